What follows belongs to an exercise in optimizing a design on an open flow for small area and a short achievable clock period; a production flow would make more cautious choices.
At most, simulation tests tie the RTL to the original design; equivalence was not proved.
Order is by start time. A run may have started before the one above it ended, and the first run may already hold edits.
Not every run is shown, and edits may drop behaviour that the tests do not exercise.
For runs 2 to 6, 8 to 10, 14, 20, 21, 31 and 32, only the layout was checked, not whether the RTL still works.
Power figures rest on the tool's default switching activity, not on a simulated workload.

===== design/flow/config.mk =====
export PLATFORM = sky130hd
export DESIGN_NAME = lowp2
export DESIGN_NICKNAME = lowp2
export VERILOG_FILES = /design/flow/design.v
export SDC_FILE = /design/flow/constraint.sdc
export NUM_CORES = 4
export LEC_CHECK = 0
export CAP_MARGIN = 20
export CORE_MARGIN = 2
export CORE_UTILIZATION = 40
export SLEW_MARGIN = 20

===== design/flow/constraint.sdc =====
create_clock -name core_clock -period 18.0 [get_ports {clock_in}]
set_input_delay 3.6000 -clock core_clock [delete_from_list [all_inputs] [get_ports {clock_in}]]
set_output_delay 3.6000 -clock core_clock [all_outputs]
set_load 0.01 [all_outputs]

===== design/flow/design.v =====
module lowp2(signal_in,
             signal_out,
             time_constant,
             clock_in,
             reset,
             enable);
input                 enable;
input  signed [27:0]  signal_in;
output signed [27:0]  signal_out;
input  signed [4:0]   time_constant;
input                 clock_in;
input                 reset;
localparam N = 256;
reg  [28*N-1:0] sr;         
reg  [7:0]      cnt;        
reg             full;       
reg  [35:0]     sum;        
wire [27:0] oldest = sr[28*N-1 -: 28];
wire [35:0] drop   = full ? {{8{oldest[27]}}, oldest} : 36'd0;
wire [35:0] base   = sum - drop;
always @(posedge clock_in) begin
    sr <= {sr[28*N-29:0], signal_in};
end
always @(posedge clock_in) begin
    if (reset) begin
        cnt  <= 8'd0;
        full <= 1'b0;
        sum  <= 36'd0;
    end else begin
        cnt  <= cnt + 8'd1;
        if (cnt == 8'd255) full <= 1'b1;
        sum  <= base + {{8{signal_in[27]}}, signal_in};
    end
end
assign signal_out = sum[35:8];
endmodule

===== design/flow/run.sh =====
#!/bin/bash
# synth_recipe.tcl (not shown) runs the flow's synth.tcl, then flattens the netlist and writes it again
# the make line also repeats each setting of config.mk as NAME=value (left out here)
make -C /OpenROAD-flow-scripts/flow DESIGN_CONFIG=/design/flow/config.mk WORK_HOME=/design/flow/orfs CLKGATE_MAP_FILE= SYNTH_SCRIPT=/design/flow/synth_recipe.tcl finish

==> results of run 1 <==
## layer usage
layer  vias to the layer above  share of wire [%]  GRT usage [%]
met4                         0                4.0           4.39
met5                         -                  0              0
met3                       526                5.1           2.45
met2                       870                 41           12.7
li1                      25527                  -              -
met1                     23696                 50           12.4
## placed cells by master (no fill, tap or decap), drive strengths merged, types with 12 or more instances in the layout
cell / synthesis / layout
nor2b: 12 / 12
xnor2: 13 / 13
nor3: 12 / 12
o21ai: 27 / 27
xor2: 14 / 14
inv: 140 / 162
nand2: 32 / 32
nor2: 62 / 62
clkinvlp: 0 / 22
fa: 35 / 35
dfxtp: 7213 / 7213
clkbuf: 18 / 915
clkinv: 0 / 144
ha: 38 / 38
and2: 28 / 28
clkdlybuf4s50: 0 / 56
a21oi: 39 / 39
nand3: 15 / 15
bufinv: 0 / 57
## how the worst max path moves through the flow
stage                              from                  to  cells past startpoint
after CTS                 signal_in[15]  sum[27]$_SDFF_PP0_                     12
after detailed placement  signal_in[15]  sum[31]$_SDFF_PP0_                     12
final                      signal_in[3]  sum[30]$_SDFF_PP0_                     12
after global placement     signal_in[1]  sum[30]$_SDFF_PP0_                     12
after global routing      signal_in[15]  sum[27]$_SDFF_PP0_                     12
after floorplan           signal_in[14]  sum[27]$_SDFF_PP0_                     12
## worst reg2reg max path: stages (launching register included)
cell	delay, ns
dfxtp_1	0.30
buf_4	0.22
and2_1	0.22
fa_1	0.49
inv_1	0.07
fa_1	0.48
a211oi_1	0.29
o211ai_1	0.24
a41oi_2	0.36
a21oi_2	0.18
a31oi_1	0.40
o21ai_1	0.13
mux2_2	0.28
## cell usage after synthesis, types with 3 or more instances
| library cell | number | area (µm²) |
|---|---|---|
| dfxtp_1 | 7213 | 144000 |
| inv_1 | 140 | 526 |
| nor2_1 | 61 | 229 |
| ha_1 | 38 | 475 |
| a21oi_1 | 36 | 180 |
| fa_1 | 35 | 701 |
| nand2_1 | 31 | 116 |
| and2_1 | 28 | 175 |
| buf_4 | 28 | 210 |
| o21ai_0 | 22 | 110 |
| clkbuf_1 | 18 | 67.6 |
| nand3_1 | 15 | 75.1 |
| xor2_1 | 14 | 123 |
| xnor2_1 | 13 | 114 |
| nor2b_1 | 12 | 75.1 |
| nor3_1 | 12 | 60.1 |
| a21o_1 | 11 | 82.6 |
| nand4_1 | 11 | 68.8 |
| o211ai_1 | 11 | 82.6 |
| a31oi_1 | 6 | 37.5 |
| and3_1 | 6 | 37.5 |
| nand2b_1 | 5 | 31.3 |
| a211oi_1 | 4 | 30.0 |
| o21ai_1 | 4 | 20.0 |
| a21oi_2 | 3 | 26.3 |
| a41oi_1 | 3 | 26.3 |
| mux2_1 | 3 | 33.8 |
| mux2_2 | 3 | 33.8 |
| o21a_1 | 3 | 22.5 |
| or3_1 | 3 | 18.8 |
## power by group through the flow
| stage | clock [mW] | sequential, mW | combinational (mW) |
|---|---|---|---|
| global route | 14.8 | 16.2 | 0.873 |
| finish | 13.7 | 16.2 | 0.790 |
| CTS | 14.1 | 16.2 | 0.809 |
| detailed placement | 0 | 16.6 | 0.803 |
| floorplan | 0 | 16.6 | 0.544 |
| global placement | 0 | 16.6 | 0.803 |
## kinds of logic (layout without fill, tap and decap cells)
family | Yosys count | count (layout) | share of synthesized area (%)
AO/OA/AOI/OAI | 121 | 121 | 0.528
XOR/XNOR | 27 | 27 | 0.159
adder cells (fa/ha/maj) | 73 | 73 | 0.792
buffers and inverters | 192 | 1360 | 0.568
flip-flops | 7213 | 7213 | 97.3
multiplexers | 6 | 6 | 0.0455
other | 0 | 4 | 0
AND/OR/NAND/NOR | 193 | 193 | 0.644
## state kept, by name, indices dropped and copies added, names as in the netlist
signal	cells
cnt	8
full	1
sr	7168
sum	36
## metrics by stage
stage	power, mW	setup WS (ns)
2_1_floorplan	17.1	11.70
5_1_grt	31.9	11.35
4_1_cts	31.2	11.50
3_3_place_gp	17.4	10.40
3_5_place_dp	17.4	10.40
6_report	30.7	11.37
## layout make-up
cell class	count	area [µm²]
clock buffers	915	18300
diodes	4	10.0
inverters	140	526
well taps	4950	6190
repair buffers	60	588
fillers	30218	192000
clock inverters	245	3770
flip-flops and latches	7213	144000
multi-input cells	420	3220
==> results.sh, run 1 <==
export IMPL_outcome="no timing/DRC/antenna violations"
export IMPL_worst_path_buf_inv=3
export IMPL_ys_seq_area_share_pct=97.3
export IMPL_final_cells=13947
export IMPL_drt_iter0_markers=1918
export IMPL_dp_cells=12783
export IMPL_syn_mean_instance_area_um2=19.0
export IMPL_crit_arrival_ns=7.50
export IMPL_final_hold_viol_count=0
export IMPL_antenna_left=0
export IMPL_cts_buffers_inserted=640
export IMPL_antenna_found_initial=13
export IMPL_reg2reg_to="sum[30]$_SDFF_PP0_"
export IMPL_dr_pass1_iters=5
export IMPL_fin_setup_tns_ns=0
export IMPL_leakage_nw=71.5
export IMPL_cp_max_fo=5
export IMPL_p_clk_share_pct=44.6
export IMPL_synth_ff_type="dfxtp_1"
export IMPL_seq_power_share_pct=52.8
export IMPL_postLayoutCoreUtil_pct=48.0
export IMPL_required_ns=18.87
export IMPL_crit_path_end_kind="flop"
export IMPL_gp_congestion=0.759
export IMPL_die_x_um=613
export IMPL_syn_area_mm2=0.148
export IMPL_hold_path_class="flop to flop"
export IMPL_io_buffers=57
export IMPL_worst_hold_path_num_cells=0
export IMPL_finalCritPeriodShare_pct=36.8
export IMPL_clk_latency_ns=1.02
export IMPL_drcViolationCount=0
export IMPL_cts_root_buf="clkbuf_16"
export IMPL_r2r_slack_ns=14.23
export IMPL_placed_cell_area_mm2=0.155
export IMPL_drive_above_1_share_pct=11.4
export IMPL_fin_area_mm2=0.177
export IMPL_areaGrowthSynthToFinish_pct=19.2
export IMPL_hp_start="sr[1928]$_DFF_P_"
export IMPL_vias=50619
export IMPL_synthDistinctLibCells=59
export IMPL_grt_max_degree=59
export IMPL_yosys_warnings=1
export IMPL_worstSetupPathType="primary input to flop"
export IMPL_report_final_slew_viol_count=0
export IMPL_worstHoldEndpoint="sr[1956]$_DFF_P_"
export IMPL_finalSetupViolations=0
export IMPL_p_int_mw=24.5
export IMPL_pin_count=64
export IMPL_syn_inst=7825
export IMPL_critical_path_top_delay_family="compound AO/OA/AOI/OAI gates"
export IMPL_clock_tree_buffer_depth=4
export IMPL_p_comb_share_pct=2.6
export IMPL_grt_pass1_wl_mm=275
export IMPL_cp_slowest_cell="clkdlybuf4s50_1"
export IMPL_syn_num_nets=7934
export IMPL_cp_cell_sequence="clkdlybuf4s50_1, inv_1, fa_1, inv_1, ha_1, o211ai_1, o211ai_1, a41oi_2, a21oi_2, a31oi_1, o21ai_1, mux2_2"
export IMPL_fin_crit_ns=6.63
export IMPL_powerDensity_mw_per_mm2=173
export IMPL_tightest_slew_ns=0.752
export IMPL_cts_tree="done"
export IMPL_rsz0062_at_grt="no"
export IMPL_wire_per_inst_um=11.9
export IMPL_postCtsSetupRepairBufs=0
export IMPL_wirelength_mm=166
export IMPL_start_util_pct=40.2
export IMPL_dieArea_mm2=0.376
export IMPL_slew_headroom_pct=49.8
export IMPL_clock_fmax_mhz=151
export IMPL_via_per_inst=3.63
export IMPL_slowest_delay_ns=0.80
export IMPL_ir_drop_v=0.000131
export IMPL_fin_hold_ws_ns=0.263
export IMPL_core_area_mm2=0.369
export IMPL_cts_hold_buf=0
export IMPL_die_y_um=613
export IMPL_r2r_start="full$_SDFFE_PP0N_"
export IMPL_track_usage_pct=8.87
export IMPL_cts_sinks=7213
export IMPL_synth_edf_count=0
export IMPL_grt_pass1_vias=53089
export IMPL_clk_pin_slew_worst_paths_ns=0.06
export IMPL_startpoint_type="primary input"
export IMPL_clock_skew_ns=0.0628
export IMPL_final_nets=8584
export IMPL_cap_viol_max_count=0
export IMPL_h_tree_depth=6
export IMPL_worstRegToRegCells=12
export IMPL_ys_ff_latch=7213
export IMPL_power_switching_mw=6.25
export IMPL_post_dp_hpwl_mm=81.8
export IMPL_num_rows=223
export IMPL_grt_ovfl_total=0
export IMPL_cts_repair_resized=0
export IMPL_async_flop_share_pct=0
export IMPL_p_sw_share_pct=20.4
==> run 2: changes to the inputs <==
==> design/flow/design.v (replaced) <==
module lowp2(signal_in,
             signal_out,
             time_constant,
             clock_in,
             reset,
             enable);
input                 enable;
input  signed [27:0]  signal_in;
output signed [27:0]  signal_out;
input  signed [4:0]   time_constant;
input                 clock_in;
input                 reset;
localparam N = 256;
localparam W = 36;
reg  [28*(N-1)-1:0] sr;     
reg  [27:0]     last;       
reg  [7:0]      cnt;        
reg             full;       
reg  [W-1:0]    sum;        
wire            full_next = ~reset & (full | (cnt == 8'd255));
wire [W-1:0] base = sum - {{(W-28){last[27]}}, last};
wire [W-1:0] a = {{(W-28){signal_in[27]}}, signal_in};
wire [W-1:0] p0 = a ^ base;
wire [W-1:0] g0 = a & base;
wire [W-1:0] gl [0:6];
wire [W-1:0] pl [0:6];
assign gl[0] = g0;
assign pl[0] = p0;
genvar l, i;
generate
    for (l = 0; l < 6; l = l + 1) begin : lev
        for (i = 0; i < W; i = i + 1) begin : bt
            if (i >= (1 << l)) begin : mix
                assign gl[l+1][i] = gl[l][i] | (pl[l][i] & gl[l][i - (1 << l)]);
                assign pl[l+1][i] = pl[l][i] & pl[l][i - (1 << l)];
            end else begin : pass
                assign gl[l+1][i] = gl[l][i];
                assign pl[l+1][i] = pl[l][i];
            end
        end
    end
endgenerate
wire [W-1:0] nsum = p0 ^ {gl[6][W-2:0], 1'b0};
always @(posedge clock_in) begin
    sr   <= {sr[28*(N-2)-1:0], signal_in};
    last <= full_next ? sr[28*(N-1)-1 -: 28] : 28'd0;
end
always @(posedge clock_in) begin
    if (reset) begin
        cnt  <= 8'd0;
        full <= 1'b0;
        sum  <= {W{1'b0}};
    end else begin
        cnt  <= cnt + 8'd1;
        full <= full_next;
        sum  <= nsum;
    end
end
assign signal_out = sum[W-1:8];
endmodule
==> run 2 against run 1 <==
  * Total power rose by 2.9%
  * Via count is 1.1% higher
  * Die area grew 0.24%
  * Register-to-register slack worse by 1.8 ns
  * Final area is 0.35% higher
  * Synthesized cell count is 0.45% higher
  * Synthesized area is 0.25% higher
  * Worst setup slack improved by 0.18 ns
  * Critical path type unchanged
  * Largest cell class unchanged
  * Highest routed layer unchanged
==> results.sh, run 2 <==
export IMPL_pin_count=64
export IMPL_synthDistinctLibCells=64
export IMPL_p_comb_share_pct=4.9
export IMPL_cts_sinks=7213
export IMPL_power_switching_mw=6.66
export IMPL_postCtsSetupRepairBufs=0
export IMPL_placed_cell_area_mm2=0.155
export IMPL_crit_arrival_ns=7.38
export IMPL_regMostFlops="sr"
export IMPL_fin_area_mm2=0.178
export IMPL_mostFrequentLayoutCells="dfxtp_1, clkbuf_16, clkbuf_1"
export IMPL_synth_most_common_cell="dfxtp_1"
export IMPL_cts_repair_resized=0
export IMPL_yosys_warnings=1
export IMPL_async_flop_share_pct=0
export IMPL_slew_headroom_pct=55.6
export IMPL_grt_ovfl_total=0
export IMPL_mostFrequentLayoutCell="dfxtp_1"
export IMPL_fin_setup_tns_ns=0
export IMPL_cap_viol_max_count=0
export IMPL_dp_slack_ns=10.36
export IMPL_io_buffers=57
export IMPL_final_hold_viol_count=0
export IMPL_powerDensity_mw_per_mm2=178
export IMPL_grt_pass1_wl_mm=279
export IMPL_synth_top_area_share_pct=97.0
export IMPL_p_clk_share_pct=43.7
export IMPL_die_y_um=614
export IMPL_cts_hold_buf=0
export IMPL_multi_input_area_mm2=0.00399
export IMPL_synth_area_leaders="dfxtp_1, ha_1, a21oi_1"
export IMPL_reg_top3="sr: 7140 flops, sum: 36 flops, last: 28 flops"
export IMPL_drcViolationCount=0
export IMPL_syn_inst=7860
export IMPL_startpoint_type="primary input"
export IMPL_fin_crit_ns=6.45
export IMPL_clk_latency_ns=1.01
export IMPL_syn_num_nets=7970
export IMPL_core_area_mm2=0.370
export IMPL_clock_fmax_mhz=155
export IMPL_syn_mean_instance_area_um2=18.9
export IMPL_track_usage_pct=8.96
export IMPL_drive_above_1_share_pct=11.5
export IMPL_die_x_um=614
export IMPL_cts_tree="done"
export IMPL_h_tree_depth=6
export IMPL_cts_buffers_inserted=639
export IMPL_clock_skew_ns=0.0430
export IMPL_dieArea_mm2=0.377
export IMPL_hold_path_class="flop to flop"
export IMPL_wirelength_mm=167
export IMPL_synth_top_cells_by_count="dfxtp_1, ha_1, nor2_1"
export IMPL_via_per_inst=3.66
export IMPL_ir_drop_v=0.000107
export IMPL_largest_register_ffs=7140
export IMPL_regArea_mm2=0.144
export IMPL_rsz0062_at_grt="no"
export IMPL_areaGrowthSynthToFinish_pct=19.3
export IMPL_cp_max_fo=5
export IMPL_start_util_pct=40.3
export IMPL_grt_pass1_vias=53939
export IMPL_grt_max_degree=46
export IMPL_yosysTopAreaCell="dfxtp_1"
export IMPL_clock_tree_buffer_depth=4
export IMPL_seq_power_share_pct=51.4
export IMPL_syn_area_mm2=0.149
export IMPL_crit_path_end_kind="flop"
export IMPL_ys_seq_area_share_pct=97.0
export IMPL_worstSetupPathType="primary input to flop"
export IMPL_synth_edf_count=0
export IMPL_vias=51194
export IMPL_cts_root_buf="clkbuf_16"
export IMPL_required_ns=18.93
export IMPL_post_dp_hpwl_mm=83.2
export IMPL_finalSetupViolations=0
export IMPL_synth_ff_type="dfxtp_1"
export IMPL_p_int_mw=24.9
export IMPL_antenna_found_initial=9
export IMPL_worst_slack_ns=11.55
export IMPL_leakage_nw=71.6
export IMPL_drt_iter0_markers=1964
export IMPL_antenna_left=0
export IMPL_p_sw_share_pct=21.1
export IMPL_report_final_slew_viol_count=0
export IMPL_gp_congestion=0.760
export IMPL_wire_per_inst_um=11.9
export IMPL_num_rows=223
export IMPL_clk_pin_slew_worst_paths_ns=0.06
export IMPL_outcome="no timing/DRC/antenna violations"
export IMPL_postLayoutCoreUtil_pct=48.0
export IMPL_dr_pass1_iters=7
export IMPL_ys_ff_latch=7213
export IMPL_final_nets=8630
export IMPL_nFillCells=30284
export IMPL_tightest_slew_ns=0.661
export IMPL_finalCritPeriodShare_pct=35.8
==> run 2: cell type report <==
type | count | area share (%)
clock buffer | 930 | 10.4
timing repair buffer | 61 | 0.335
multi-input combinational | 558 | 2.25
antenna | 3 | 0.00423
inverter | 47 | 0.0993
clock inverter | 230 | 2.09
tap | 4950 | 3.49
sequential | 7213 | 81.3
==> run 2: logic make-up after synthesis <==
group | share of synthesized area, %
AND/OR/NAND/NOR | 0.682
flip-flops | 97.0
multiplexers | 0.00757
AO/OA/AOI/OAI | 0.996
buffers and inverters | 0.295
adder cells (fa/ha/maj) | 0.632
XOR/XNOR | 0.362
==> run 2: critical path, cell delays in order <==
cell	delay (ns)
clkdlybuf4s50_1	0.65
ha_1	0.47
o21ai_0	0.18
nor2_1	0.10
a41oi_1	0.48
o221ai_1	0.18
buf_4	0.19
a41oi_1	0.54
o2111ai_1	0.25
a21oi_1	0.21
xnor3_1	0.41
nor2_1	0.08
==> run 2: path summary, 6_finish.rpt <==
path | startpoint | to | slack (ns) | depth (start not counted)
min reg2reg | sr[3385]$_DFF_P_ | sr[3413]$_DFF_P_ | 0.29 | 0
max | signal_in[2] | sum[35]$_SDFF_PP0_ | 11.55 | 12
min | sr[3385]$_DFF_P_ | sr[3413]$_DFF_P_ | 0.29 | 0
max reg2reg | sum[0]$_SDFF_PP0_ | sum[34]$_SDFF_PP0_ | 12.44 | 23
==> run 2: routing by layer <==
metal	wire [µm]	track usage, %	vias up
li1	-	-	25935
met1	84600	12.4	23980
met2	68600	13.0	829
met3	8350	2.49	450
met4	5600	4.02	0
met5	0	0	-
==> run 2: per-stage QoR <==
stage                     power [mW]  hold WS [ns]  instances
after global placement          18.2         0.310      12829
after global routing            32.9         0.282      13990
after CTS                       32.1         0.278      13989
after floorplan                 17.7         0.310       7860
final                           31.6         0.286      13992
after detailed placement        18.2         0.312      12829
==> run 2: power by group through the flow <==
stage,Sequential (mW),Clock [mW],Combinational (mW)
CTS,16.2,14.2,1.59
floorplan,16.6,0,1.10
detailed placement,16.6,0,1.58
global route,16.2,14.9,1.74
global placement,16.6,0,1.61
finish,16.2,13.8,1.56
==> run 3: changes to the inputs <==
==> design/flow/flow/run.sh (new file) <==
#!/bin/bash
# The standard layout (standard.sh), with changes to how it is made:
#  - ports are buffered with buf_4 instead of the delay buffer buffer_ports picks by default;
#  - CTS inserts no dummy loads and clusters more sinks per leaf buffer;
#  - timing repair aims for a setup margin, so that it sizes the few paths through the
#    adder and the ports for speed (the SDC and its clock period are the standard flow's, unchanged).
set -euo pipefail
CTS="-sink_clustering_enable -repair_clock_nets -dont_use_dummy_load"
CTS="$CTS"
bash standard.sh \
  "BUFFER_PORTS_ARGS=-buffer_cell sky130_fd_sc_hd__buf_4" \
  "CTS_ARGS=$CTS" \
  "SETUP_SLACK_MARGIN=0" \
  finish > standard_make.log 2>&1
==> design/flow/standard.sh (new file) <==
#!/bin/bash
# synth_recipe.tcl (not shown) runs the flow's synth.tcl, then flattens the netlist and writes it again
# the make line also repeats each setting of config.mk as NAME=value (left out here)
make -C /OpenROAD-flow-scripts/flow DESIGN_CONFIG=/design/flow/config.mk WORK_HOME=/design/flow/orfs CLKGATE_MAP_FILE= SYNTH_SCRIPT=/design/flow/synth_recipe.tcl "${@:-finish}"
--- a/design/flow/config.mk
+++ b/design/flow/config.mk
@@ -7,5 +7,6 @@
 export LEC_CHECK = 0
 export CAP_MARGIN = 20
 export CORE_MARGIN = 2
-export CORE_UTILIZATION = 40
+export CORE_UTILIZATION = 70
+export PLACE_DENSITY = 0.78
 export SLEW_MARGIN = 20
removed: design/flow/run.sh
==> run 3 against run 2 <==
  * Global-route usage grew 16 points
  * Total power decreased by 7.9%
  * Core utilization rose by 31 points
  * Synthesized area is the same
  * Maximum frequency grew 8.9%
  * Register-to-register slack got worse by 0.04 ns
  * Via count is 3.0% higher
  * Count of clock-buffer cells in the layout is 325 lower
  * Hold slack worse by 0.018 ns
  * Wire length rose by 54%
==> results.sh, run 3 <==
export IMPL_outcome="no timing/DRC/antenna violations"
export IMPL_clk_latency_ns=0.95
export IMPL_synth_top_cells_by_count="dfxtp_1, ha_1, nor2_1"
export IMPL_slew_headroom_pct=58.3
export IMPL_dieArea_mm2=0.216
export IMPL_drcViolationCount=0
export IMPL_tightest_slew_ns=0.625
export IMPL_io_buffers=57
export IMPL_core_area_mm2=0.212
export IMPL_synth_xor_xnor_area_share_pct=0.362
export IMPL_cts_repair_resized=0
export IMPL_fin_crit_ns=5.92
export IMPL_ir_drop_v=0.000174
export IMPL_synth_edf_count=0
export IMPL_cts_tree="done"
export IMPL_cap_viol_max_count=0
export IMPL_h_tree_depth=6
export IMPL_clock_skew_ns=0.0893
export IMPL_syn_area_mm2=0.149
export IMPL_synth_top_family_by_area="compound AO/OA/AOI/OAI gates"
export IMPL_final_nets=8594
export IMPL_gp_congestion=0.798
export IMPL_cts_buffers_inserted=605
export IMPL_final_hold_viol_count=0
export IMPL_yosys_warnings=1
export IMPL_cp_max_fo=5
export IMPL_start_util_pct=70.3
export IMPL_synthSimpleGateAreaFrac_pct=0.682
export IMPL_die_x_um=465
export IMPL_drt_iter0_markers=2880
export IMPL_cts_hold_buf=0
export IMPL_p_sw_share_pct=22.0
export IMPL_hold_path_class="flop to flop"
export IMPL_synthMuxAreaShare_pct=0.00757
export IMPL_vias=52749
export IMPL_synthDistinctLibCells=64
export IMPL_fin_hold_ws_ns=0.268
export IMPL_grt_max_degree=46
export IMPL_regMostFlops="sr"
export IMPL_ys_ff_latch=7213
export IMPL_synth_top_area_share_pct=97.0
export IMPL_dr_pass1_iters=5
export IMPL_yosysTopAreaCell="dfxtp_1"
export IMPL_clock_tree_buffer_depth=4
export IMPL_post_dp_hpwl_mm=94.4
export IMPL_synth_area_leaders="dfxtp_1, ha_1, a21oi_1"
export IMPL_leakage_nw=68.2
export IMPL_rsz0062_at_grt="no"
export IMPL_mostFrequentLayoutCell="dfxtp_1"
export IMPL_syn_inst=7860
export IMPL_fin_setup_tns_ns=0
export IMPL_num_rows=169
export IMPL_largest_register_ffs=7140
export IMPL_required_ns=18.88
export IMPL_cts_root_buf="clkbuf_16"
export IMPL_finalSetupViolations=0
export IMPL_drive_above_1_share_pct=8.06
export IMPL_nFillCells=9520
export IMPL_synthAdderAreaFrac_pct=0.632
export IMPL_antenna_found_initial=17
export IMPL_pin_count=64
export IMPL_synth_compound_area_share_pct=0.996
export IMPL_worst_hold_path_num_cells=0
export IMPL_dp_cells=10698
export IMPL_finalCritPeriodShare_pct=32.9
export IMPL_syn_num_nets=7970
export IMPL_via_per_inst=4.67
export IMPL_die_y_um=465
export IMPL_p_clk_share_pct=38.9
export IMPL_synth_ff_type="dfxtp_1"
export IMPL_crit_arrival_ns=6.80
export IMPL_track_usage_pct=24.5
export IMPL_grt_ovfl_total=0
export IMPL_worstRegToRegCells=22
export IMPL_cts_sinks=7213
export IMPL_crit_path_end_kind="flop"
export IMPL_wire_per_inst_um=22.8
export IMPL_startpoint_type="primary input"
export IMPL_async_flop_share_pct=0
export IMPL_report_final_slew_viol_count=0
export IMPL_areaGrowthSynthToFinish_pct=12.7
export IMPL_mostFrequentLayoutCells="dfxtp_1, clkbuf_16, ha_1"
export IMPL_postCtsSetupRepairBufs=0
export IMPL_worstSetupPathType="primary input to flop"
export IMPL_seq_power_share_pct=55.9
export IMPL_antenna_left=0
export IMPL_clock_fmax_mhz=169
export IMPL_grt_pass1_wl_mm=395
export IMPL_syn_mean_instance_area_um2=18.9
export IMPL_p_int_mw=22.7
export IMPL_ys_seq_area_share_pct=97.0
export IMPL_grt_pass1_vias=62428
export IMPL_power_switching_mw=6.39
export IMPL_synth_most_common_cell="dfxtp_1"
export IMPL_wirelength_mm=258
export IMPL_clk_pin_slew_worst_paths_ns=0.06
export IMPL_p_comb_share_pct=5.2
export IMPL_reg_top3="sr: 7140 flops, sum: 36 flops, last: 28 flops"
export IMPL_final_cells=11305
export IMPL_powerDensity_mw_per_mm2=174
run 3: cell counts after synthesis:
Identical to the previous run, type by type.
run 3: worst paths after layout:
kind,start,endpoint,slack (ns)
max,signal_in[2],sum[35]$_SDFF_PP0_,12.08
min,sr[6707]$_DFF_P_,sr[6735]$_DFF_P_,0.27
max reg2reg,last[0]$_SDFF_PN0_,sum[35]$_SDFF_PP0_,12.40
min reg2reg,sr[6707]$_DFF_P_,sr[6735]$_DFF_P_,0.27
run 3: per-layer routing:
layer | track usage, % | wire length, µm | up-vias
met5 | 0 | 0 | -
met4 | 8.98 | 8740 | 0
met3 | 4.11 | 7210 | 477
met2 | 45.7 | 142000 | 951
met1 | 28.2 | 99800 | 25973
li1 | - | - | 25348
run 3: layout make-up:
type / count / area (µm²) / share of cell area (%)
Inverter: 47 / 176 / 0.105
Antenna cell: 2 / 5.00 / 0.00298
Multi-Input combinational cell: 558 / 3990 / 2.38
Sequential cell: 7213 / 144000 / 86.1
Clock buffer: 605 / 15100 / 9.03
Timing Repair Buffer: 59 / 443 / 0.264
Tap cell: 2821 / 3530 / 2.10
run 3: per-stage QoR:
step                      utilization (%)  setup WS [ns]  instance area [µm²]  total power [mW]
after floorplan                         -          11.94               149000              17.7
after global placement               72.1          11.11               153000              18.1
after detailed placement             72.1          11.15               153000              18.1
after CTS                            79.2          12.13               168000              29.3
after global routing                 79.2          12.03               168000              30.0
final                                79.2          12.08               168000              29.1
run 3: kinds of logic (layout without fill, tap and decap cells):
kind of cell,Yosys count,count (layout)
simple gates,204,204
other cells,0,2
fa+ha+maj,74,74
xor+xnor,60,60
compound gates,219,219
flops,7213,7213
buf+inv,89,711
mux,1,1
run 3: critical path, stage by stage:
cell and delay, ns:
buf_4 0.16, ha_1 0.40, o21ai_0 0.22, nor2_1 0.12, a41oi_1 0.44, o221ai_1 0.32, a41oi_1 0.60, o2111ai_1 0.26
a21oi_1 0.19, xnor3_1 0.40, nor2_1 0.08
run 3: power groups by stage:
| stage | clock network, mW | logic [mW] | registers [mW] |
|---|---|---|---|
| 5_1_grt | 12.1 | 1.68 | 16.3 |
| 6_report | 11.3 | 1.52 | 16.3 |
| 3_5_place_dp | 0 | 1.48 | 16.6 |
| 4_1_cts | 11.6 | 1.51 | 16.3 |
| 3_3_place_gp | 0 | 1.50 | 16.6 |
| 2_1_floorplan | 0 | 1.10 | 16.6 |
==> run 4: changes to the inputs <==
==> design/flow/design.v (replaced) <==
module lowp2(signal_in,
             signal_out,
             time_constant,
             clock_in,
             reset,
             enable);
input                 enable;
input  signed [27:0]  signal_in;
output signed [27:0]  signal_out;
input  signed [4:0]   time_constant;
input                 clock_in;
input                 reset;
localparam N = 256;
localparam W = 36;
reg  [28*(N-1)-1:0] sr;     
reg  [27:0]     last;       
reg  [7:0]      cnt;        
reg             full;       
reg  [W-1:0]    sum;        
wire            full_next = ~reset & (full | (cnt == 8'd255));
wire [W-1:0] base = sum - {{(W-28){last[27]}}, last};
wire [W-1:0] nsum;
lowp2_add #(.W(W)) add (.a({{(W-28){signal_in[27]}}, signal_in}), .b(base), .y(nsum));
always @(posedge clock_in) begin
    sr   <= {sr[28*(N-2)-1:0], signal_in};
    last <= full_next ? sr[28*(N-1)-1 -: 28] : 28'd0;
end
always @(posedge clock_in) begin
    if (reset) begin
        cnt  <= 8'd0;
        full <= 1'b0;
        sum  <= {W{1'b0}};
    end else begin
        cnt  <= cnt + 8'd1;
        full <= full_next;
        sum  <= nsum;
    end
end
assign signal_out = sum[W-1:8];
endmodule
module lowp2_add #(parameter W = 36) (a, b, y);
input  [W-1:0] a;
input  [W-1:0] b;
output [W-1:0] y;
localparam L = $clog2(W);
wire [W-1:0] gl [0:L];
wire [W-1:0] pl [0:L];
assign gl[0] = a & b;
assign pl[0] = a ^ b;
genvar l, i;
generate
    for (l = 0; l < L; l = l + 1) begin : lev
        for (i = 0; i < W; i = i + 1) begin : bt
            if (i >= (1 << l)) begin : mix
                assign gl[l+1][i] = gl[l][i] | (pl[l][i] & gl[l][i - (1 << l)]);
                assign pl[l+1][i] = pl[l][i] & pl[l][i - (1 << l)];
            end else begin : pass
                assign gl[l+1][i] = gl[l][i];
                assign pl[l+1][i] = pl[l][i];
            end
        end
    end
endgenerate
assign y = pl[0] ^ {gl[L][W-2:0], 1'b0};
endmodule
--- a/design/flow/flow/run.sh
+++ b/design/flow/flow/run.sh
@@ -6,9 +6,9 @@
 #    adder and the ports for speed (the SDC and its clock period are the standard flow's, unchanged).
 set -euo pipefail
 CTS="-sink_clustering_enable -repair_clock_nets -dont_use_dummy_load"
-CTS="$CTS"
+CTS="$CTS -sink_clustering_size 20 -sink_clustering_max_diameter 60"
 bash standard.sh \
   "BUFFER_PORTS_ARGS=-buffer_cell sky130_fd_sc_hd__buf_4" \
   "CTS_ARGS=$CTS" \
-  "SETUP_SLACK_MARGIN=0" \
+  "SETUP_SLACK_MARGIN=13.8" \
   finish > standard_make.log 2>&1
--- a/design/flow/config.mk
+++ b/design/flow/config.mk
@@ -10,3 +10,5 @@
 export CORE_UTILIZATION = 70
 export PLACE_DENSITY = 0.78
 export SLEW_MARGIN = 20
+export SYNTH_HIERARCHICAL = 1
+export SYNTH_MINIMUM_KEEP_SIZE = 0
==> run 4 against run 3 <==
  * The run now fails in 4_1_cts
  * Synthesized cell count increased by 1.1%
  * Synthesized area rose by 0.34%
==> results.sh, run 4 <==
export IMPL_synthAdderAreaFrac_pct=0.622
export IMPL_synth_top_family_by_area="compound AO/OA/AOI/OAI gates"
export IMPL_syn_inst=7950
export IMPL_synthSimpleGateAreaFrac_pct=0.903
export IMPL_cts_buffers_inserted=416
export IMPL_yosys_warnings=8
export IMPL_synth_top_cells_by_count="dfxtp_1, a21oi_1, ha_1"
export IMPL_ys_ff_latch=7213
export IMPL_synth_xor_xnor_area_share_pct=0.422
export IMPL_synthMuxAreaShare_pct=0
export IMPL_synthDistinctLibCells=70
export IMPL_postCtsSetupRepairBufs=40
export IMPL_outcome="aborted with a tool error"
export IMPL_syn_num_nets=8059
export IMPL_start_util_pct=70.4
export IMPL_synth_ff_type="dfxtp_1"
export IMPL_cts_repair_resized=206
export IMPL_error="[ERROR DPL-0033] detailed placement checks failed during check placement."
export IMPL_clock_tree_buffer_depth=4
export IMPL_pin_count=64
export IMPL_cts_root_buf="clkbuf_16"
export IMPL_gp_congestion=0.745
export IMPL_async_flop_share_pct=0
export IMPL_die_x_um=466
export IMPL_synth_area_leaders="dfxtp_1, ha_1, xnor2_1"
export IMPL_synth_top_area_share_pct=96.7
export IMPL_post_dp_hpwl_mm=114
export IMPL_lastStage="4_1_cts"
export IMPL_synth_compound_area_share_pct=0.985
export IMPL_syn_area_mm2=0.149
export IMPL_cts_hold_buf=0
export IMPL_die_y_um=466
export IMPL_h_tree_depth=5
export IMPL_yosysTopAreaCell="dfxtp_1"
export IMPL_synth_edf_count=0
export IMPL_ys_seq_area_share_pct=96.7
export IMPL_cts_sinks=7213
export IMPL_io_buffers=57
export IMPL_syn_mean_instance_area_um2=18.8
export IMPL_num_rows=169
export IMPL_synth_most_common_cell="dfxtp_1"
==> run 4: changes by cell type after synthesis, moves of 6 or more <==
cell,change
nor2_1,-22
nand4_1,+13
xnor2_1,+11
a21oi_1,+11
nand2_1,+29
o21a_1,-7
nor2b_1,+26
a31oi_1,+6
clkbuf_1,+12
a211oi_1,-8
o21ai_1,+7
a21o_1,-10
==> run 4: worst min-delay path by stage <==
stage / from / to / slack, ns / cells after the start
after detailed placement: sr[1202]$_DFF_P_ / sr[1230]$_DFF_P_ / 0.31 / 0
after global placement: sr[1952]$_DFF_P_ / sr[1980]$_DFF_P_ / 0.31 / 0
after floorplan: sr[972]$_DFF_P_ / sr[1000]$_DFF_P_ / 0.31 / 0
==> run 4: logic make-up after synthesis <==
kind of cell | Yosys count
AOI/OAI and AO/OA | 223
buffers and inverters | 115
adders and majority gates | 73
DFF | 7213
and+or+nand+nor | 254
xor gates and xnor gates | 72
==> run 4: through the flow <==
stage | power (mW) | area (µm²) | worst slack [ns] | hold slack (ns) | std cells
detailed placement | 18.6 | 153000 | 11.81 | 0.312 | 10766
global placement | 18.6 | 153000 | 11.84 | 0.310 | 10766
floorplan | 18.0 | 150000 | 12.63 | 0.310 | 7950
==> run 4: power by group through the flow <==
stage	sequential, mW	clock [mW]	combinational [mW]
floorplan	16.6	0	1.43
global placement	16.6	0	2.05
detailed placement	16.6	0	2.00
==> run 5: changes to the inputs <==
--- a/design/flow/config.mk
+++ b/design/flow/config.mk
@@ -7,8 +7,8 @@
 export LEC_CHECK = 0
 export CAP_MARGIN = 20
 export CORE_MARGIN = 2
-export CORE_UTILIZATION = 70
-export PLACE_DENSITY = 0.78
+export CORE_UTILIZATION = 62
+export PLACE_DENSITY = 0.72
 export SLEW_MARGIN = 20
 export SYNTH_HIERARCHICAL = 1
 export SYNTH_MINIMUM_KEEP_SIZE = 0
==> run 5 against run 4 <==
  * The run now finishes clean
  * Synthesized area unchanged
  * Synthesized cell count unchanged
==> results.sh, run 5 <==
export IMPL_outcome="no timing/DRC/antenna violations"
export IMPL_fin_crit_ns=5.03
export IMPL_cts_sinks=7213
export IMPL_cp_slowest_cell="dfxtp_4"
export IMPL_grt_pass1_wl_mm=291
export IMPL_post_dp_hpwl_mm=87.6
export IMPL_p_sw_share_pct=22.1
export IMPL_syn_inst=7950
export IMPL_cap_viol_max_count=0
export IMPL_cp_max_fo=2
export IMPL_powerDensity_mw_per_mm2=167
export IMPL_cts_tree="done"
export IMPL_cts_buffers_inserted=421
export IMPL_synth_top_area_share_pct=96.7
export IMPL_clk_pin_slew_worst_paths_ns=0.08
export IMPL_tightest_slew_ns=0.683
export IMPL_mostFrequentLayoutCell="dfxtp_1"
export IMPL_gp_congestion=0.748
export IMPL_reg_top3="sr: 7140 flops, sum: 36 flops, last: 28 flops"
export IMPL_multi_input_area_mm2=0.00533
export IMPL_wire_per_inst_um=15.6
export IMPL_finalSetupViolations=0
export IMPL_antenna_found_initial=7
export IMPL_nFillCells=14696
export IMPL_slowest_delay_ns=0.40
export IMPL_rsz0062_at_grt="yes"
export IMPL_power_switching_mw=6.10
export IMPL_drcViolationCount=0
export IMPL_async_flop_share_pct=0
export IMPL_cts_root_buf="clkbuf_16"
export IMPL_final_nets=8525
export IMPL_core_area_mm2=0.240
export IMPL_start_util_pct=62.2
export IMPL_synth_most_common_cell="dfxtp_1"
export IMPL_dieArea_mm2=0.245
export IMPL_mostFrequentLayoutCells="dfxtp_1, clkbuf_16, a21oi_1"
export IMPL_grt_max_degree=46
export IMPL_slew_headroom_pct=53.9
export IMPL_required_ns=14.40
export IMPL_regArea_mm2=0.144
export IMPL_syn_area_mm2=0.149
export IMPL_clock_fmax_mhz=199
export IMPL_largest_register_ffs=7140
export IMPL_fin_setup_tns_ns=0
export IMPL_cp_cell_sequence="buf_6"
export IMPL_crit_path_end_kind="primary output"
export IMPL_p_clk_share_pct=31.5
export IMPL_io_buffers=57
export IMPL_vias=49957
export IMPL_hold_path_class="flop to flop"
export IMPL_h_tree_depth=5
export IMPL_wirelength_mm=182
export IMPL_postLayoutCoreUtil_pct=69.0
export IMPL_antenna_left=0
export IMPL_clk_latency_ns=0.95
export IMPL_final_hold_viol_count=0
export IMPL_cts_hold_buf=0
export IMPL_startpoint_type="flop"
export IMPL_p_comb_share_pct=9.7
export IMPL_leakage_nw=66.5
export IMPL_ir_drop_v=0.000111
export IMPL_syn_num_nets=8059
export IMPL_p_int_mw=21.5
export IMPL_r2r_slack_ns=13.23
export IMPL_report_final_slew_viol_count=0
export IMPL_areaGrowthSynthToFinish_pct=10.9
export IMPL_track_usage_pct=15.0
export IMPL_synth_edf_count=0
export IMPL_drt_iter0_markers=2183
export IMPL_syn_mean_instance_area_um2=18.8
export IMPL_critical_path_top_delay_family="flip-flops"
export IMPL_finalCritPeriodShare_pct=28.0
export IMPL_ys_seq_area_share_pct=96.7
export IMPL_drive_above_1_share_pct=8.26
export IMPL_num_rows=180
export IMPL_die_y_um=495
export IMPL_yosys_warnings=8
export IMPL_die_x_um=495
export IMPL_power_total_mw=27.6
export IMPL_seq_power_share_pct=58.8
export IMPL_ys_ff_latch=7213
export IMPL_final_cells=11605
export IMPL_dp_cells=11129
export IMPL_grt_ovfl_total=0
export IMPL_clock_skew_ns=0.129
export IMPL_pin_count=64
export IMPL_crit_arrival_ns=1.43
export IMPL_synth_ff_type="dfxtp_1"
export IMPL_via_per_inst=4.30
export IMPL_synth_top_cells_by_count="dfxtp_1, a21oi_1, ha_1"
export IMPL_clock_tree_buffer_depth=4
export IMPL_dr_pass1_iters=4
export IMPL_yosysTopAreaCell="dfxtp_1"
export IMPL_grt_pass1_vias=53197
export IMPL_regMostFlops="sr"
export IMPL_synth_area_leaders="dfxtp_1, ha_1, xnor2_1"
export IMPL_worstSetupPathType="flop to primary output"
export IMPL_synthDistinctLibCells=70
export IMPL_worst_path_buf_inv=1
[run 5: path summary, 6_finish.rpt]
| path | endpoint | from | cells after the start |
|---|---|---|---|
| worst max register to register | sum[35]$_SDFF_PP0_ | last[0]$_SDFF_PN0_ | 18 |
| worst max-delay path | signal_out[20] | sum[28]$_SDFF_PP0_ | 1 |
| worst min register to register | sr[7083]$_DFF_P_ | sr[7055]$_DFF_P_ | 0 |
| worst min-delay path | sr[7083]$_DFF_P_ | sr[7055]$_DFF_P_ | 0 |
[run 5: final cells by class]
class	count	area share [%]
clock buffer	421	6.36
tap	3185	2.41
antenna	6	0.00907
multi-input combinational	622	3.22
sequential	7213	87.2
timing repair buffer	106	0.650
inverter	52	0.118
[run 5: repair_timing]
item,CTS,global route
hold endpoints to repair,0,0
resized for setup,201,34
pin swaps,38,29
setup endpoints to repair,76,58
buffers inserted,36,13
[run 5: metrics by stage]
step,setup WS (ns),instance area [µm²],hold WS (ns)
floorplan,12.63,150000,0.310
finish,12.97,166000,0.226
global placement,11.84,154000,0.310
global route,12.87,166000,0.223
detailed placement,11.86,154000,0.312
CTS,12.85,165000,0.225
[run 5: per-layer routing]
layer,vias up,GRT usage [%],part of all wire [%]
li1,25294,-,-
met1,23662,21.5,49
met2,599,23.1,44
met3,402,2.63,3.1
met4,0,5.59,3.4
met5,-,0,0
[run 5: kinds of logic after synthesis]
kind of cell    after synthesis  synth area share [%]
flops                      7213                  96.7
simple gates                254                 0.903
compound gates              223                 0.985
buf+inv                     115                 0.374
fa+ha+maj                    73                 0.622
xor+xnor                     72                 0.422
[run 5: power groups by stage]
stage,sequential (mW),clock [mW],combinational [mW]
floorplan,16.6,0,1.43
global placement,16.6,0,2.07
CTS,16.2,8.95,2.54
finish,16.2,8.69,2.67
detailed placement,16.6,0,2.04
global route,16.3,9.48,2.90
==> run 6: changes to the inputs <==
--- a/design/flow/design.v
+++ b/design/flow/design.v
@@ -16,9 +16,10 @@
 reg  [27:0]     last;       
 reg  [7:0]      cnt;        
 reg             full;       
-reg  [W-1:0]    sum;        
+reg  [W-1:0]    sumn;       
+reg  [27:0]     outq;       
 wire            full_next = ~reset & (full | (cnt == 8'd255));
-wire [W-1:0] base = sum - {{(W-28){last[27]}}, last};
+wire [W-1:0] base = ~sumn - {{(W-28){last[27]}}, last};
 wire [W-1:0] nsum;
 lowp2_add #(.W(W)) add (.a({{(W-28){signal_in[27]}}, signal_in}), .b(base), .y(nsum));
 always @(posedge clock_in) begin
@@ -29,14 +30,16 @@
     if (reset) begin
         cnt  <= 8'd0;
         full <= 1'b0;
-        sum  <= {W{1'b0}};
+        sumn <= {W{1'b1}};
+        outq <= 28'd0;
     end else begin
         cnt  <= cnt + 8'd1;
         full <= full_next;
-        sum  <= nsum;
+        sumn <= ~nsum;
+        outq <= nsum[W-1:8];
     end
 end
-assign signal_out = sum[W-1:8];
+assign signal_out = outq;
 endmodule
 module lowp2_add #(parameter W = 36) (a, b, y);
 input  [W-1:0] a;
--- a/design/flow/flow/run.sh
+++ b/design/flow/flow/run.sh
@@ -6,7 +6,7 @@
 #    adder and the ports for speed (the SDC and its clock period are the standard flow's, unchanged).
 set -euo pipefail
 CTS="-sink_clustering_enable -repair_clock_nets -dont_use_dummy_load"
-CTS="$CTS -sink_clustering_size 20 -sink_clustering_max_diameter 60"
+CTS="$CTS -sink_clustering_size 28 -sink_clustering_max_diameter 50"
 bash standard.sh \
   "BUFFER_PORTS_ARGS=-buffer_cell sky130_fd_sc_hd__buf_4" \
   "CTS_ARGS=$CTS" \
==> run 6 against run 5 <==
  * Largest power group unchanged
  * Global-route usage rose by 1.3 points
  * First-iteration DRC count rose by 2.9%
  * Non-clock buffer count rose by 3
  * Sequential cell count rose by 28
  * Synthesized area rose by 0.43%
  * Critical path depth rose by 13
==> results.sh, run 6 <==
export IMPL_start_util_pct=62.4
export IMPL_mostFrequentLayoutCells="dfxtp_1, clkbuf_16, inv_1"
export IMPL_slowest_delay_ns=0.35
export IMPL_cts_root_buf="clkbuf_16"
export IMPL_grt_pass1_vias=55361
export IMPL_synthDistinctLibCells=65
export IMPL_post_dp_hpwl_mm=87.8
export IMPL_dieArea_mm2=0.246
export IMPL_gp_congestion=0.748
export IMPL_die_y_um=496
export IMPL_h_tree_depth=5
export IMPL_worst_path_buf_inv=4
export IMPL_cp_max_fo=3
export IMPL_track_usage_pct=16.3
export IMPL_critical_path_top_delay_family="compound AO/OA/AOI/OAI gates"
export IMPL_mostFrequentLayoutCell="dfxtp_1"
export IMPL_fin_crit_ns=5.06
export IMPL_clk_pin_slew_worst_paths_ns=0.10
export IMPL_slew_headroom_pct=37.1
export IMPL_syn_area_mm2=0.150
export IMPL_cp_slowest_cell="fa_2"
export IMPL_yosysTopAreaCell="dfxtp_1"
export IMPL_syn_inst=8034
export IMPL_async_flop_share_pct=0
export IMPL_syn_mean_instance_area_um2=18.7
export IMPL_required_ns=18.77
export IMPL_final_nets=8625
export IMPL_cts_sinks=7241
export IMPL_wirelength_mm=196
export IMPL_multi_input_area_mm2=0.00569
export IMPL_wire_per_inst_um=16.7
export IMPL_drive_above_1_share_pct=8.35
export IMPL_clock_fmax_mhz=197
export IMPL_fin_setup_tns_ns=0
export IMPL_yosys_warnings=8
export IMPL_crit_arrival_ns=5.83
export IMPL_synth_most_common_cell="dfxtp_1"
export IMPL_dp_cells=11243
export IMPL_clock_tree_buffer_depth=4
export IMPL_synth_area_leaders="dfxtp_1, ha_1, a21oi_1"
export IMPL_antenna_found_initial=3
export IMPL_dr_pass1_iters=5
export IMPL_nFillCells=14085
export IMPL_ys_seq_area_share_pct=96.7
export IMPL_finalCritPeriodShare_pct=28.1
export IMPL_drcViolationCount=0
export IMPL_crit_path_end_kind="flop"
export IMPL_cap_viol_max_count=0
export IMPL_leakage_nw=67.1
export IMPL_cts_tree="done"
export IMPL_report_final_slew_viol_count=0
export IMPL_final_cells=11700
export IMPL_die_x_um=496
export IMPL_ys_ff_latch=7241
export IMPL_io_buffers=57
export IMPL_reg_top3="sr: 7140 flops, sumn: 36 flops"
export IMPL_hold_path_class="flop to flop"
export IMPL_largest_register_ffs=7140
export IMPL_antenna_left=0
export IMPL_ir_drop_v=0.000122
export IMPL_final_hold_viol_count=0
export IMPL_rsz0062_at_grt="yes"
export IMPL_finalSetupViolations=0
export IMPL_synth_top_area_share_pct=96.7
export IMPL_cts_buffers_inserted=405
export IMPL_drt_iter0_markers=2247
export IMPL_areaGrowthSynthToFinish_pct=10.9
export IMPL_synth_ff_type="dfxtp_1"
export IMPL_grt_ovfl_total=0
export IMPL_num_rows=180
export IMPL_cp_cell_sequence="buf_12, ha_4, inv_2, fa_2, nand2b_4, a21oi_4, o21ai_4, a31oi_4, buf_12, a31oi_4, o21ai_2, xor2_1, nor2b_4, inv_2"
export IMPL_clk_latency_ns=0.96
export IMPL_outcome="no timing/DRC/antenna violations"
export IMPL_core_area_mm2=0.241
export IMPL_vias=50590
export IMPL_tightest_slew_ns=0.943
export IMPL_startpoint_type="primary input"
export IMPL_clock_skew_ns=0.106
export IMPL_fin_area_mm2=0.166
export IMPL_pin_count=64
export IMPL_worstSetupPathType="primary input to flop"
export IMPL_placed_cell_area_mm2=0.155
export IMPL_grt_max_degree=46
export IMPL_syn_num_nets=8143
export IMPL_regMostFlops="sr"
export IMPL_synth_edf_count=0
export IMPL_via_per_inst=4.32
export IMPL_regArea_mm2=0.145
export IMPL_grt_pass1_wl_mm=316
export IMPL_synth_top_cells_by_count="dfxtp_1, inv_1, a21oi_1"
export IMPL_powerDensity_mw_per_mm2=168
==> run 6: worst reg2reg max path, delay by kind of cell (launching register included) <==
kind	cells	cell delay (ns)
simple gates	3	0.66
buf+inv	3	0.27
flops	1	0.32
xor+xnor	2	0.38
compound gates	10	2.10
fa+ha+maj	3	0.88
==> run 6: kinds of logic after synthesis <==
kind of cell | synth area share (%)
flops | 96.7
xor+xnor | 0.409
fa+ha+maj | 0.619
buf+inv | 0.381
mux | 0.0133
compound gates | 0.977
simple gates | 0.950
==> run 6: per-stage QoR <==
step                utilization (%)  power, mW  hold slack [ns]  worst slack (ns)
CTS                            68.9       28.0            0.252             12.88
floorplan                         -       18.1            0.310             12.54
global route                   69.2       29.0            0.244             12.89
global placement               64.3       19.0            0.310             11.60
finish                         69.2       27.9            0.249             12.94
detailed placement             64.3       18.9            0.312             11.59
==> run 6: what timing repair did <==
action | CTS | global route
resized for setup | 228 | 65
hold endpoints to repair | 0 | 0
hold buffers | 0 | 0
pin swaps | 56 | 41
endpoints found under the setup margin | 86 | 88
setup buffers | 27 | 24
==> run 6: final timing paths <==
path | from | end | slack (ns) | cells past startpoint
max | signal_in[0] | sumn[32]$_SDFF_PP1_ | 12.94 | 14
min | sr[6116]$_DFF_P_ | sr[6144]$_DFF_P_ | 0.25 | 0
max reg2reg | sumn[0]$_SDFF_PP1_ | sumn[35]$_SDFF_PP1_ | 13.25 | 21
min reg2reg | sr[6116]$_DFF_P_ | sr[6144]$_DFF_P_ | 0.25 | 0
==> run 6: report_power, final <==
group | internal (mW) | leakage [nW] | switching, mW | total, mW
Sequential | 16.3 | 58.9 | 0.0891 | 16.4
Combinational | 1.35 | 3.24 | 1.62 | 2.98
Clock | 3.99 | 4.99 | 4.61 | 8.60
Total | 21.6 | 67.1 | 6.32 | 27.9
==> run 6: area by class of cell <==
cell class / count / share of cell area, %
timing repair buffer: 109 / 0.652
clock buffer: 405 / 6.09
tap: 3185 / 2.40
sequential: 7241 / 87.2
multi-input combinational: 644 / 3.42
inverter: 115 / 0.259
antenna: 1 / 0.00150
==> run 6: metal layers <==
layer,global-route usage [%],wire length [µm],vias up
met5,0,0,-
met4,4.60,4600,0
met3,2.67,5220,366
met2,26.3,92000,513
met1,23.1,93900,24161
li1,-,-,25550
==> run 7: changes to the inputs <==
--- a/design/flow/design.v
+++ b/design/flow/design.v
@@ -16,10 +16,9 @@
 reg  [27:0]     last;       
 reg  [7:0]      cnt;        
 reg             full;       
-reg  [W-1:0]    sumn;       
-reg  [27:0]     outq;       
+reg  [W-1:0]    sum;        
 wire            full_next = ~reset & (full | (cnt == 8'd255));
-wire [W-1:0] base = ~sumn - {{(W-28){last[27]}}, last};
+wire [W-1:0] base = sum - {{(W-28){last[27]}}, last};
 wire [W-1:0] nsum;
 lowp2_add #(.W(W)) add (.a({{(W-28){signal_in[27]}}, signal_in}), .b(base), .y(nsum));
 always @(posedge clock_in) begin
@@ -30,22 +29,20 @@
     if (reset) begin
         cnt  <= 8'd0;
         full <= 1'b0;
-        sumn <= {W{1'b1}};
-        outq <= 28'd0;
+        sum  <= {W{1'b0}};
     end else begin
         cnt  <= cnt + 8'd1;
         full <= full_next;
-        sumn <= ~nsum;
-        outq <= nsum[W-1:8];
+        sum  <= nsum;
     end
 end
-assign signal_out = outq;
+assign signal_out = sum[W-1:8];
 endmodule
 module lowp2_add #(parameter W = 36) (a, b, y);
 input  [W-1:0] a;
 input  [W-1:0] b;
 output [W-1:0] y;
-localparam L = $clog2(W);
+localparam L = 6;                   
 wire [W-1:0] gl [0:L];
 wire [W-1:0] pl [0:L];
 assign gl[0] = a & b;
--- a/design/flow/flow/run.sh
+++ b/design/flow/flow/run.sh
@@ -6,7 +6,7 @@
 #    adder and the ports for speed (the SDC and its clock period are the standard flow's, unchanged).
 set -euo pipefail
 CTS="-sink_clustering_enable -repair_clock_nets -dont_use_dummy_load"
-CTS="$CTS -sink_clustering_size 28 -sink_clustering_max_diameter 50"
+CTS="$CTS -sink_clustering_size 20 -sink_clustering_max_diameter 60"
 bash standard.sh \
   "BUFFER_PORTS_ARGS=-buffer_cell sky130_fd_sc_hd__buf_4" \
   "CTS_ARGS=$CTS" \
==> run 7 against run 6 <==
  * Clock skew grew 0.022 ns
  * Clock power grew 1%
  * Sequential share of layout area grew 0.059 points
  * Maximum frequency grew 0.60%
  * Sequential cell count shrank 28
  * Largest power group unchanged
  * Worst setup slack gained 0.030 ns
  * Sequential power is essentially flat
==> results.sh, run 7 <==
export IMPL_regMostFlops="sr"
export IMPL_syn_inst=7950
export IMPL_vias=49957
export IMPL_wirelength_mm=182
export IMPL_via_per_inst=4.30
export IMPL_required_ns=14.40
export IMPL_synthDistinctLibCells=70
export IMPL_cts_tree="done"
export IMPL_grt_pass1_vias=53197
export IMPL_mostFrequentLayoutCells="dfxtp_1, clkbuf_16, a21oi_1"
export IMPL_fin_hold_ws_ns=0.226
export IMPL_worstSetupPathType="flop to primary output"
export IMPL_synth_area_leaders="dfxtp_1, ha_1, xnor2_1"
export IMPL_powerDensity_mw_per_mm2=167
export IMPL_dr_pass1_iters=4
export IMPL_ir_drop_v=0.000111
export IMPL_cp_max_fo=2
export IMPL_synth_top_area_share_pct=96.7
export IMPL_syn_mean_instance_area_um2=18.8
export IMPL_start_util_pct=62.2
export IMPL_tightest_slew_ns=0.683
export IMPL_drcViolationCount=0
export IMPL_worst_slack_ns=12.97
export IMPL_ys_seq_area_share_pct=96.7
export IMPL_syn_num_nets=8059
export IMPL_worst_path_buf_inv=1
export IMPL_finalSetupViolations=0
export IMPL_gp_congestion=0.748
export IMPL_crit_path_end_kind="primary output"
export IMPL_num_rows=180
export IMPL_synth_edf_count=0
export IMPL_fin_setup_tns_ns=0
export IMPL_grt_max_degree=46
export IMPL_cts_root_buf="clkbuf_16"
export IMPL_outcome="no timing/DRC/antenna violations"
export IMPL_clk_pin_slew_worst_paths_ns=0.08
export IMPL_track_usage_pct=15.0
export IMPL_finalCritPeriodShare_pct=28.0
export IMPL_mostFrequentLayoutCell="dfxtp_1"
export IMPL_antenna_left=0
export IMPL_cts_sinks=7213
export IMPL_largest_register_ffs=7140
export IMPL_slowest_delay_ns=0.40
export IMPL_rsz0062_at_grt="yes"
export IMPL_antenna_found_initial=7
export IMPL_clock_tree_buffer_depth=4
export IMPL_clock_fmax_mhz=199
export IMPL_grt_ovfl_total=0
export IMPL_syn_area_mm2=0.149
export IMPL_cp_cell_sequence="buf_6"
export IMPL_reg_top3="sr: 7140 flops, sum: 36 flops, last: 28 flops"
export IMPL_yosysTopAreaCell="dfxtp_1"
export IMPL_core_area_mm2=0.240
export IMPL_final_nets=8525
export IMPL_die_y_um=495
export IMPL_areaGrowthSynthToFinish_pct=10.9
export IMPL_drive_above_1_share_pct=8.26
export IMPL_pin_count=64
export IMPL_report_final_slew_viol_count=0
export IMPL_synth_top_cells_by_count="dfxtp_1, a21oi_1, ha_1"
export IMPL_synth_most_common_cell="dfxtp_1"
export IMPL_ys_ff_latch=7213
export IMPL_synth_ff_type="dfxtp_1"
export IMPL_wire_per_inst_um=15.6
export IMPL_startpoint_type="flop"
export IMPL_drt_iter0_markers=2183
export IMPL_clock_skew_ns=0.129
export IMPL_die_x_um=495
export IMPL_post_dp_hpwl_mm=87.6
export IMPL_clk_latency_ns=0.95
export IMPL_io_buffers=57
export IMPL_cap_viol_max_count=0
export IMPL_power_total_mw=27.6
export IMPL_yosys_warnings=8
export IMPL_cp_slowest_cell="dfxtp_4"
export IMPL_leakage_nw=66.5
export IMPL_slew_headroom_pct=53.9
export IMPL_critical_path_top_delay_family="flip-flops"
export IMPL_async_flop_share_pct=0
export IMPL_cts_buffers_inserted=421
export IMPL_final_hold_viol_count=0
export IMPL_crit_arrival_ns=1.43
export IMPL_fin_crit_ns=5.03
export IMPL_hold_path_class="flop to flop"
export IMPL_dp_slack_ns=11.86
export IMPL_h_tree_depth=5
export IMPL_nFillCells=14696
export IMPL_dieArea_mm2=0.245
export IMPL_grt_pass1_wl_mm=291
==> run 7: cell types whose count changed after synthesis, moves of 4 or more <==
cell	previous run	this run
inv_1	115	52
xor2_1	35	27
buf_4	1	30
xnor2_1	35	45
a21oi_1	90	78
dfxtp_1	7241	7213
nand2b_1	18	7
nor2b_1	35	40
nor2_1	51	46
o21ai_1	5	9
==> run 7: per-stage QoR <==
| stage | cell area, µm² | cells | util (%) |
|---|---|---|---|
| 2_1_floorplan | 150000 | 7950 | - |
| 6_report | 166000 | 11605 | 69.0 |
| 5_1_grt | 166000 | 11600 | 69.0 |
| 3_3_place_gp | 154000 | 11129 | 64.0 |
| 4_1_cts | 165000 | 11586 | 68.9 |
| 3_5_place_dp | 154000 | 11129 | 64.0 |
==> run 7: kinds of logic (layout without fill, tap and decap cells) <==
| logic type | count (synthesis) | in the layout | share of synthesized area (%) |
|---|---|---|---|
| simple gates | 254 | 254 | 0.903 |
| flops | 7213 | 7213 | 96.7 |
| buf+inv | 115 | 579 | 0.374 |
| compound gates | 223 | 223 | 0.985 |
| xor+xnor | 72 | 72 | 0.422 |
| fa+ha+maj | 73 | 73 | 0.622 |
| other cells | 0 | 6 | 0 |
==> run 7: per-layer routing <==
layer / track usage (%) / routed length [µm]
met1: 21.5 / 89000
met2: 23.1 / 80700
met3: 2.63 / 5570
met4: 5.59 / 6150
met5: 0 / 0
==> run 7: cell type report <==
class                           instances  area (µm²)  area share [%]
Inverter                               52         195           0.118
Tap cell                             3185        3990            2.41
Multi-Input combinational cell        622        5330            3.22
Antenna cell                            6        15.0         0.00907
Timing Repair Buffer                  106        1080           0.650
Sequential cell                      7213      144000            87.2
Clock buffer                          421       10500            6.36
==> run 7: worst paths after layout <==
check	startpoint	to	slack, ns	depth (start not counted)
worst max-delay path	sum[28]$_SDFF_PP0_	signal_out[20]	12.97	1
worst min-delay path	sr[7055]$_DFF_P_	sr[7083]$_DFF_P_	0.23	0
worst max register to register	last[0]$_SDFF_PN0_	sum[35]$_SDFF_PP0_	13.23	18
worst min register to register	sr[7055]$_DFF_P_	sr[7083]$_DFF_P_	0.23	0
==> run 7: timing repair <==
item,CTS,global route
pin swaps,38,29
gates resized for setup,201,34
buffers inserted,36,13
hold buffers,0,0
setup endpoints to repair,76,58
==> run 7: power by group <==
group          switching [mW]  internal (mW)
Sequential             0.0813           16.2
Clock                    4.56           4.14
Combinational            1.46           1.21
Total                    6.10           21.5
==> run 8: changes to the inputs <==
--- a/design/flow/design.v
+++ b/design/flow/design.v
@@ -16,9 +16,10 @@
 reg  [27:0]     last;       
 reg  [7:0]      cnt;        
 reg             full;       
-reg  [W-1:0]    sum;        
+reg  [W-1:0]    sumn;       
+reg  [27:0]     outq;       
 wire            full_next = ~reset & (full | (cnt == 8'd255));
-wire [W-1:0] base = sum - {{(W-28){last[27]}}, last};
+wire [W-1:0] base = ~sumn - {{(W-28){last[27]}}, last};
 wire [W-1:0] nsum;
 lowp2_add #(.W(W)) add (.a({{(W-28){signal_in[27]}}, signal_in}), .b(base), .y(nsum));
 always @(posedge clock_in) begin
@@ -29,14 +30,16 @@
     if (reset) begin
         cnt  <= 8'd0;
         full <= 1'b0;
-        sum  <= {W{1'b0}};
+        sumn <= {W{1'b1}};
+        outq <= 28'd0;
     end else begin
         cnt  <= cnt + 8'd1;
         full <= full_next;
-        sum  <= nsum;
+        sumn <= ~nsum;
+        outq <= nsum[W-1:8];
     end
 end
-assign signal_out = sum[W-1:8];
+assign signal_out = outq;
 endmodule
 module lowp2_add #(parameter W = 36) (a, b, y);
 input  [W-1:0] a;
--- a/design/flow/flow/run.sh
+++ b/design/flow/flow/run.sh
@@ -6,7 +6,7 @@
 #    adder and the ports for speed (the SDC and its clock period are the standard flow's, unchanged).
 set -euo pipefail
 CTS="-sink_clustering_enable -repair_clock_nets -dont_use_dummy_load"
-CTS="$CTS -sink_clustering_size 20 -sink_clustering_max_diameter 60"
+CTS="$CTS -sink_clustering_size 20 -sink_clustering_max_diameter 60 -sink_clustering_buffer sky130_fd_sc_hd__clkbuf_8"
 bash standard.sh \
   "BUFFER_PORTS_ARGS=-buffer_cell sky130_fd_sc_hd__buf_4" \
   "CTS_ARGS=$CTS" \
==> run 8 against run 7 <==
  * Sequential power hardly changed
  * Synthesized area is 0.43% higher
  * Total power is 5.9% lower
  * Core utilization fell by 1.4 points
  * Die area is 0.43% higher
  * Critical path depth is 14 higher
  * Wire length fell by 7.4%
  * Critical endpoint is now sumn[32]$_SDFF_PP1_
  * Maximum frequency down 1.9%
  * Synthesized cell count up 1.1%
  * Count of clock-buffer cells in the layout increased by 1
  * Clock skew shrank 0.017 ns
  * Final area is 1.8% lower
==> results.sh, run 8 <==
export IMPL_fin_setup_tns_ns=0
export IMPL_p_int_mw=20.0
export IMPL_dr_pass1_iters=5
export IMPL_largest_register_ffs=7140
export IMPL_tightest_slew_ns=0.959
export IMPL_powerDensity_mw_per_mm2=160
export IMPL_grt_pass1_vias=51590
export IMPL_vias=49683
export IMPL_met1_usage_pct=21.3
export IMPL_rsz0062_at_grt="yes"
export IMPL_regArea_mm2=0.145
export IMPL_startpoint="signal_in[0]"
export IMPL_gp_congestion=0.748
export IMPL_mostFrequentLayoutCells="dfxtp_1, clkbuf_8, inv_1"
export IMPL_worstHoldEndpoint="sr[1621]$_DFF_P_"
export IMPL_worst_hold_path_num_cells=0
export IMPL_drive_above_1_share_pct=8.50
export IMPL_start_util_pct=62.4
export IMPL_clk_latency_ns=0.91
export IMPL_finalSetupViolations=0
export IMPL_outcome="no timing/DRC/antenna violations"
export IMPL_cts_sinks=7241
export IMPL_groute_layer_met2_usage_pct=19.8
export IMPL_cts_root_buf="clkbuf_16"
export IMPL_async_flop_share_pct=0
export IMPL_clk_pin_slew_worst_paths_ns=0.11
export IMPL_grt_max_degree=46
export IMPL_ys_seq_area_share_pct=96.7
export IMPL_placed_cell_area_mm2=0.155
export IMPL_num_rows=180
export IMPL_power_switching_mw=5.96
export IMPL_final_hold_viol_count=0
export IMPL_yosysTopAreaCell="dfxtp_1"
export IMPL_fin_hold_ws_ns=0.279
export IMPL_multi_input_area_mm2=0.00575
export IMPL_reg2reg_to="sumn[28]$_SDFF_PP1_"
export IMPL_worstRegToRegCells=20
export IMPL_final_nets=8638
export IMPL_core_area_mm2=0.241
export IMPL_synth_area_leaders="dfxtp_1, ha_1, a21oi_1"
export IMPL_grt_pass1_wl_mm=274
export IMPL_via_per_inst=4.24
export IMPL_seq_power_share_pct=62.9
export IMPL_antenna_found_initial=6
export IMPL_wire_per_inst_um=14.3
export IMPL_startpoint_type="primary input"
export IMPL_r2r_slack_ns=13.26
export IMPL_reg_top3="sr: 7140 flops, sumn: 36 flops"
export IMPL_crit_arrival_ns=5.88
export IMPL_slew_headroom_pct=36.1
export IMPL_synth_ff_type="dfxtp_1"
export IMPL_antenna_left=0
export IMPL_syn_num_nets=8143
export IMPL_hp_start="sr[1593]$_DFF_P_"
export IMPL_top_usage_layer="met1"
export IMPL_drt_iter0_markers=1866
export IMPL_leakage_nw=65.4
export IMPL_finalCritPeriodShare_pct=28.5
export IMPL_report_final_slew_viol_count=0
export IMPL_clock_skew_ns=0.112
export IMPL_use_met3_pct=2.62
export IMPL_syn_area_mm2=0.150
export IMPL_fin_crit_ns=5.13
export IMPL_cp_max_fo=3
export IMPL_wirelength_mm=168
export IMPL_die_x_um=496
export IMPL_pin_count=64
export IMPL_dp_cells=11243
export IMPL_nFillCells=15061
export IMPL_p_clk_share_pct=25.4
export IMPL_clock_tree_buffer_depth=4
export IMPL_synth_top_area_share_pct=96.7
export IMPL_required_ns=18.75
export IMPL_fin_area_mm2=0.163
export IMPL_dieArea_mm2=0.246
export IMPL_synthDistinctLibCells=65
export IMPL_syn_inst=8034
export IMPL_areaGrowthSynthToFinish_pct=8.42
export IMPL_syn_mean_instance_area_um2=18.7
export IMPL_p_comb_share_pct=11.6
export IMPL_mostFrequentLayoutCell="dfxtp_1"
export IMPL_p_sw_share_pct=22.9
export IMPL_cts_tree="done"
export IMPL_grt_ovfl_total=0
export IMPL_synth_most_common_cell="dfxtp_1"
export IMPL_track_usage_pct=13.9
export IMPL_clock_fmax_mhz=195
export IMPL_regMostFlops="sr"
export IMPL_die_y_um=496
export IMPL_ir_drop_v=0.000112
export IMPL_worstSetupPathType="primary input to flop"
export IMPL_ys_ff_latch=7241
export IMPL_final_cells=11713
export IMPL_crit_path_end_kind="flop"
export IMPL_synth_top_cells_by_count="dfxtp_1, inv_1, a21oi_1"
export IMPL_post_dp_hpwl_mm=87.8
export IMPL_cap_viol_max_count=0
export IMPL_synth_edf_count=0
export IMPL_io_buffers=57
export IMPL_h_tree_depth=5
export IMPL_drcViolationCount=0
export IMPL_yosys_warnings=8
export IMPL_cts_buffers_inserted=422
export IMPL_hold_path_class="flop to flop"
export IMPL_r2r_start="last[1]$_SDFF_PN0_"
[run 8: cell count changes after synthesis, sizes merged, moves of 5 or more]
cell / delta
nor2b: -5
dfxtp: +28
buf: -28
xnor2: -10
nor2: +5
inv: +63
nand2b: +11
a21oi: +9
xor2: +8
[run 8: how the worst max path moves through the flow]
stage	to	cells past startpoint
5_1_grt	sumn[32]$_SDFF_PP1_	15
6_report	sumn[32]$_SDFF_PP1_	15
2_1_floorplan	sumn[32]$_SDFF_PP1_	12
4_1_cts	signal_out[1]	1
3_3_place_gp	sumn[26]$_SDFF_PP1_	13
3_5_place_dp	sumn[26]$_SDFF_PP1_	13
[run 8: critical path, cell delays in order]
cell,delay (ns)
buf_12,0.10
ha_4,0.14
inv_2,0.04
fa_2,0.35
nand2b_4,0.16
a21oi_4,0.19
o21ai_4,0.11
a31oi_4,0.21
buf_12,0.14
buf_6,0.09
a31oi_4,0.10
o21ai_2,0.20
xor2_1,0.21
nor2b_4,0.19
inv_2,0.04
[run 8: layout make-up]
type | count | share of cell area (%)
sequential | 7241 | 89.2
clock buffer | 422 | 3.91
multi-input combinational | 644 | 3.53
tap | 3185 | 2.45
timing repair buffer | 105 | 0.646
inverter | 115 | 0.265
antenna | 1 | 0.00154
[run 8: power by group through the flow]
stage / clock network [mW] / logic, mW / registers, mW
2_1_floorplan: 0 / 1.45 / 16.7
3_3_place_gp: 0 / 2.24 / 16.7
3_5_place_dp: 0 / 2.20 / 16.7
4_1_cts: 6.87 / 2.81 / 16.4
5_1_grt: 7.40 / 3.32 / 16.4
6_report: 6.61 / 3.02 / 16.3
[run 8: kinds of logic (layout without fill, tap and decap cells)]
| logic type | Yosys count | count (layout) | share of synthesized area (%) |
|---|---|---|---|
| flip-flops | 7241 | 7241 | 96.7 |
| buffers and inverters | 149 | 642 | 0.381 |
| AND/OR/NAND/NOR | 268 | 268 | 0.950 |
| XOR/XNOR | 70 | 70 | 0.409 |
| other | 0 | 1 | 0 |
| adder cells (fa/ha/maj) | 73 | 73 | 0.619 |
| AO/OA/AOI/OAI | 231 | 231 | 0.977 |
| multiplexers | 2 | 2 | 0.0133 |
[run 8: timing repair]
action                                  CTS  global route
gates resized for setup                 242            62
hold endpoints to repair                  0             0
pin swaps                                51            36
setup buffers                            25            22
hold buffers                              0             0
cloned                                    0             0
endpoints found under the setup margin   86            88
[run 8: metrics by stage]
step | util [%] | total power [mW] | setup WS [ns]
4_1_cts | 67.4 | 26.0 | 12.90
5_1_grt | 67.6 | 27.1 | 12.83
6_report | 67.6 | 26.0 | 12.87
2_1_floorplan | - | 18.1 | 12.54
3_3_place_gp | 64.3 | 19.0 | 11.60
3_5_place_dp | 64.3 | 18.9 | 11.59
[run 8: routing by layer]
| metal | part of all wire, % | vias up |
|---|---|---|
| li1 | - | 25501 |
| met1 | 53 | 23249 |
| met2 | 41 | 544 |
| met3 | 3.2 | 389 |
| met4 | 2.8 | 0 |
| met5 | 0 | - |
==> run 9: changes to the inputs <==
--- a/design/flow/design.v
+++ b/design/flow/design.v
@@ -20,8 +20,9 @@
 reg  [27:0]     outq;       
 wire            full_next = ~reset & (full | (cnt == 8'd255));
 wire [W-1:0] base = ~sumn - {{(W-28){last[27]}}, last};
-wire [W-1:0] nsum;
-lowp2_add #(.W(W)) add (.a({{(W-28){signal_in[27]}}, signal_in}), .b(base), .y(nsum));
+wire [W-1:0] nsum, nsumn;
+lowp2_add #(.W(W)) add (.a({{(W-28){signal_in[27]}}, signal_in}), .b(base), .clr(reset),
+                        .y(nsum), .yn(nsumn));
 always @(posedge clock_in) begin
     sr   <= {sr[28*(N-2)-1:0], signal_in};
     last <= full_next ? sr[28*(N-1)-1 -: 28] : 28'd0;
@@ -30,26 +31,28 @@
     if (reset) begin
         cnt  <= 8'd0;
         full <= 1'b0;
-        sumn <= {W{1'b1}};
-        outq <= 28'd0;
     end else begin
         cnt  <= cnt + 8'd1;
         full <= full_next;
-        sumn <= ~nsum;
-        outq <= nsum[W-1:8];
     end
+end
+always @(posedge clock_in) begin
+    sumn <= nsumn;
+    outq <= nsum[W-1:8];
 end
 assign signal_out = outq;
 endmodule
-module lowp2_add #(parameter W = 36) (a, b, y);
+module lowp2_add #(parameter W = 36) (a, b, clr, y, yn);
 input  [W-1:0] a;
 input  [W-1:0] b;
+input          clr;
 output [W-1:0] y;
+output [W-1:0] yn;
 localparam L = 6;                   
 wire [W-1:0] gl [0:L];
 wire [W-1:0] pl [0:L];
-assign gl[0] = a & b;
-assign pl[0] = a ^ b;
+assign gl[0] = a & b & {W{~clr}};
+assign pl[0] = (a ^ b) & {W{~clr}};
 genvar l, i;
 generate
     for (l = 0; l < L; l = l + 1) begin : lev
@@ -64,5 +67,6 @@
         end
     end
 endgenerate
-assign y = pl[0] ^ {gl[L][W-2:0], 1'b0};
+assign y  = pl[0] ^ {gl[L][W-2:0], 1'b0};
+assign yn = ~y;
 endmodule
--- a/design/flow/flow/run.sh
+++ b/design/flow/flow/run.sh
@@ -6,7 +6,7 @@
 #    adder and the ports for speed (the SDC and its clock period are the standard flow's, unchanged).
 set -euo pipefail
 CTS="-sink_clustering_enable -repair_clock_nets -dont_use_dummy_load"
-CTS="$CTS -sink_clustering_size 20 -sink_clustering_max_diameter 60 -sink_clustering_buffer sky130_fd_sc_hd__clkbuf_8"
+CTS="$CTS -sink_clustering_size 28 -sink_clustering_max_diameter 50"
 bash standard.sh \
   "BUFFER_PORTS_ARGS=-buffer_cell sky130_fd_sc_hd__buf_4" \
   "CTS_ARGS=$CTS" \
==> run 9 against run 8 <==
  * Highest routed layer unchanged
  * Synthesized area increased by 0.18%
  * Register-to-register slack got worse by 0.11 ns
  * Critical path type unchanged
  * Count of clock-buffer cells in the layout decreased by 16
  * Sequential cell count unchanged
  * Critical path depth unchanged
==> results.sh, run 9 <==
export IMPL_worstRegToRegCells=19
export IMPL_yosys_warnings=8
export IMPL_cts_sinks=7241
export IMPL_reg_top3="sr: 7140 flops, sumn: 36 flops"
export IMPL_p_comb_share_pct=8.5
export IMPL_cp_max_fo=3
export IMPL_dr_pass1_iters=4
export IMPL_drive_above_1_share_pct=7.85
export IMPL_required_ns=18.73
export IMPL_core_area_mm2=0.241
export IMPL_grt_pass1_wl_mm=308
export IMPL_fin_area_mm2=0.166
export IMPL_clk_latency_ns=0.95
export IMPL_rsz0062_at_grt="yes"
export IMPL_vias=50988
export IMPL_grt_pass1_vias=55064
export IMPL_largest_register_ffs=7140
export IMPL_worstSetupPathType="primary input to flop"
export IMPL_hold_path_class="flop to flop"
export IMPL_final_hold_viol_count=0
export IMPL_powerDensity_mw_per_mm2=164
export IMPL_drt_iter0_markers=2341
export IMPL_fin_crit_ns=5.37
export IMPL_report_final_slew_viol_count=0
export IMPL_grt_max_degree=34
export IMPL_clock_fmax_mhz=186
export IMPL_reg2reg_to="outq[26]$_DFF_P_"
export IMPL_track_usage_pct=15.9
export IMPL_cap_viol_max_count=0
export IMPL_areaGrowthSynthToFinish_pct=10.7
export IMPL_startpoint_type="primary input"
export IMPL_cts_root_buf="clkbuf_16"
export IMPL_post_dp_hpwl_mm=88.9
export IMPL_via_per_inst=4.34
export IMPL_seq_power_share_pct=60.0
export IMPL_crit_arrival_ns=6.10
export IMPL_regMostFlops="sr"
export IMPL_clock_skew_ns=0.118
export IMPL_final_nets=8659
export IMPL_finalCritPeriodShare_pct=29.8
export IMPL_critical_path_top_delay_family="compound AO/OA/AOI/OAI gates"
export IMPL_finalSetupViolations=0
export IMPL_worstHoldEndpoint="sr[4018]$_DFF_P_"
export IMPL_ir_drop_v=0.000114
export IMPL_worst_hold_path_num_cells=0
export IMPL_io_buffers=57
export IMPL_wirelength_mm=194
export IMPL_antenna_found_initial=8
export IMPL_wire_per_inst_um=16.5
export IMPL_outcome="no timing/DRC/antenna violations"
export IMPL_die_x_um=496
export IMPL_power_switching_mw=6.08
export IMPL_nFillCells=14372
export IMPL_r2r_start="last[0]$_SDFF_PN0_"
export IMPL_p_sw_share_pct=22.3
export IMPL_cts_buffers_inserted=406
export IMPL_clock_tree_buffer_depth=4
export IMPL_crit_path_end_kind="flop"
export IMPL_tightest_slew_ns=0.857
export IMPL_grt_ovfl_total=0
export IMPL_p_clk_share_pct=31.5
export IMPL_gp_congestion=0.745
export IMPL_syn_mean_instance_area_um2=18.6
export IMPL_pin_count=64
export IMPL_mostFrequentLayoutCells="dfxtp_1, clkbuf_16, inv_1"
export IMPL_h_tree_depth=5
export IMPL_dieArea_mm2=0.246
export IMPL_drcViolationCount=0
export IMPL_die_y_um=496
export IMPL_slew_headroom_pct=42.2
export IMPL_worst_path_buf_inv=4
export IMPL_syn_num_nets=8176
export IMPL_cts_tree="done"
export IMPL_leakage_nw=67.1
export IMPL_cts_hold_buf=0
export IMPL_fin_setup_tns_ns=0
export IMPL_multi_input_area_mm2=0.00572
export IMPL_regArea_mm2=0.145
export IMPL_cp_cell_sequence="buf_8, ha_4, nor2b_4, ha_4, or2_4, a32o_2, buf_4, buf_6, a32oi_4, a21oi_4, o21ai_4, o21ai_2, xor2_1, buf_4, and2_4"
export IMPL_syn_inst=8067
export IMPL_mostFrequentLayoutCell="dfxtp_1"
export IMPL_antenna_left=0
export IMPL_placed_cell_area_mm2=0.155
export IMPL_slowest_delay_ns=0.26
export IMPL_r2r_slack_ns=13.15
export IMPL_num_rows=180
export IMPL_cp_slowest_cell="a32o_2"
export IMPL_clk_pin_slew_worst_paths_ns=0.10
export IMPL_start_util_pct=62.4
export IMPL_p_int_mw=21.2
export IMPL_hp_start="sr[3990]$_DFF_P_"
export IMPL_syn_area_mm2=0.150
-- run 9: timing repair --
action,4_1_cts,5_1_grt
gates resized for setup,158,84
pin swaps,47,45
setup endpoints to repair,87,87
buffers inserted,25,17
gates cloned,0,1
-- run 9: per-layer routing --
metal | vias to the layer above | track usage (%) | part of all wire, %
met5 | - | 0 | 0
met4 | 0 | 4.71 | 2.5
met3 | 375 | 2.62 | 2.9
met2 | 575 | 25.1 | 45
met1 | 24255 | 22.9 | 50
li1 | 25783 | - | -
-- run 9: through the flow --
| stage | hold slack [ns] | cells | util, % | setup slack [ns] | power (mW) |
|---|---|---|---|---|---|
| finish | 0.239 | 11740 | 69.1 | 12.63 | 27.3 |
| global route | 0.239 | 11734 | 69.1 | 12.63 | 28.3 |
| CTS | 0.234 | 11715 | 68.8 | 12.53 | 27.3 |
| detailed placement | 0.312 | 11284 | 64.3 | 11.39 | 18.6 |
| global placement | 0.310 | 11284 | 64.3 | 11.47 | 18.6 |
| floorplan | 0.310 | 8067 | - | 11.86 | 17.9 |
-- run 9: power groups by stage --
stage / combinational, mW / sequential [mW] / clock, mW
2_1_floorplan: 1.23 / 16.7 / 0
3_3_place_gp: 1.89 / 16.7 / 0
3_5_place_dp: 1.85 / 16.7 / 0
4_1_cts: 2.11 / 16.4 / 8.84
5_1_grt: 2.54 / 16.4 / 9.37
6_report: 2.31 / 16.4 / 8.61
-- run 9: cell type report --
class	instances	share of cell area, %
Sequential cell	7241	87.2
Clock buffer	406	6.11
Multi-Input combinational cell	691	3.44
Tap cell	3185	2.40
Timing Repair Buffer	103	0.611
Inverter	107	0.244
Antenna cell	7	0.0105
-- run 9: worst max-delay path by stage --
stage / start / end / slack, ns / depth (start not counted)
final: signal_in[1] / outq[24]$_DFF_P_ / 12.63 / 15
after global routing: signal_in[1] / sumn[34]$_DFF_P_ / 12.63 / 13
after CTS: signal_in[1] / sumn[34]$_DFF_P_ / 12.53 / 12
after detailed placement: signal_in[1] / sumn[26]$_DFF_P_ / 11.39 / 12
after global placement: reset / sumn[26]$_DFF_P_ / 11.47 / 10
after floorplan: reset / sumn[34]$_DFF_P_ / 11.86 / 15
==> run 10: changes to the inputs <==
==> design/flow/flow/run.sh (replaced) <==
#!/bin/bash
# The standard layout (standard.sh), with changes to how it is made:
#  - ports are buffered with buf_4 instead of the delay buffer buffer_ports picks by default;
#  - CTS inserts no dummy loads, and drives up to 20 flip-flops from each clkbuf_8 leaf;
#  - timing repair aims for a setup margin, so that it sizes the few paths through the
#    adder and the ports for speed (the SDC and its clock period are the standard flow's, unchanged);
#  - synthesis leaves full/half adders to ABC instead of mapping them to fa/ha cells
#    (registers are untouched: same names, same cells).
set -euo pipefail
CTS="-sink_clustering_enable -repair_clock_nets -dont_use_dummy_load"
CTS="$CTS -sink_clustering_size 20 -sink_clustering_max_diameter 60"
CTS="$CTS -sink_clustering_buffer sky130_fd_sc_hd__clkbuf_8"
bash standard.sh \
  "ADDER_MAP_FILE=" \
  "BUFFER_PORTS_ARGS=-buffer_cell sky130_fd_sc_hd__buf_4" \
  "CTS_ARGS=$CTS" \
  "SETUP_SLACK_MARGIN=13.8" \
  finish > standard_make.log 2>&1
==> run 10 against run 9 <==
  * Critical endpoint is now sumn[25]$_DFF_P_
  * Critical path type unchanged
  * Final cell count hardly changed
  * Sequential cell count stayed put
  * Still clean on timing, DRC and antenna
  * Largest power group unchanged
  * Core utilization fell by 1.7 points
  * Highest routed layer unchanged
==> results.sh, run 10 <==
export IMPL_largest_register_ffs=7140
export IMPL_worstSetupPathType="primary input to flop"
export IMPL_die_x_um=496
export IMPL_cts_root_buf="clkbuf_16"
export IMPL_mostFrequentLayoutCells="dfxtp_1, clkbuf_8, nor2_1"
export IMPL_worst_path_buf_inv=4
export IMPL_fin_setup_tns_ns=0
export IMPL_drcViolationCount=0
export IMPL_crit_path_end_kind="flop"
export IMPL_syn_mean_instance_area_um2=18.6
export IMPL_crit_arrival_ns=5.90
export IMPL_ir_drop_v=0.000101
export IMPL_tightest_slew_ns=0.943
export IMPL_cp_slowest_cell="or4_4"
export IMPL_syn_inst=8082
export IMPL_yosys_warnings=8
export IMPL_clock_skew_ns=0.108
export IMPL_power_total_mw=24.5
export IMPL_finalCritPeriodShare_pct=28.7
export IMPL_grt_ovfl_total=0
export IMPL_outcome="no timing/DRC/antenna violations"
export IMPL_nFillCells=15107
export IMPL_mostFrequentLayoutCell="dfxtp_1"
export IMPL_report_final_slew_viol_count=0
export IMPL_cap_viol_max_count=0
export IMPL_drt_iter0_markers=2067
export IMPL_wire_per_inst_um=13.9
export IMPL_wirelength_mm=163
export IMPL_post_dp_hpwl_mm=86.7
export IMPL_gp_congestion=0.748
export IMPL_clk_pin_slew_worst_paths_ns=0.11
export IMPL_finalSetupViolations=0
export IMPL_core_area_mm2=0.241
export IMPL_num_rows=180
export IMPL_via_per_inst=4.27
export IMPL_io_buffers=57
export IMPL_final_hold_viol_count=0
export IMPL_cts_sinks=7241
export IMPL_worst_hold_path_num_cells=0
export IMPL_vias=50167
export IMPL_cts_tree="done"
export IMPL_die_y_um=496
export IMPL_critical_path_top_delay_family="simple AND/OR/NAND/NOR gates"
export IMPL_syn_num_nets=8118
export IMPL_cp_cell_sequence="buf_12, xnor2_4, or4_4, a211o_4, buf_6, nand2_4, a21oi_4, o311a_4, nor2_4, buf_12, xor2_4, inv_1"
export IMPL_slew_headroom_pct=36.7
export IMPL_cp_depth=12
export IMPL_regMostFlops="sr"
export IMPL_cp_max_fo=4
export IMPL_antenna_found_initial=6
export IMPL_required_ns=18.73
export IMPL_start_util_pct=62.4
export IMPL_hold_path_class="flop to flop"
export IMPL_cpMostUsedCell="buf_12"
export IMPL_leakage_nw=64.7
export IMPL_grt_max_degree=81
export IMPL_cts_buffers_inserted=419
export IMPL_track_usage_pct=13.4
export IMPL_pin_count=64
export IMPL_clock_fmax_mhz=193
export IMPL_dr_pass1_iters=5
export IMPL_startpoint_type="primary input"
export IMPL_slowest_delay_ns=0.61
export IMPL_final_nets=8588
export IMPL_fin_crit_ns=5.17
export IMPL_worstRegToRegCells=19
export IMPL_areaGrowthSynthToFinish_pct=7.96
export IMPL_drive_above_1_share_pct=7.92
export IMPL_grt_pass1_wl_mm=267
export IMPL_clk_latency_ns=0.94
export IMPL_dieArea_mm2=0.246
export IMPL_clock_tree_buffer_depth=4
export IMPL_powerDensity_mw_per_mm2=151
export IMPL_antenna_left=0
export IMPL_rsz0062_at_grt="yes"
export IMPL_syn_area_mm2=0.150
export IMPL_h_tree_depth=5
export IMPL_grt_pass1_vias=51411
export IMPL_reg_top3="sr: 7140 flops, sumn: 36 flops"
==> run 10: stage by stage <==
stage / utilization [%] / area [µm²] / std cells / hold slack (ns) / setup WS (ns)
floorplan: - / 151000 / 8082 / 0.310 / 12.36
detailed placement: 64.2 / 155000 / 11285 / 0.312 / 11.50
CTS: 67.2 / 162000 / 11724 / 0.267 / 12.82
global route: 67.3 / 162000 / 11738 / 0.260 / 12.85
global placement: 64.2 / 155000 / 11285 / 0.309 / 11.44
finish: 67.4 / 162000 / 11743 / 0.263 / 12.83
==> run 10: what timing repair did <==
| action | 4_1_cts | 5_1_grt |
|---|---|---|
| buffers inserted | 20 | 11 |
| pin swaps | 31 | 26 |
| endpoints found under the setup margin | 89 | 87 |
| hold endpoints to repair | 0 | 0 |
| hold buffers | 0 | 0 |
| resized for setup | 164 | 46 |
==> run 10: worst paths after layout <==
path | from | to | slack, ns
min reg2reg | sr[4591]$_DFF_P_ | sr[4619]$_DFF_P_ | 0.26
min | sr[4591]$_DFF_P_ | sr[4619]$_DFF_P_ | 0.26
max reg2reg | sumn[2]$_DFF_P_ | sumn[33]$_DFF_P_ | 13.21
max | signal_in[6] | sumn[25]$_DFF_P_ | 12.83
==> run 10: power breakdown <==
group,leakage [nW],switching (mW),internal [mW]
Combinational,2.55,0.875,0.622
Clock,3.26,4.20,2.36
Sequential,58.9,0.148,16.3
==> run 10: layout make-up <==
| type | instances | area [µm²] | area share (%) |
|---|---|---|---|
| Sequential cell | 7241 | 145000 | 89.5 |
| Multi-Input combinational cell | 766 | 5740 | 3.54 |
| Antenna cell | 8 | 20.0 | 0.0123 |
| Tap cell | 3185 | 3990 | 2.46 |
| Timing Repair Buffer | 88 | 892 | 0.550 |
| Clock buffer | 419 | 6320 | 3.90 |
| Inverter | 36 | 143 | 0.0880 |
==> run 10: metal layers <==
layer | vias up | global-route usage, % | wire length, µm
li1 | 25756 | - | -
met1 | 23453 | 20.4 | 87000
met2 | 618 | 19.0 | 65600
met3 | 340 | 3.05 | 6580
met4 | 0 | 4.54 | 3840
met5 | - | 0 | 0
==> run 11: changes to the inputs <==
--- a/design/flow/design.v
+++ b/design/flow/design.v
@@ -16,13 +16,11 @@
 reg  [27:0]     last;       
 reg  [7:0]      cnt;        
 reg             full;       
-reg  [W-1:0]    sumn;       
-reg  [27:0]     outq;       
+reg  [W-1:0]    sum;        
 wire            full_next = ~reset & (full | (cnt == 8'd255));
-wire [W-1:0] base = ~sumn - {{(W-28){last[27]}}, last};
-wire [W-1:0] nsum, nsumn;
-lowp2_add #(.W(W)) add (.a({{(W-28){signal_in[27]}}, signal_in}), .b(base), .clr(reset),
-                        .y(nsum), .yn(nsumn));
+wire [W-1:0] base = sum - {{(W-28){last[27]}}, last};
+wire [W-1:0] nsum;
+lowp2_add #(.W(W)) add (.a({{(W-28){signal_in[27]}}, signal_in}), .b(base), .y(nsum));
 always @(posedge clock_in) begin
     sr   <= {sr[28*(N-2)-1:0], signal_in};
     last <= full_next ? sr[28*(N-1)-1 -: 28] : 28'd0;
@@ -31,28 +29,24 @@
     if (reset) begin
         cnt  <= 8'd0;
         full <= 1'b0;
+        sum  <= {W{1'b0}};
     end else begin
         cnt  <= cnt + 8'd1;
         full <= full_next;
+        sum  <= nsum;
     end
 end
-always @(posedge clock_in) begin
-    sumn <= nsumn;
-    outq <= nsum[W-1:8];
-end
-assign signal_out = outq;
+assign signal_out = sum[W-1:8];
 endmodule
-module lowp2_add #(parameter W = 36) (a, b, clr, y, yn);
+module lowp2_add #(parameter W = 36) (a, b, y);
 input  [W-1:0] a;
 input  [W-1:0] b;
-input          clr;
 output [W-1:0] y;
-output [W-1:0] yn;
 localparam L = 6;                   
 wire [W-1:0] gl [0:L];
 wire [W-1:0] pl [0:L];
-assign gl[0] = a & b & {W{~clr}};
-assign pl[0] = (a ^ b) & {W{~clr}};
+assign gl[0] = a & b;
+assign pl[0] = a ^ b;
 genvar l, i;
 generate
     for (l = 0; l < L; l = l + 1) begin : lev
@@ -67,6 +61,5 @@
         end
     end
 endgenerate
-assign y  = pl[0] ^ {gl[L][W-2:0], 1'b0};
-assign yn = ~y;
+assign y = pl[0] ^ {gl[L][W-2:0], 1'b0};
 endmodule
==> run 11 against run 10 <==
  * Still clean on timing, DRC and antenna
  * Global-route usage fell by 0.19 points
  * Register-to-register slack got worse by 0.35 ns
  * Worst setup slack gained 0.021 ns
  * Largest cell class unchanged
==> results.sh, run 11 <==
export IMPL_syn_inst=7984
export IMPL_areaGrowthSynthToFinish_pct=8.31
export IMPL_synth_edf_count=0
export IMPL_die_y_um=495
export IMPL_clock_fmax_mhz=194
export IMPL_dieArea_mm2=0.245
export IMPL_synthDistinctLibCells=78
export IMPL_wirelength_mm=160
export IMPL_async_flop_share_pct=0
export IMPL_crit_path_end_kind="primary output"
export IMPL_fin_crit_ns=5.15
export IMPL_cts_hold_buf=0
export IMPL_met1_usage_pct=19.5
export IMPL_regMostFlops="sr"
export IMPL_dr_pass1_iters=5
export IMPL_cts_buffers_inserted=419
export IMPL_synth_top_cells_by_count="dfxtp_1, xnor2_1, nor2_1"
export IMPL_hold_path_class="flop to flop"
export IMPL_synth_ff_type="dfxtp_1"
export IMPL_slowest_delay_ns=0.47
export IMPL_vias=49518
export IMPL_cts_sinks=7213
export IMPL_report_final_slew_viol_count=0
export IMPL_fin_setup_tns_ns=0
export IMPL_powerDensity_mw_per_mm2=151
export IMPL_drive_above_1_share_pct=9.08
export IMPL_outcome="no timing/DRC/antenna violations"
export IMPL_drcViolationCount=0
export IMPL_h_tree_depth=5
export IMPL_gp_congestion=0.786
export IMPL_final_nets=8531
export IMPL_ir_drop_v=0.000107
export IMPL_leakage_nw=64.8
export IMPL_track_usage_pct=13.2
export IMPL_cap_viol_max_count=0
export IMPL_start_util_pct=62.3
export IMPL_reg_top3="sr: 7140 flops, sum: 36 flops, last: 28 flops"
export IMPL_antenna_found_initial=11
export IMPL_cts_tree="done"
export IMPL_clk_latency_ns=0.92
export IMPL_cts_root_buf="clkbuf_16"
export IMPL_r2r_start="sum[5]$_SDFF_PP0_"
export IMPL_fin_hold_ws_ns=0.242
export IMPL_groute_layer_met2_usage_pct=19.0
export IMPL_core_area_mm2=0.240
export IMPL_crit_arrival_ns=1.55
export IMPL_cp_slowest_cell="dfxtp_2"
export IMPL_clk_pin_slew_worst_paths_ns=0.10
export IMPL_yosys_warnings=8
export IMPL_grt_max_degree=54
export IMPL_post_dp_hpwl_mm=82.6
export IMPL_required_ns=14.40
export IMPL_grt_pass1_vias=50928
export IMPL_postLayoutCoreUtil_pct=67.5
export IMPL_die_x_um=495
export IMPL_worstSetupPathType="flop to primary output"
export IMPL_top_usage_layer="met1"
export IMPL_yosysTopAreaCell="dfxtp_1"
export IMPL_syn_area_mm2=0.150
export IMPL_startpoint_type="flop"
export IMPL_startpoint="sum[30]$_SDFF_PP0_"
export IMPL_cp_max_fo=12
export IMPL_wire_per_inst_um=13.7
export IMPL_tightest_slew_ns=1.05
export IMPL_synth_area_leaders="dfxtp_1, xnor2_1, xor2_1"
export IMPL_mostFrequentLayoutCells="dfxtp_1, clkbuf_8, buf_4"
export IMPL_mostFrequentLayoutCell="dfxtp_1"
export IMPL_syn_mean_instance_area_um2=18.7
export IMPL_cp_cell_sequence="buf_4"
export IMPL_antenna_left=0
export IMPL_finalSetupViolations=0
export IMPL_drt_iter0_markers=1825
export IMPL_via_per_inst=4.24
export IMPL_final_hold_viol_count=0
export IMPL_nFillCells=15329
export IMPL_grt_ovfl_total=0
export IMPL_grt_pass1_wl_mm=264
export IMPL_hp_start="sr[3014]$_DFF_P_"
export IMPL_worst_path_buf_inv=1
export IMPL_critical_path_top_delay_family="flip-flops"
export IMPL_use_met3_pct=2.96
export IMPL_rsz0062_at_grt="yes"
export IMPL_finalCritPeriodShare_pct=28.6
export IMPL_pin_count=64
export IMPL_syn_num_nets=8020
export IMPL_clock_tree_buffer_depth=4
export IMPL_num_rows=180
export IMPL_slew_headroom_pct=29.8
export IMPL_synth_top_area_share_pct=96.6
export IMPL_clock_skew_ns=0.0891
export IMPL_ys_ff_latch=7213
export IMPL_io_buffers=57
export IMPL_synth_most_common_cell="dfxtp_1"
export IMPL_largest_register_ffs=7140
export IMPL_ys_seq_area_share_pct=96.6
==> run 11: changes by cell type in the layout (fill, tap and decap cells not counted), sizes merged, moves of 15 or more <==
cell,delta
o31ai,-16
dfxtp,-28
buf,+73
a21oi,-24
nand2,-38
maj3,+15
nor2,-47
nor2b,+51
==> run 11: logic make-up after synthesis <==
kind of cell    Yosys count  share of synthesized area (%)
fa+ha+maj                46                          0.314
xor+xnor                139                          0.814
compound gates          186                          0.862
buf+inv                 101                          0.336
mux                       1                        0.00670
flops                  7213                           96.6
simple gates            298                           1.09
==> run 11: final timing paths <==
path | slack, ns | end | cells after the start
worst max register to register | 12.86 | sum[29]$_SDFF_PP0_ | 21
worst min-delay path | 0.24 | sr[3042]$_DFF_P_ | 0
worst min register to register | 0.24 | sr[3042]$_DFF_P_ | 0
worst max-delay path | 12.85 | signal_out[22] | 1
==> run 11: metal layers <==
layer	wire length, µm	vias up	part of all wire (%)
li1	-	25427	-
met1	83100	23123	52
met2	65400	608	41
met3	5950	360	3.7
met4	5530	0	3.5
met5	0	-	0
==> run 11: where the power goes <==
part / internal, mW / switching [mW] / total [mW]
Sequential: 16.2 / 0.0774 / 16.2
Combinational: 0.783 / 0.836 / 1.62
Clock: 2.36 / 4.17 / 6.53
==> run 11: cell type report <==
class / instances / area, µm² / share of cell area (%)
clock buffers: 419 / 6320 / 3.90
inverters: 30 / 113 / 0.0695
multi-input cells: 670 / 5550 / 3.43
flip-flops and latches: 7213 / 144000 / 89.2
diodes: 8 / 20.0 / 0.0124
repair buffers: 161 / 1470 / 0.907
well taps: 3185 / 3990 / 2.46
==> run 11: metrics by stage <==
| step | worst slack [ns] | std cells | power (mW) | cell area, µm² |
|---|---|---|---|---|
| after global routing | 12.63 | 11684 | 25.4 | 162000 |
| after CTS | 12.71 | 11648 | 24.5 | 161000 |
| final | 12.85 | 11686 | 24.4 | 162000 |
| after global placement | 11.75 | 11155 | 17.8 | 154000 |
| after detailed placement | 11.76 | 11155 | 17.8 | 154000 |
| after floorplan | 12.35 | 7984 | 17.5 | 150000 |
==> run 11: timing repair <==
| item | in CTS | in global routing |
|---|---|---|
| resized for setup | 194 | 70 |
| setup endpoints to repair | 75 | 59 |
| pin swaps | 56 | 55 |
| setup buffers | 74 | 30 |
==> run 12: changes to the inputs <==
--- a/design/flow/flow/run.sh
+++ b/design/flow/flow/run.sh
@@ -11,7 +11,6 @@
 CTS="$CTS -sink_clustering_size 20 -sink_clustering_max_diameter 60"
 CTS="$CTS -sink_clustering_buffer sky130_fd_sc_hd__clkbuf_8"
 bash standard.sh \
-  "ADDER_MAP_FILE=" \
   "BUFFER_PORTS_ARGS=-buffer_cell sky130_fd_sc_hd__buf_4" \
   "CTS_ARGS=$CTS" \
   "SETUP_SLACK_MARGIN=13.8" \
==> run 12 against run 11 <==
  * Still clean
  * Sequential share of layout area grew 0.34 points
  * Maximum frequency grew 2.5%
  * Worst setup slack gained 0.13 ns
  * Synthesized area shrank 0.12%
  * Clock power is essentially flat
  * Non-clock buffer count shrank 59
  * Final area shrank 0.39%
  * Critical endpoint is now signal_out[20]
  * Largest power group unchanged
==> results.sh, run 12 <==
export IMPL_syn_inst=7950
export IMPL_synthMuxAreaShare_pct=0
export IMPL_clock_fmax_mhz=199
export IMPL_die_x_um=495
export IMPL_syn_area_mm2=0.149
export IMPL_track_usage_pct=13.4
export IMPL_finalSetupViolations=0
export IMPL_clk_latency_ns=0.91
export IMPL_slew_headroom_pct=50.7
export IMPL_wirelength_mm=163
export IMPL_ys_ff_latch=7213
export IMPL_drcViolationCount=0
export IMPL_areaGrowthSynthToFinish_pct=8.02
export IMPL_crit_path_end_kind="primary output"
export IMPL_cts_tree="done"
export IMPL_cap_viol_max_count=0
export IMPL_syn_mean_instance_area_um2=18.8
export IMPL_critical_path_top_delay_family="flip-flops"
export IMPL_largest_register_ffs=7140
export IMPL_reg_top3="sr: 7140 flops, sum: 36 flops, last: 28 flops"
export IMPL_fin_area_mm2=0.161
export IMPL_synth_edf_count=0
export IMPL_worst_slack_ns=12.98
export IMPL_rsz0062_at_grt="yes"
export IMPL_antenna_found_initial=11
export IMPL_mostFrequentLayoutCell="dfxtp_1"
export IMPL_syn_num_nets=8059
export IMPL_hold_path_class="flop to flop"
export IMPL_synth_top_cells_by_count="dfxtp_1, a21oi_1, ha_1"
export IMPL_via_per_inst=4.23
export IMPL_async_flop_share_pct=0
export IMPL_worst_path_buf_inv=1
export IMPL_io_buffers=57
export IMPL_gp_congestion=0.748
export IMPL_finalCritPeriodShare_pct=27.9
export IMPL_ys_seq_area_share_pct=96.7
export IMPL_dr_wl_met3_mm=5.43
export IMPL_drt_iter0_markers=2011
export IMPL_yosys_warnings=8
export IMPL_cts_sinks=7213
export IMPL_vias=49073
export IMPL_slowest_delay_ns=0.41
export IMPL_synth_area_leaders="dfxtp_1, ha_1, xnor2_1"
export IMPL_cts_hold_buf=0
export IMPL_power_total_mw=25.4
export IMPL_regMostFlops="sr"
export IMPL_synth_most_common_cell="dfxtp_1"
export IMPL_leakage_nw=64.6
export IMPL_required_ns=14.40
export IMPL_synth_compound_area_share_pct=0.985
export IMPL_synthDistinctLibCells=70
export IMPL_core_area_mm2=0.240
export IMPL_synthSimpleGateAreaFrac_pct=0.903
export IMPL_grt_max_degree=46
export IMPL_final_hold_viol_count=0
export IMPL_dr_pass1_iters=4
export IMPL_cp_cell_sequence="buf_6"
export IMPL_fin_setup_tns_ns=0
export IMPL_report_final_slew_viol_count=0
export IMPL_antenna_left=0
export IMPL_startpoint_type="flop"
export IMPL_drt_met1_wl_mm=85.8
export IMPL_dp_slack_ns=11.86
export IMPL_powerDensity_mw_per_mm2=157
export IMPL_start_util_pct=62.2
export IMPL_cts_root_buf="clkbuf_16"
export IMPL_synth_ff_type="dfxtp_1"
export IMPL_dieArea_mm2=0.245
export IMPL_ir_drop_v=0.000139
export IMPL_cp_slowest_cell="dfxtp_4"
export IMPL_cts_buffers_inserted=421
export IMPL_num_rows=180
export IMPL_h_tree_depth=5
export IMPL_post_dp_hpwl_mm=87.6
export IMPL_clock_tree_buffer_depth=4
export IMPL_grt_ovfl_total=0
export IMPL_synthAdderAreaFrac_pct=0.622
export IMPL_route_met2_wl_mm=65.9
export IMPL_pin_count=64
export IMPL_fin_crit_ns=5.02
export IMPL_grt_pass1_vias=50479
export IMPL_yosysTopAreaCell="dfxtp_1"
export IMPL_outcome="no timing/DRC/antenna violations"
export IMPL_routed_top_layer="met4"
export IMPL_drive_above_1_share_pct=8.20
export IMPL_die_y_um=495
export IMPL_regArea_mm2=0.144
export IMPL_wire_per_inst_um=14.0
export IMPL_nFillCells=15482
export IMPL_crit_arrival_ns=1.42
export IMPL_mostFrequentLayoutCells="dfxtp_1, clkbuf_8, a21oi_1"
export IMPL_clk_pin_slew_worst_paths_ns=0.11
export IMPL_clock_skew_ns=0.121
export IMPL_cp_max_fo=2
export IMPL_synth_top_area_share_pct=96.7
export IMPL_synth_xor_xnor_area_share_pct=0.422
export IMPL_grt_pass1_wl_mm=263
export IMPL_tightest_slew_ns=0.730
export IMPL_worstSetupPathType="flop to primary output"
export IMPL_multi_input_area_mm2=0.00527
export IMPL_synth_top_family_by_area="compound AO/OA/AOI/OAI gates"
export IMPL_placed_cell_area_mm2=0.154
export IMPL_final_nets=8521
run 12: cell count changes in the layout (fill, tap and decap cells not counted), sizes merged, moves of 18 or more:
cell	delta
a21oi	+39
buf	-59
ha	+71
inv	+22
maj3	-46
nand4	+18
xnor2	-45
xor2	-22
run 12: kinds of logic after synthesis:
logic type / Yosys count
simple gates: 254
fa+ha+maj: 73
flops: 7213
buf+inv: 115
compound gates: 223
xor+xnor: 72
run 12: layout make-up:
cell class | instances | share of cell area (%)
inverter | 52 | 0.121
multi-input combinational | 622 | 3.27
tap | 3185 | 2.47
clock buffer | 421 | 3.93
timing repair buffer | 102 | 0.645
antenna | 3 | 0.00465
sequential | 7213 | 89.6
run 12: power breakdown:
part | total (mW) | leakage [nW] | internal [mW] | switching [mW]
combinational | 2.60 | 2.67 | 1.16 | 1.44
sequential | 16.2 | 58.6 | 16.2 | 0.0752
clock | 6.54 | 3.28 | 2.37 | 4.18
run 12: worst paths after layout:
check / start / depth (start not counted) / end / slack (ns)
setup reg to reg: sum[0]$_SDFF_PP0_ / 19 / sum[35]$_SDFF_PP0_ / 13.24
hold / removal: sr[1083]$_DFF_P_ / 0 / sr[1111]$_DFF_P_ / 0.24
hold reg to reg: sr[1083]$_DFF_P_ / 0 / sr[1111]$_DFF_P_ / 0.24
setup / recovery: sum[28]$_SDFF_PP0_ / 1 / signal_out[20] / 12.98
run 12: timing repair:
action	in CTS	in global routing
gates cloned	0	0
setup endpoints to repair	74	58
pin swaps	34	36
buffers inserted	31	14
resized for setup	191	41
run 12: per-stage QoR:
step / instances / utilization (%) / hold slack (ns)
after global placement: 11129 / 64.0 / 0.310
final: 11598 / 67.2 / 0.239
after detailed placement: 11129 / 64.0 / 0.312
after floorplan: 7950 / - / 0.310
after CTS: 11581 / 67.1 / 0.239
after global routing: 11596 / 67.2 / 0.234
run 12: layer usage:
layer	vias to the layer above	track usage, %
met4	0	5.29
li1	25209	-
met2	564	18.9
met1	22914	20.3
met3	386	2.60
met5	-	0
==> run 13: changes to the inputs <==
--- a/design/flow/flow/run.sh
+++ b/design/flow/flow/run.sh
@@ -8,7 +8,7 @@
 #    (registers are untouched: same names, same cells).
 set -euo pipefail
 CTS="-sink_clustering_enable -repair_clock_nets -dont_use_dummy_load"
-CTS="$CTS -sink_clustering_size 20 -sink_clustering_max_diameter 60"
+CTS="$CTS -sink_clustering_size 20 -sink_clustering_max_diameter 60 -distance_between_buffers 400"
 CTS="$CTS -sink_clustering_buffer sky130_fd_sc_hd__clkbuf_8"
 bash standard.sh \
   "BUFFER_PORTS_ARGS=-buffer_cell sky130_fd_sc_hd__buf_4" \
==> run 13 against run 12 <==
  * Register-to-register slack improved by 0.24 ns
  * Total power shrank 0.40%
  * Still clean on timing, DRC and antenna
  * Highest routed layer unchanged
  * Maximum frequency shrank 1.8%
  * Final cell count is essentially flat
==> results.sh, run 13 <==
export IMPL_outcome="no timing/DRC/antenna violations"
export IMPL_cts_hold_buf=0
export IMPL_synth_top_area_share_pct=96.7
export IMPL_worst_slack_ns=12.89
export IMPL_via_per_inst=4.22
export IMPL_crit_arrival_ns=1.51
export IMPL_h_tree_depth=5
export IMPL_clock_skew_ns=0.123
export IMPL_gp_congestion=0.748
export IMPL_postLayoutCoreUtil_pct=67.1
export IMPL_synth_edf_count=0
export IMPL_cts_buffers_inserted=405
export IMPL_largest_register_ffs=7140
export IMPL_grt_pass1_wl_mm=260
export IMPL_grt_max_degree=46
export IMPL_p_sw_share_pct=22.5
export IMPL_worstSetupPathType="flop to primary output"
export IMPL_drive_above_1_share_pct=8.28
export IMPL_track_usage_pct=13.3
export IMPL_synth_top_cells_by_count="dfxtp_1, a21oi_1, ha_1"
export IMPL_powerDensity_mw_per_mm2=157
export IMPL_clk_latency_ns=1.00
export IMPL_vias=48945
export IMPL_io_buffers=57
export IMPL_yosysTopAreaCell="dfxtp_1"
export IMPL_num_rows=180
export IMPL_fin_area_mm2=0.161
export IMPL_worst_path_buf_inv=1
export IMPL_regArea_mm2=0.144
export IMPL_critical_path_top_delay_family="flip-flops"
export IMPL_p_clk_share_pct=25.0
export IMPL_yosys_warnings=8
export IMPL_cp_slowest_cell="dfxtp_4"
export IMPL_reg_top3="sr: 7140 flops, sum: 36 flops, last: 28 flops"
export IMPL_syn_area_mm2=0.149
export IMPL_leakage_nw=64.4
export IMPL_slew_headroom_pct=56.8
export IMPL_antenna_found_initial=6
export IMPL_ys_ff_latch=7213
export IMPL_final_hold_viol_count=0
export IMPL_synthDistinctLibCells=70
export IMPL_cap_viol_max_count=0
export IMPL_startpoint_type="flop"
export IMPL_dp_cells=11129
export IMPL_power_switching_mw=5.68
export IMPL_start_util_pct=62.2
export IMPL_multi_input_area_mm2=0.00544
export IMPL_cts_root_buf="clkbuf_16"
export IMPL_cts_tree="done"
export IMPL_syn_num_nets=8059
export IMPL_mostFrequentLayoutCell="dfxtp_1"
export IMPL_final_cells=11592
export IMPL_ir_drop_v=0.000107
export IMPL_drt_iter0_markers=1993
export IMPL_report_final_slew_viol_count=0
export IMPL_required_ns=14.40
export IMPL_regMostFlops="sr"
export IMPL_die_x_um=495
export IMPL_async_flop_share_pct=0
export IMPL_finalCritPeriodShare_pct=28.4
export IMPL_cts_sinks=7213
export IMPL_synth_area_leaders="dfxtp_1, ha_1, xnor2_1"
export IMPL_placed_cell_area_mm2=0.154
export IMPL_synth_most_common_cell="dfxtp_1"
export IMPL_syn_inst=7950
export IMPL_antenna_left=0
export IMPL_syn_mean_instance_area_um2=18.8
export IMPL_dieArea_mm2=0.245
export IMPL_dr_pass1_iters=4
export IMPL_dp_slack_ns=11.86
export IMPL_cp_max_fo=2
export IMPL_die_y_um=495
export IMPL_core_area_mm2=0.240
export IMPL_pin_count=64
export IMPL_ys_seq_area_share_pct=96.7
export IMPL_p_comb_share_pct=10.7
export IMPL_wirelength_mm=160
export IMPL_clock_tree_buffer_depth=3
export IMPL_areaGrowthSynthToFinish_pct=7.87
export IMPL_mostFrequentLayoutCells="dfxtp_1, clkbuf_8, buf_4"
export IMPL_tightest_slew_ns=0.647
export IMPL_grt_pass1_vias=50090
export IMPL_fin_setup_tns_ns=0
export IMPL_p_int_mw=19.6
export IMPL_final_nets=8512
export IMPL_wire_per_inst_um=13.8
export IMPL_clk_pin_slew_worst_paths_ns=0.11
export IMPL_cp_cell_sequence="buf_6"
export IMPL_nFillCells=15569
export IMPL_seq_power_share_pct=64.3
export IMPL_synth_ff_type="dfxtp_1"
export IMPL_finalSetupViolations=0
export IMPL_hold_path_class="flop to flop"
export IMPL_drcViolationCount=0
export IMPL_clock_fmax_mhz=196
export IMPL_rsz0062_at_grt="yes"
export IMPL_crit_path_end_kind="primary output"
export IMPL_grt_ovfl_total=0
export IMPL_fin_crit_ns=5.11
export IMPL_slowest_delay_ns=0.41
export IMPL_post_dp_hpwl_mm=87.6
[run 13: cell counts after synthesis]
No cell type changed its count.
[run 13: layout make-up]
type / instances / share of cell area (%)
multi-input combinational: 622 / 3.37
clock buffer: 405 / 3.69
timing repair buffer: 109 / 0.646
tap: 3185 / 2.47
inverter: 52 / 0.121
sequential: 7213 / 89.7
antenna: 6 / 0.00932
[run 13: cell families after synthesis]
logic type / Yosys count / share of synthesized area [%]
xor+xnor: 72 / 0.422
compound gates: 223 / 0.985
simple gates: 254 / 0.903
buf+inv: 115 / 0.374
fa+ha+maj: 73 / 0.622
flops: 7213 / 96.7
[run 13: final timing paths]
path,endpoint,cells after the start,startpoint,slack (ns)
setup / recovery,signal_out[20],1,sum[28]$_SDFF_PP0_,12.89
hold / removal,sr[1111]$_DFF_P_,0,sr[1083]$_DFF_P_,0.24
setup reg to reg,sum[31]$_SDFF_PP0_,20,sum[0]$_SDFF_PP0_,13.48
hold reg to reg,sr[1111]$_DFF_P_,0,sr[1083]$_DFF_P_,0.24
[run 13: timing repair]
action                     CTS  global route
setup buffers               35            17
setup endpoints to repair   53            56
resized for setup          200            45
pin swaps                   52            26
[run 13: power groups by stage]
stage	clock [mW]	sequential [mW]	combinational (mW)
2_1_floorplan	0	16.6	1.43
3_3_place_gp	0	16.6	2.07
3_5_place_dp	0	16.6	2.04
4_1_cts	6.59	16.2	2.56
5_1_grt	7.13	16.3	2.95
6_report	6.32	16.2	2.71
[run 13: per-layer routing]
metal	share of wire (%)	wire, µm	GRT usage, %
met5	0	0	0
met4	3.3	5310	5.53
met3	3.4	5460	3.02
met2	40	63900	18.5
met1	53	85300	20.2
[run 13: stage by stage]
stage	total power [mW]	hold slack [ns]
2_1_floorplan	18.0	0.310
3_3_place_gp	18.7	0.310
3_5_place_dp	18.6	0.312
4_1_cts	25.4	0.236
5_1_grt	26.4	0.234
6_report	25.3	0.238
==> run 14: changes to the inputs <==
==> design/flow/design.v (replaced) <==
module lowp2(signal_in,
             signal_out,
             time_constant,
             clock_in,
             reset,
             enable);
input                 enable;
input  signed [27:0]  signal_in;
output signed [27:0]  signal_out;
input  signed [4:0]   time_constant;
input                 clock_in;
input                 reset;
localparam N = 256;
localparam W = 36;
reg  [28*(N-1)-1:0] sr;     
reg  [27:0]     last;       
reg  [7:0]      cnt;        
reg             full;       
reg  [W-1:0]    sumn;       
reg  [27:0]     outq;       
wire            full_next = ~reset & (full | (cnt == 8'd255));
wire [W-1:0] base = ~sumn - {{(W-28){last[27]}}, last};
wire [W-1:0] nsum, nsumn;
lowp2_add #(.W(W)) add (.a({{(W-28){signal_in[27]}}, signal_in}), .b(base), .clr(reset),
                        .y(nsum), .yn(nsumn));
always @(posedge clock_in) begin
    sr   <= {sr[28*(N-2)-1:0], signal_in};
    last <= full_next ? sr[28*(N-1)-1 -: 28] : 28'd0;
end
always @(posedge clock_in) begin
    if (reset) begin
        cnt  <= 8'd0;
        full <= 1'b0;
    end else begin
        cnt  <= cnt + 8'd1;
        full <= full_next;
    end
    sumn <= nsumn;
    outq <= nsum[W-1:8];
end
assign signal_out = outq;
endmodule
module lowp2_add #(parameter W = 36) (a, b, clr, y, yn);
input  [W-1:0] a;
input  [W-1:0] b;
input          clr;
output [W-1:0] y;
output [W-1:0] yn;
wire [W-1:0] gn0 = ~(a & b);
wire [W-1:0] pn0 = ~(a ^ b);
wire [W-1:0] p   = a ^ b;
wire [W-1:0] g1, p1, gn2, pn2, g3, p3, gn4, pn4, g5, p5, gn6, pn6;
lowp2_pfx_n #(.W(W), .D(1))  l1 (.gn(gn0), .pn(pn0), .g(g1),  .p(p1));
lowp2_pfx_t #(.W(W), .D(2))  l2 (.g(g1),  .p(p1),  .gn(gn2), .pn(pn2));
lowp2_pfx_n #(.W(W), .D(4))  l3 (.gn(gn2), .pn(pn2), .g(g3),  .p(p3));
lowp2_pfx_t #(.W(W), .D(8))  l4 (.g(g3),  .p(p3),  .gn(gn4), .pn(pn4));
lowp2_pfx_n #(.W(W), .D(16)) l5 (.gn(gn4), .pn(pn4), .g(g5),  .p(p5));
lowp2_pfx_t #(.W(W), .D(32)) l6 (.g(g5),  .p(p5),  .gn(gn6), .pn(pn6));
lowp2_sum #(.W(W)) s (.p(p), .cn({gn6[W-2:0], 1'b1}), .clr(clr), .y(y), .yn(yn));
endmodule
module lowp2_pfx_t #(parameter W = 36, parameter D = 1) (g, p, gn, pn);
input  [W-1:0] g;
input  [W-1:0] p;
output [W-1:0] gn;
output [W-1:0] pn;
genvar i;
generate
    for (i = 0; i < W; i = i + 1) begin : bt
        if (i >= D) begin : mix
            assign gn[i] = ~(g[i] | (p[i] & g[i-D]));
            assign pn[i] = ~(p[i] & p[i-D]);
        end else begin : pass
            assign gn[i] = ~g[i];
            assign pn[i] = ~p[i];
        end
    end
endgenerate
endmodule
module lowp2_pfx_n #(parameter W = 36, parameter D = 1) (gn, pn, g, p);
input  [W-1:0] gn;
input  [W-1:0] pn;
output [W-1:0] g;
output [W-1:0] p;
genvar i;
generate
    for (i = 0; i < W; i = i + 1) begin : bt
        if (i >= D) begin : mix
            assign g[i] = ~(gn[i] & (pn[i] | gn[i-D]));
            assign p[i] = ~(pn[i] | pn[i-D]);
        end else begin : pass
            assign g[i] = ~gn[i];
            assign p[i] = ~pn[i];
        end
    end
endgenerate
endmodule
module lowp2_sum #(parameter W = 36) (p, cn, clr, y, yn);
input  [W-1:0] p;
input  [W-1:0] cn;
input          clr;
output [W-1:0] y;
output [W-1:0] yn;
assign yn = (p ^ cn) | {W{clr}};
assign y  = ~yn;
endmodule
==> design/flow/flow/run.sh (replaced) <==
#!/bin/bash
# The standard layout (standard.sh), with changes to how it is made:
#  - ports are buffered with buf_4 instead of the delay buffer buffer_ports picks by default;
#  - CTS inserts no dummy loads, and drives up to 18 flip-flops from each clkbuf_8 leaf;
#  - timing repair aims for a setup margin, so that it sizes the few paths through the
#    adder and the ports for speed (the SDC and its clock period are the standard flow's, unchanged);
set -euo pipefail
CTS="-sink_clustering_enable -repair_clock_nets -dont_use_dummy_load"
CTS="$CTS -sink_clustering_size 18 -sink_clustering_max_diameter 50"
CTS="$CTS -sink_clustering_buffer sky130_fd_sc_hd__clkbuf_8"
bash standard.sh \
  "BUFFER_PORTS_ARGS=-buffer_cell sky130_fd_sc_hd__buf_4" \
  "CTS_ARGS=$CTS" \
  "SETUP_SLACK_MARGIN=13.8" \
  finish > standard_make.log 2>&1
==> run 14 against run 13 <==
  * Wire length up 6.5%
  * Still clean
  * Core utilization increased by 1.7 points
  * Via count is 3.0% higher
  * Sequential cell count rose by 28
  * Clock skew is 0.017 ns lower
  * Non-clock buffer count rose by 42
  * Clock power rose by 8.2%
  * Highest routed layer unchanged
  * Hold slack better by 0.026 ns
  * Final cell count is 3.1% higher
  * Synthesized cell count increased by 2.7%
==> results.sh, run 14 <==
export IMPL_clk_pin_slew_worst_paths_ns=0.10
export IMPL_startpoint="outq[19]$_DFF_P_"
export IMPL_report_final_slew_viol_count=0
export IMPL_syn_area_mm2=0.150
export IMPL_fin_setup_tns_ns=0
export IMPL_required_ns=14.40
export IMPL_syn_inst=8163
export IMPL_num_rows=180
export IMPL_grt_pass1_vias=52395
export IMPL_dieArea_mm2=0.246
export IMPL_crit_path_end_kind="primary output"
export IMPL_syn_mean_instance_area_um2=18.4
export IMPL_grt_ovfl_total=0
export IMPL_worstRegToRegCells=23
export IMPL_clock_fmax_mhz=199
export IMPL_final_hold_viol_count=0
export IMPL_leakage_nw=66.6
export IMPL_pin_count=64
export IMPL_finalSetupViolations=0
export IMPL_fin_hold_ws_ns=0.265
export IMPL_finalCritPeriodShare_pct=27.9
export IMPL_reg2reg_to="outq[24]$_DFF_P_"
export IMPL_vias=50395
export IMPL_h_tree_depth=5
export IMPL_mostFrequentLayoutCells="dfxtp_1, clkbuf_8, inv_1"
export IMPL_hp_start="sr[844]$_DFF_P_"
export IMPL_io_buffers=57
export IMPL_p_comb_share_pct=15.5
export IMPL_syn_num_nets=8272
export IMPL_via_per_inst=4.22
export IMPL_start_util_pct=62.5
export IMPL_gp_congestion=0.746
export IMPL_largest_register_ffs=7140
export IMPL_worst_path_buf_inv=1
export IMPL_cp_max_fo=1
export IMPL_grt_max_degree=74
export IMPL_power_switching_mw=6.72
export IMPL_powerDensity_mw_per_mm2=166
export IMPL_core_area_mm2=0.241
export IMPL_cts_root_buf="clkbuf_16"
export IMPL_p_clk_share_pct=24.9
export IMPL_cts_sinks=7241
export IMPL_worst_hold_path_num_cells=0
export IMPL_p_int_mw=20.7
export IMPL_hold_path_class="flop to flop"
export IMPL_cts_tree="done"
export IMPL_clock_tree_buffer_depth=4
export IMPL_areaGrowthSynthToFinish_pct=10.1
export IMPL_worstSetupPathType="flop to primary output"
export IMPL_fin_crit_ns=5.01
export IMPL_outcome="no timing/DRC/antenna violations"
export IMPL_die_x_um=496
export IMPL_cap_viol_max_count=0
export IMPL_antenna_left=0
export IMPL_regMostFlops="sr"
export IMPL_clock_skew_ns=0.106
export IMPL_r2r_start="sumn[0]$_DFF_P_"
export IMPL_startpoint_type="flop"
export IMPL_die_y_um=496
export IMPL_tightest_slew_ns=0.841
export IMPL_yosys_warnings=7
export IMPL_crit_arrival_ns=1.41
export IMPL_wirelength_mm=170
export IMPL_drcViolationCount=0
export IMPL_wire_per_inst_um=14.3
export IMPL_p_sw_share_pct=24.5
export IMPL_dr_pass1_iters=4
export IMPL_nFillCells=14836
export IMPL_drive_above_1_share_pct=12.1
export IMPL_post_dp_hpwl_mm=92.4
export IMPL_r2r_slack_ns=13.65
export IMPL_grt_pass1_wl_mm=278
export IMPL_drt_iter0_markers=1928
export IMPL_critical_path_top_delay_family="flip-flops"
export IMPL_track_usage_pct=14.1
export IMPL_cp_slowest_cell="dfxtp_2"
export IMPL_final_nets=8870
export IMPL_reg_top3="sr: 7140 flops, sumn: 36 flops"
export IMPL_cts_buffers_inserted=464
export IMPL_rsz0062_at_grt="yes"
export IMPL_cp_cell_sequence="buf_6"
export IMPL_slowest_delay_ns=0.36
export IMPL_worstHoldEndpoint="sr[872]$_DFF_P_"
export IMPL_antenna_found_initial=5
export IMPL_mostFrequentLayoutCell="dfxtp_1"
export IMPL_seq_power_share_pct=59.5
export IMPL_ir_drop_v=0.000117
export IMPL_slew_headroom_pct=43.9
export IMPL_clk_latency_ns=0.93
-- run 14: power by group through the flow --
stage	logic, mW	registers, mW	clock network [mW]
2_1_floorplan	1.66	16.7	0
3_3_place_gp	2.54	16.7	0
3_5_place_dp	2.53	16.7	0
4_1_cts	3.93	16.4	7.11
5_1_grt	4.60	16.4	7.67
6_report	4.26	16.3	6.84
-- run 14: worst max-delay path by stage --
stage                       end  depth (start not counted)
6_report         signal_out[19]                          1
5_1_grt           signal_out[1]                          1
4_1_cts           signal_out[0]                          1
3_5_place_dp   outq[15]$_DFF_P_                         11
3_3_place_gp   outq[15]$_DFF_P_                         11
2_1_floorplan  outq[25]$_DFF_P_                         10
-- run 14: repair_timing --
item                       CTS  global route
setup endpoints to repair   87            88
pin swaps                  134           100
hold buffers                 0             0
setup buffers               71            23
gates resized for setup    507           128
-- run 14: through the flow --
| stage | setup slack (ns) | total power [mW] | std cells | utilization, % | cell area (µm²) |
|---|---|---|---|---|---|
| after floorplan | 13.11 | 18.3 | 8163 | - | 151000 |
| after global placement | 11.98 | 19.2 | 11386 | 64.5 | 155000 |
| after detailed placement | 11.99 | 19.2 | 11386 | 64.5 | 155000 |
| after CTS | 12.86 | 27.4 | 11921 | 68.5 | 165000 |
| after global routing | 12.88 | 28.6 | 11945 | 68.8 | 166000 |
| final | 12.99 | 27.4 | 11948 | 68.8 | 166000 |
-- run 14: area by class of cell --
cell class,instances,area [µm²],share of cell area (%)
repair buffers,151,1660,1.00
diodes,4,10.0,0.00604
well taps,3185,3990,2.41
inverters,201,845,0.510
clock buffers,464,6940,4.19
multi-input cells,702,7140,4.31
flip-flops and latches,7241,145000,87.6
-- run 14: layer usage --
layer	track usage (%)	vias up	routed length (µm)
met3	3.30	362	6770
met5	0	-	0
met1	21.4	23481	90200
met4	4.47	0	4150
li1	-	25974	-
met2	20.2	578	69300
==> run 15: changes to the inputs <==
--- a/design/flow/design.v
+++ b/design/flow/design.v
@@ -16,13 +16,12 @@
 reg  [27:0]     last;       
 reg  [7:0]      cnt;        
 reg             full;       
-reg  [W-1:0]    sumn;       
-reg  [27:0]     outq;       
+reg  [W-1:0]    sum;        
 wire            full_next = ~reset & (full | (cnt == 8'd255));
-wire [W-1:0] base = ~sumn - {{(W-28){last[27]}}, last};
-wire [W-1:0] nsum, nsumn;
+wire [W-1:0] base = sum - {{(W-28){last[27]}}, last};
+wire [W-1:0] nsum;
 lowp2_add #(.W(W)) add (.a({{(W-28){signal_in[27]}}, signal_in}), .b(base), .clr(reset),
-                        .y(nsum), .yn(nsumn));
+                        .y(nsum));
 always @(posedge clock_in) begin
     sr   <= {sr[28*(N-2)-1:0], signal_in};
     last <= full_next ? sr[28*(N-1)-1 -: 28] : 28'd0;
@@ -35,17 +34,15 @@
         cnt  <= cnt + 8'd1;
         full <= full_next;
     end
-    sumn <= nsumn;
-    outq <= nsum[W-1:8];
+    sum <= nsum;
 end
-assign signal_out = outq;
+assign signal_out = sum[W-1:8];
 endmodule
-module lowp2_add #(parameter W = 36) (a, b, clr, y, yn);
+module lowp2_add #(parameter W = 36) (a, b, clr, y);
 input  [W-1:0] a;
 input  [W-1:0] b;
 input          clr;
 output [W-1:0] y;
-output [W-1:0] yn;
 wire [W-1:0] gn0 = ~(a & b);
 wire [W-1:0] pn0 = ~(a ^ b);
 wire [W-1:0] p   = a ^ b;
@@ -56,7 +53,7 @@
 lowp2_pfx_t #(.W(W), .D(8))  l4 (.g(g3),  .p(p3),  .gn(gn4), .pn(pn4));
 lowp2_pfx_n #(.W(W), .D(16)) l5 (.gn(gn4), .pn(pn4), .g(g5),  .p(p5));
 lowp2_pfx_t #(.W(W), .D(32)) l6 (.g(g5),  .p(p5),  .gn(gn6), .pn(pn6));
-lowp2_sum #(.W(W)) s (.p(p), .cn({gn6[W-2:0], 1'b1}), .clr(clr), .y(y), .yn(yn));
+lowp2_sum #(.W(W)) s (.p(p), .cn({gn6[W-2:0], 1'b1}), .clr(clr), .y(y));
 endmodule
 module lowp2_pfx_t #(parameter W = 36, parameter D = 1) (g, p, gn, pn);
 input  [W-1:0] g;
@@ -94,12 +91,10 @@
     end
 endgenerate
 endmodule
-module lowp2_sum #(parameter W = 36) (p, cn, clr, y, yn);
+module lowp2_sum #(parameter W = 36) (p, cn, clr, y);
 input  [W-1:0] p;
 input  [W-1:0] cn;
 input          clr;
 output [W-1:0] y;
-output [W-1:0] yn;
-assign yn = (p ^ cn) | {W{clr}};
-assign y  = ~yn;
+assign y = ~((p ^ cn) | {W{clr}});
 endmodule
==> run 15 against run 14 <==
  * Sequential cell count down 28
  * Register-to-register slack about the same
  * Critical endpoint is now signal_out[18]
  * Non-clock buffer count down 10
  * Still clean
  * Global-route usage up 0.49 points
  * Highest routed layer unchanged
==> results.sh, run 15 <==
export IMPL_clock_skew_ns=0.121
export IMPL_io_buffers=57
export IMPL_cts_buffers_inserted=469
export IMPL_slew_headroom_pct=50.3
export IMPL_wirelength_mm=177
export IMPL_wire_per_inst_um=14.9
export IMPL_hp_start="sr[7064]$_DFF_P_"
export IMPL_drive_above_1_share_pct=11.8
export IMPL_reg2reg_to="sum[34]$_DFF_P_"
export IMPL_cp_slowest_cell="dfxtp_4"
export IMPL_reg_top3="sr: 7140 flops, sum: 36 flops, last: 28 flops"
export IMPL_outcome="no timing/DRC/antenna violations"
export IMPL_finalSetupViolations=0
export IMPL_yosys_warnings=7
export IMPL_dr_wl_met3_mm=5.60
export IMPL_clock_tree_buffer_depth=4
export IMPL_pin_count=64
export IMPL_finalCritPeriodShare_pct=27.6
export IMPL_r2r_slack_ns=13.66
export IMPL_syn_area_mm2=0.150
export IMPL_placed_cell_area_mm2=0.154
export IMPL_core_area_mm2=0.240
export IMPL_ir_drop_v=0.000110
export IMPL_tightest_slew_ns=0.740
export IMPL_clk_pin_slew_worst_paths_ns=0.10
export IMPL_largest_register_ffs=7140
export IMPL_fin_crit_ns=4.97
export IMPL_postLayoutCoreUtil_pct=68.4
export IMPL_required_ns=14.40
export IMPL_regMostFlops="sr"
export IMPL_route_met2_wl_mm=74.9
export IMPL_seq_power_share_pct=60.6
export IMPL_fin_area_mm2=0.164
export IMPL_grt_max_degree=46
export IMPL_drt_iter0_markers=2186
export IMPL_die_y_um=495
export IMPL_power_switching_mw=6.59
export IMPL_routed_top_layer="met4"
export IMPL_post_dp_hpwl_mm=94.9
export IMPL_gp_congestion=0.739
export IMPL_via_per_inst=4.21
export IMPL_crit_path_end_kind="primary output"
export IMPL_worst_slack_ns=13.03
export IMPL_clock_fmax_mhz=201
export IMPL_dp_slack_ns=12.00
export IMPL_mostFrequentLayoutCell="dfxtp_1"
export IMPL_h_tree_depth=5
export IMPL_grt_ovfl_total=0
export IMPL_cp_max_fo=2
export IMPL_final_nets=8789
export IMPL_r2r_start="last[1]$_SDFF_PN0_"
export IMPL_track_usage_pct=14.6
export IMPL_p_int_mw=20.2
export IMPL_p_comb_share_pct=13.7
export IMPL_cap_viol_max_count=0
export IMPL_slowest_delay_ns=0.39
export IMPL_cts_root_buf="clkbuf_16"
export IMPL_die_x_um=495
export IMPL_worst_path_buf_inv=1
export IMPL_cts_tree="done"
export IMPL_num_rows=180
export IMPL_worstRegToRegCells=19
export IMPL_rsz0062_at_grt="yes"
export IMPL_critical_path_top_delay_family="flip-flops"
export IMPL_dieArea_mm2=0.245
export IMPL_p_clk_share_pct=25.7
export IMPL_crit_arrival_ns=1.37
export IMPL_final_hold_viol_count=0
export IMPL_startpoint_type="flop"
export IMPL_worstSetupPathType="flop to primary output"
export IMPL_start_util_pct=62.3
export IMPL_syn_inst=8114
export IMPL_fin_setup_tns_ns=0
export IMPL_powerDensity_mw_per_mm2=163
export IMPL_antenna_found_initial=11
export IMPL_hold_path_class="flop to flop"
export IMPL_cp_cell_sequence="buf_6"
export IMPL_leakage_nw=65.9
export IMPL_drt_met1_wl_mm=91.5
export IMPL_worst_hold_path_num_cells=0
export IMPL_p_sw_share_pct=24.6
export IMPL_areaGrowthSynthToFinish_pct=9.74
export IMPL_worstHoldEndpoint="sr[7092]$_DFF_P_"
export IMPL_dr_pass1_iters=4
export IMPL_vias=49987
export IMPL_report_final_slew_viol_count=0
export IMPL_grt_pass1_vias=52763
export IMPL_syn_num_nets=8223
export IMPL_grt_pass1_wl_mm=284
export IMPL_mostFrequentLayoutCells="dfxtp_1, clkbuf_8, inv_1"
export IMPL_clk_latency_ns=0.92
export IMPL_drcViolationCount=0
export IMPL_cts_sinks=7213
export IMPL_antenna_left=0
export IMPL_syn_mean_instance_area_um2=18.4
## run 15: how the worst max path moves through the flow
stage / from / slack [ns] / depth (start not counted) / to
2_1_floorplan: signal_in[7] / 13.14 / 10 / sum[34]$_DFF_P_
4_1_cts: sum[26]$_DFF_P_ / 12.90 / 1 / signal_out[18]
5_1_grt: sum[26]$_DFF_P_ / 12.92 / 1 / signal_out[18]
3_3_place_gp: signal_in[27] / 11.98 / 11 / sum[34]$_DFF_P_
3_5_place_dp: signal_in[27] / 12.00 / 11 / sum[34]$_DFF_P_
6_report: sum[26]$_DFF_P_ / 13.03 / 1 / signal_out[18]
## run 15: timing repair
item	4_1_cts	5_1_grt
resized for setup	494	97
setup buffers	67	17
pin swaps	135	90
endpoints found under the hold margin	0	0
endpoints found under the setup margin	61	61
hold buffers	0	0
## run 15: power groups by stage
| stage | Clock, mW | Sequential (mW) | Combinational (mW) |
|---|---|---|---|
| after floorplan | 0 | 16.6 | 1.49 |
| after global placement | 0 | 16.6 | 2.43 |
| after detailed placement | 0 | 16.6 | 2.38 |
| after CTS | 7.14 | 16.3 | 3.50 |
| after global routing | 7.69 | 16.3 | 4.02 |
| final | 6.89 | 16.2 | 3.67 |
## run 15: metal layers
layer  global-route usage (%)  vias to the layer above
met5                        0                        -
met4                     5.11                        0
li1                         -                    25775
met1                     21.6                    23268
met3                     2.82                      361
met2                     21.6                      583
## run 15: layout make-up
class                           instances  area, µm²
Fill cell                           14669      76000
Timing Repair Buffer                  141       1490
Clock buffer                          469       7010
Multi-Input combinational cell        683       6550
Inverter                              172        771
Tap cell                             3185       3990
Antenna cell                            2       5.00
Sequential cell                      7213     144000
## run 15: through the flow
| step | total power, mW | hold WS [ns] | std cells |
|---|---|---|---|
| floorplan | 18.0 | 0.310 | 8114 |
| CTS | 26.9 | 0.237 | 11846 |
| finish | 26.8 | 0.238 | 11865 |
| global route | 28.0 | 0.230 | 11865 |
| detailed placement | 19.0 | 0.312 | 11310 |
| global placement | 19.0 | 0.310 | 11310 |
==> run 16: changes to the inputs <==
--- a/design/flow/flow/run.sh
+++ b/design/flow/flow/run.sh
@@ -11,5 +11,5 @@
 bash standard.sh \
   "BUFFER_PORTS_ARGS=-buffer_cell sky130_fd_sc_hd__buf_4" \
   "CTS_ARGS=$CTS" \
-  "SETUP_SLACK_MARGIN=13.8" \
+  "SETUP_SLACK_MARGIN=13.15" \
   finish > standard_make.log 2>&1
==> run 16 against run 15 <==
  * Still clean on timing, DRC and antenna
  * Via count down 0.28%
  * Count of clock-buffer cells in the layout up 1
  * Die area unchanged
  * Hold slack better by 0.032 ns
  * First-iteration DRC count down 7.9%
  * Clock skew up 0.017 ns
  * Final cell count down 0.58%
  * Critical path type unchanged
  * Critical endpoint is now signal_out[13]
==> results.sh, run 16 <==
export IMPL_wire_per_inst_um=14.6
export IMPL_mostFrequentLayoutCells="dfxtp_1, clkbuf_8, inv_1"
export IMPL_syn_area_mm2=0.150
export IMPL_leakage_nw=65.0
export IMPL_dp_cells=11310
export IMPL_cp_slowest_cell="dfxtp_4"
export IMPL_cts_root_buf="clkbuf_16"
export IMPL_grt_max_degree=46
export IMPL_clock_fmax_mhz=200
export IMPL_start_util_pct=62.3
export IMPL_drive_above_1_share_pct=8.01
export IMPL_via_per_inst=4.23
export IMPL_worst_path_buf_inv=1
export IMPL_dp_slack_ns=12.05
export IMPL_post_dp_hpwl_mm=95.6
export IMPL_clock_skew_ns=0.138
export IMPL_cp_max_fo=2
export IMPL_grt_pass1_wl_mm=278
export IMPL_final_nets=8717
export IMPL_r2r_start="last[0]$_SDFF_PN0_"
export IMPL_worstSetupPathType="flop to primary output"
export IMPL_p_clk_share_pct=27.0
export IMPL_gp_congestion=0.744
export IMPL_worstHoldEndpoint="sr[6663]$_DFF_P_"
export IMPL_seq_power_share_pct=63.9
export IMPL_largest_register_ffs=7140
export IMPL_slew_headroom_pct=32.0
export IMPL_regMostFlops="sr"
export IMPL_p_int_mw=19.5
export IMPL_power_switching_mw=5.87
export IMPL_yosys_warnings=7
export IMPL_core_area_mm2=0.240
export IMPL_cap_viol_max_count=0
export IMPL_clock_tree_buffer_depth=4
export IMPL_hold_path_class="flop to flop"
export IMPL_p_sw_share_pct=23.1
export IMPL_grt_pass1_vias=52072
export IMPL_finalCritPeriodShare_pct=27.8
export IMPL_rsz0062_at_grt="yes"
export IMPL_cts_tree="done"
export IMPL_worst_slack_ns=13.00
export IMPL_syn_mean_instance_area_um2=18.4
export IMPL_fin_crit_ns=5.00
export IMPL_cts_buffers_inserted=470
export IMPL_tightest_slew_ns=1.02
export IMPL_antenna_found_initial=8
export IMPL_worstRegToRegCells=19
export IMPL_mostFrequentLayoutCell="dfxtp_1"
export IMPL_r2r_slack_ns=13.33
export IMPL_fin_setup_tns_ns=0
export IMPL_areaGrowthSynthToFinish_pct=8.01
export IMPL_crit_arrival_ns=1.40
export IMPL_ir_drop_v=0.000123
export IMPL_required_ns=14.40
export IMPL_syn_inst=8114
export IMPL_syn_num_nets=8223
export IMPL_wirelength_mm=172
export IMPL_final_cells=11796
export IMPL_cp_cell_sequence="buf_6"
export IMPL_die_x_um=495
export IMPL_die_y_um=495
export IMPL_slowest_delay_ns=0.40
export IMPL_drcViolationCount=0
export IMPL_cts_sinks=7213
export IMPL_reg2reg_to="sum[33]$_DFF_P_"
export IMPL_clk_pin_slew_worst_paths_ns=0.10
export IMPL_reg_top3="sr: 7140 flops, sum: 36 flops, last: 28 flops"
export IMPL_finalSetupViolations=0
export IMPL_hp_start="sr[6635]$_DFF_P_"
export IMPL_num_rows=180
export IMPL_powerDensity_mw_per_mm2=157
export IMPL_dieArea_mm2=0.245
export IMPL_vias=49848
export IMPL_dr_pass1_iters=4
export IMPL_grt_ovfl_total=0
export IMPL_crit_path_end_kind="primary output"
export IMPL_h_tree_depth=5
export IMPL_startpoint_type="flop"
export IMPL_report_final_slew_viol_count=0
export IMPL_clk_latency_ns=0.93
export IMPL_io_buffers=57
export IMPL_drt_iter0_markers=2014
export IMPL_critical_path_top_delay_family="flip-flops"
export IMPL_final_hold_viol_count=0
export IMPL_outcome="no timing/DRC/antenna violations"
export IMPL_p_comb_share_pct=9.1
export IMPL_worst_hold_path_num_cells=0
export IMPL_pin_count=64
export IMPL_antenna_left=0
export IMPL_track_usage_pct=14.3
==> run 16: stage by stage <==
step | utilization (%) | cell area, µm² | power (mW) | hold slack (ns)
after CTS | 67.2 | 161000 | 25.7 | 0.259
after global routing | 67.3 | 162000 | 26.6 | 0.267
after global placement | 64.2 | 154000 | 18.9 | 0.309
after detailed placement | 64.2 | 154000 | 18.9 | 0.312
after floorplan | - | 150000 | 18.0 | 0.310
final | 67.3 | 162000 | 25.4 | 0.270
==> run 16: metal layers <==
metal / routed length (µm) / GRT usage, %
met2: 70400 / 20.7
met1: 89700 / 21.3
met4: 5840 / 5.54
met3: 6080 / 2.85
met5: 0 / 0
==> run 16: worst max path at each step <==
stage                     from               to  cells past startpoint  slack [ns]
2_1_floorplan     signal_in[7]  sum[34]$_DFF_P_                     10       13.14
3_3_place_gp     signal_in[15]  sum[17]$_DFF_P_                     11       11.95
3_5_place_dp     signal_in[15]  sum[17]$_DFF_P_                     11       12.05
4_1_cts        sum[21]$_DFF_P_   signal_out[13]                      1       12.89
5_1_grt        sum[21]$_DFF_P_   signal_out[13]                      1       12.89
6_report       sum[21]$_DFF_P_   signal_out[13]                      1       13.00
==> run 16: timing repair <==
item | 4_1_cts | 5_1_grt
pin swaps | 2 | 4
setup endpoints to repair | 32 | 49
resized for setup | 80 | 36
cloned | 0 | 0
hold buffers | 0 | 0
setup buffers | 8 | 3
==> run 16: cell type report <==
cell class	instances	area, µm²
antenna	5	12.5
clock buffer	470	7020
fill	15017	78600
inverter	172	646
multi-input combinational	683	4900
sequential	7213	144000
tap	3185	3990
timing repair buffer	68	642
==> run 16: power groups by stage <==
stage | Combinational [mW] | Sequential, mW | Clock [mW]
3_3_place_gp | 2.33 | 16.6 | 0
5_1_grt | 2.62 | 16.3 | 7.67
3_5_place_dp | 2.29 | 16.6 | 0
4_1_cts | 2.34 | 16.3 | 7.12
2_1_floorplan | 1.46 | 16.6 | 0
6_report | 2.32 | 16.2 | 6.85
==> run 17: changes to the inputs <==
--- a/design/flow/flow/run.sh
+++ b/design/flow/flow/run.sh
@@ -6,7 +6,7 @@
 #    adder and the ports for speed (the SDC and its clock period are the standard flow's, unchanged);
 set -euo pipefail
 CTS="-sink_clustering_enable -repair_clock_nets -dont_use_dummy_load"
-CTS="$CTS -sink_clustering_size 18 -sink_clustering_max_diameter 50"
+CTS="$CTS -sink_clustering_size 20 -sink_clustering_max_diameter 50"
 CTS="$CTS -sink_clustering_buffer sky130_fd_sc_hd__clkbuf_8"
 bash standard.sh \
   "BUFFER_PORTS_ARGS=-buffer_cell sky130_fd_sc_hd__buf_4" \
==> run 17 against run 16 <==
  * Core utilization decreased by 0.16 points
  * Final cell count decreased by 0.24%
  * Critical path type unchanged
  * Synthesized area unchanged
  * Still clean on timing, DRC and antenna
  * Die area unchanged
==> results.sh, run 17 <==
export IMPL_final_hold_viol_count=0
export IMPL_drcViolationCount=0
export IMPL_dr_pass1_iters=4
export IMPL_grt_pass1_vias=51679
export IMPL_grt_ovfl_total=0
export IMPL_h_tree_depth=5
export IMPL_clock_skew_ns=0.131
export IMPL_fin_crit_ns=5.00
export IMPL_cts_hold_buf=0
export IMPL_wirelength_mm=170
export IMPL_syn_area_mm2=0.150
export IMPL_antenna_left=0
export IMPL_drive_above_1_share_pct=7.72
export IMPL_core_area_mm2=0.240
export IMPL_fin_hold_ws_ns=0.241
export IMPL_gp_congestion=0.744
export IMPL_start_util_pct=62.3
export IMPL_powerDensity_mw_per_mm2=156
export IMPL_cp_slowest_cell="dfxtp_4"
export IMPL_cap_viol_max_count=0
export IMPL_syn_num_nets=8223
export IMPL_finalSetupViolations=0
export IMPL_post_dp_hpwl_mm=95.6
export IMPL_syn_inst=8114
export IMPL_clock_fmax_mhz=200
export IMPL_track_usage_pct=14.0
export IMPL_worstRegToRegCells=19
export IMPL_areaGrowthSynthToFinish_pct=7.75
export IMPL_cts_root_buf="clkbuf_16"
export IMPL_die_y_um=495
export IMPL_mostFrequentLayoutCell="dfxtp_1"
export IMPL_num_rows=180
export IMPL_io_buffers=57
export IMPL_tightest_slew_ns=0.999
export IMPL_finalCritPeriodShare_pct=27.8
export IMPL_fin_setup_tns_ns=0
export IMPL_yosys_warnings=7
export IMPL_cp_depth=1
export IMPL_dieArea_mm2=0.245
export IMPL_mostFrequentLayoutCells="dfxtp_1, clkbuf_8, inv_1"
export IMPL_worst_hold_path_num_cells=0
export IMPL_die_x_um=495
export IMPL_report_final_slew_viol_count=0
export IMPL_crit_arrival_ns=1.40
export IMPL_clock_tree_buffer_depth=4
export IMPL_wire_per_inst_um=14.4
export IMPL_via_per_inst=4.23
export IMPL_hold_path_class="flop to flop"
export IMPL_final_nets=8689
export IMPL_crit_path_end_kind="primary output"
export IMPL_worst_path_buf_inv=1
export IMPL_pin_count=64
export IMPL_critical_path_top_delay_family="flip-flops"
export IMPL_postLayoutCoreUtil_pct=67.1
export IMPL_grt_pass1_wl_mm=274
export IMPL_clk_latency_ns=0.92
export IMPL_slowest_delay_ns=0.40
export IMPL_placed_cell_area_mm2=0.154
export IMPL_ir_drop_v=0.000105
export IMPL_cts_tree="done"
export IMPL_grt_max_degree=46
export IMPL_clk_pin_slew_worst_paths_ns=0.11
export IMPL_cp_cell_sequence="buf_6"
export IMPL_largest_register_ffs=7140
export IMPL_antenna_found_initial=8
export IMPL_syn_mean_instance_area_um2=18.4
export IMPL_startpoint_type="flop"
export IMPL_cp_max_fo=2
export IMPL_worstSetupPathType="flop to primary output"
export IMPL_vias=49722
export IMPL_outcome="no timing/DRC/antenna violations"
export IMPL_rsz0062_at_grt="yes"
export IMPL_drt_iter0_markers=1962
export IMPL_slew_headroom_pct=33.3
export IMPL_leakage_nw=64.8
export IMPL_cts_buffers_inserted=441
export IMPL_regMostFlops="sr"
export IMPL_fin_area_mm2=0.161
export IMPL_reg_top3="sr: 7140 flops, sum: 36 flops, last: 28 flops"
export IMPL_required_ns=14.40
export IMPL_cts_sinks=7213
run 17: changes by cell type in the layout (fill, tap and decap cells not counted), sizes merged:
| cell | before | now |
|---|---|---|
| clkbuf | 470 | 441 |
| buf | 68 | 69 |
run 17: final timing paths:
kind	start	to	slack [ns]
setup / recovery	sum[29]$_DFF_P_	signal_out[21]	13.00
hold / removal	sr[2150]$_DFF_P_	sr[2178]$_DFF_P_	0.24
setup reg to reg	last[0]$_SDFF_PN0_	sum[33]$_DFF_P_	13.32
hold reg to reg	sr[2150]$_DFF_P_	sr[2178]$_DFF_P_	0.24
run 17: final cells by class:
type                            instances  area, µm²
Antenna cell                            5       12.5
Tap cell                             3185       3990
Clock buffer                          441       6620
Inverter                              172        646
Sequential cell                      7213     144000
Multi-Input combinational cell        683       4910
Fill cell                           15108      79000
Timing Repair Buffer                   69        646
run 17: metal layers:
metal	vias to the layer above	wire length, µm	global-route usage (%)
li1	25596	-	-
met1	23091	88800	21.1
met2	613	68600	20.2
met3	422	6450	2.79
met4	0	5760	5.44
met5	-	0	0
run 17: repair_timing:
item | 4_1_cts | 5_1_grt
endpoints found under the setup margin | 32 | 49
buffers inserted | 9 | 3
gates resized for setup | 78 | 37
pin swaps | 2 | 4
run 17: stage by stage:
step / worst slack [ns] / std cells / total power [mW]
after floorplan: 13.14 / 8114 / 18.0
after detailed placement: 12.05 / 11310 / 18.9
after global routing: 12.91 / 11764 / 26.4
after CTS: 12.91 / 11760 / 25.5
final: 13.00 / 11768 / 25.2
after global placement: 11.95 / 11310 / 18.9
run 17: report_power, final:
| part | internal (mW) | switching (mW) |
|---|---|---|
| registers | 16.2 | 0.0811 |
| clock network | 2.46 | 4.20 |
| logic | 0.789 | 1.54 |
| total | 19.4 | 5.82 |
==> run 18: changes to the inputs <==
--- a/design/flow/flow/run.sh
+++ b/design/flow/flow/run.sh
@@ -1,7 +1,7 @@
 #!/bin/bash
 # The standard layout (standard.sh), with changes to how it is made:
 #  - ports are buffered with buf_4 instead of the delay buffer buffer_ports picks by default;
-#  - CTS inserts no dummy loads, and drives up to 18 flip-flops from each clkbuf_8 leaf;
+#  - CTS inserts no dummy loads, and drives up to 20 flip-flops from each clkbuf_8 leaf;
 #  - timing repair aims for a setup margin, so that it sizes the few paths through the
 #    adder and the ports for speed (the SDC and its clock period are the standard flow's, unchanged);
 set -euo pipefail
==> run 18 against run 17 <==
  * Register-to-register slack barely moved
  * Still clean
  * Count of clock-buffer cells in the layout did not move
  * Die area did not move
  * Clock power barely moved
  * Hold slack did not move
  * Sequential cell count did not move
  * Sequential share of layout area did not move
==> results.sh, run 18 <==
export IMPL_outcome="no timing/DRC/antenna violations"
export IMPL_crit_path_end_kind="primary output"
export IMPL_clk_pin_slew_worst_paths_ns=0.11
export IMPL_syn_mean_instance_area_um2=18.4
export IMPL_rsz0062_at_grt="yes"
export IMPL_dieArea_mm2=0.245
export IMPL_cts_sinks=7213
export IMPL_mostFrequentLayoutCells="dfxtp_1, clkbuf_8, inv_1"
export IMPL_final_hold_viol_count=0
export IMPL_post_dp_hpwl_mm=95.6
export IMPL_die_x_um=495
export IMPL_slowest_delay_ns=0.40
export IMPL_startpoint_type="flop"
export IMPL_track_usage_pct=14.0
export IMPL_via_per_inst=4.23
export IMPL_syn_num_nets=8223
export IMPL_hold_path_class="flop to flop"
export IMPL_cp_cell_sequence="buf_6"
export IMPL_wire_per_inst_um=14.4
export IMPL_regMostFlops="sr"
export IMPL_slew_headroom_pct=33.3
export IMPL_die_y_um=495
export IMPL_mostFrequentLayoutCell="dfxtp_1"
export IMPL_fin_area_mm2=0.161
export IMPL_ir_drop_v=0.000105
export IMPL_clock_tree_buffer_depth=4
export IMPL_cp_max_fo=2
export IMPL_h_tree_depth=5
export IMPL_antenna_left=0
export IMPL_yosys_warnings=7
export IMPL_required_ns=14.40
export IMPL_finalCritPeriodShare_pct=27.8
export IMPL_cap_viol_max_count=0
export IMPL_leakage_nw=64.8
export IMPL_grt_pass1_wl_mm=274
export IMPL_report_final_slew_viol_count=0
export IMPL_cts_root_buf="clkbuf_16"
export IMPL_grt_max_degree=46
export IMPL_reg_top3="sr: 7140 flops, sum: 36 flops, last: 28 flops"
export IMPL_critical_path_top_delay_family="flip-flops"
export IMPL_crit_arrival_ns=1.40
export IMPL_dr_pass1_iters=4
export IMPL_tightest_slew_ns=0.999
export IMPL_core_area_mm2=0.240
export IMPL_drive_above_1_share_pct=7.72
export IMPL_num_rows=180
export IMPL_pin_count=64
export IMPL_syn_area_mm2=0.150
export IMPL_powerDensity_mw_per_mm2=156
export IMPL_fin_crit_ns=5.00
export IMPL_placed_cell_area_mm2=0.154
export IMPL_fin_setup_tns_ns=0
export IMPL_largest_register_ffs=7140
export IMPL_r2r_slack_ns=13.32
export IMPL_drcViolationCount=0
export IMPL_final_nets=8689
export IMPL_cts_tree="done"
export IMPL_io_buffers=57
export IMPL_clock_skew_ns=0.131
export IMPL_grt_pass1_vias=51679
export IMPL_start_util_pct=62.3
export IMPL_worstSetupPathType="flop to primary output"
export IMPL_power_total_mw=25.2
export IMPL_clk_latency_ns=0.92
export IMPL_cts_buffers_inserted=441
export IMPL_antenna_found_initial=8
export IMPL_clock_fmax_mhz=200
export IMPL_wirelength_mm=170
export IMPL_gp_congestion=0.744
export IMPL_finalSetupViolations=0
export IMPL_drt_iter0_markers=1962
export IMPL_syn_inst=8114
export IMPL_cp_slowest_cell="dfxtp_4"
export IMPL_worst_path_buf_inv=1
export IMPL_grt_ovfl_total=0
export IMPL_vias=49722
export IMPL_areaGrowthSynthToFinish_pct=7.75
==> run 18: worst register-to-register path: stages, from the launching register on <==
cell and delay [ns]:
dfxtp_1 0.39, ha_1 0.27, fa_1 0.42, nor2b_1 0.19, o31a_1 0.26, o21ai_2 0.15
o211ai_1 0.38, a31oi_2 0.23, o221ai_2 0.24, xor2_1 0.29, ha_1 0.32, inv_1 0.11
o21ai_1 0.11, a21oi_1 0.24, o21ai_1 0.16, a21oi_1 0.15, o21ai_1 0.09, a21oi_2 0.26
xor2_1 0.18, nor2_1 0.07
==> run 18: worst paths after layout <==
path,start,end,depth (start not counted)
worst max register to register,last[0]$_SDFF_PN0_,sum[33]$_DFF_P_,19
worst min-delay path,sr[2150]$_DFF_P_,sr[2178]$_DFF_P_,0
worst min register to register,sr[2150]$_DFF_P_,sr[2178]$_DFF_P_,0
worst max-delay path,sum[29]$_DFF_P_,signal_out[21],1
==> run 18: where the power goes <==
group,internal (mW),switching (mW)
logic,0.789,1.54
clock network,2.46,4.20
registers,16.2,0.0811
total,19.4,5.82
==> run 18: cell type report <==
cell class	instances	area, µm²
Clock buffer	441	6620
Antenna cell	5	12.5
Fill cell	15108	79000
Sequential cell	7213	144000
Inverter	172	646
Multi-Input combinational cell	683	4910
Tap cell	3185	3990
Timing Repair Buffer	69	646
==> run 18: metal layers <==
| metal | track usage, % | share of wire (%) |
|---|---|---|
| met3 | 2.79 | 3.8 |
| met4 | 5.44 | 3.4 |
| met1 | 21.1 | 52 |
| met2 | 20.2 | 40 |
| met5 | 0 | 0 |
==> run 18: repair_timing <==
action	4_1_cts	5_1_grt
resized for setup	78	37
endpoints found under the setup margin	32	49
pin swaps	2	4
hold buffers	0	0
setup buffers	9	3
==> run 18: through the flow <==
step	setup WS, ns	hold WS (ns)	instances	utilization (%)
4_1_cts	12.91	0.242	11760	67.0
6_report	13.00	0.241	11768	67.1
3_5_place_dp	12.05	0.312	11310	64.2
2_1_floorplan	13.14	0.310	8114	-
3_3_place_gp	11.95	0.309	11310	64.2
5_1_grt	12.91	0.231	11764	67.1
==> run 19: changes to the inputs <==
--- a/design/flow/flow/run.sh
+++ b/design/flow/flow/run.sh
@@ -6,8 +6,8 @@
 #    adder and the ports for speed (the SDC and its clock period are the standard flow's, unchanged);
 set -euo pipefail
 CTS="-sink_clustering_enable -repair_clock_nets -dont_use_dummy_load"
-CTS="$CTS -sink_clustering_size 20 -sink_clustering_max_diameter 50"
-CTS="$CTS -sink_clustering_buffer sky130_fd_sc_hd__clkbuf_8"
+CTS="$CTS -sink_clustering_size 36 -sink_clustering_max_diameter 50"
+CTS="$CTS -sink_clustering_buffer sky130_fd_sc_hd__clkbuf_16"
 bash standard.sh \
   "BUFFER_PORTS_ARGS=-buffer_cell sky130_fd_sc_hd__buf_4" \
   "CTS_ARGS=$CTS" \
==> run 19 against run 18 <==
  * Clock power grew 27%
  * Combinational power is essentially flat
  * Wire length grew 16%
  * Sequential share of layout area shrank 1.8 points
  * Via count grew 1.9%
  * Worst setup slack lost 0.074 ns
  * Largest power group unchanged
  * Highest routed layer unchanged
==> results.sh, run 19 <==
export IMPL_ir_drop_v=0.000110
export IMPL_wire_per_inst_um=16.7
export IMPL_nFillCells=14298
export IMPL_clock_skew_ns=0.156
export IMPL_startpoint_type="flop"
export IMPL_crit_path_end_kind="primary output"
export IMPL_tightest_slew_ns=0.721
export IMPL_cts_root_buf="clkbuf_16"
export IMPL_finalCritPeriodShare_pct=28.2
export IMPL_clk_latency_ns=0.96
export IMPL_drcViolationCount=0
export IMPL_cts_sinks=7213
export IMPL_dieArea_mm2=0.245
export IMPL_die_y_um=495
export IMPL_io_buffers=57
export IMPL_required_ns=14.40
export IMPL_clock_fmax_mhz=197
export IMPL_clk_pin_slew_worst_paths_ns=0.10
export IMPL_leakage_nw=66.3
export IMPL_antenna_found_initial=10
export IMPL_antenna_left=0
export IMPL_final_cells=11724
export IMPL_mostFrequentLayoutCell="dfxtp_1"
export IMPL_wirelength_mm=196
export IMPL_fin_setup_tns_ns=0
export IMPL_cts_tree="done"
export IMPL_syn_area_mm2=0.150
export IMPL_syn_inst=8114
export IMPL_grt_pass1_wl_mm=313
export IMPL_postLayoutCoreUtil_pct=68.5
export IMPL_grt_pass1_vias=55396
export IMPL_cp_slowest_cell="dfxtp_4"
export IMPL_cts_buffers_inserted=398
export IMPL_areaGrowthSynthToFinish_pct=9.99
export IMPL_die_x_um=495
export IMPL_vias=50643
export IMPL_core_area_mm2=0.240
export IMPL_syn_mean_instance_area_um2=18.4
export IMPL_reg_top3="sr: 7140 flops, sum: 36 flops, last: 28 flops"
export IMPL_track_usage_pct=16.4
export IMPL_slowest_delay_ns=0.39
export IMPL_mostFrequentLayoutCells="dfxtp_1, clkbuf_16, inv_1"
export IMPL_critical_path_top_delay_family="flip-flops"
export IMPL_grt_max_degree=46
export IMPL_yosys_warnings=7
export IMPL_fin_crit_ns=5.07
export IMPL_cp_max_fo=2
export IMPL_via_per_inst=4.32
export IMPL_pin_count=64
export IMPL_outcome="no timing/DRC/antenna violations"
export IMPL_grt_ovfl_total=0
export IMPL_power_total_mw=27.0
export IMPL_drt_iter0_markers=2393
export IMPL_report_final_slew_viol_count=0
export IMPL_regMostFlops="sr"
export IMPL_h_tree_depth=5
export IMPL_dp_cells=11310
export IMPL_clock_tree_buffer_depth=4
export IMPL_slew_headroom_pct=51.9
export IMPL_crit_arrival_ns=1.47
export IMPL_rsz0062_at_grt="yes"
export IMPL_cap_viol_max_count=0
export IMPL_worst_path_buf_inv=1
export IMPL_num_rows=180
export IMPL_final_nets=8649
export IMPL_dr_pass1_iters=4
export IMPL_syn_num_nets=8223
export IMPL_cp_cell_sequence="buf_6"
export IMPL_final_hold_viol_count=0
export IMPL_powerDensity_mw_per_mm2=164
export IMPL_gp_congestion=0.744
export IMPL_worstSetupPathType="flop to primary output"
export IMPL_largest_register_ffs=7140
export IMPL_hold_path_class="flop to flop"
export IMPL_post_dp_hpwl_mm=95.6
export IMPL_start_util_pct=62.3
export IMPL_finalSetupViolations=0
export IMPL_drive_above_1_share_pct=7.30
[run 19: area by class of cell]
type | instances | area [µm²] | area share [%]
inverter | 172 | 646 | 0.392
antenna | 1 | 2.50 | 0.00152
sequential | 7213 | 144000 | 87.7
tap | 3185 | 3990 | 2.42
clock buffer | 398 | 9960 | 6.05
multi-input combinational | 683 | 4920 | 2.99
timing repair buffer | 72 | 668 | 0.406
[run 19: path summary, 6_finish.rpt]
check,slack [ns],startpoint,cells past startpoint,end
max,12.93,sum[33]$_DFF_P_,1,signal_out[25]
min reg2reg,0.21,sr[2150]$_DFF_P_,0,sr[2178]$_DFF_P_
min,0.21,sr[2150]$_DFF_P_,0,sr[2178]$_DFF_P_
max reg2reg,13.43,last[0]$_SDFF_PN0_,19,sum[35]$_DFF_P_
[run 19: per-stage QoR]
stage / instance area [µm²] / setup WS [ns] / hold slack [ns]
6_report: 165000 / 12.93 / 0.214
3_3_place_gp: 154000 / 11.95 / 0.309
2_1_floorplan: 150000 / 13.14 / 0.310
3_5_place_dp: 154000 / 12.05 / 0.312
4_1_cts: 164000 / 12.83 / 0.209
5_1_grt: 165000 / 12.83 / 0.200
[run 19: report_power, final]
part | total [mW] | switching, mW | internal, mW
registers | 16.3 | 0.0842 | 16.2
clock network | 8.45 | 4.53 | 3.92
logic | 2.34 | 1.55 | 0.796
[run 19: repair_timing]
| item | 4_1_cts | 5_1_grt |
|---|---|---|
| hold endpoints to repair | 0 | 0 |
| setup buffers | 8 | 6 |
| hold buffers | 0 | 0 |
| pin swaps | 0 | 6 |
| setup endpoints to repair | 30 | 47 |
| resized for setup | 76 | 40 |
[run 19: layer usage]
metal,share of wire [%],up-vias,GRT usage (%)
li1,-,25575,-
met1,48,24115,22.9
met2,46,563,26.3
met3,2.8,390,2.64
met4,2.9,0,5.29
met5,0,-,0
==> run 20: changes to the inputs <==
--- a/design/flow/design.v
+++ b/design/flow/design.v
@@ -16,12 +16,13 @@
 reg  [27:0]     last;       
 reg  [7:0]      cnt;        
 reg             full;       
-reg  [W-1:0]    sum;        
+reg  [W-1:0]    sumn;       
+reg  [27:0]     outq;       
 wire            full_next = ~reset & (full | (cnt == 8'd255));
-wire [W-1:0] base = sum - {{(W-28){last[27]}}, last};
-wire [W-1:0] nsum;
+wire [W-1:0] base = ~sumn - {{(W-28){last[27]}}, last};
+wire [W-1:0] nsum, nsumn;
 lowp2_add #(.W(W)) add (.a({{(W-28){signal_in[27]}}, signal_in}), .b(base), .clr(reset),
-                        .y(nsum));
+                        .y(nsum), .yn(nsumn));
 always @(posedge clock_in) begin
     sr   <= {sr[28*(N-2)-1:0], signal_in};
     last <= full_next ? sr[28*(N-1)-1 -: 28] : 28'd0;
@@ -34,15 +35,17 @@
         cnt  <= cnt + 8'd1;
         full <= full_next;
     end
-    sum <= nsum;
+    sumn <= nsumn;
+    outq <= nsum[W-1:8];
 end
-assign signal_out = sum[W-1:8];
+assign signal_out = outq;
 endmodule
-module lowp2_add #(parameter W = 36) (a, b, clr, y);
+module lowp2_add #(parameter W = 36) (a, b, clr, y, yn);
 input  [W-1:0] a;
 input  [W-1:0] b;
 input          clr;
 output [W-1:0] y;
+output [W-1:0] yn;
 wire [W-1:0] gn0 = ~(a & b);
 wire [W-1:0] pn0 = ~(a ^ b);
 wire [W-1:0] p   = a ^ b;
@@ -53,7 +56,7 @@
 lowp2_pfx_t #(.W(W), .D(8))  l4 (.g(g3),  .p(p3),  .gn(gn4), .pn(pn4));
 lowp2_pfx_n #(.W(W), .D(16)) l5 (.gn(gn4), .pn(pn4), .g(g5),  .p(p5));
 lowp2_pfx_t #(.W(W), .D(32)) l6 (.g(g5),  .p(p5),  .gn(gn6), .pn(pn6));
-lowp2_sum #(.W(W)) s (.p(p), .cn({gn6[W-2:0], 1'b1}), .clr(clr), .y(y));
+lowp2_sum #(.W(W)) s (.p(p), .cn({gn6[W-2:0], 1'b1}), .clr(clr), .y(y), .yn(yn));
 endmodule
 module lowp2_pfx_t #(parameter W = 36, parameter D = 1) (g, p, gn, pn);
 input  [W-1:0] g;
@@ -91,10 +94,12 @@
     end
 endgenerate
 endmodule
-module lowp2_sum #(parameter W = 36) (p, cn, clr, y);
+module lowp2_sum #(parameter W = 36) (p, cn, clr, y, yn);
 input  [W-1:0] p;
 input  [W-1:0] cn;
 input          clr;
 output [W-1:0] y;
-assign y = ~((p ^ cn) | {W{clr}});
+output [W-1:0] yn;
+assign yn = (p ^ cn) | {W{clr}};
+assign y  = ~yn;
 endmodule
--- a/design/flow/flow/run.sh
+++ b/design/flow/flow/run.sh
@@ -6,10 +6,13 @@
 #    adder and the ports for speed (the SDC and its clock period are the standard flow's, unchanged);
 set -euo pipefail
 CTS="-sink_clustering_enable -repair_clock_nets -dont_use_dummy_load"
-CTS="$CTS -sink_clustering_size 36 -sink_clustering_max_diameter 50"
-CTS="$CTS -sink_clustering_buffer sky130_fd_sc_hd__clkbuf_16"
+CTS="$CTS -sink_clustering_size 20 -sink_clustering_max_diameter 50"
+CTS="$CTS -sink_clustering_buffer sky130_fd_sc_hd__clkbuf_8"
+# all ports on one stretch of the left edge, beside the adder and the sum registers
+PINS="-exclude top:* -exclude bottom:* -exclude right:* -exclude left:0-200 -exclude left:300-490"
 bash standard.sh \
   "BUFFER_PORTS_ARGS=-buffer_cell sky130_fd_sc_hd__buf_4" \
   "CTS_ARGS=$CTS" \
+  "PLACE_PINS_ARGS=$PINS" \
   "SETUP_SLACK_MARGIN=13.15" \
   finish > standard_make.log 2>&1
==> run 20 against run 19 <==
  * First-iteration DRC count decreased by 17%
  * Critical path type unchanged
  * Hold slack improved by 0.0073 ns
  * Critical path depth unchanged
==> results.sh, run 20 <==
export IMPL_yosys_warnings=7
export IMPL_via_per_inst=4.22
export IMPL_worst_hold_path_num_cells=0
export IMPL_required_ns=14.40
export IMPL_cts_sinks=7241
export IMPL_report_final_slew_viol_count=0
export IMPL_outcome="no timing/DRC/antenna violations"
export IMPL_crit_arrival_ns=1.37
export IMPL_cp_cell_sequence="buf_6"
export IMPL_final_hold_viol_count=0
export IMPL_final_nets=8766
export IMPL_cp_slowest_cell="dfxtp_2"
export IMPL_gp_congestion=0.787
export IMPL_fin_hold_ws_ns=0.221
export IMPL_leakage_nw=65.5
export IMPL_track_usage_pct=14.1
export IMPL_drive_above_1_share_pct=8.84
export IMPL_cp_max_fo=1
export IMPL_clock_skew_ns=0.119
export IMPL_num_rows=180
export IMPL_slowest_delay_ns=0.36
export IMPL_worstSetupPathType="flop to primary output"
export IMPL_hold_path_class="flop to flop"
export IMPL_cts_buffers_inserted=444
export IMPL_fin_crit_ns=4.97
export IMPL_dr_pass1_iters=5
export IMPL_worstRegToRegCells=22
export IMPL_powerDensity_mw_per_mm2=160
export IMPL_clock_tree_buffer_depth=4
export IMPL_start_util_pct=62.5
export IMPL_die_y_um=496
export IMPL_rsz0062_at_grt="yes"
export IMPL_tightest_slew_ns=0.562
export IMPL_wirelength_mm=171
export IMPL_areaGrowthSynthToFinish_pct=8.24
export IMPL_mostFrequentLayoutCell="dfxtp_1"
export IMPL_syn_area_mm2=0.150
export IMPL_cts_tree="done"
export IMPL_reg_top3="sr: 7140 flops, sumn: 36 flops"
export IMPL_cts_hold_buf=0
export IMPL_clk_latency_ns=0.93
export IMPL_cts_root_buf="clkbuf_16"
export IMPL_largest_register_ffs=7140
export IMPL_die_x_um=496
export IMPL_syn_num_nets=8272
export IMPL_clock_fmax_mhz=201
export IMPL_h_tree_depth=5
export IMPL_grt_ovfl_total=0
export IMPL_slew_headroom_pct=62.5
export IMPL_critical_path_top_delay_family="flip-flops"
export IMPL_clk_pin_slew_worst_paths_ns=0.10
export IMPL_ir_drop_v=0.0000990
export IMPL_dieArea_mm2=0.246
export IMPL_core_area_mm2=0.241
export IMPL_wire_per_inst_um=14.4
export IMPL_io_buffers=57
export IMPL_startpoint_type="flop"
export IMPL_cap_viol_max_count=0
export IMPL_antenna_left=0
export IMPL_fin_setup_tns_ns=0
export IMPL_grt_max_degree=42
export IMPL_cp_depth=1
export IMPL_worst_path_buf_inv=1
export IMPL_antenna_found_initial=6
export IMPL_post_dp_hpwl_mm=94.3
export IMPL_drcViolationCount=0
export IMPL_grt_pass1_vias=51981
export IMPL_finalCritPeriodShare_pct=27.6
export IMPL_vias=50000
export IMPL_syn_inst=8163
export IMPL_syn_mean_instance_area_um2=18.4
export IMPL_regMostFlops="sr"
export IMPL_crit_path_end_kind="primary output"
export IMPL_drt_iter0_markers=1985
export IMPL_finalSetupViolations=0
export IMPL_mostFrequentLayoutCells="dfxtp_1, clkbuf_8, inv_1"
export IMPL_pin_count=64
export IMPL_grt_pass1_wl_mm=276
[run 20: area by class of cell]
class | count | area [µm²]
inverters | 201 | 769
well taps | 3185 | 3990
flip-flops and latches | 7241 | 145000
repair buffers | 67 | 616
clock buffers | 444 | 6660
fillers | 15106 | 78000
diodes | 4 | 10.0
multi-input cells | 702 | 5700
[run 20: where the power goes]
group	internal, mW	total [mW]	switching [mW]
Combinational	1.11	2.97	1.86
Sequential	16.3	16.3	0.0750
Clock	2.47	6.70	4.23
Total	19.8	26.0	6.16
[run 20: final timing paths]
| check | slack (ns) | to | startpoint |
|---|---|---|---|
| setup / recovery | 13.03 | signal_out[0] | outq[0]$_DFF_P_ |
| hold reg to reg | 0.22 | sr[7123]$_DFF_P_ | sr[7095]$_DFF_P_ |
| setup reg to reg | 13.39 | outq[26]$_DFF_P_ | last[4]$_SDFF_PN0_ |
| hold / removal | 0.22 | sr[7123]$_DFF_P_ | sr[7095]$_DFF_P_ |
[run 20: metrics by stage]
step / power (mW) / instances / cell area, µm² / utilization, % / setup slack [ns]
final: 26.0 / 11844 / 163000 / 67.6 / 13.03
after CTS: 26.2 / 11836 / 162000 / 67.4 / 12.94
after global routing: 27.2 / 11841 / 163000 / 67.6 / 12.93
after global placement: 19.4 / 11387 / 155000 / 64.5 / 11.66
after detailed placement: 19.3 / 11387 / 155000 / 64.5 / 11.67
after floorplan: 18.3 / 8163 / 151000 / - / 13.11
[run 20: what timing repair did]
| item | in CTS | in global routing |
|---|---|---|
| setup endpoints to repair | 68 | 66 |
| pin swaps | 4 | 13 |
| resized for setup | 113 | 88 |
| setup buffers | 5 | 4 |
[run 20: routing by layer]
metal	global-route usage (%)	vias to the layer above	share of wire, %
met1	22.3	23230	55
met3	2.77	386	3.5
met5	0	-	0
met2	19.4	628	39
met4	4.38	0	2.6
li1	-	25756	-
==> run 21: changes to the inputs <==
--- a/design/flow/flow/run.sh
+++ b/design/flow/flow/run.sh
@@ -4,6 +4,8 @@
 #  - CTS inserts no dummy loads, and drives up to 20 flip-flops from each clkbuf_8 leaf;
 #  - timing repair aims for a setup margin, so that it sizes the few paths through the
 #    adder and the ports for speed (the SDC and its clock period are the standard flow's, unchanged);
+#  - synthesis leaves the adder's gates to ABC instead of mapping them to fa/ha cells
+#    (registers are untouched: same names, same cells);
 set -euo pipefail
 CTS="-sink_clustering_enable -repair_clock_nets -dont_use_dummy_load"
 CTS="$CTS -sink_clustering_size 20 -sink_clustering_max_diameter 50"
@@ -11,6 +13,7 @@
 # all ports on one stretch of the left edge, beside the adder and the sum registers
 PINS="-exclude top:* -exclude bottom:* -exclude right:* -exclude left:0-200 -exclude left:300-490"
 bash standard.sh \
+  "ADDER_MAP_FILE=" \
   "BUFFER_PORTS_ARGS=-buffer_cell sky130_fd_sc_hd__buf_4" \
   "CTS_ARGS=$CTS" \
   "PLACE_PINS_ARGS=$PINS" \
==> run 21 against run 20 <==
  * Non-clock buffer count shrank 1
  * Largest power group unchanged
  * Hold slack gained 0.030 ns
  * Still clean on timing, DRC and antenna
  * Worst setup slack lost 0.019 ns
  * Via count grew 0.12%
  * Final area shrank 0.39%
  * Critical path depth is the same
  * Highest routed layer unchanged
  * Critical path type unchanged
  * Sequential share of layout area grew 0.36 points
==> results.sh, run 21 <==
export IMPL_outcome="no timing/DRC/antenna violations"
export IMPL_dr_pass1_iters=5
export IMPL_areaGrowthSynthToFinish_pct=7.62
export IMPL_worstHoldEndpoint="sr[968]$_DFF_P_"
export IMPL_cap_viol_max_count=0
export IMPL_via_per_inst=4.23
export IMPL_worstRegToRegCells=17
export IMPL_regMostFlops="sr"
export IMPL_power_switching_mw=5.67
export IMPL_fin_setup_tns_ns=0
export IMPL_cts_sinks=7241
export IMPL_antenna_left=0
export IMPL_startpoint="outq[2]$_DFF_P_"
export IMPL_cts_tree="done"
export IMPL_slew_headroom_pct=31.1
export IMPL_hp_start="sr[940]$_DFF_P_"
export IMPL_syn_inst=8181
export IMPL_drive_above_1_share_pct=7.34
export IMPL_syn_mean_instance_area_um2=18.4
export IMPL_dp_slack_ns=12.00
export IMPL_clock_skew_ns=0.126
export IMPL_mostFrequentLayoutCells="dfxtp_1, clkbuf_8, nand2_1"
export IMPL_post_dp_hpwl_mm=95.4
export IMPL_dp_cells=11390
export IMPL_die_x_um=497
export IMPL_clk_latency_ns=0.93
export IMPL_powerDensity_mw_per_mm2=155
export IMPL_clk_pin_slew_worst_paths_ns=0.11
export IMPL_pin_count=64
export IMPL_crit_path_end_kind="primary output"
export IMPL_r2r_slack_ns=13.47
export IMPL_ir_drop_v=0.000110
export IMPL_report_final_slew_viol_count=0
export IMPL_final_cells=11840
export IMPL_final_hold_viol_count=0
export IMPL_cts_root_buf="clkbuf_16"
export IMPL_cts_hold_buf=0
export IMPL_required_ns=14.40
export IMPL_p_int_mw=19.5
export IMPL_clock_tree_buffer_depth=4
export IMPL_p_sw_share_pct=22.6
export IMPL_syn_num_nets=8217
export IMPL_reg_top3="sr: 7140 flops, sumn: 36 flops"
export IMPL_vias=50059
export IMPL_grt_pass1_vias=52610
export IMPL_clock_fmax_mhz=201
export IMPL_hold_path_class="flop to flop"
export IMPL_wirelength_mm=172
export IMPL_worstSetupPathType="flop to primary output"
export IMPL_power_total_mw=25.1
export IMPL_tightest_slew_ns=1.03
export IMPL_reg2reg_to="outq[26]$_DFF_P_"
export IMPL_die_y_um=497
export IMPL_worst_slack_ns=13.01
export IMPL_r2r_start="sumn[13]$_DFF_P_"
export IMPL_wire_per_inst_um=14.6
export IMPL_start_util_pct=62.5
export IMPL_worst_path_buf_inv=1
export IMPL_leakage_nw=64.9
export IMPL_final_nets=8689
export IMPL_postLayoutCoreUtil_pct=67.3
export IMPL_cp_max_fo=1
export IMPL_cp_slowest_cell="dfxtp_2"
export IMPL_placed_cell_area_mm2=0.155
export IMPL_yosys_warnings=7
export IMPL_finalCritPeriodShare_pct=27.7
export IMPL_dieArea_mm2=0.247
export IMPL_seq_power_share_pct=65.3
export IMPL_crit_arrival_ns=1.39
export IMPL_grt_max_degree=51
export IMPL_fin_crit_ns=4.99
export IMPL_p_comb_share_pct=8.1
export IMPL_worst_hold_path_num_cells=0
export IMPL_h_tree_depth=5
export IMPL_critical_path_top_delay_family="flip-flops"
export IMPL_fin_hold_ws_ns=0.252
export IMPL_gp_congestion=0.757
export IMPL_track_usage_pct=14.1
export IMPL_drt_iter0_markers=2163
export IMPL_drcViolationCount=0
export IMPL_cts_buffers_inserted=439
export IMPL_startpoint_type="flop"
export IMPL_syn_area_mm2=0.151
export IMPL_fin_area_mm2=0.162
export IMPL_mostFrequentLayoutCell="dfxtp_1"
export IMPL_p_clk_share_pct=26.6
export IMPL_grt_ovfl_total=0
export IMPL_largest_register_ffs=7140
export IMPL_io_buffers=57
export IMPL_slowest_delay_ns=0.36
export IMPL_core_area_mm2=0.241
export IMPL_finalSetupViolations=0
export IMPL_cp_cell_sequence="buf_6"
export IMPL_num_rows=180
export IMPL_rsz0062_at_grt="yes"
export IMPL_antenna_found_initial=1
export IMPL_grt_pass1_wl_mm=279
[run 21: what timing repair did]
item | in CTS | in global routing
endpoints found under the setup margin | 64 | 68
buffers inserted | 0 | 7
pin swaps | 0 | 4
hold endpoints to repair | 0 | 0
cloned | 0 | 0
gates resized for setup | 101 | 52
[run 21: power groups by stage]
stage | registers, mW | logic (mW) | clock network, mW
2_1_floorplan | 16.7 | 1.16 | 0
3_3_place_gp | 16.8 | 1.88 | 0
3_5_place_dp | 16.8 | 1.85 | 0
4_1_cts | 16.4 | 1.96 | 6.95
5_1_grt | 16.4 | 2.24 | 7.50
6_report | 16.4 | 2.02 | 6.68
[run 21: worst max path at each step]
stage	to	depth (start not counted)	slack [ns]
after global routing	signal_out[22]	1	12.92
after CTS	signal_out[22]	1	12.92
final	signal_out[2]	1	13.01
after global placement	outq[7]$_DFF_P_	10	11.90
after floorplan	outq[26]$_DFF_P_	9	13.16
after detailed placement	sumn[25]$_DFF_P_	10	12.00
[run 21: cell type report]
class                           instances  area, µm²
Antenna cell                            4       10.0
Clock buffer                          439       6590
Fill cell                           15171      78900
Inverter                               74        278
Multi-Input combinational cell        831       5610
Sequential cell                      7241     145000
Tap cell                             3185       3990
Timing Repair Buffer                   66        621
[run 21: metal layers]
metal,vias to the layer above,global-route usage (%),routed length (µm)
met1,23259,22.1,94200
met2,610,19.7,67800
li1,25890,-,-
met5,-,0,0
met3,300,3.25,6990
met4,0,3.92,3410
==> run 22: changes to the inputs <==
--- a/design/flow/design.v
+++ b/design/flow/design.v
@@ -16,13 +16,12 @@
 reg  [27:0]     last;       
 reg  [7:0]      cnt;        
 reg             full;       
-reg  [W-1:0]    sumn;       
-reg  [27:0]     outq;       
+reg  [W-1:0]    sum;        
 wire            full_next = ~reset & (full | (cnt == 8'd255));
-wire [W-1:0] base = ~sumn - {{(W-28){last[27]}}, last};
-wire [W-1:0] nsum, nsumn;
+wire [W-1:0] base = sum - {{(W-28){last[27]}}, last};
+wire [W-1:0] nsum;
 lowp2_add #(.W(W)) add (.a({{(W-28){signal_in[27]}}, signal_in}), .b(base), .clr(reset),
-                        .y(nsum), .yn(nsumn));
+                        .y(nsum));
 always @(posedge clock_in) begin
     sr   <= {sr[28*(N-2)-1:0], signal_in};
     last <= full_next ? sr[28*(N-1)-1 -: 28] : 28'd0;
@@ -35,17 +34,15 @@
         cnt  <= cnt + 8'd1;
         full <= full_next;
     end
-    sumn <= nsumn;
-    outq <= nsum[W-1:8];
+    sum <= nsum;
 end
-assign signal_out = outq;
+assign signal_out = sum[W-1:8];
 endmodule
-module lowp2_add #(parameter W = 36) (a, b, clr, y, yn);
+module lowp2_add #(parameter W = 36) (a, b, clr, y);
 input  [W-1:0] a;
 input  [W-1:0] b;
 input          clr;
 output [W-1:0] y;
-output [W-1:0] yn;
 wire [W-1:0] gn0 = ~(a & b);
 wire [W-1:0] pn0 = ~(a ^ b);
 wire [W-1:0] p   = a ^ b;
@@ -56,7 +53,7 @@
 lowp2_pfx_t #(.W(W), .D(8))  l4 (.g(g3),  .p(p3),  .gn(gn4), .pn(pn4));
 lowp2_pfx_n #(.W(W), .D(16)) l5 (.gn(gn4), .pn(pn4), .g(g5),  .p(p5));
 lowp2_pfx_t #(.W(W), .D(32)) l6 (.g(g5),  .p(p5),  .gn(gn6), .pn(pn6));
-lowp2_sum #(.W(W)) s (.p(p), .cn({gn6[W-2:0], 1'b1}), .clr(clr), .y(y), .yn(yn));
+lowp2_sum #(.W(W)) s (.p(p), .cn({gn6[W-2:0], 1'b1}), .clr(clr), .y(y));
 endmodule
 module lowp2_pfx_t #(parameter W = 36, parameter D = 1) (g, p, gn, pn);
 input  [W-1:0] g;
@@ -94,12 +91,10 @@
     end
 endgenerate
 endmodule
-module lowp2_sum #(parameter W = 36) (p, cn, clr, y, yn);
+module lowp2_sum #(parameter W = 36) (p, cn, clr, y);
 input  [W-1:0] p;
 input  [W-1:0] cn;
 input          clr;
 output [W-1:0] y;
-output [W-1:0] yn;
-assign yn = (p ^ cn) | {W{clr}};
-assign y  = ~yn;
+assign y = ~((p ^ cn) | {W{clr}});
 endmodule
==> design/flow/flow/run.sh (replaced) <==
#!/bin/bash
# The standard layout (standard.sh), with changes to how it is made:
#  - ports are buffered with buf_4 instead of the delay buffer buffer_ports picks by default;
#  - CTS inserts no dummy loads, and drives up to 20 flip-flops from each clkbuf_8 leaf;
#  - timing repair aims for a setup margin, so that it sizes the few paths through the
#    adder and the ports for speed (the SDC and its clock period are the standard flow's, unchanged);
set -euo pipefail
CTS="-sink_clustering_enable -repair_clock_nets -dont_use_dummy_load"
CTS="$CTS -sink_clustering_size 30 -sink_clustering_max_diameter 70"
CTS="$CTS -sink_clustering_buffer sky130_fd_sc_hd__clkbuf_16"
# all ports on one stretch of the left edge, beside the adder and the sum registers
PINS="-exclude top:* -exclude bottom:* -exclude right:* -exclude left:0-200 -exclude left:300-490"
bash standard.sh \
  "BUFFER_PORTS_ARGS=-buffer_cell sky130_fd_sc_hd__buf_4" \
  "CTS_ARGS=$CTS" \
  "PLACE_PINS_ARGS=$PINS" \
  "SETUP_SLACK_MARGIN=13.15" \
  finish > standard_make.log 2>&1
==> run 22 against run 21 <==
  * Hold slack got worse by 0.016 ns
  * Global-route usage rose by 1.5 points
  * Still clean
  * First-iteration DRC count rose by 4.0%
  * Final area barely moved
  * Sequential cell count fell by 28
  * Largest cell class unchanged
  * Largest power group unchanged
  * Maximum frequency fell by 1.1%
  * Sequential power barely moved
  * Synthesized cell count fell by 0.82%
  * Critical endpoint is now signal_out[26]
==> results.sh, run 22 <==
export IMPL_outcome="no timing/DRC/antenna violations"
export IMPL_grt_pass1_vias=53002
export IMPL_powerDensity_mw_per_mm2=160
export IMPL_syn_num_nets=8223
export IMPL_dp_slack_ns=11.84
export IMPL_rsz0062_at_grt="yes"
export IMPL_antenna_found_initial=5
export IMPL_hold_path_class="flop to flop"
export IMPL_crit_arrival_ns=1.44
export IMPL_syn_mean_instance_area_um2=18.4
export IMPL_dieArea_mm2=0.245
export IMPL_crit_path_end_kind="primary output"
export IMPL_cts_tree="done"
export IMPL_die_x_um=495
export IMPL_clock_tree_buffer_depth=4
export IMPL_slew_headroom_pct=33.1
export IMPL_final_hold_viol_count=0
export IMPL_cp_slowest_cell="dfxtp_4"
export IMPL_p_int_mw=20.0
export IMPL_report_final_slew_viol_count=0
export IMPL_h_tree_depth=5
export IMPL_regMostFlops="sr"
export IMPL_post_dp_hpwl_mm=97.3
export IMPL_critical_path_top_delay_family="flip-flops"
export IMPL_cp_cell_sequence="buf_6"
export IMPL_die_y_um=495
export IMPL_mostFrequentLayoutCells="dfxtp_1, clkbuf_16, inv_1"
export IMPL_syn_area_mm2=0.150
export IMPL_worstSetupPathType="flop to primary output"
export IMPL_antenna_left=0
export IMPL_fin_setup_tns_ns=0
export IMPL_cp_max_fo=2
export IMPL_vias=49665
export IMPL_cp_depth=1
export IMPL_io_buffers=57
export IMPL_fin_hold_ws_ns=0.236
export IMPL_grt_ovfl_total=0
export IMPL_dr_pass1_iters=4
export IMPL_pin_count=64
export IMPL_worst_slack_ns=12.96
export IMPL_tightest_slew_ns=1.00
export IMPL_cts_hold_buf=0
export IMPL_slowest_delay_ns=0.43
export IMPL_syn_inst=8114
export IMPL_drt_iter0_markers=2250
export IMPL_drive_above_1_share_pct=6.34
export IMPL_r2r_slack_ns=13.32
export IMPL_cap_viol_max_count=0
export IMPL_clk_latency_ns=0.93
export IMPL_cts_buffers_inserted=298
export IMPL_largest_register_ffs=7140
export IMPL_track_usage_pct=15.6
export IMPL_reg_top3="sr: 7140 flops, sum: 36 flops, last: 28 flops"
export IMPL_grt_max_degree=31
export IMPL_reg2reg_to="sum[21]$_DFF_P_"
export IMPL_via_per_inst=4.27
export IMPL_dp_cells=11312
export IMPL_p_comb_share_pct=9.1
export IMPL_grt_pass1_wl_mm=299
export IMPL_areaGrowthSynthToFinish_pct=8.38
export IMPL_wire_per_inst_um=16.3
export IMPL_finalCritPeriodShare_pct=28.0
export IMPL_power_switching_mw=5.97
export IMPL_final_cells=11639
export IMPL_gp_congestion=0.735
export IMPL_core_area_mm2=0.240
export IMPL_cts_root_buf="clkbuf_16"
export IMPL_critical_path_endpoint="signal_out[26]"
export IMPL_yosys_warnings=7
export IMPL_cts_sinks=7213
export IMPL_startpoint_type="flop"
export IMPL_num_rows=180
export IMPL_final_nets=8562
export IMPL_p_clk_share_pct=28.2
export IMPL_finalSetupViolations=0
export IMPL_ir_drop_v=0.000130
export IMPL_p_sw_share_pct=23.0
export IMPL_worst_path_buf_inv=1
export IMPL_clock_skew_ns=0.132
export IMPL_wirelength_mm=189
export IMPL_fin_crit_ns=5.04
export IMPL_worstRegToRegCells=18
export IMPL_drcViolationCount=0
export IMPL_startpoint="sum[34]$_DFF_P_"
export IMPL_clk_pin_slew_worst_paths_ns=0.10
export IMPL_clock_fmax_mhz=198
export IMPL_r2r_start="last[7]$_SDFF_PN0_"
export IMPL_start_util_pct=62.3
export IMPL_mostFrequentLayoutCell="dfxtp_1"
export IMPL_leakage_nw=65.2
export IMPL_seq_power_share_pct=62.7
export IMPL_postLayoutCoreUtil_pct=67.5
export IMPL_required_ns=14.40
run 22: worst min path at each step:
stage | start | end | depth (start not counted)
detailed placement | sr[1859]$_DFF_P_ | sr[1887]$_DFF_P_ | 0
floorplan | sr[972]$_DFF_P_ | sr[1000]$_DFF_P_ | 0
global placement | sr[2880]$_DFF_P_ | sr[2908]$_DFF_P_ | 0
global route | sr[183]$_DFF_P_ | sr[211]$_DFF_P_ | 0
finish | sr[183]$_DFF_P_ | sr[211]$_DFF_P_ | 0
CTS | sr[183]$_DFF_P_ | sr[211]$_DFF_P_ | 0
run 22: routing by layer:
| metal | vias up | wire length, µm | GRT usage (%) |
|---|---|---|---|
| met5 | - | 0 | 0 |
| met4 | 0 | 4460 | 3.99 |
| met3 | 341 | 6060 | 2.58 |
| met2 | 479 | 81000 | 23.7 |
| met1 | 23471 | 97700 | 23.5 |
| li1 | 25374 | - | - |
run 22: power by group through the flow:
stage	Sequential (mW)	Clock [mW]	Combinational (mW)
floorplan	16.6	0	1.46
global placement	16.6	0	2.31
detailed placement	16.6	0	2.28
CTS	16.3	7.52	2.39
global route	16.3	8.02	2.64
finish	16.3	7.31	2.36
run 22: final cells by class:
cell class                      instances  area (µm²)
Tap cell                             3185        3990
Multi-Input combinational cell        683        4890
Timing Repair Buffer                   85         756
Fill cell                           14787       78100
Sequential cell                      7213      144000
Antenna cell                            3        7.51
Inverter                              172         646
Clock buffer                          298        7460
run 22: metrics by stage:
stage / total power, mW / instance area [µm²]
after global routing: 26.9 / 162000
final: 25.9 / 162000
after CTS: 26.2 / 162000
after detailed placement: 18.9 / 154000
after global placement: 18.9 / 154000
after floorplan: 18.0 / 150000
run 22: what timing repair did:
| item | in CTS | in global routing |
|---|---|---|
| buffers inserted | 24 | 2 |
| gates resized for setup | 95 | 25 |
| pin swaps | 3 | 2 |
| setup endpoints to repair | 48 | 45 |
==> run 23: changes to the inputs <==
--- a/design/flow/flow/run.sh
+++ b/design/flow/flow/run.sh
@@ -6,13 +6,14 @@
 #    adder and the ports for speed (the SDC and its clock period are the standard flow's, unchanged);
 set -euo pipefail
 CTS="-sink_clustering_enable -repair_clock_nets -dont_use_dummy_load"
-CTS="$CTS -sink_clustering_size 30 -sink_clustering_max_diameter 70"
-CTS="$CTS -sink_clustering_buffer sky130_fd_sc_hd__clkbuf_16"
+CTS="$CTS -sink_clustering_size 20 -sink_clustering_max_diameter 50"
+CTS="$CTS -sink_clustering_buffer sky130_fd_sc_hd__clkbuf_8"
 # all ports on one stretch of the left edge, beside the adder and the sum registers
 PINS="-exclude top:* -exclude bottom:* -exclude right:* -exclude left:0-200 -exclude left:300-490"
 bash standard.sh \
   "BUFFER_PORTS_ARGS=-buffer_cell sky130_fd_sc_hd__buf_4" \
   "CTS_ARGS=$CTS" \
   "PLACE_PINS_ARGS=$PINS" \
+  "GLOBAL_PLACEMENT_ARGS=-timing_driven_net_weight_max 5 -timing_driven_nets_percentage 3" \
   "SETUP_SLACK_MARGIN=13.15" \
   finish > standard_make.log 2>&1
==> run 23 against run 22 <==
  * First-iteration DRC count decreased by 10%
  * Die area unchanged
  * Highest routed layer unchanged
  * Largest cell class unchanged
  * Global-route usage decreased by 1.2 points
  * Non-clock buffer count decreased by 9
==> results.sh, run 23 <==
export IMPL_final_cells=11771
export IMPL_drcViolationCount=0
export IMPL_final_hold_viol_count=0
export IMPL_drive_above_1_share_pct=8.06
export IMPL_antenna_found_initial=7
export IMPL_p_comb_share_pct=9.6
export IMPL_crit_path_end_kind="primary output"
export IMPL_antenna_left=0
export IMPL_gp_congestion=0.744
export IMPL_crit_arrival_ns=1.41
export IMPL_clk_pin_slew_worst_paths_ns=0.11
export IMPL_syn_area_mm2=0.150
export IMPL_p_int_mw=19.4
export IMPL_hold_path_class="flop to flop"
export IMPL_track_usage_pct=14.3
export IMPL_p_clk_share_pct=26.3
export IMPL_syn_mean_instance_area_um2=18.4
export IMPL_cts_hold_buf=0
export IMPL_leakage_nw=64.9
export IMPL_regMostFlops="sr"
export IMPL_cts_buffers_inserted=437
export IMPL_power_switching_mw=5.92
export IMPL_worst_path_buf_inv=1
export IMPL_cp_max_fo=2
export IMPL_startpoint_type="flop"
export IMPL_grt_ovfl_total=0
export IMPL_syn_inst=8114
export IMPL_critical_path_top_delay_family="flip-flops"
export IMPL_cts_tree="done"
export IMPL_wire_per_inst_um=14.8
export IMPL_mostFrequentLayoutCells="dfxtp_1, clkbuf_8, inv_1"
export IMPL_ir_drop_v=0.0000970
export IMPL_worstSetupPathType="flop to primary output"
export IMPL_yosys_warnings=7
export IMPL_grt_pass1_wl_mm=279
export IMPL_num_rows=180
export IMPL_final_nets=8692
export IMPL_post_dp_hpwl_mm=97.2
export IMPL_clk_latency_ns=0.92
export IMPL_grt_pass1_vias=51789
export IMPL_seq_power_share_pct=64.1
export IMPL_start_util_pct=62.3
export IMPL_pin_count=64
export IMPL_report_final_slew_viol_count=0
export IMPL_fin_setup_tns_ns=0
export IMPL_mostFrequentLayoutCell="dfxtp_1"
export IMPL_die_x_um=495
export IMPL_finalCritPeriodShare_pct=27.8
export IMPL_cap_viol_max_count=0
export IMPL_die_y_um=495
export IMPL_nFillCells=15094
export IMPL_core_area_mm2=0.240
export IMPL_reg_top3="sr: 7140 flops, sum: 36 flops, last: 28 flops"
export IMPL_slew_headroom_pct=57.9
export IMPL_h_tree_depth=5
export IMPL_multi_input_area_mm2=0.00503
export IMPL_regArea_mm2=0.144
export IMPL_outcome="no timing/DRC/antenna violations"
export IMPL_required_ns=14.40
export IMPL_cp_slowest_cell="dfxtp_4"
export IMPL_io_buffers=57
export IMPL_clock_fmax_mhz=200
export IMPL_cts_root_buf="clkbuf_16"
export IMPL_powerDensity_mw_per_mm2=157
export IMPL_p_sw_share_pct=23.3
export IMPL_cts_sinks=7213
export IMPL_largest_register_ffs=7140
export IMPL_clock_skew_ns=0.130
export IMPL_finalSetupViolations=0
export IMPL_tightest_slew_ns=0.626
export IMPL_grt_max_degree=26
export IMPL_dp_cells=11312
export IMPL_syn_num_nets=8223
export IMPL_vias=49788
export IMPL_areaGrowthSynthToFinish_pct=7.82
export IMPL_drt_iter0_markers=2019
export IMPL_wirelength_mm=175
export IMPL_dr_pass1_iters=4
export IMPL_cp_cell_sequence="buf_6"
export IMPL_power_total_mw=25.4
export IMPL_via_per_inst=4.23
export IMPL_slowest_delay_ns=0.43
export IMPL_clock_tree_buffer_depth=4
export IMPL_fin_crit_ns=5.01
export IMPL_dieArea_mm2=0.245
export IMPL_rsz0062_at_grt="yes"
## run 23: changes by cell type in the layout (fill, tap and decap cells not counted), moves of 3 or more
cell,previous run,this run
xnor2_1,23,20
nor2_1,103,99
clkbuf_8,0,388
buf_4,56,48
o21ai_2,11,18
a21oi_2,15,21
a21oi_1,82,75
xnor2_2,0,3
nor2_4,0,4
o21ai_1,77,69
clkbuf_16,298,49
## run 23: per-stage QoR
step / utilization (%) / hold slack (ns) / instance area (µm²) / worst slack (ns)
global placement: 64.2 / 0.310 / 154000 / 11.79
global route: 67.2 / 0.224 / 161000 / 12.87
floorplan: - / 0.310 / 150000 / 13.14
CTS: 67.1 / 0.219 / 161000 / 12.87
finish: 67.2 / 0.214 / 161000 / 12.99
detailed placement: 64.2 / 0.312 / 154000 / 11.83
## run 23: layout make-up
cell class              count  share of cell area (%)
diodes                      5                 0.00775
clock buffers             437                    4.07
inverters                 172                   0.400
multi-input cells         683                    3.11
flip-flops and latches   7213                    89.5
well taps                3185                    2.47
repair buffers             76                   0.419
## run 23: what timing repair did
action                     CTS  global route
buffers inserted            15             2
setup endpoints to repair   46            48
hold endpoints to repair     0             0
pin swaps                    6             6
gates resized for setup    101            50
## run 23: final timing paths
check / from / end / slack, ns / depth (start not counted)
worst max-delay path: sum[33]$_DFF_P_ / signal_out[25] / 12.99 / 1
worst min-delay path: sr[183]$_DFF_P_ / sr[211]$_DFF_P_ / 0.21 / 0
worst max register to register: last[0]$_SDFF_PN0_ / sum[35]$_DFF_P_ / 13.48 / 20
worst min register to register: sr[183]$_DFF_P_ / sr[211]$_DFF_P_ / 0.21 / 0
## run 23: power by group through the flow
| stage | sequential (mW) | combinational, mW | clock [mW] |
|---|---|---|---|
| floorplan | 16.6 | 1.46 | 0 |
| global placement | 16.6 | 2.33 | 0 |
| detailed placement | 16.6 | 2.29 | 0 |
| CTS | 16.3 | 2.41 | 6.92 |
| global route | 16.3 | 2.73 | 7.45 |
| finish | 16.3 | 2.43 | 6.66 |
## run 23: routing by layer
metal	global-route usage [%]	vias up	wire, µm
met1	22.5	23167	94700
met4	4.76	0	5200
met5	0	-	0
met3	2.83	428	6250
li1	-	25606	-
met2	19.9	587	68500
==> run 24: changes to the inputs <==
--- a/design/flow/flow/run.sh
+++ b/design/flow/flow/run.sh
@@ -14,6 +14,6 @@
   "BUFFER_PORTS_ARGS=-buffer_cell sky130_fd_sc_hd__buf_4" \
   "CTS_ARGS=$CTS" \
   "PLACE_PINS_ARGS=$PINS" \
-  "GLOBAL_PLACEMENT_ARGS=-timing_driven_net_weight_max 5 -timing_driven_nets_percentage 3" \
+  "GLOBAL_PLACEMENT_ARGS=-timing_driven_net_weight_max 10 -timing_driven_nets_percentage 1" \
   "SETUP_SLACK_MARGIN=13.15" \
   finish > standard_make.log 2>&1
==> run 24 against run 23 <==
  * Still clean
  * Synthesized area did not move
  * Critical path depth unchanged
  * Hold slack better by 0.037 ns
  * Worst setup slack got worse by 0.011 ns
  * Largest power group unchanged
==> results.sh, run 24 <==
export IMPL_outcome="no timing/DRC/antenna violations"
export IMPL_wire_per_inst_um=14.7
export IMPL_die_y_um=495
export IMPL_cts_root_buf="clkbuf_16"
export IMPL_slew_headroom_pct=56.6
export IMPL_die_x_um=495
export IMPL_cp_slowest_cell="dfxtp_4"
export IMPL_mostFrequentLayoutCells="dfxtp_1, clkbuf_8, inv_1"
export IMPL_largest_register_ffs=7140
export IMPL_hold_path_class="flop to flop"
export IMPL_track_usage_pct=14.3
export IMPL_post_dp_hpwl_mm=96.2
export IMPL_multi_input_area_mm2=0.00508
export IMPL_drcViolationCount=0
export IMPL_finalCritPeriodShare_pct=27.9
export IMPL_critical_path_top_delay_family="flip-flops"
export IMPL_grt_ovfl_total=0
export IMPL_crit_arrival_ns=1.42
export IMPL_rsz0062_at_grt="yes"
export IMPL_fin_crit_ns=5.02
export IMPL_h_tree_depth=5
export IMPL_yosys_warnings=7
export IMPL_required_ns=14.40
export IMPL_antenna_found_initial=6
export IMPL_report_final_slew_viol_count=0
export IMPL_syn_mean_instance_area_um2=18.4
export IMPL_cap_viol_max_count=0
export IMPL_final_nets=8695
export IMPL_clock_skew_ns=0.126
export IMPL_nFillCells=15077
export IMPL_regMostFlops="sr"
export IMPL_core_area_mm2=0.240
export IMPL_cts_buffers_inserted=440
export IMPL_gp_congestion=0.722
export IMPL_drt_iter0_markers=2016
export IMPL_dieArea_mm2=0.245
export IMPL_cp_cell_sequence="buf_6"
export IMPL_syn_num_nets=8223
export IMPL_powerDensity_mw_per_mm2=157
export IMPL_antenna_left=0
export IMPL_syn_inst=8114
export IMPL_regArea_mm2=0.144
export IMPL_grt_pass1_wl_mm=278
export IMPL_reg_top3="sr: 7140 flops, sum: 36 flops, last: 28 flops"
export IMPL_grt_pass1_vias=51980
export IMPL_postLayoutCoreUtil_pct=67.2
export IMPL_drive_above_1_share_pct=8.22
export IMPL_power_total_mw=25.4
export IMPL_via_per_inst=4.21
export IMPL_cts_tree="done"
export IMPL_num_rows=180
export IMPL_leakage_nw=64.9
export IMPL_clock_tree_buffer_depth=4
export IMPL_syn_area_mm2=0.150
export IMPL_cts_sinks=7213
export IMPL_start_util_pct=62.3
export IMPL_mostFrequentLayoutCell="dfxtp_1"
export IMPL_slowest_delay_ns=0.40
export IMPL_final_hold_viol_count=0
export IMPL_clk_pin_slew_worst_paths_ns=0.11
export IMPL_dr_pass1_iters=5
export IMPL_worst_path_buf_inv=1
export IMPL_io_buffers=57
export IMPL_tightest_slew_ns=0.650
export IMPL_worstSetupPathType="flop to primary output"
export IMPL_fin_setup_tns_ns=0
export IMPL_vias=49546
export IMPL_grt_max_degree=46
export IMPL_fin_hold_ws_ns=0.252
export IMPL_r2r_slack_ns=13.37
export IMPL_wirelength_mm=173
export IMPL_clk_latency_ns=0.93
export IMPL_areaGrowthSynthToFinish_pct=7.89
export IMPL_finalSetupViolations=0
export IMPL_cp_max_fo=2
export IMPL_startpoint_type="flop"
export IMPL_clock_fmax_mhz=199
export IMPL_pin_count=64
export IMPL_crit_path_end_kind="primary output"
export IMPL_ir_drop_v=0.000101
## run 24: cell types whose count changed in the layout (fill, tap and decap cells not counted), moves of 2 or more
cell / delta
nor2_2: +2
diode_2: -4
nor2_1: -5
nor2_4: +3
a21oi_1: +2
ha_1: -3
a21oi_2: -2
buf_4: -2
clkbuf_8: +3
o21ai_1: -4
ha_2: +3
o21ai_2: +4
## run 24: per-layer routing
metal | GRT usage [%] | wire length [µm] | part of all wire (%) | up-vias
li1 | - | - | - | 25597
met1 | 22.5 | 94600 | 55 | 23029
met2 | 19.8 | 68000 | 39 | 619
met3 | 3.10 | 6670 | 3.9 | 301
met4 | 4.05 | 3360 | 1.9 | 0
met5 | 0 | 0 | 0 | -
## run 24: final cells by class
class	count	share of cell area, %
timing repair buffer	76	0.428
multi-input combinational	683	3.15
inverter	172	0.400
antenna	1	0.00155
sequential	7213	89.5
clock buffer	440	4.09
tap	3185	2.47
## run 24: report_power, final
part | internal (mW) | switching [mW] | leakage [nW] | total [mW]
clock network | 2.46 | 4.22 | 3.42 | 6.67
logic | 0.847 | 1.63 | 2.84 | 2.48
registers | 16.2 | 0.0866 | 58.6 | 16.3
## run 24: timing repair
item	in CTS	in global routing
buffers inserted	15	3
hold buffers	0	0
pin swaps	7	5
endpoints found under the setup margin	43	45
gates resized for setup	111	56
## run 24: per-stage QoR
step,instance area [µm²],setup WS [ns],cells
2_1_floorplan,150000,13.14,8114
3_3_place_gp,154000,11.80,11311
3_5_place_dp,154000,11.83,11311
4_1_cts,161000,12.88,11766
5_1_grt,162000,12.89,11770
6_report,162000,12.98,11770
## run 24: final timing paths
check	cells past startpoint	from	end
setup / recovery	1	sum[9]$_DFF_P_	signal_out[1]
hold / removal	0	sr[300]$_DFF_P_	sr[328]$_DFF_P_
setup reg to reg	19	last[8]$_SDFF_PN0_	sum[33]$_DFF_P_
hold reg to reg	0	sr[300]$_DFF_P_	sr[328]$_DFF_P_
==> run 25: changes to the inputs <==
--- a/design/flow/flow/run.sh
+++ b/design/flow/flow/run.sh
@@ -14,6 +14,5 @@
   "BUFFER_PORTS_ARGS=-buffer_cell sky130_fd_sc_hd__buf_4" \
   "CTS_ARGS=$CTS" \
   "PLACE_PINS_ARGS=$PINS" \
-  "GLOBAL_PLACEMENT_ARGS=-timing_driven_net_weight_max 10 -timing_driven_nets_percentage 1" \
   "SETUP_SLACK_MARGIN=13.15" \
   finish > standard_make.log 2>&1
==> run 25 against run 24 <==
  * Combinational power is 5% lower
  * Critical endpoint is now signal_out[25]
  * Sequential share of layout area hardly changed
  * First-iteration DRC count rose by 2.6%
  * Count of clock-buffer cells in the layout grew 3
  * Sequential cell count stayed put
  * Hold slack worse by 0.034 ns
  * Still clean on timing, DRC and antenna
  * Die area unchanged
==> results.sh, run 25 <==
export IMPL_tightest_slew_ns=0.968
export IMPL_regMostFlops="sr"
export IMPL_pin_count=64
export IMPL_clk_pin_slew_worst_paths_ns=0.11
export IMPL_clock_tree_buffer_depth=4
export IMPL_vias=49772
export IMPL_ir_drop_v=0.0000969
export IMPL_power_switching_mw=5.87
export IMPL_final_nets=8707
export IMPL_syn_inst=8114
export IMPL_clock_skew_ns=0.133
export IMPL_antenna_left=0
export IMPL_cp_slowest_cell="dfxtp_4"
export IMPL_top_usage_layer="met1"
export IMPL_use_met3_pct=2.93
export IMPL_leakage_nw=64.9
export IMPL_seq_power_share_pct=64.2
export IMPL_wirelength_mm=174
export IMPL_fin_crit_ns=4.99
export IMPL_grt_pass1_wl_mm=280
export IMPL_critical_path_top_delay_family="flip-flops"
export IMPL_dr_pass1_iters=4
export IMPL_track_usage_pct=14.3
export IMPL_p_sw_share_pct=23.2
export IMPL_postLayoutCoreUtil_pct=67.2
export IMPL_num_rows=180
export IMPL_drcViolationCount=0
export IMPL_dp_cells=11312
export IMPL_report_final_slew_viol_count=0
export IMPL_worstSetupPathType="flop to primary output"
export IMPL_antenna_found_initial=5
export IMPL_post_dp_hpwl_mm=97.3
export IMPL_yosys_warnings=7
export IMPL_finalSetupViolations=0
export IMPL_die_x_um=495
export IMPL_met1_usage_pct=22.6
export IMPL_grt_max_degree=30
export IMPL_areaGrowthSynthToFinish_pct=7.85
export IMPL_crit_arrival_ns=1.39
export IMPL_syn_mean_instance_area_um2=18.4
export IMPL_mostFrequentLayoutCell="dfxtp_1"
export IMPL_groute_layer_met2_usage_pct=20.0
export IMPL_cp_max_fo=2
export IMPL_via_per_inst=4.22
export IMPL_wire_per_inst_um=14.8
export IMPL_dieArea_mm2=0.245
export IMPL_io_buffers=57
export IMPL_final_hold_viol_count=0
export IMPL_nFillCells=15013
export IMPL_slew_headroom_pct=35.4
export IMPL_gp_congestion=0.735
export IMPL_cts_root_buf="clkbuf_16"
export IMPL_worst_path_buf_inv=1
export IMPL_p_comb_share_pct=9.3
export IMPL_dp_slack_ns=11.84
export IMPL_cap_viol_max_count=0
export IMPL_required_ns=14.40
export IMPL_reg_top3="sr: 7140 flops, sum: 36 flops, last: 28 flops"
export IMPL_start_util_pct=62.3
export IMPL_cts_tree="done"
export IMPL_core_area_mm2=0.240
export IMPL_hold_path_class="flop to flop"
export IMPL_mostFrequentLayoutCells="dfxtp_1, clkbuf_8, inv_1"
export IMPL_clock_fmax_mhz=200
export IMPL_slowest_delay_ns=0.41
export IMPL_cp_cell_sequence="buf_6"
export IMPL_power_total_mw=25.3
export IMPL_p_int_mw=19.4
export IMPL_grt_ovfl_total=0
export IMPL_startpoint_type="flop"
export IMPL_fin_setup_tns_ns=0
export IMPL_h_tree_depth=5
export IMPL_rsz0062_at_grt="yes"
export IMPL_die_y_um=495
export IMPL_crit_path_end_kind="primary output"
export IMPL_cts_sinks=7213
export IMPL_worst_slack_ns=13.01
export IMPL_clk_latency_ns=0.93
export IMPL_finalCritPeriodShare_pct=27.7
export IMPL_drive_above_1_share_pct=7.99
export IMPL_largest_register_ffs=7140
export IMPL_cts_buffers_inserted=443
export IMPL_grt_pass1_vias=51790
export IMPL_final_cells=11786
export IMPL_syn_area_mm2=0.150
export IMPL_powerDensity_mw_per_mm2=157
export IMPL_drt_iter0_markers=2068
export IMPL_p_clk_share_pct=26.5
export IMPL_outcome="no timing/DRC/antenna violations"
export IMPL_syn_num_nets=8223
-- run 25: per-layer routing --
layer | wire length, µm | part of all wire, %
met2 | 68700 | 39
met5 | 0 | 0
met3 | 6640 | 3.8
met4 | 4590 | 2.6
met1 | 94500 | 54
-- run 25: power by group through the flow --
stage	combinational, mW	clock, mW	sequential [mW]
finish	2.36	6.70	16.3
detailed placement	2.28	0	16.6
floorplan	1.46	0	16.6
global route	2.64	7.49	16.3
global placement	2.31	0	16.6
CTS	2.39	6.96	16.3
-- run 25: path summary, 6_finish.rpt --
path	slack, ns	depth (start not counted)	end	start
min	0.22	0	sr[7088]$_DFF_P_	sr[7060]$_DFF_P_
max	13.01	1	signal_out[25]	sum[33]$_DFF_P_
min reg2reg	0.22	0	sr[7088]$_DFF_P_	sr[7060]$_DFF_P_
max reg2reg	13.47	19	sum[34]$_DFF_P_	last[16]$_SDFF_PN0_
-- run 25: cell type report --
| type | count | area (µm²) | area share [%] |
|---|---|---|---|
| Sequential cell | 7213 | 144000 | 89.5 |
| Clock buffer | 443 | 6650 | 4.12 |
| Multi-Input combinational cell | 683 | 4900 | 3.04 |
| Tap cell | 3185 | 3990 | 2.47 |
| Timing Repair Buffer | 85 | 756 | 0.468 |
| Inverter | 172 | 646 | 0.400 |
| Antenna cell | 5 | 12.5 | 0.00775 |
-- run 25: what timing repair did --
action,in CTS,in global routing
gates resized for setup,93,33
endpoints found under the setup margin,48,45
pin swaps,4,2
buffers inserted,24,2
hold buffers,0,0
cloned,0,0
-- run 25: worst register-to-register path: stages (launching register included) --
cell	delay, ns
dfxtp_1	0.54
inv_1	0.10
ha_1	0.38
a21oi_1	0.44
o221ai_2	0.18
a21oi_2	0.39
o41ai_4	0.13
buf_4	0.17
a41oi_1	0.32
xnor2_1	0.21
ha_1	0.33
inv_1	0.14
nor2_1	0.09
a21oi_1	0.17
o21ai_1	0.11
a21oi_1	0.13
o21ai_1	0.09
a21oi_2	0.20
xor2_1	0.17
nor2_1	0.05
-- run 25: metrics by stage --
stage | cell area, µm² | hold slack (ns)
after detailed placement | 154000 | 0.312
after floorplan | 150000 | 0.310
final | 161000 | 0.217
after global placement | 154000 | 0.310
after CTS | 161000 | 0.228
after global routing | 161000 | 0.218
==> run 26: changes to the inputs <==
--- a/design/flow/flow/run.sh
+++ b/design/flow/flow/run.sh
@@ -11,6 +11,7 @@
 # all ports on one stretch of the left edge, beside the adder and the sum registers
 PINS="-exclude top:* -exclude bottom:* -exclude right:* -exclude left:0-200 -exclude left:300-490"
 bash standard.sh \
+  "ADDER_MAP_FILE=" \
   "BUFFER_PORTS_ARGS=-buffer_cell sky130_fd_sc_hd__buf_4" \
   "CTS_ARGS=$CTS" \
   "PLACE_PINS_ARGS=$PINS" \
==> run 26 against run 25 <==
  * First-iteration DRC count fell by 1.3%
  * Combinational power is 25% lower
  * Global-route usage is 0.33 points lower
  * Via count fell by 0.21%
  * Count of clock-buffer cells in the layout fell by 5
  * Sequential share of layout area up 0.092 points
  * Still clean on timing, DRC and antenna
  * Sequential power hardly changed
  * Clock power down 0.7%
  * Maximum frequency is 0.46% lower
  * Core utilization is 0.064 points lower
  * Register-to-register slack lost 0.13 ns
  * Hold slack better by 0.043 ns
==> results.sh, run 26 <==
export IMPL_outcome="no timing/DRC/antenna violations"
export IMPL_yosys_warnings=7
export IMPL_cp_cell_sequence="buf_6"
export IMPL_clk_latency_ns=0.91
export IMPL_via_per_inst=4.21
export IMPL_report_final_slew_viol_count=0
export IMPL_powerDensity_mw_per_mm2=153
export IMPL_fin_setup_tns_ns=0
export IMPL_start_util_pct=62.3
export IMPL_finalSetupViolations=0
export IMPL_syn_inst=8124
export IMPL_fin_hold_ws_ns=0.260
export IMPL_leakage_nw=64.7
export IMPL_mostFrequentLayoutCells="dfxtp_1, clkbuf_8, nor2_1"
export IMPL_finalCritPeriodShare_pct=27.9
export IMPL_drcViolationCount=0
export IMPL_fin_crit_ns=5.01
export IMPL_ir_drop_v=0.000103
export IMPL_die_x_um=495
export IMPL_track_usage_pct=14.0
export IMPL_grt_ovfl_total=0
export IMPL_reg_top3="sr: 7140 flops, sum: 36 flops, last: 28 flops"
export IMPL_crit_arrival_ns=1.41
export IMPL_cts_tree="done"
export IMPL_dieArea_mm2=0.245
export IMPL_mostFrequentLayoutCell="dfxtp_1"
export IMPL_antenna_left=0
export IMPL_worstSetupPathType="flop to primary output"
export IMPL_syn_area_mm2=0.150
export IMPL_required_ns=14.40
export IMPL_clock_tree_buffer_depth=4
export IMPL_rsz0062_at_grt="yes"
export IMPL_antenna_found_initial=1
export IMPL_num_rows=180
export IMPL_clk_pin_slew_worst_paths_ns=0.11
export IMPL_pin_count=64
export IMPL_grt_max_degree=45
export IMPL_post_dp_hpwl_mm=92.9
export IMPL_grt_pass1_wl_mm=274
export IMPL_final_nets=8655
export IMPL_syn_mean_instance_area_um2=18.4
export IMPL_crit_path_end_kind="primary output"
export IMPL_clock_fmax_mhz=199
export IMPL_wire_per_inst_um=14.4
export IMPL_cts_sinks=7213
export IMPL_largest_register_ffs=7140
export IMPL_clock_skew_ns=0.0985
export IMPL_worst_path_buf_inv=1
export IMPL_slowest_delay_ns=0.40
export IMPL_nFillCells=15207
export IMPL_die_y_um=495
export IMPL_cap_viol_max_count=0
export IMPL_drt_iter0_markers=2041
export IMPL_tightest_slew_ns=0.885
export IMPL_final_hold_viol_count=0
export IMPL_dr_pass1_iters=4
export IMPL_regMostFlops="sr"
export IMPL_critical_path_top_delay_family="flip-flops"
export IMPL_io_buffers=57
export IMPL_cp_max_fo=2
export IMPL_h_tree_depth=5
export IMPL_startpoint_type="flop"
export IMPL_hold_path_class="flop to flop"
export IMPL_core_area_mm2=0.240
export IMPL_cts_root_buf="clkbuf_16"
export IMPL_vias=49666
export IMPL_cp_slowest_cell="dfxtp_4"
export IMPL_grt_pass1_vias=51413
export IMPL_cts_buffers_inserted=438
export IMPL_postLayoutCoreUtil_pct=67.1
export IMPL_gp_congestion=0.752
export IMPL_drive_above_1_share_pct=7.38
export IMPL_syn_num_nets=8160
export IMPL_wirelength_mm=169
export IMPL_multi_input_area_mm2=0.00498
export IMPL_slew_headroom_pct=40.9
export IMPL_regArea_mm2=0.145
export IMPL_areaGrowthSynthToFinish_pct=7.74
-- run 26: per-stage QoR --
step / instances / setup WS (ns) / cell area, µm² / power (mW)
after floorplan: 8124 / 13.20 / 150000 / 17.6
after global placement: 11323 / 11.93 / 154000 / 18.2
after detailed placement: 11323 / 11.97 / 154000 / 18.2
after CTS: 11794 / 12.88 / 161000 / 24.9
after global routing: 11802 / 12.88 / 161000 / 25.7
final: 11806 / 12.99 / 161000 / 24.7
-- run 26: layout make-up --
type	instances	share of cell area [%]
well taps	3185	2.47
inverters	95	0.221
diodes	4	0.00621
flip-flops and latches	7213	89.6
clock buffers	438	4.08
repair buffers	100	0.543
multi-input cells	771	3.09
-- run 26: per-layer routing --
metal,global-route usage (%),share of wire (%),up-vias
met3,3.62,4.8,328
li1,-,-,25664
met1,22.0,55,23054
met2,19.1,39,620
met4,4.04,2.1,0
met5,0,0,-
-- run 26: repair_timing --
item,CTS,global route
buffers inserted,33,8
hold buffers,0,0
setup endpoints to repair,43,46
gates resized for setup,98,50
pin swaps,4,7
-- run 26: where the power goes --
group / switching [mW] / total, mW / internal [mW]
sequential: 0.0747 / 16.2 / 16.2
clock: 4.20 / 6.65 / 2.45
combinational: 1.14 / 1.76 / 0.626
total: 5.41 / 24.7 / 19.2
-- run 26: path summary, 6_finish.rpt --
kind                        start              end  slack (ns)  depth (start not counted)
setup reg to reg   sum[8]$_DFF_P_  sum[34]$_DFF_P_       13.34                         21
setup / recovery  sum[33]$_DFF_P_   signal_out[25]       12.99                          1
hold / removal    sr[213]$_DFF_P_  sr[241]$_DFF_P_        0.26                          0
hold reg to reg   sr[213]$_DFF_P_  sr[241]$_DFF_P_        0.26                          0
==> run 27: changes to the inputs <==
--- a/design/flow/flow/run.sh
+++ b/design/flow/flow/run.sh
@@ -6,12 +6,11 @@
 #    adder and the ports for speed (the SDC and its clock period are the standard flow's, unchanged);
 set -euo pipefail
 CTS="-sink_clustering_enable -repair_clock_nets -dont_use_dummy_load"
-CTS="$CTS -sink_clustering_size 20 -sink_clustering_max_diameter 50"
+CTS="$CTS -sink_clustering_size 20 -sink_clustering_max_diameter 50 -branching_point_buffers_distance 1000"
 CTS="$CTS -sink_clustering_buffer sky130_fd_sc_hd__clkbuf_8"
 # all ports on one stretch of the left edge, beside the adder and the sum registers
 PINS="-exclude top:* -exclude bottom:* -exclude right:* -exclude left:0-200 -exclude left:300-490"
 bash standard.sh \
-  "ADDER_MAP_FILE=" \
   "BUFFER_PORTS_ARGS=-buffer_cell sky130_fd_sc_hd__buf_4" \
   "CTS_ARGS=$CTS" \
   "PLACE_PINS_ARGS=$PINS" \
==> run 27 against run 26 <==
  * Synthesized cell count is 0.12% lower
  * Maximum frequency is 0.46% higher
  * Register-to-register slack better by 0.13 ns
  * First-iteration DRC count is 1.3% higher
  * Clock skew is 0.034 ns higher
  * Via count is 0.21% higher
  * Non-clock buffer count is 15 lower
  * Combinational power is 34% higher
  * Worst setup slack better by 0.023 ns
  * Hold slack worse by 0.043 ns
  * Global-route usage is 0.33 points higher
  * Final area hardly changed
  * Highest routed layer unchanged
==> results.sh, run 27 <==
export IMPL_leakage_nw=64.9
export IMPL_grt_max_degree=30
export IMPL_tightest_slew_ns=0.968
export IMPL_clk_pin_slew_worst_paths_ns=0.11
export IMPL_track_usage_pct=14.3
export IMPL_antenna_left=0
export IMPL_dieArea_mm2=0.245
export IMPL_num_rows=180
export IMPL_hold_path_class="flop to flop"
export IMPL_drt_iter0_markers=2068
export IMPL_cp_max_fo=2
export IMPL_die_y_um=495
export IMPL_powerDensity_mw_per_mm2=157
export IMPL_drive_above_1_share_pct=7.99
export IMPL_finalSetupViolations=0
export IMPL_pin_count=64
export IMPL_r2r_start="last[16]$_SDFF_PN0_"
export IMPL_mostFrequentLayoutCell="dfxtp_1"
export IMPL_syn_area_mm2=0.150
export IMPL_h_tree_depth=5
export IMPL_worst_path_buf_inv=1
export IMPL_reg2reg_to="sum[34]$_DFF_P_"
export IMPL_fin_area_mm2=0.161
export IMPL_cts_root_buf="clkbuf_16"
export IMPL_wire_per_inst_um=14.8
export IMPL_wirelength_mm=174
export IMPL_grt_pass1_vias=51790
export IMPL_mostFrequentLayoutCells="dfxtp_1, clkbuf_8, inv_1"
export IMPL_largest_register_ffs=7140
export IMPL_core_area_mm2=0.240
export IMPL_slew_headroom_pct=35.4
export IMPL_syn_inst=8114
export IMPL_clock_tree_buffer_depth=4
export IMPL_crit_arrival_ns=1.39
export IMPL_hp_start="sr[7060]$_DFF_P_"
export IMPL_cts_buffers_inserted=443
export IMPL_cap_viol_max_count=0
export IMPL_syn_mean_instance_area_um2=18.4
export IMPL_final_hold_viol_count=0
export IMPL_worstRegToRegCells=19
export IMPL_fin_crit_ns=4.99
export IMPL_clock_skew_ns=0.133
export IMPL_die_x_um=495
export IMPL_fin_setup_tns_ns=0
export IMPL_worst_hold_path_num_cells=0
export IMPL_slowest_delay_ns=0.41
export IMPL_cts_sinks=7213
export IMPL_outcome="no timing/DRC/antenna violations"
export IMPL_rsz0062_at_grt="yes"
export IMPL_r2r_slack_ns=13.47
export IMPL_report_final_slew_viol_count=0
export IMPL_cp_slowest_cell="dfxtp_4"
export IMPL_finalCritPeriodShare_pct=27.7
export IMPL_final_nets=8707
export IMPL_antenna_found_initial=5
export IMPL_grt_ovfl_total=0
export IMPL_reg_top3="sr: 7140 flops, sum: 36 flops, last: 28 flops"
export IMPL_ir_drop_v=0.0000969
export IMPL_worstSetupPathType="flop to primary output"
export IMPL_grt_pass1_wl_mm=280
export IMPL_io_buffers=57
export IMPL_critical_path_top_delay_family="flip-flops"
export IMPL_cts_hold_buf=0
export IMPL_clk_latency_ns=0.93
export IMPL_cp_cell_sequence="buf_6"
export IMPL_syn_num_nets=8223
export IMPL_cts_tree="done"
export IMPL_regMostFlops="sr"
export IMPL_required_ns=14.40
export IMPL_crit_path_end_kind="primary output"
export IMPL_drcViolationCount=0
export IMPL_clock_fmax_mhz=200
export IMPL_placed_cell_area_mm2=0.154
export IMPL_post_dp_hpwl_mm=97.3
export IMPL_yosys_warnings=7
export IMPL_vias=49772
export IMPL_gp_congestion=0.735
export IMPL_start_util_pct=62.3
export IMPL_dr_pass1_iters=4
export IMPL_worstHoldEndpoint="sr[7088]$_DFF_P_"
export IMPL_areaGrowthSynthToFinish_pct=7.85
export IMPL_startpoint_type="flop"
export IMPL_via_per_inst=4.22
## run 27: report_power, final
group / total (mW) / switching, mW / leakage, nW / internal (mW)
Clock: 6.70 / 4.23 / 3.44 / 2.47
Combinational: 2.36 / 1.55 / 2.84 / 0.805
Sequential: 16.3 / 0.0905 / 58.6 / 16.2
## run 27: layout make-up
cell class / instances / area, µm²
Inverter: 172 / 646
Tap cell: 3185 / 3990
Fill cell: 15013 / 78900
Multi-Input combinational cell: 683 / 4900
Timing Repair Buffer: 85 / 756
Antenna cell: 5 / 12.5
Clock buffer: 443 / 6650
Sequential cell: 7213 / 144000
## run 27: worst max path at each step
stage / start / end / cells after the start / slack, ns
2_1_floorplan: signal_in[7] / sum[34]$_DFF_P_ / 10 / 13.14
3_3_place_gp: signal_in[12] / sum[29]$_DFF_P_ / 11 / 11.81
3_5_place_dp: signal_in[12] / sum[29]$_DFF_P_ / 11 / 11.84
4_1_cts: sum[33]$_DFF_P_ / signal_out[25] / 1 / 12.89
5_1_grt: sum[33]$_DFF_P_ / signal_out[25] / 1 / 12.90
6_report: sum[33]$_DFF_P_ / signal_out[25] / 1 / 13.01
## run 27: repair_timing
action,CTS,global route
setup buffers,24,2
pin swaps,4,2
setup endpoints to repair,48,45
resized for setup,93,33
## run 27: through the flow
| stage | power (mW) | hold slack (ns) | setup slack [ns] | cells | util, % |
|---|---|---|---|---|---|
| after detailed placement | 18.9 | 0.312 | 11.84 | 11312 | 64.2 |
| final | 25.3 | 0.217 | 13.01 | 11786 | 67.2 |
| after floorplan | 18.0 | 0.310 | 13.14 | 8114 | - |
| after global routing | 26.4 | 0.218 | 12.90 | 11782 | 67.2 |
| after CTS | 25.6 | 0.228 | 12.89 | 11779 | 67.1 |
| after global placement | 18.9 | 0.310 | 11.81 | 11312 | 64.2 |
## run 27: metal layers
metal  vias up  routed length (µm)  global-route usage, %
met5         -                   0                      0
met4         0                4590                   4.43
met3       388                6640                   2.93
met2       617               68700                   20.0
met1     23152               94500                   22.6
li1      25615                   -                      -
==> run 28: changes to the inputs <==
--- a/design/flow/flow/run.sh
+++ b/design/flow/flow/run.sh
@@ -6,7 +6,7 @@
 #    adder and the ports for speed (the SDC and its clock period are the standard flow's, unchanged);
 set -euo pipefail
 CTS="-sink_clustering_enable -repair_clock_nets -dont_use_dummy_load"
-CTS="$CTS -sink_clustering_size 20 -sink_clustering_max_diameter 50 -branching_point_buffers_distance 1000"
+CTS="$CTS -sink_clustering_size 20 -sink_clustering_max_diameter 50 -branching_point_buffers_distance 1000 -distance_between_buffers 200"
 CTS="$CTS -sink_clustering_buffer sky130_fd_sc_hd__clkbuf_8"
 # all ports on one stretch of the left edge, beside the adder and the sum registers
 PINS="-exclude top:* -exclude bottom:* -exclude right:* -exclude left:0-200 -exclude left:300-490"
==> run 28 against run 27 <==
  * Still clean on timing, DRC and antenna
  * Count of clock-buffer cells in the layout decreased by 12
  * Register-to-register slack got worse by 0.05 ns
  * Total power decreased by 0.34%
  * Critical endpoint unchanged
==> results.sh, run 28 <==
export IMPL_gp_congestion=0.735
export IMPL_regMostFlops="sr"
export IMPL_outcome="no timing/DRC/antenna violations"
export IMPL_final_nets=8695
export IMPL_dr_wl_met3_mm=6.60
export IMPL_critical_path_top_delay_family="flip-flops"
export IMPL_grt_max_degree=30
export IMPL_syn_num_nets=8223
export IMPL_dieArea_mm2=0.245
export IMPL_startpoint_type="flop"
export IMPL_grt_pass1_vias=51506
export IMPL_slowest_delay_ns=0.42
export IMPL_vias=49658
export IMPL_cap_viol_max_count=0
export IMPL_slew_headroom_pct=34.8
export IMPL_finalSetupViolations=0
export IMPL_dr_pass1_iters=6
export IMPL_powerDensity_mw_per_mm2=156
export IMPL_grt_ovfl_total=0
export IMPL_cts_tree="done"
export IMPL_fin_area_mm2=0.161
export IMPL_final_cells=11773
export IMPL_fin_crit_ns=4.93
export IMPL_grt_pass1_wl_mm=278
export IMPL_die_y_um=495
export IMPL_postLayoutCoreUtil_pct=67.1
export IMPL_clock_skew_ns=0.126
export IMPL_start_util_pct=62.3
export IMPL_largest_register_ffs=7140
export IMPL_cts_buffers_inserted=431
export IMPL_rsz0062_at_grt="yes"
export IMPL_areaGrowthSynthToFinish_pct=7.72
export IMPL_wire_per_inst_um=14.7
export IMPL_final_hold_viol_count=0
export IMPL_reg_top3="sr: 7140 flops, sum: 36 flops, last: 28 flops"
export IMPL_worst_path_buf_inv=1
export IMPL_power_total_mw=25.2
export IMPL_clock_tree_buffer_depth=4
export IMPL_syn_inst=8114
export IMPL_tightest_slew_ns=0.977
export IMPL_required_ns=14.40
export IMPL_syn_mean_instance_area_um2=18.4
export IMPL_fin_setup_tns_ns=0
export IMPL_crit_arrival_ns=1.33
export IMPL_core_area_mm2=0.240
export IMPL_report_final_slew_viol_count=0
export IMPL_cp_cell_sequence="buf_6"
export IMPL_clk_latency_ns=0.85
export IMPL_io_buffers=57
export IMPL_worstSetupPathType="flop to primary output"
export IMPL_dp_cells=11312
export IMPL_antenna_found_initial=5
export IMPL_drt_iter0_markers=2066
export IMPL_cts_hold_buf=0
export IMPL_crit_path_end_kind="primary output"
export IMPL_h_tree_depth=5
export IMPL_num_rows=180
export IMPL_cts_sinks=7213
export IMPL_wirelength_mm=173
export IMPL_ir_drop_v=0.0000969
export IMPL_die_x_um=495
export IMPL_placed_cell_area_mm2=0.154
export IMPL_mostFrequentLayoutCell="dfxtp_1"
export IMPL_via_per_inst=4.22
export IMPL_yosys_warnings=7
export IMPL_pin_count=64
export IMPL_cp_max_fo=2
export IMPL_hold_path_class="flop to flop"
export IMPL_syn_area_mm2=0.150
export IMPL_drt_met1_wl_mm=94.5
export IMPL_track_usage_pct=14.1
export IMPL_leakage_nw=64.8
export IMPL_antenna_left=0
export IMPL_clk_pin_slew_worst_paths_ns=0.10
export IMPL_routed_top_layer="met4"
export IMPL_clock_fmax_mhz=203
export IMPL_post_dp_hpwl_mm=97.3
export IMPL_route_met2_wl_mm=67.9
export IMPL_drive_above_1_share_pct=8.05
export IMPL_cp_slowest_cell="dfxtp_4"
export IMPL_cts_root_buf="clkbuf_16"
export IMPL_mostFrequentLayoutCells="dfxtp_1, clkbuf_8, inv_1"
export IMPL_drcViolationCount=0
export IMPL_finalCritPeriodShare_pct=27.4
## run 28: cell count changes in the layout (fill, tap and decap cells not counted), moves of 2 or more
| cell | change |
|---|---|
| a21oi_2 | -2 |
| a21oi_4 | +3 |
| clkbuf_16 | -12 |
| nor2_1 | -8 |
| nor2_2 | +4 |
| nor2_4 | +4 |
| o21ai_1 | -8 |
| o21ai_2 | +6 |
| o21ai_4 | +2 |
## run 28: worst reg2reg max path, stage by stage (launching register included)
cell and delay (ns):
dfxtp_1 0.33, inv_1 0.08, ha_1 0.44, a2111o_1 0.46
o21ai_4 0.31, o211ai_1 0.27, a221oi_4 0.42, o21ai_1 0.12
xor2_1 0.27, ha_4 0.26, inv_2 0.08, o21ai_1 0.14
a21oi_1 0.32, o21ai_1 0.17, a21oi_1 0.14, o21ai_1 0.11
inv_1 0.20, xor2_1 0.17, nor2_1 0.06
## run 28: layout make-up
cell class	instances	area (µm²)
Inverter	172	646
Tap cell	3185	3990
Multi-Input combinational cell	683	5010
Antenna cell	4	10.0
Sequential cell	7213	144000
Clock buffer	431	6350
Timing Repair Buffer	85	756
Fill cell	15068	79100
## run 28: power breakdown
part           switching, mW  internal (mW)  total, mW
Sequential            0.0892           16.2       16.3
Combinational           1.59          0.826       2.42
Clock                   4.20           2.35       6.55
Total                   5.88           19.4       25.2
## run 28: repair_timing
| item | in CTS | in global routing |
|---|---|---|
| endpoints found under the setup margin | 51 | 50 |
| buffers inserted | 23 | 3 |
| gates resized for setup | 98 | 53 |
| pin swaps | 3 | 3 |
## run 28: worst paths after layout
check / startpoint / cells past startpoint / endpoint / slack (ns)
worst min-delay path: sr[7060]$_DFF_P_ / 0 / sr[7088]$_DFF_P_ / 0.22
worst min register to register: sr[7060]$_DFF_P_ / 0 / sr[7088]$_DFF_P_ / 0.22
worst max-delay path: sum[33]$_DFF_P_ / 1 / signal_out[25] / 13.07
worst max register to register: last[7]$_SDFF_PN0_ / 18 / sum[25]$_DFF_P_ / 13.42
## run 28: layer usage
layer / global-route usage (%) / vias to the layer above
met5: 0 / -
met1: 22.5 / 23112
met2: 19.7 / 588
li1: - / 25595
met4: 4.19 / 0
met3: 2.58 / 363
## run 28: stage by stage
step / hold slack, ns / worst slack (ns)
finish: 0.222 / 13.07
detailed placement: 0.312 / 11.84
global placement: 0.310 / 11.81
global route: 0.216 / 12.98
CTS: 0.219 / 12.96
floorplan: 0.310 / 13.14
==> run 29: changes to the inputs <==
--- a/design/flow/flow/run.sh
+++ b/design/flow/flow/run.sh
@@ -14,5 +14,5 @@
   "BUFFER_PORTS_ARGS=-buffer_cell sky130_fd_sc_hd__buf_4" \
   "CTS_ARGS=$CTS" \
   "PLACE_PINS_ARGS=$PINS" \
-  "SETUP_SLACK_MARGIN=13.15" \
+  "SETUP_SLACK_MARGIN=13.6" \
   finish > standard_make.log 2>&1
==> run 29 against run 28 <==
  * Still clean on timing, DRC and antenna
  * Die area unchanged
  * Combinational power up 48%
  * Maximum frequency down 1.2%
  * Synthesized area unchanged
  * Synthesized cell count unchanged
  * Final cell count up 0.36%
  * Worst setup slack worse by 0.060 ns
  * Critical path depth unchanged
  * Count of clock-buffer cells in the layout down 5
  * First-iteration DRC count down 9.0%
  * Highest routed layer unchanged
==> results.sh, run 29 <==
export IMPL_drt_iter0_markers=1881
export IMPL_yosys_warnings=7
export IMPL_track_usage_pct=14.2
export IMPL_mostFrequentLayoutCells="dfxtp_1, clkbuf_8, inv_1"
export IMPL_critical_path_top_delay_family="flip-flops"
export IMPL_grt_pass1_vias=52216
export IMPL_gp_congestion=0.760
export IMPL_regMostFlops="sr"
export IMPL_final_hold_viol_count=0
export IMPL_clk_pin_slew_worst_paths_ns=0.11
export IMPL_antenna_left=0
export IMPL_clock_fmax_mhz=200
export IMPL_start_util_pct=62.3
export IMPL_areaGrowthSynthToFinish_pct=9.07
export IMPL_clock_skew_ns=0.119
export IMPL_rsz0062_at_grt="yes"
export IMPL_cts_hold_buf=0
export IMPL_syn_area_mm2=0.150
export IMPL_cts_buffers_inserted=426
export IMPL_h_tree_depth=5
export IMPL_die_y_um=495
export IMPL_cp_slowest_cell="dfxtp_4"
export IMPL_leakage_nw=65.4
export IMPL_report_final_slew_viol_count=0
export IMPL_nFillCells=14815
export IMPL_post_dp_hpwl_mm=97.0
export IMPL_clk_latency_ns=0.85
export IMPL_core_area_mm2=0.240
export IMPL_seq_power_share_pct=61.7
export IMPL_dp_cells=11312
export IMPL_tightest_slew_ns=0.708
export IMPL_grt_pass1_wl_mm=279
export IMPL_cts_sinks=7213
export IMPL_grt_ovfl_total=0
export IMPL_dr_pass1_iters=5
export IMPL_largest_register_ffs=7140
export IMPL_p_int_mw=19.9
export IMPL_powerDensity_mw_per_mm2=161
export IMPL_dieArea_mm2=0.245
export IMPL_regArea_mm2=0.144
export IMPL_p_sw_share_pct=24.4
export IMPL_drive_above_1_share_pct=11.2
export IMPL_cap_viol_max_count=0
export IMPL_required_ns=14.40
export IMPL_final_cells=11815
export IMPL_cts_root_buf="clkbuf_16"
export IMPL_fin_setup_tns_ns=0
export IMPL_worstSetupPathType="flop to primary output"
export IMPL_wire_per_inst_um=14.7
export IMPL_finalCritPeriodShare_pct=27.7
export IMPL_syn_num_nets=8223
export IMPL_mostFrequentLayoutCell="dfxtp_1"
export IMPL_crit_arrival_ns=1.39
export IMPL_ir_drop_v=0.000114
export IMPL_pin_count=64
export IMPL_reg_top3="sr: 7140 flops, sum: 36 flops, last: 28 flops"
export IMPL_p_comb_share_pct=13.6
export IMPL_outcome="no timing/DRC/antenna violations"
export IMPL_startpoint_type="flop"
export IMPL_cp_max_fo=2
export IMPL_syn_inst=8114
export IMPL_power_switching_mw=6.43
export IMPL_multi_input_area_mm2=0.00639
export IMPL_slowest_delay_ns=0.44
export IMPL_grt_max_degree=46
export IMPL_cp_cell_sequence="buf_6"
export IMPL_die_x_um=495
export IMPL_io_buffers=57
export IMPL_wirelength_mm=174
export IMPL_crit_path_end_kind="primary output"
export IMPL_fin_crit_ns=4.99
export IMPL_vias=49960
export IMPL_drcViolationCount=0
export IMPL_p_clk_share_pct=24.7
export IMPL_cts_tree="done"
export IMPL_syn_mean_instance_area_um2=18.4
export IMPL_num_rows=180
export IMPL_finalSetupViolations=0
export IMPL_worst_path_buf_inv=1
export IMPL_via_per_inst=4.23
export IMPL_hold_path_class="flop to flop"
export IMPL_slew_headroom_pct=52.8
export IMPL_final_nets=8740
export IMPL_clock_tree_buffer_depth=4
export IMPL_antenna_found_initial=8
[run 29: cell types whose count changed in the layout (fill, tap and decap cells not counted), moves of 13 or more]
| cell | previous run | this run |
|---|---|---|
| nor2_4 | 4 | 40 |
| inv_1 | 143 | 82 |
| nand2_2 | 1 | 15 |
| buf_6 | 28 | 54 |
| o21ai_1 | 67 | 20 |
| o21ai_4 | 4 | 39 |
| nand2_1 | 85 | 56 |
| nor2_1 | 94 | 64 |
| a21oi_4 | 4 | 28 |
| buf_4 | 56 | 69 |
| a21oi_1 | 81 | 45 |
| inv_2 | 29 | 62 |
[run 29: repair_timing]
item,in CTS,in global routing
resized for setup,416,133
endpoints found under the setup margin,58,60
buffers inserted,61,15
pin swaps,91,84
[run 29: metal layers]
metal	routed length [µm]	global-route usage, %
met5	0	0
met4	3910	3.75
met3	6950	2.86
met2	68400	19.9
met1	94300	22.5
[run 29: worst reg2reg max path, stage by stage (launching register included)]
cell	delay (ns)
dfxtp_1	0.33
inv_1	0.08
ha_1	0.38
nor2b_1	0.17
o31a_1	0.30
o21ai_4	0.29
o211ai_1	0.14
buf_4	0.18
a31oi_4	0.28
o221ai_1	0.28
xor2_2	0.31
ha_4	0.27
inv_2	0.10
nor2_2	0.08
a21oi_2	0.15
o21ai_1	0.11
a21oi_2	0.12
o21ai_2	0.07
a21oi_2	0.19
xor2_1	0.21
nor2_1	0.06
[run 29: area by class of cell]
type                            instances  area share, %
Timing Repair Buffer                  135          0.834
Sequential cell                      7213           88.5
Multi-Input combinational cell        683           3.91
Antenna cell                            1        0.00153
Inverter                              172          0.464
Clock buffer                          426           3.85
Tap cell                             3185           2.44
[run 29: power by group through the flow]
stage	clock network (mW)	registers (mW)	logic [mW]
5_1_grt	7.31	16.3	3.90
3_5_place_dp	0	16.6	2.32
3_3_place_gp	0	16.6	2.36
4_1_cts	6.77	16.3	3.31
2_1_floorplan	0	16.6	1.49
6_report	6.51	16.3	3.58
[run 29: per-stage QoR]
stage	hold WS, ns	total power, mW	util [%]	setup WS (ns)	instance area [µm²]
global route	0.224	27.5	67.9	12.93	163000
floorplan	0.310	18.0	-	13.14	150000
global placement	0.309	19.0	64.2	11.93	154000
detailed placement	0.312	18.9	64.2	11.96	154000
finish	0.227	26.3	67.9	13.01	163000
CTS	0.223	26.3	67.7	12.93	163000
[run 29: path summary, 6_finish.rpt]
| kind | end | slack [ns] | depth (start not counted) | start |
|---|---|---|---|---|
| min reg2reg | sr[127]$_DFF_P_ | 0.23 | 0 | sr[99]$_DFF_P_ |
| min | sr[127]$_DFF_P_ | 0.23 | 0 | sr[99]$_DFF_P_ |
| max reg2reg | sum[34]$_DFF_P_ | 13.66 | 20 | last[2]$_SDFF_PN0_ |
| max | signal_out[27] | 13.01 | 1 | sum[35]$_DFF_P_ |
==> run 30: changes to the inputs <==
--- a/design/flow/flow/run.sh
+++ b/design/flow/flow/run.sh
@@ -6,7 +6,7 @@
 #    adder and the ports for speed (the SDC and its clock period are the standard flow's, unchanged);
 set -euo pipefail
 CTS="-sink_clustering_enable -repair_clock_nets -dont_use_dummy_load"
-CTS="$CTS -sink_clustering_size 20 -sink_clustering_max_diameter 50 -branching_point_buffers_distance 1000 -distance_between_buffers 200"
+CTS="$CTS -sink_clustering_size 20 -sink_clustering_max_diameter 50 -branching_point_buffers_distance 1000 -distance_between_buffers 150"
 CTS="$CTS -sink_clustering_buffer sky130_fd_sc_hd__clkbuf_8"
 # all ports on one stretch of the left edge, beside the adder and the sum registers
 PINS="-exclude top:* -exclude bottom:* -exclude right:* -exclude left:0-200 -exclude left:300-490"
==> run 30 against run 29 <==
  * Critical path depth unchanged
  * Largest cell class unchanged
  * Via count up 0.15%
  * Non-clock buffer count up 14
  * Worst setup slack worse by 0.039 ns
  * Critical path type unchanged
  * Synthesized area unchanged
  * Count of clock-buffer cells in the layout up 16
  * Synthesized cell count unchanged
  * Sequential cell count unchanged
  * Die area unchanged
  * First-iteration DRC count up 7.3%
  * Largest power group unchanged
  * Sequential share of layout area down 0.27 points
  * Wire length up 0.85%
==> results.sh, run 30 <==
export IMPL_reg2reg_to="sum[34]$_DFF_P_"
export IMPL_slowest_delay_ns=0.44
export IMPL_worst_slack_ns=12.97
export IMPL_p_comb_share_pct=13.5
export IMPL_required_ns=14.40
export IMPL_drive_above_1_share_pct=11.2
export IMPL_cp_max_fo=2
export IMPL_grt_ovfl_total=0
export IMPL_regArea_mm2=0.144
export IMPL_yosys_warnings=7
export IMPL_cts_tree="done"
export IMPL_cts_hold_buf=0
export IMPL_cts_buffers_inserted=442
export IMPL_grt_pass1_vias=52585
export IMPL_areaGrowthSynthToFinish_pct=9.41
export IMPL_drt_iter0_markers=2018
export IMPL_dp_slack_ns=11.96
export IMPL_die_y_um=495
export IMPL_largest_register_ffs=7140
export IMPL_pin_count=64
export IMPL_wirelength_mm=175
export IMPL_syn_area_mm2=0.150
export IMPL_core_area_mm2=0.240
export IMPL_reg_top3="sr: 7140 flops, sum: 36 flops, last: 28 flops"
export IMPL_post_dp_hpwl_mm=97.0
export IMPL_hp_start="sr[99]$_DFF_P_"
export IMPL_worstHoldEndpoint="sr[127]$_DFF_P_"
export IMPL_leakage_nw=65.6
export IMPL_clock_tree_buffer_depth=5
export IMPL_track_usage_pct=14.4
export IMPL_nFillCells=14756
export IMPL_p_sw_share_pct=24.4
export IMPL_seq_power_share_pct=61.2
export IMPL_wire_per_inst_um=14.8
export IMPL_p_int_mw=20.1
export IMPL_startpoint_type="flop"
export IMPL_dr_pass1_iters=5
export IMPL_fin_crit_ns=5.03
export IMPL_crit_arrival_ns=1.43
export IMPL_grt_pass1_wl_mm=281
export IMPL_critical_path_top_delay_family="flip-flops"
export IMPL_clk_latency_ns=0.89
export IMPL_tightest_slew_ns=0.712
export IMPL_cp_slowest_cell="dfxtp_4"
export IMPL_clock_fmax_mhz=199
export IMPL_syn_mean_instance_area_um2=18.4
export IMPL_start_util_pct=62.3
export IMPL_fin_setup_tns_ns=0
export IMPL_final_nets=8770
export IMPL_worstSetupPathType="flop to primary output"
export IMPL_powerDensity_mw_per_mm2=162
export IMPL_regMostFlops="sr"
export IMPL_rsz0062_at_grt="yes"
export IMPL_multi_input_area_mm2=0.00637
export IMPL_slew_headroom_pct=52.5
export IMPL_hold_path_class="flop to flop"
export IMPL_cts_sinks=7213
export IMPL_p_clk_share_pct=25.2
export IMPL_power_switching_mw=6.47
export IMPL_ir_drop_v=0.000114
export IMPL_clk_pin_slew_worst_paths_ns=0.11
export IMPL_h_tree_depth=5
export IMPL_worstRegToRegCells=21
export IMPL_drcViolationCount=0
export IMPL_io_buffers=57
export IMPL_clock_skew_ns=0.116
export IMPL_worst_hold_path_num_cells=0
export IMPL_antenna_left=0
export IMPL_syn_num_nets=8223
export IMPL_r2r_slack_ns=13.62
export IMPL_cp_cell_sequence="buf_6"
export IMPL_antenna_found_initial=9
export IMPL_num_rows=180
export IMPL_mostFrequentLayoutCell="dfxtp_1"
export IMPL_r2r_start="last[2]$_SDFF_PN0_"
export IMPL_vias=50034
export IMPL_outcome="no timing/DRC/antenna violations"
export IMPL_die_x_um=495
export IMPL_worst_path_buf_inv=1
export IMPL_finalSetupViolations=0
export IMPL_mostFrequentLayoutCells="dfxtp_1, clkbuf_8, inv_1"
export IMPL_finalCritPeriodShare_pct=28.0
export IMPL_syn_inst=8114
export IMPL_fin_hold_ws_ns=0.225
export IMPL_cts_root_buf="clkbuf_16"
export IMPL_gp_congestion=0.760
export IMPL_dieArea_mm2=0.245
export IMPL_crit_path_end_kind="primary output"
export IMPL_final_hold_viol_count=0
export IMPL_cap_viol_max_count=0
export IMPL_report_final_slew_viol_count=0
export IMPL_via_per_inst=4.22
export IMPL_grt_max_degree=46
-- run 30: power groups by stage --
stage	clock network [mW]	registers, mW	logic [mW]
2_1_floorplan	0	16.6	1.49
3_3_place_gp	0	16.6	2.36
3_5_place_dp	0	16.6	2.32
4_1_cts	6.97	16.3	3.45
5_1_grt	7.51	16.3	3.92
6_report	6.70	16.3	3.60
-- run 30: area by class of cell --
class / count / share of cell area [%]
clock buffers: 442 / 4.08
well taps: 3185 / 2.43
flip-flops and latches: 7213 / 88.2
diodes: 1 / 0.00153
repair buffers: 149 / 0.918
multi-input cells: 683 / 3.89
inverters: 172 / 0.451
-- run 30: per-layer routing --
layer,share of wire (%),vias to the layer above,global-route usage [%],wire [µm]
li1,-,25736,-,-
met2,39,660,20.1,69000
met5,0,-,0,0
met1,54,23304,22.6,95200
met3,4.1,334,3.44,7160
met4,2.1,0,3.78,3700
-- run 30: through the flow --
step                      area, µm²  utilization [%]  cells  total power [mW]
after global placement       154000             64.2  11312              19.0
after global routing         164000             68.2  11844              27.7
after detailed placement     154000             64.2  11312              18.9
after floorplan              150000                -   8114              18.0
after CTS                    163000             68.0  11827              26.7
final                        164000             68.2  11845              26.6
-- run 30: repair_timing --
action / 4_1_cts / 5_1_grt
pin swaps: 93 / 76
setup endpoints to repair: 56 / 59
gates resized for setup: 464 / 77
setup buffers: 73 / 17
-- run 30: worst max-delay path by stage --
stage / startpoint / to / depth (start not counted)
3_5_place_dp: signal_in[8] / sum[29]$_DFF_P_ / 11
2_1_floorplan: signal_in[7] / sum[34]$_DFF_P_ / 10
6_report: sum[35]$_DFF_P_ / signal_out[27] / 1
3_3_place_gp: signal_in[13] / sum[21]$_DFF_P_ / 11
4_1_cts: sum[33]$_DFF_P_ / signal_out[25] / 1
5_1_grt: sum[33]$_DFF_P_ / signal_out[25] / 1
==> run 31: changes to the inputs <==
--- a/design/flow/design.v
+++ b/design/flow/design.v
@@ -16,12 +16,13 @@
 reg  [27:0]     last;       
 reg  [7:0]      cnt;        
 reg             full;       
-reg  [W-1:0]    sum;        
+reg  [W-1:0]    sumn;       
+reg  [27:0]     outq;       
 wire            full_next = ~reset & (full | (cnt == 8'd255));
-wire [W-1:0] base = sum - {{(W-28){last[27]}}, last};
-wire [W-1:0] nsum;
+wire [W-1:0] base = ~sumn - {{(W-28){last[27]}}, last};
+wire [W-1:0] nsum, nsumn;
 lowp2_add #(.W(W)) add (.a({{(W-28){signal_in[27]}}, signal_in}), .b(base), .clr(reset),
-                        .y(nsum));
+                        .y(nsum), .yn(nsumn));
 always @(posedge clock_in) begin
     sr   <= {sr[28*(N-2)-1:0], signal_in};
     last <= full_next ? sr[28*(N-1)-1 -: 28] : 28'd0;
@@ -34,15 +35,17 @@
         cnt  <= cnt + 8'd1;
         full <= full_next;
     end
-    sum <= nsum;
+    sumn <= nsumn;
+    outq <= nsum[W-1:8];
 end
-assign signal_out = sum[W-1:8];
+assign signal_out = outq;
 endmodule
-module lowp2_add #(parameter W = 36) (a, b, clr, y);
+module lowp2_add #(parameter W = 36) (a, b, clr, y, yn);
 input  [W-1:0] a;
 input  [W-1:0] b;
 input          clr;
 output [W-1:0] y;
+output [W-1:0] yn;
 wire [W-1:0] gn0 = ~(a & b);
 wire [W-1:0] pn0 = ~(a ^ b);
 wire [W-1:0] p   = a ^ b;
@@ -53,7 +56,7 @@
 lowp2_pfx_t #(.W(W), .D(8))  l4 (.g(g3),  .p(p3),  .gn(gn4), .pn(pn4));
 lowp2_pfx_n #(.W(W), .D(16)) l5 (.gn(gn4), .pn(pn4), .g(g5),  .p(p5));
 lowp2_pfx_t #(.W(W), .D(32)) l6 (.g(g5),  .p(p5),  .gn(gn6), .pn(pn6));
-lowp2_sum #(.W(W)) s (.p(p), .cn({gn6[W-2:0], 1'b1}), .clr(clr), .y(y));
+lowp2_sum #(.W(W)) s (.p(p), .cn({gn6[W-2:0], 1'b1}), .clr(clr), .y(y), .yn(yn));
 endmodule
 module lowp2_pfx_t #(parameter W = 36, parameter D = 1) (g, p, gn, pn);
 input  [W-1:0] g;
@@ -91,10 +94,12 @@
     end
 endgenerate
 endmodule
-module lowp2_sum #(parameter W = 36) (p, cn, clr, y);
+module lowp2_sum #(parameter W = 36) (p, cn, clr, y, yn);
 input  [W-1:0] p;
 input  [W-1:0] cn;
 input          clr;
 output [W-1:0] y;
-assign y = ~((p ^ cn) | {W{clr}});
+output [W-1:0] yn;
+assign yn = (p ^ cn) | {W{clr}};
+assign y  = ~yn;
 endmodule
--- a/design/flow/flow/run.sh
+++ b/design/flow/flow/run.sh
@@ -6,7 +6,7 @@
 #    adder and the ports for speed (the SDC and its clock period are the standard flow's, unchanged);
 set -euo pipefail
 CTS="-sink_clustering_enable -repair_clock_nets -dont_use_dummy_load"
-CTS="$CTS -sink_clustering_size 20 -sink_clustering_max_diameter 50 -branching_point_buffers_distance 1000 -distance_between_buffers 150"
+CTS="$CTS -sink_clustering_size 20 -sink_clustering_max_diameter 50 -branching_point_buffers_distance 1000 -distance_between_buffers 200"
 CTS="$CTS -sink_clustering_buffer sky130_fd_sc_hd__clkbuf_8"
 # all ports on one stretch of the left edge, beside the adder and the sum registers
 PINS="-exclude top:* -exclude bottom:* -exclude right:* -exclude left:0-200 -exclude left:300-490"
@@ -14,5 +14,5 @@
   "BUFFER_PORTS_ARGS=-buffer_cell sky130_fd_sc_hd__buf_4" \
   "CTS_ARGS=$CTS" \
   "PLACE_PINS_ARGS=$PINS" \
-  "SETUP_SLACK_MARGIN=13.6" \
+  "SETUP_SLACK_MARGIN=13.4" \
   finish > standard_make.log 2>&1
==> run 31 against run 30 <==
  * Synthesized area increased by 0.45%
  * Critical endpoint is now signal_out[10]
  * Critical path type unchanged
  * Register-to-register slack worse by 0.20 ns
  * Combinational power rose by 23%
  * Die area is 0.45% higher
  * Final cell count up 0.57%
==> results.sh, run 31 <==
export IMPL_outcome="no timing/DRC/antenna violations"
export IMPL_startpoint="outq[10]$_DFF_P_"
export IMPL_cp_cell_sequence="buf_6"
export IMPL_post_dp_hpwl_mm=96.3
export IMPL_postLayoutCoreUtil_pct=68.5
export IMPL_die_y_um=496
export IMPL_yosys_warnings=7
export IMPL_required_ns=14.40
export IMPL_worst_path_buf_inv=1
export IMPL_final_cells=11912
export IMPL_leakage_nw=66.3
export IMPL_cp_depth=1
export IMPL_critical_path_top_delay_family="flip-flops"
export IMPL_startpoint_type="flop"
export IMPL_drive_above_1_share_pct=11.5
export IMPL_core_area_mm2=0.241
export IMPL_fin_crit_ns=4.93
export IMPL_clk_pin_slew_worst_paths_ns=0.10
export IMPL_placed_cell_area_mm2=0.155
export IMPL_r2r_start="sumn[1]$_DFF_P_"
export IMPL_cp_max_fo=1
export IMPL_slew_headroom_pct=36.8
export IMPL_grt_ovfl_total=0
export IMPL_p_clk_share_pct=24.0
export IMPL_grt_max_degree=43
export IMPL_slowest_delay_ns=0.42
export IMPL_mostFrequentLayoutCells="dfxtp_1, clkbuf_8, inv_1"
export IMPL_drt_iter0_markers=2050
export IMPL_cts_hold_buf=0
export IMPL_critical_path_endpoint="signal_out[10]"
export IMPL_cts_tree="done"
export IMPL_cap_viol_max_count=0
export IMPL_mostFrequentLayoutCell="dfxtp_1"
export IMPL_powerDensity_mw_per_mm2=166
export IMPL_clock_fmax_mhz=203
export IMPL_dr_pass1_iters=4
export IMPL_dieArea_mm2=0.246
export IMPL_cts_sinks=7241
export IMPL_final_hold_viol_count=0
export IMPL_power_switching_mw=6.81
export IMPL_syn_mean_instance_area_um2=18.4
export IMPL_wire_per_inst_um=14.5
export IMPL_clock_tree_buffer_depth=4
export IMPL_clock_skew_ns=0.120
export IMPL_p_comb_share_pct=16.2
export IMPL_worstSetupPathType="flop to primary output"
export IMPL_report_final_slew_viol_count=0
export IMPL_syn_num_nets=8272
export IMPL_reg_top3="sr: 7140 flops, sumn: 36 flops"
export IMPL_seq_power_share_pct=59.8
export IMPL_syn_area_mm2=0.150
export IMPL_reg2reg_to="outq[26]$_DFF_P_"
export IMPL_clk_latency_ns=0.84
export IMPL_tightest_slew_ns=0.941
export IMPL_cts_buffers_inserted=432
export IMPL_cp_slowest_cell="dfxtp_4"
export IMPL_rsz0062_at_grt="yes"
export IMPL_crit_arrival_ns=1.33
export IMPL_hold_path_class="flop to flop"
export IMPL_cts_root_buf="clkbuf_16"
export IMPL_fin_hold_ws_ns=0.246
export IMPL_dp_cells=11387
export IMPL_r2r_slack_ns=13.42
export IMPL_h_tree_depth=5
export IMPL_worstRegToRegCells=21
export IMPL_track_usage_pct=13.9
export IMPL_syn_inst=8163
export IMPL_fin_setup_tns_ns=0
export IMPL_areaGrowthSynthToFinish_pct=9.64
export IMPL_io_buffers=57
export IMPL_fin_area_mm2=0.165
export IMPL_num_rows=180
export IMPL_die_x_um=496
export IMPL_antenna_found_initial=3
export IMPL_gp_congestion=0.741
export IMPL_vias=50204
export IMPL_p_int_mw=20.5
export IMPL_pin_count=64
export IMPL_crit_path_end_kind="primary output"
export IMPL_start_util_pct=62.5
export IMPL_drcViolationCount=0
export IMPL_largest_register_ffs=7140
export IMPL_grt_pass1_vias=51695
export IMPL_finalCritPeriodShare_pct=27.4
export IMPL_grt_pass1_wl_mm=276
export IMPL_final_nets=8830
export IMPL_regMostFlops="sr"
export IMPL_wirelength_mm=172
export IMPL_antenna_left=0
export IMPL_p_sw_share_pct=24.9
export IMPL_finalSetupViolations=0
export IMPL_ir_drop_v=0.000119
export IMPL_via_per_inst=4.21
## run 31: cell types whose count changed in the layout (fill, tap and decap cells not counted), moves of 16 or more
| cell | delta |
|---|---|
| inv_1 | +41 |
| nand2b_1 | +36 |
| dfxtp_2 | +16 |
| nand2_1 | -19 |
| xnor2_2 | +21 |
| clkbuf_16 | -16 |
| nor2_1 | -39 |
| xor2_1 | -28 |
| dfxtp_1 | +27 |
## run 31: area by class of cell
cell class	count	area (µm²)
multi-input cells	702	7100
clock buffers	432	6360
flip-flops and latches	7241	145000
fillers	14948	75900
inverters	201	862
repair buffers	143	1520
well taps	3185	3990
diodes	8	20.0
## run 31: per-stage QoR
stage / power [mW] / setup slack, ns
floorplan: 18.3 / 13.11
detailed placement: 19.4 / 11.87
global route: 28.5 / 12.97
CTS: 27.0 / 12.95
global placement: 19.4 / 11.80
finish: 27.3 / 13.07
## run 31: worst min-delay path by stage
stage / from / end / slack (ns) / cells after the start
final: sr[7092]$_DFF_P_ / sr[7120]$_DFF_P_ / 0.25 / 0
after global routing: sr[7037]$_DFF_P_ / sr[7065]$_DFF_P_ / 0.24 / 0
after CTS: sr[7092]$_DFF_P_ / sr[7120]$_DFF_P_ / 0.25 / 0
after detailed placement: sr[1397]$_DFF_P_ / sr[1425]$_DFF_P_ / 0.31 / 0
after global placement: sr[2247]$_DFF_P_ / sr[2275]$_DFF_P_ / 0.31 / 0
after floorplan: sr[972]$_DFF_P_ / sr[1000]$_DFF_P_ / 0.31 / 0
## run 31: power groups by stage
stage / sequential, mW / combinational [mW] / clock, mW
final: 16.4 / 4.42 / 6.57
after global routing: 16.4 / 4.77 / 7.35
after CTS: 16.4 / 3.80 / 6.83
after detailed placement: 16.7 / 2.68 / 0
after global placement: 16.7 / 2.73 / 0
after floorplan: 16.7 / 1.65 / 0
## run 31: metal layers
metal  GRT usage [%]  part of all wire, %
met1            22.3                   55
met2            19.2                   39
met3            2.44                  3.5
met4            4.41                  2.7
met5               0                    0
## run 31: what timing repair did
| action | 4_1_cts | 5_1_grt |
|---|---|---|
| setup endpoints to repair | 83 | 84 |
| buffers inserted | 46 | 39 |
| resized for setup | 372 | 233 |
| cloned | 0 | 0 |
| hold endpoints to repair | 0 | 0 |
| pin swaps | 105 | 135 |
==> run 32: changes to the inputs <==
--- a/design/flow/flow/run.sh
+++ b/design/flow/flow/run.sh
@@ -14,5 +14,5 @@
   "BUFFER_PORTS_ARGS=-buffer_cell sky130_fd_sc_hd__buf_4" \
   "CTS_ARGS=$CTS" \
   "PLACE_PINS_ARGS=$PINS" \
-  "SETUP_SLACK_MARGIN=13.4" \
+  "SETUP_SLACK_MARGIN=13.6" \
   finish > standard_make.log 2>&1
==> run 32 against run 31 <==
  * Via count about the same
  * Count of clock-buffer cells in the layout rose by 1
  * Hold slack got worse by 0.0035 ns
  * Synthesized cell count stayed put
  * Critical path type unchanged
  * Largest cell class unchanged
==> results.sh, run 32 <==
export IMPL_regMostFlops="sr"
export IMPL_fin_setup_tns_ns=0
export IMPL_powerDensity_mw_per_mm2=166
export IMPL_antenna_left=0
export IMPL_cp_cell_sequence="buf_6"
export IMPL_nFillCells=14886
export IMPL_p_clk_share_pct=24.0
export IMPL_clock_fmax_mhz=204
export IMPL_worst_hold_path_num_cells=0
export IMPL_grt_max_degree=42
export IMPL_drcViolationCount=0
export IMPL_finalCritPeriodShare_pct=27.3
export IMPL_seq_power_share_pct=59.7
export IMPL_p_sw_share_pct=24.8
export IMPL_syn_inst=8163
export IMPL_core_area_mm2=0.241
export IMPL_crit_path_end_kind="primary output"
export IMPL_clk_pin_slew_worst_paths_ns=0.09
export IMPL_cts_sinks=7241
export IMPL_vias=50252
export IMPL_final_hold_viol_count=0
export IMPL_largest_register_ffs=7140
export IMPL_cts_tree="done"
export IMPL_yosys_warnings=7
export IMPL_critical_path_top_delay_family="flip-flops"
export IMPL_required_ns=14.40
export IMPL_cap_viol_max_count=0
export IMPL_worst_slack_ns=13.09
export IMPL_report_final_slew_viol_count=0
export IMPL_syn_num_nets=8272
export IMPL_crit_arrival_ns=1.31
export IMPL_syn_mean_instance_area_um2=18.4
export IMPL_grt_pass1_vias=52244
export IMPL_clock_skew_ns=0.114
export IMPL_wirelength_mm=172
export IMPL_dp_slack_ns=11.95
export IMPL_finalSetupViolations=0
export IMPL_cp_depth=1
export IMPL_mostFrequentLayoutCell="dfxtp_1"
export IMPL_antenna_found_initial=1
export IMPL_mostFrequentLayoutCells="dfxtp_1, clkbuf_8, inv_1"
export IMPL_p_int_mw=20.6
export IMPL_final_nets=8839
export IMPL_die_x_um=496
export IMPL_reg_top3="sr: 7140 flops, sumn: 36 flops"
export IMPL_leakage_nw=66.4
export IMPL_worstSetupPathType="flop to primary output"
export IMPL_rsz0062_at_grt="yes"
export IMPL_num_rows=180
export IMPL_clk_latency_ns=0.84
export IMPL_cp_max_fo=1
export IMPL_start_util_pct=62.5
export IMPL_dieArea_mm2=0.246
export IMPL_drt_iter0_markers=2078
export IMPL_clock_tree_buffer_depth=4
export IMPL_worstRegToRegCells=20
export IMPL_io_buffers=57
export IMPL_fin_crit_ns=4.91
export IMPL_drive_above_1_share_pct=11.8
export IMPL_cp_slowest_cell="dfxtp_2"
export IMPL_slowest_delay_ns=0.38
export IMPL_die_y_um=496
export IMPL_startpoint_type="flop"
export IMPL_p_comb_share_pct=16.3
export IMPL_track_usage_pct=14.1
export IMPL_ir_drop_v=0.000126
export IMPL_via_per_inst=4.22
export IMPL_cts_buffers_inserted=433
export IMPL_grt_pass1_wl_mm=279
export IMPL_cts_root_buf="clkbuf_16"
export IMPL_syn_area_mm2=0.150
export IMPL_multi_input_area_mm2=0.00716
export IMPL_post_dp_hpwl_mm=94.3
export IMPL_h_tree_depth=5
export IMPL_tightest_slew_ns=0.592
export IMPL_wire_per_inst_um=14.5
export IMPL_hold_path_class="flop to flop"
export IMPL_regArea_mm2=0.145
export IMPL_gp_congestion=0.757
export IMPL_outcome="no timing/DRC/antenna violations"
export IMPL_power_switching_mw=6.80
export IMPL_areaGrowthSynthToFinish_pct=9.78
export IMPL_worst_path_buf_inv=1
export IMPL_grt_ovfl_total=0
export IMPL_slew_headroom_pct=60.4
export IMPL_fin_hold_ws_ns=0.242
export IMPL_pin_count=64
export IMPL_cts_hold_buf=0
export IMPL_dr_pass1_iters=4
## run 32: power groups by stage
stage | registers, mW | clock network, mW | logic [mW]
2_1_floorplan | 16.7 | 0 | 1.65
3_3_place_gp | 16.7 | 0 | 2.65
3_5_place_dp | 16.7 | 0 | 2.61
4_1_cts | 16.4 | 6.84 | 4.14
5_1_grt | 16.4 | 7.38 | 4.80
6_report | 16.3 | 6.58 | 4.46
## run 32: final timing paths
| kind | from | to | slack [ns] |
|---|---|---|---|
| worst max-delay path | outq[17]$_DFF_P_ | signal_out[17] | 13.09 |
| worst min-delay path | sr[6517]$_DFF_P_ | sr[6545]$_DFF_P_ | 0.24 |
| worst max register to register | last[11]$_SDFF_PN0_ | outq[26]$_DFF_P_ | 13.57 |
| worst min register to register | sr[6517]$_DFF_P_ | sr[6545]$_DFF_P_ | 0.24 |
## run 32: routing by layer
| metal | vias up | share of wire [%] | GRT usage [%] | wire length, µm |
|---|---|---|---|---|
| met2 | 583 | 39 | 19.6 | 67500 |
| li1 | 25903 | - | - | - |
| met1 | 23388 | 55 | 22.5 | 94000 |
| met4 | 0 | 2.8 | 4.45 | 4810 |
| met5 | - | 0 | 0 | 0 |
| met3 | 378 | 3.5 | 2.35 | 6010 |
## run 32: layout make-up
cell class,count,area share (%)
Sequential cell,7241,87.9
Multi-Input combinational cell,702,4.34
Clock buffer,433,3.86
Tap cell,3185,2.41
Timing Repair Buffer,151,0.979
Inverter,201,0.547
Antenna cell,2,0.00303
## run 32: what timing repair did
action,in CTS,in global routing
gates resized for setup,512,132
buffers inserted,66,27
pin swaps,98,100
setup endpoints to repair,87,102
## run 32: stage by stage
stage | instances | util, % | power, mW | area (µm²)
4_1_cts | 11886 | 68.3 | 27.3 | 164000
6_report | 11915 | 68.6 | 27.4 | 165000
2_1_floorplan | 8163 | - | 18.3 | 151000
3_5_place_dp | 11387 | 64.5 | 19.3 | 155000
5_1_grt | 11913 | 68.6 | 28.6 | 165000
3_3_place_gp | 11387 | 64.5 | 19.4 | 155000

static timing again, ports no longer ideal:
Ports are ideal in the flow. The routed layouts listed here were re-timed in OpenROAD. Step 1, drivers: a clkbuf_16 drives clock_in and a buf_2 each remaining input, both assumed. Step 2 times the ports against the registers' clock, not the clock port: input delays grow and output delays shrink by t, the midpoint of the rising clock arrivals with the driver on. a / b / c = ideal ports / drivers / drivers and shift; a / b = the first two.
run | t, ns | slack for setup (ns) | hold WS [ns] | worst data-port slew with drivers (ns)
run 1 | 1.075 | 11.368 / 11.439 / 10.363 | 0.263 / 0.263 / 0.263 | 0.06
run 2 | 1.068 | 11.551 / 11.620 / 10.552 | 0.286 / 0.286 / 0.286 | 0.03
run 3 | 1.002 | 12.080 / 12.142 / 11.140 | 0.268 / 0.268 / 0.268 | 0.04
run 5 | 0.977 | 12.965 / 12.876 / 12.075 | 0.226 / 0.226 / 0.226 | 0.12
run 6 | 1.007 | 12.935 / 12.901 / 11.954 | 0.249 / 0.249 / 0.249 | 0.08
run 7 | 0.977 | 12.965 / 12.876 / 12.075 | 0.226 / 0.226 / 0.226 | 0.12
run 8 | 0.963 | 12.868 / 12.898 / 11.935 | 0.279 / 0.279 / 0.279 | 0.15
run 9 | 1.004 | 12.631 / 12.681 / 11.677 | 0.239 / 0.239 / 0.239 | 0.07
run 10 | 0.992 | 12.829 / 12.851 / 11.878 | 0.263 / 0.263 / 0.263 | 0.16
run 11 | 0.982 | 12.850 / 12.758 / 11.991 | 0.242 / 0.242 / 0.242 | 0.23
run 12 | 0.941 | 12.976 / 12.888 / 12.075 | 0.239 / 0.239 / 0.239 | 0.12
run 13 | 1.030 | 12.885 / 12.795 / 12.115 | 0.238 / 0.238 / 0.238 | 0.12
run 14 | 0.992 | 12.986 / 12.892 / 12.355 | 0.265 / 0.265 / 0.265 | 0.11
run 15 | 0.970 | 13.028 / 12.937 / 12.475 | 0.238 / 0.238 / 0.238 | 0.15
run 16 | 0.969 | 13.001 / 12.905 / 12.104 | 0.270 / 0.270 / 0.270 | 0.08
run 17 | 0.961 | 13.004 / 12.907 / 12.164 | 0.241 / 0.241 / 0.241 | 0.09
run 18 | 0.961 | 13.004 / 12.907 / 12.164 | 0.241 / 0.241 / 0.241 | 0.09
run 19 | 0.993 | 12.930 / 12.834 / 12.255 | 0.214 / 0.214 / 0.214 | 0.08
run 20 | 0.940 | 13.032 / 12.960 / 12.216 | 0.221 / 0.221 / 0.221 | 0.08
run 21 | 0.944 | 13.013 / 12.946 / 12.315 | 0.252 / 0.252 / 0.252 | 0.07
run 22 | 0.934 | 12.959 / 12.891 / 12.185 | 0.236 / 0.236 / 0.236 | 0.06
run 23 | 0.936 | 12.988 / 12.919 / 12.191 | 0.214 / 0.214 / 0.214 | 0.07
run 24 | 0.952 | 12.977 / 12.907 / 12.243 | 0.252 / 0.252 / 0.252 | 0.07
run 25 | 0.915 | 13.008 / 12.943 / 12.269 | 0.217 / 0.217 / 0.217 | 0.06
run 26 | 0.950 | 12.986 / 12.920 / 12.331 | 0.260 / 0.260 / 0.260 | 0.06
run 27 | 0.915 | 13.008 / 12.943 / 12.269 | 0.217 / 0.217 / 0.217 | 0.06
run 28 | 0.851 | 13.066 / 13.000 / 12.277 | 0.222 / 0.222 / 0.222 | 0.07
run 29 | 0.869 | 13.007 / 12.942 / 12.426 | 0.227 / 0.227 / 0.227 | 0.11
run 30 | 0.902 | 12.968 / 12.902 / 12.471 | 0.225 / 0.225 / 0.225 | 0.11
run 31 | 0.863 | 13.072 / 13.003 / 12.336 | 0.246 / 0.246 / 0.246 | 0.10
run 32 | 0.859 | 13.094 / 13.028 / 12.448 | 0.242 / 0.242 / 0.242 | 0.10
After both steps setup and hold are still met in every run listed. The setup slack of run 1, which loses most, moves by +0.071 ns with the drivers and by -1.005 ns with both steps.
